Source: an optimization exercise on an open RTL-to-GDS flow (aim: small area and a short achievable clock period). Production flows keep margins and buffers that such runs may drop.
At most, simulation tests tie the RTL to the original design; equivalence was not proved.
The runs stand in the order in which they began. Some may have run side by side, so a run need not build on the results above it, and the first need not be the original design.
Some runs may be left out. An edit can pass the tests and still lose a function that they never use.
No functional check of the RTL was part of runs 2, 3 and 10.

==> flow/design.v <==
module aipp_coherent_phase_recovery (
    input wire clk_local_ref,        
    input wire rst_n,
    input wire [127:0] optical_in,   
    input wire lock_enable,
    output reg clk_omega_out,        
    output reg phase_locked,         
    output reg [15:0] phase_error    
);
    reg [31:0] phase_accumulator;
    reg [15:0] loop_filter_acc;
    localparam KP = 16'd100;
    localparam KI = 16'd10;
    always @(posedge clk_local_ref or negedge rst_n) begin
        if (!rst_n) begin
            phase_accumulator <= 32'b0;
            loop_filter_acc <= 16'b0;
            clk_omega_out <= 1'b0;
            phase_locked <= 1'b0;
            phase_error <= 16'b0;
        end else if (lock_enable) begin
            phase_error <= optical_in[15:0] - phase_accumulator[31:16];
            loop_filter_acc <= loop_filter_acc + (phase_error * KI);
            phase_accumulator <= phase_accumulator + loop_filter_acc + (phase_error * KP);
            clk_omega_out <= phase_accumulator[31];
            if (phase_error < 16'd50) begin
                phase_locked <= 1'b1;
            end else begin
                phase_locked <= 1'b0;
            end
        end
    end
endmodule
==> flow/run.sh <==
#!/bin/bash
# synth_recipe.tcl (not shown) runs the flow's synth.tcl, then flattens the netlist and writes it again
# the make line also repeats each setting of config.mk as NAME=value (left out here)
make -C /OpenROAD-flow-scripts/flow DESIGN_CONFIG=/design/flow/config.mk WORK_HOME=/design/flow/orfs CLKGATE_MAP_FILE= SYNTH_SCRIPT=/design/flow/synth_recipe.tcl finish
==> flow/config.mk <==
export PLATFORM = sky130hd
export DESIGN_NAME = aipp_coherent_phase_recovery
export DESIGN_NICKNAME = aipp_coherent_phase_recovery
export VERILOG_FILES = /design/flow/design.v
export SDC_FILE = /design/flow/constraint.sdc
export NUM_CORES = 4
export LEC_CHECK = 0
export CAP_MARGIN = 20
export CORE_MARGIN = 2
export CORE_UTILIZATION = 40
export PLACE_DENSITY = 0.6
export SLEW_MARGIN = 20
==> flow/constraint.sdc <==
create_clock -name core_clock -period 5.5 [get_ports {clk_local_ref}]
set_input_delay 1.1000 -clock core_clock [delete_from_list [all_inputs] [get_ports {clk_local_ref}]]
set_output_delay 1.1000 -clock core_clock [all_outputs]
set_load 0.01 [all_outputs]
==> metrics.cfg, run 1 <==
[outcome]
status=timing/DRC/antenna clean

[timing]
tightestPinTransition_ns=0.7239
relSlewSlack_pct=51.74
fin_skew_ns=0.007794
max_freq_ghz=0.1922
fin_crit_ns=5.202
setup_viol=0
final-hold-violation-count=0
drv_slew=0
finalCritPeriodShare_pct=94.59
hold_slack_ns=0.4732

[job]
drv_cap=0

[clocking]
clkLatencyLatePin_ns=0.34
cts_tree=yes
clkTransAtPathRegs_ns=0.06
htreeDepth=3
cts_sinks=64
cts_buffer_depth=2
cts_buffers=9
cts-root-buf=clkbuf_16

[worst_hold_path]
hold_depth=1
min_to=phase_accumulator[29]
hp-class=register to register
hold_start=phase_accumulator[29]

[logic_synthesis]
synth-edff-count=0
ys_ff_latch=64
ys_seq_area_share_pct=20.83
yosys_warnings=1
synth_area_per_cell_um2=8.786
synth_area_leader_cell=ha_1
synth_top_area_share_pct=23.27
ys_types=65
synth.net_count=1178
synthArstFlopShare_pct=100.0
yosys-top-cells-area=ha_1 (23%), dfrtp_1 (21%), fa_1 (7.6%)
synthCells=875
yosysMostFrequentCell=inv_1
synth_common_cells=inv_1 (147), ha_1 (143), dfrtp_1 (64)
ys.flop_type=dfrtp_1
synth_area_um2=7687

[critical_path]
worstPathCellList=inv_2 -> ha_1 -> ha_1 -> fa_1 -> ha_4 -> nor2b_1 -> o21ai_2 -> a21boi_2 -> o41ai_2 -> nor2b_1 -> nor2_1 -> xor2_1 -> fa_1 -> inv_1 -> ha_2 -> a21oi_2 -> o221ai_2 -> a21oi_2 -> o221ai_2 -> a41o_1 -> a21oi_2 -> xor2_1 -> mux2i_1
arrival_ns=5.42
criticalPathCategory=register to register
worstReg2RegEnd=phase_accumulator[22]
slowest_delay_ns=0.54
critPathLaunchType=register
startpoint=phase_error[2]
path_delay_family=adder cells
critPathCaptureType=register
cp_common_cell=a21oi_2
r2r_cells=23
required_ns=5.71
crit_slowest_cell=fa_1
crit_buf_inv=2
reg2reg_from=phase_error[2]
crit_fanout=5
reg2reg_setup_slack_ns=0.30

[detailed_routing]
drtPass1Iterations=5
remaining_drc_errors=0
vias=6155
drt_iter0_drc=281
via_per_inst=5.190
wl_um=17970
ant_nets=0
wl_per_cell_um=15.15

[global_routing]
grt_antenna_before_repair=0
grt-ovfl-total=0
grt_pass1_vias=6157
grt_max_degree=57
met1_usage_pct=27.28
grt_usage_pct=18.92
grtUsageMet2_pct=30.14
met3_usage_pct=2.079
grt_busiest_layer=met2
grt_pass1_wl_um=30300

[place]
dp_hpwl_um=14310
finalWeightedCongestion=0.8204
port-buffer-count=36
dpl.cell_count=1169

[cells_and_area]
area_delta_synth_final_pct=17.61
stdcell_count=1186
layout-drive-gt1-share_pct=11.76
num_antenna_cells=0
finalNetCount=1250
final.fill_count=1823

[floorplan]
dieHeight_um=142.6
io_pins=149
rows=50
start_util_pct=40.96
core_region_area_um2=18770
dieArea_um2=20340
die_w_um=142.6

==> what timing repair did <==
action | in CTS | in global routing
hold buffers | 0 | 0
setup buffers | 1 | 0
pin swaps | 1 | 18
endpoints found under the setup margin | 2 | 13
resized for setup | 2 | 30
==> cell families (layout without fill, tap and decap cells) <==
kind of cell | count (synthesis) | in the layout | synth area share [%]
XOR/XNOR | 73 | 73 | 8.317
AO/OA/AOI/OAI | 198 | 198 | 17.12
buffers and inverters | 161 | 238 | 7.894
multiplexers | 25 | 25 | 3.450
flip-flops | 64 | 64 | 20.83
AND/OR/NAND/NOR | 182 | 182 | 11.56
adder cells (fa/ha/maj) | 172 | 172 | 30.83
==> how the worst max path moves through the flow <==
stage,to,slack (ns),cells past startpoint
final,phase_accumulator[22],0.30,23
after global routing,phase_accumulator[20],-0.03,24
after CTS,phase_accumulator[22],0.04,23
after detailed placement,phase_accumulator[22],0.07,23
after global placement,phase_accumulator[22],0.08,23
after floorplan,phase_accumulator[22],0.29,24
==> per-layer routing <==
metal  vias up  part of all wire, %  routed length [um]
li1       3146                    -                   -
met1      2892                   51                9160
met2       101                   45                8017
met3        16                  3.2                 575
met4         0                  1.2                 214
met5         -                    0                   0
==> state kept, by name (all words and copies together) (netlist names) <==
| name | flops |
|---|---|
| phase_accumulator | 31 |
| phase_error | 16 |
| loop_filter_acc | 15 |
| clk_omega_out | 1 |
| phase_locked | 1 |
==> through the flow <==
| stage | area [um2] | utilization (%) | setup slack, ns | TNS, ns |
|---|---|---|---|---|
| floorplan | 7687 | - | 0.2872 | 0 |
| global placement | 8563 | 45.63 | 0.08010 | 0 |
| detailed placement | 8563 | 45.63 | 0.06646 | 0 |
| CTS | 8894 | 47.39 | 0.03743 | 0 |
| global route | 9041 | 48.17 | -0.02733 | -0.08931 |
| finish | 9041 | 48.17 | 0.2978 | 0 |
==> cell usage in the layout, fill, tap and decap left out, drive strengths merged, types with 5 or more instances in the layout <==
cell type      Yosys  final
nand4              9      9
a21o              28     28
ha               143    143
nor3               9      9
nor2b              9      9
xor2              26     26
inv              147    147
mux2i             13     13
nand3b             7      7
mux2              12     12
xnor2             47     47
dfrtp             64     64
clkbuf            10     14
a211oi             9      9
a21boi             5      5
clkdlybuf4s50      0     34
o21ai             48     48
nand2             61     61
and3               7      7
fa                29     29
nand2b            11     11
or2                5      5
nand3             15     15
o21a               8      8
nor2              35     35
a21oi             51     51
buf                4     41
o211ai             8      8
==> area by class of cell <==
type | count | area [um2] | share of cell area [%]
well taps | 234 | 292.8 | 3.238
clock buffers | 14 | 284.0 | 3.141
flip-flops and latches | 64 | 1604 | 17.74
repair buffers | 75 | 649.4 | 7.182
inverters | 147 | 551.8 | 6.103
multi-input cells | 650 | 5624 | 62.21
clock inverters | 2 | 35.03 | 0.3875
Power of run 1 is not shown: default switching activity piles up to over one toggle a cycle in this logic, so the estimate is an artifact.
==> run 2: changes to the inputs <==
==> flow/design.v (replaced) <==
module aipp_coherent_phase_recovery (
    input wire clk_local_ref,
    input wire rst_n,
    input wire [127:0] optical_in,
    input wire lock_enable,
    output reg clk_omega_out,
    output reg phase_locked,
    output reg [15:0] phase_error
);
    reg [31:1] pa_r;
    reg [15:1] lf_r;
    reg pc16;
    wire [31:0] pa = {pa_r, 1'b0};
    wire [15:0] lf = {lf_r, 1'b0};
    wire [15:0] pe = phase_error;
    wire [15:0] opt = optical_in[15:0];
    wire [15:0] pa_hi_n = ~pa[31:16];
    wire pc16_n = ~pc16;
    wire [15:0] peg = pe & {16{lock_enable}};
    wire [15:0] lfg = lf & {16{lock_enable}};
    wire pc16g = pc16;
    wire t1 = pa[6] ^ lfg[6];
    wire t2 = pa[6] & lfg[6];
    wire t3 = pa[7] ^ lfg[7] ^ peg[5];
    wire t4 = (pa[7] & lfg[7]) | (pa[7] & peg[5]) | (lfg[7] & peg[5]);
    wire t5 = pa[8] ^ lfg[8] ^ peg[6];
    wire t6 = (pa[8] & lfg[8]) | (pa[8] & peg[6]) | (lfg[8] & peg[6]);
    wire t7 = pa[9] ^ lfg[9] ^ peg[7];
    wire t8 = (pa[9] & lfg[9]) | (pa[9] & peg[7]) | (lfg[9] & peg[7]);
    wire t9 = pa[10] ^ lfg[10] ^ peg[8];
    wire t10 = (pa[10] & lfg[10]) | (pa[10] & peg[8]) | (lfg[10] & peg[8]);
    wire t11 = pa[11] ^ lfg[11] ^ peg[9];
    wire t12 = (pa[11] & lfg[11]) | (pa[11] & peg[9]) | (lfg[11] & peg[9]);
    wire t13 = pa[12] ^ lfg[12] ^ peg[10];
    wire t14 = (pa[12] & lfg[12]) | (pa[12] & peg[10]) | (lfg[12] & peg[10]);
    wire t15 = pa[13] ^ lfg[13] ^ peg[11];
    wire t16 = (pa[13] & lfg[13]) | (pa[13] & peg[11]) | (lfg[13] & peg[11]);
    wire t17 = pa[14] ^ lfg[14] ^ peg[12];
    wire t18 = (pa[14] & lfg[14]) | (pa[14] & peg[12]) | (lfg[14] & peg[12]);
    wire t19 = pa[15] ^ lfg[15] ^ peg[13];
    wire t20 = (pa[15] & lfg[15]) | (pa[15] & peg[13]) | (lfg[15] & peg[13]);
    wire t21 = pa[16] ^ peg[14];
    wire t22 = pa[16] & peg[14];
    wire t23 = pa[17] ^ peg[15];
    wire t24 = pa[17] & peg[15];
    wire t25 = pa[5] ^ lfg[5];
    wire t26 = pa[5] & lfg[5];
    wire t27 = peg[4] ^ peg[1] ^ peg[0];
    wire t28 = (peg[4] & peg[1]) | (peg[4] & peg[0]) | (peg[1] & peg[0]);
    wire t29 = peg[2] ^ peg[1] ^ t3;
    wire t30 = (peg[2] & peg[1]) | (peg[2] & t3) | (peg[1] & t3);
    wire t31 = peg[3] ^ peg[2] ^ t5;
    wire t32 = (peg[3] & peg[2]) | (peg[3] & t5) | (peg[2] & t5);
    wire t33 = peg[4] ^ peg[3] ^ t7;
    wire t34 = (peg[4] & peg[3]) | (peg[4] & t7) | (peg[3] & t7);
    wire t35 = peg[5] ^ peg[4] ^ t9;
    wire t36 = (peg[5] & peg[4]) | (peg[5] & t9) | (peg[4] & t9);
    wire t37 = peg[6] ^ peg[5] ^ t11;
    wire t38 = (peg[6] & peg[5]) | (peg[6] & t11) | (peg[5] & t11);
    wire t39 = peg[7] ^ peg[6] ^ t13;
    wire t40 = (peg[7] & peg[6]) | (peg[7] & t13) | (peg[6] & t13);
    wire t41 = peg[8] ^ peg[7] ^ t15;
    wire t42 = (peg[8] & peg[7]) | (peg[8] & t15) | (peg[7] & t15);
    wire t43 = peg[9] ^ peg[8] ^ t17;
    wire t44 = (peg[9] & peg[8]) | (peg[9] & t17) | (peg[8] & t17);
    wire t45 = peg[10] ^ peg[9] ^ t19;
    wire t46 = (peg[10] & peg[9]) | (peg[10] & t19) | (peg[9] & t19);
    wire t47 = peg[11] ^ peg[10] ^ t21;
    wire t48 = (peg[11] & peg[10]) | (peg[11] & t21) | (peg[10] & t21);
    wire t49 = peg[12] ^ peg[11] ^ t23;
    wire t50 = (peg[12] & peg[11]) | (peg[12] & t23) | (peg[11] & t23);
    wire t51 = pa[18] ^ peg[13] ^ peg[12];
    wire t52 = (pa[18] & peg[13]) | (pa[18] & peg[12]) | (peg[13] & peg[12]);
    wire t53 = pa[19] ^ peg[14];
    wire t54 = pa[19] & peg[14];
    wire t55 = pa[20] ^ peg[15];
    wire t56 = pa[20] & peg[15];
    wire t57 = pa[2] ^ lfg[2];
    wire t58 = pa[2] & lfg[2];
    wire t59 = pa[3] ^ lfg[3] ^ peg[1];
    wire t60 = (pa[3] & lfg[3]) | (pa[3] & peg[1]) | (lfg[3] & peg[1]);
    wire t61 = pa[4] ^ lfg[4] ^ peg[2];
    wire t62 = (pa[4] & lfg[4]) | (pa[4] & peg[2]) | (lfg[4] & peg[2]);
    wire t63 = peg[3] ^ peg[0] ^ t25;
    wire t64 = (peg[3] & peg[0]) | (peg[3] & t25) | (peg[0] & t25);
    wire t65 = t1 ^ t27 ^ t26;
    wire t66 = (t1 & t27) | (t1 & t26) | (t27 & t26);
    wire t67 = t2 ^ t29 ^ t28;
    wire t68 = (t2 & t29) | (t2 & t28) | (t29 & t28);
    wire t69 = t4 ^ t31 ^ t30;
    wire t70 = (t4 & t31) | (t4 & t30) | (t31 & t30);
    wire t71 = t6 ^ t33 ^ t32;
    wire t72 = (t6 & t33) | (t6 & t32) | (t33 & t32);
    wire t73 = t8 ^ t35 ^ t34;
    wire t74 = (t8 & t35) | (t8 & t34) | (t35 & t34);
    wire t75 = t10 ^ t37 ^ t36;
    wire t76 = (t10 & t37) | (t10 & t36) | (t37 & t36);
    wire t77 = t12 ^ t39 ^ t38;
    wire t78 = (t12 & t39) | (t12 & t38) | (t39 & t38);
    wire t79 = t14 ^ t41 ^ t40;
    wire t80 = (t14 & t41) | (t14 & t40) | (t41 & t40);
    wire t81 = t16 ^ t43 ^ t42;
    wire t82 = (t16 & t43) | (t16 & t42) | (t43 & t42);
    wire t83 = t18 ^ t45 ^ t44;
    wire t84 = (t18 & t45) | (t18 & t44) | (t45 & t44);
    wire t85 = t20 ^ t47 ^ t46;
    wire t86 = (t20 & t47) | (t20 & t46) | (t47 & t46);
    wire t87 = t22 ^ t49 ^ t48;
    wire t88 = (t22 & t49) | (t22 & t48) | (t49 & t48);
    wire t89 = t24 ^ t51 ^ t50;
    wire t90 = (t24 & t51) | (t24 & t50) | (t51 & t50);
    wire t91 = peg[13] ^ t53 ^ t52;
    wire t92 = (peg[13] & t53) | (peg[13] & t52) | (t53 & t52);
    wire t93 = peg[14] ^ t55 ^ t54;
    wire t94 = (peg[14] & t55) | (peg[14] & t54) | (t55 & t54);
    wire t95 = pa[21] ^ peg[15] ^ t56;
    wire t96 = (pa[21] & peg[15]) | (pa[21] & t56) | (peg[15] & t56);
    wire t97 = pa[1] ^ lfg[1];
    wire t98 = pa[1] & lfg[1];
    wire t99 = peg[0] ^ t57;
    wire t100 = peg[0] & t57;
    wire t101 = t59 ^ t58;
    wire t102 = t59 & t58;
    wire t103 = t61 ^ t60;
    wire t104 = t61 & t60;
    wire t105 = t63 ^ t62;
    wire t106 = t63 & t62;
    wire t107 = t65 ^ t64;
    wire t108 = t65 & t64;
    wire t109 = t67 ^ t66;
    wire t110 = t67 & t66;
    wire t111 = t69 ^ t68;
    wire t112 = t69 & t68;
    wire t113 = t71 ^ t70;
    wire t114 = t71 & t70;
    wire t115 = t73 ^ t72;
    wire t116 = t73 & t72;
    wire t117 = t75 ^ t74;
    wire t118 = t75 & t74;
    wire t119 = t77 ^ t76;
    wire t120 = t77 & t76;
    wire t121 = t79 ^ t78;
    wire t122 = t79 & t78;
    wire t123 = t81 ^ t80;
    wire t124 = t81 & t80;
    wire t125 = t83 ^ t82;
    wire t126 = t83 & t82;
    wire t127 = t100 | (t99 & t98);
    wire t128 = t99 & t97;
    wire t129 = t104 | (t103 & t102);
    wire t130 = t103 & t101;
    wire t131 = t108 | (t107 & t106);
    wire t132 = t107 & t105;
    wire t133 = t112 | (t111 & t110);
    wire t134 = t111 & t109;
    wire t135 = t116 | (t115 & t114);
    wire t136 = t115 & t113;
    wire t137 = t120 | (t119 & t118);
    wire t138 = t119 & t117;
    wire t139 = t124 | (t123 & t122);
    wire t140 = t123 & t121;
    wire t141 = t102 | (t101 & t127);
    wire t142 = t101 & t128;
    wire t143 = t129 | (t130 & t127);
    wire t144 = t130 & t128;
    wire t145 = t110 | (t109 & t131);
    wire t146 = t109 & t132;
    wire t147 = t133 | (t134 & t131);
    wire t148 = t134 & t132;
    wire t149 = t118 | (t117 & t135);
    wire t150 = t117 & t136;
    wire t151 = t137 | (t138 & t135);
    wire t152 = t138 & t136;
    wire t153 = t126 | (t125 & t139);
    wire t154 = t125 & t140;
    wire t155 = t106 | (t105 & t143);
    wire t156 = t105 & t144;
    wire t157 = t131 | (t132 & t143);
    wire t158 = t132 & t144;
    wire t159 = t145 | (t146 & t143);
    wire t160 = t146 & t144;
    wire t161 = t147 | (t148 & t143);
    wire t162 = t148 & t144;
    wire t163 = t122 | (t121 & t151);
    wire t164 = t121 & t152;
    wire t165 = t139 | (t140 & t151);
    wire t166 = t140 & t152;
    wire t167 = t153 | (t154 & t151);
    wire t168 = t154 & t152;
    wire t169 = t114 | (t113 & t161);
    wire t170 = t113 & t162;
    wire t171 = t135 | (t136 & t161);
    wire t172 = t136 & t162;
    wire t173 = t149 | (t150 & t161);
    wire t174 = t150 & t162;
    wire t175 = t151 | (t152 & t161);
    wire t176 = t152 & t162;
    wire t177 = t163 | (t164 & t161);
    wire t178 = t164 & t162;
    wire t179 = t165 | (t166 & t161);
    wire t180 = t166 & t162;
    wire t181 = t167 | (t168 & t161);
    wire t182 = t168 & t162;
    wire t183 = t99 ^ t98;
    wire t184 = t101 ^ t127;
    wire t185 = t103 ^ t141;
    wire t186 = t105 ^ t143;
    wire t187 = t107 ^ t155;
    wire t188 = t109 ^ t157;
    wire t189 = t111 ^ t159;
    wire t190 = t113 ^ t161;
    wire t191 = t115 ^ t169;
    wire t192 = t117 ^ t171;
    wire t193 = t119 ^ t173;
    wire t194 = t121 ^ t175;
    wire t195 = t123 ^ t177;
    wire t196 = t125 ^ t179;
    wire t197 = t85 ^ t84;
    wire t198 = t85 & t84;
    wire t199 = t87 ^ t86;
    wire t200 = t87 & t86;
    wire t201 = t89 ^ t88;
    wire t202 = t89 & t88;
    wire t203 = t91 ^ t90;
    wire t204 = t91 & t90;
    wire t205 = t93 ^ t92;
    wire t206 = t93 & t92;
    wire t207 = t95 ^ t94;
    wire t208 = t95 & t94;
    wire t209 = pa[22] ^ t96;
    wire t210 = pa[22] & t96;
    wire t211 = pa[23] ^ 1'b0;
    wire t212 = pa[23] & 1'b0;
    wire t213 = pa[24] ^ 1'b0;
    wire t214 = pa[24] & 1'b0;
    wire t215 = pa[25] ^ 1'b0;
    wire t216 = pa[25] & 1'b0;
    wire t217 = pa[26] ^ 1'b0;
    wire t218 = pa[26] & 1'b0;
    wire t219 = pa[27] ^ 1'b0;
    wire t220 = pa[27] & 1'b0;
    wire t221 = pa[28] ^ 1'b0;
    wire t222 = pa[28] & 1'b0;
    wire t223 = pa[29] ^ 1'b0;
    wire t224 = pa[29] & 1'b0;
    wire t225 = pa[30] ^ 1'b0;
    wire t226 = pa[30] & 1'b0;
    wire t227 = pa[31] ^ 1'b0;
    wire t228 = pa[31] & 1'b0;
    wire t229 = t198 | (t197 & pc16);
    wire t230 = t200 | (t199 & t229);
    wire t231 = t199 & t197;
    wire t232 = t204 | (t203 & t202);
    wire t233 = t203 & t201;
    wire t234 = t208 | (t207 & t206);
    wire t235 = t207 & t205;
    wire t236 = t212 | (t211 & t210);
    wire t237 = t211 & t209;
    wire t238 = t216 | (t215 & t214);
    wire t239 = t215 & t213;
    wire t240 = t220 | (t219 & t218);
    wire t241 = t219 & t217;
    wire t242 = t224 | (t223 & t222);
    wire t243 = t223 & t221;
    wire t244 = t228 | (t227 & t226);
    wire t245 = t227 & t225;
    wire t246 = t202 | (t201 & t230);
    wire t247 = t201 & t231;
    wire t248 = t232 | (t233 & t230);
    wire t249 = t233 & t231;
    wire t250 = t210 | (t209 & t234);
    wire t251 = t209 & t235;
    wire t252 = t236 | (t237 & t234);
    wire t253 = t237 & t235;
    wire t254 = t218 | (t217 & t238);
    wire t255 = t217 & t239;
    wire t256 = t240 | (t241 & t238);
    wire t257 = t241 & t239;
    wire t258 = t226 | (t225 & t242);
    wire t259 = t225 & t243;
    wire t260 = t244 | (t245 & t242);
    wire t261 = t245 & t243;
    wire t262 = t206 | (t205 & t248);
    wire t263 = t205 & t249;
    wire t264 = t234 | (t235 & t248);
    wire t265 = t235 & t249;
    wire t266 = t250 | (t251 & t248);
    wire t267 = t251 & t249;
    wire t268 = t252 | (t253 & t248);
    wire t269 = t253 & t249;
    wire t270 = t222 | (t221 & t256);
    wire t271 = t221 & t257;
    wire t272 = t242 | (t243 & t256);
    wire t273 = t243 & t257;
    wire t274 = t258 | (t259 & t256);
    wire t275 = t259 & t257;
    wire t276 = t260 | (t261 & t256);
    wire t277 = t261 & t257;
    wire t278 = t214 | (t213 & t268);
    wire t279 = t213 & t269;
    wire t280 = t238 | (t239 & t268);
    wire t281 = t239 & t269;
    wire t282 = t254 | (t255 & t268);
    wire t283 = t255 & t269;
    wire t284 = t256 | (t257 & t268);
    wire t285 = t257 & t269;
    wire t286 = t270 | (t271 & t268);
    wire t287 = t271 & t269;
    wire t288 = t272 | (t273 & t268);
    wire t289 = t273 & t269;
    wire t290 = t274 | (t275 & t268);
    wire t291 = t275 & t269;
    wire t292 = t276 | (t277 & t268);
    wire t293 = t277 & t269;
    wire t294 = t197 ^ pc16;
    wire t295 = t199 ^ t229;
    wire t296 = t201 ^ t230;
    wire t297 = t203 ^ t246;
    wire t298 = t205 ^ t248;
    wire t299 = t207 ^ t262;
    wire t300 = t209 ^ t264;
    wire t301 = t211 ^ t266;
    wire t302 = t213 ^ t268;
    wire t303 = t215 ^ t278;
    wire t304 = t217 ^ t280;
    wire t305 = t219 ^ t282;
    wire t306 = t221 ^ t284;
    wire t307 = t223 ^ t286;
    wire t308 = t225 ^ t288;
    wire t309 = t227 ^ t290;
    wire t310 = lf[3] ^ peg[2];
    wire t311 = lf[3] & peg[2];
    wire t312 = lf[4] ^ peg[3] ^ peg[1];
    wire t313 = (lf[4] & peg[3]) | (lf[4] & peg[1]) | (peg[3] & peg[1]);
    wire t314 = lf[5] ^ peg[4] ^ peg[2];
    wire t315 = (lf[5] & peg[4]) | (lf[5] & peg[2]) | (peg[4] & peg[2]);
    wire t316 = lf[6] ^ peg[5] ^ peg[3];
    wire t317 = (lf[6] & peg[5]) | (lf[6] & peg[3]) | (peg[5] & peg[3]);
    wire t318 = lf[7] ^ peg[6] ^ peg[4];
    wire t319 = (lf[7] & peg[6]) | (lf[7] & peg[4]) | (peg[6] & peg[4]);
    wire t320 = lf[8] ^ peg[7] ^ peg[5];
    wire t321 = (lf[8] & peg[7]) | (lf[8] & peg[5]) | (peg[7] & peg[5]);
    wire t322 = lf[9] ^ peg[8] ^ peg[6];
    wire t323 = (lf[9] & peg[8]) | (lf[9] & peg[6]) | (peg[8] & peg[6]);
    wire t324 = lf[10] ^ peg[9] ^ peg[7];
    wire t325 = (lf[10] & peg[9]) | (lf[10] & peg[7]) | (peg[9] & peg[7]);
    wire t326 = lf[11] ^ peg[10] ^ peg[8];
    wire t327 = (lf[11] & peg[10]) | (lf[11] & peg[8]) | (peg[10] & peg[8]);
    wire t328 = lf[12] ^ peg[11] ^ peg[9];
    wire t329 = (lf[12] & peg[11]) | (lf[12] & peg[9]) | (peg[11] & peg[9]);
    wire t330 = lf[13] ^ peg[12] ^ peg[10];
    wire t331 = (lf[13] & peg[12]) | (lf[13] & peg[10]) | (peg[12] & peg[10]);
    wire t332 = lf[14] ^ peg[13] ^ peg[11];
    wire t333 = (lf[14] & peg[13]) | (lf[14] & peg[11]) | (peg[13] & peg[11]);
    wire t334 = lf[15] ^ peg[14] ^ peg[12];
    wire t335 = (lf[15] & peg[14]) | (lf[15] & peg[12]) | (peg[14] & peg[12]);
    wire t336 = lf[1] ^ peg[0];
    wire t337 = lf[1] & peg[0];
    wire t338 = lf[2] ^ peg[1];
    wire t339 = lf[2] & peg[1];
    wire t340 = peg[0] ^ t310;
    wire t341 = peg[0] & t310;
    wire t342 = t312 ^ t311;
    wire t343 = t312 & t311;
    wire t344 = t314 ^ t313;
    wire t345 = t314 & t313;
    wire t346 = t316 ^ t315;
    wire t347 = t316 & t315;
    wire t348 = t318 ^ t317;
    wire t349 = t318 & t317;
    wire t350 = t320 ^ t319;
    wire t351 = t320 & t319;
    wire t352 = t322 ^ t321;
    wire t353 = t322 & t321;
    wire t354 = t324 ^ t323;
    wire t355 = t324 & t323;
    wire t356 = t326 ^ t325;
    wire t357 = t326 & t325;
    wire t358 = t328 ^ t327;
    wire t359 = t328 & t327;
    wire t360 = t330 ^ t329;
    wire t361 = t330 & t329;
    wire t362 = t332 ^ t331;
    wire t363 = t332 & t331;
    wire t364 = t334 ^ t333;
    wire t365 = t334 & t333;
    wire t366 = t339 | (t338 & t337);
    wire t367 = t338 & t336;
    wire t368 = t343 | (t342 & t341);
    wire t369 = t342 & t340;
    wire t370 = t347 | (t346 & t345);
    wire t371 = t346 & t344;
    wire t372 = t351 | (t350 & t349);
    wire t373 = t350 & t348;
    wire t374 = t355 | (t354 & t353);
    wire t375 = t354 & t352;
    wire t376 = t359 | (t358 & t357);
    wire t377 = t358 & t356;
    wire t378 = t363 | (t362 & t361);
    wire t379 = t362 & t360;
    wire t380 = t341 | (t340 & t366);
    wire t381 = t340 & t367;
    wire t382 = t368 | (t369 & t366);
    wire t383 = t369 & t367;
    wire t384 = t349 | (t348 & t370);
    wire t385 = t348 & t371;
    wire t386 = t372 | (t373 & t370);
    wire t387 = t373 & t371;
    wire t388 = t357 | (t356 & t374);
    wire t389 = t356 & t375;
    wire t390 = t376 | (t377 & t374);
    wire t391 = t377 & t375;
    wire t392 = t365 | (t364 & t378);
    wire t393 = t364 & t379;
    wire t394 = t345 | (t344 & t382);
    wire t395 = t344 & t383;
    wire t396 = t370 | (t371 & t382);
    wire t397 = t371 & t383;
    wire t398 = t384 | (t385 & t382);
    wire t399 = t385 & t383;
    wire t400 = t386 | (t387 & t382);
    wire t401 = t387 & t383;
    wire t402 = t361 | (t360 & t390);
    wire t403 = t360 & t391;
    wire t404 = t378 | (t379 & t390);
    wire t405 = t379 & t391;
    wire t406 = t392 | (t393 & t390);
    wire t407 = t393 & t391;
    wire t408 = t353 | (t352 & t400);
    wire t409 = t352 & t401;
    wire t410 = t374 | (t375 & t400);
    wire t411 = t375 & t401;
    wire t412 = t388 | (t389 & t400);
    wire t413 = t389 & t401;
    wire t414 = t390 | (t391 & t400);
    wire t415 = t391 & t401;
    wire t416 = t402 | (t403 & t400);
    wire t417 = t403 & t401;
    wire t418 = t404 | (t405 & t400);
    wire t419 = t405 & t401;
    wire t420 = t406 | (t407 & t400);
    wire t421 = t407 & t401;
    wire t422 = t338 ^ t337;
    wire t423 = t340 ^ t366;
    wire t424 = t342 ^ t380;
    wire t425 = t344 ^ t382;
    wire t426 = t346 ^ t394;
    wire t427 = t348 ^ t396;
    wire t428 = t350 ^ t398;
    wire t429 = t352 ^ t400;
    wire t430 = t354 ^ t408;
    wire t431 = t356 ^ t410;
    wire t432 = t358 ^ t412;
    wire t433 = t360 ^ t414;
    wire t434 = t362 ^ t416;
    wire t435 = t364 ^ t418;
    wire t436 = opt[0] ^ pa_hi_n[0];
    wire t437 = opt[0] & pa_hi_n[0];
    wire t438 = opt[1] ^ pa_hi_n[1];
    wire t439 = opt[1] & pa_hi_n[1];
    wire t440 = opt[2] ^ pa_hi_n[2];
    wire t441 = opt[2] & pa_hi_n[2];
    wire t442 = opt[3] ^ pa_hi_n[3];
    wire t443 = opt[3] & pa_hi_n[3];
    wire t444 = opt[4] ^ pa_hi_n[4];
    wire t445 = opt[4] & pa_hi_n[4];
    wire t446 = opt[5] ^ pa_hi_n[5];
    wire t447 = opt[5] & pa_hi_n[5];
    wire t448 = opt[6] ^ pa_hi_n[6];
    wire t449 = opt[6] & pa_hi_n[6];
    wire t450 = opt[7] ^ pa_hi_n[7];
    wire t451 = opt[7] & pa_hi_n[7];
    wire t452 = opt[8] ^ pa_hi_n[8];
    wire t453 = opt[8] & pa_hi_n[8];
    wire t454 = opt[9] ^ pa_hi_n[9];
    wire t455 = opt[9] & pa_hi_n[9];
    wire t456 = opt[10] ^ pa_hi_n[10];
    wire t457 = opt[10] & pa_hi_n[10];
    wire t458 = opt[11] ^ pa_hi_n[11];
    wire t459 = opt[11] & pa_hi_n[11];
    wire t460 = opt[12] ^ pa_hi_n[12];
    wire t461 = opt[12] & pa_hi_n[12];
    wire t462 = opt[13] ^ pa_hi_n[13];
    wire t463 = opt[13] & pa_hi_n[13];
    wire t464 = opt[14] ^ pa_hi_n[14];
    wire t465 = opt[14] & pa_hi_n[14];
    wire t466 = opt[15] ^ pa_hi_n[15];
    wire t467 = opt[15] & pa_hi_n[15];
    wire t468 = t437 | (t436 & pc16_n);
    wire t469 = t439 | (t438 & t468);
    wire t470 = t438 & t436;
    wire t471 = t443 | (t442 & t441);
    wire t472 = t442 & t440;
    wire t473 = t447 | (t446 & t445);
    wire t474 = t446 & t444;
    wire t475 = t451 | (t450 & t449);
    wire t476 = t450 & t448;
    wire t477 = t455 | (t454 & t453);
    wire t478 = t454 & t452;
    wire t479 = t459 | (t458 & t457);
    wire t480 = t458 & t456;
    wire t481 = t463 | (t462 & t461);
    wire t482 = t462 & t460;
    wire t483 = t467 | (t466 & t465);
    wire t484 = t466 & t464;
    wire t485 = t441 | (t440 & t469);
    wire t486 = t440 & t470;
    wire t487 = t471 | (t472 & t469);
    wire t488 = t472 & t470;
    wire t489 = t449 | (t448 & t473);
    wire t490 = t448 & t474;
    wire t491 = t475 | (t476 & t473);
    wire t492 = t476 & t474;
    wire t493 = t457 | (t456 & t477);
    wire t494 = t456 & t478;
    wire t495 = t479 | (t480 & t477);
    wire t496 = t480 & t478;
    wire t497 = t465 | (t464 & t481);
    wire t498 = t464 & t482;
    wire t499 = t483 | (t484 & t481);
    wire t500 = t484 & t482;
    wire t501 = t445 | (t444 & t487);
    wire t502 = t444 & t488;
    wire t503 = t473 | (t474 & t487);
    wire t504 = t474 & t488;
    wire t505 = t489 | (t490 & t487);
    wire t506 = t490 & t488;
    wire t507 = t491 | (t492 & t487);
    wire t508 = t492 & t488;
    wire t509 = t461 | (t460 & t495);
    wire t510 = t460 & t496;
    wire t511 = t481 | (t482 & t495);
    wire t512 = t482 & t496;
    wire t513 = t497 | (t498 & t495);
    wire t514 = t498 & t496;
    wire t515 = t499 | (t500 & t495);
    wire t516 = t500 & t496;
    wire t517 = t453 | (t452 & t507);
    wire t518 = t452 & t508;
    wire t519 = t477 | (t478 & t507);
    wire t520 = t478 & t508;
    wire t521 = t493 | (t494 & t507);
    wire t522 = t494 & t508;
    wire t523 = t495 | (t496 & t507);
    wire t524 = t496 & t508;
    wire t525 = t509 | (t510 & t507);
    wire t526 = t510 & t508;
    wire t527 = t511 | (t512 & t507);
    wire t528 = t512 & t508;
    wire t529 = t513 | (t514 & t507);
    wire t530 = t514 & t508;
    wire t531 = t515 | (t516 & t507);
    wire t532 = t516 & t508;
    wire t533 = t436 ^ pc16_n;
    wire t534 = t438 ^ t468;
    wire t535 = t440 ^ t469;
    wire t536 = t442 ^ t485;
    wire t537 = t444 ^ t487;
    wire t538 = t446 ^ t501;
    wire t539 = t448 ^ t503;
    wire t540 = t450 ^ t505;
    wire t541 = t452 ^ t507;
    wire t542 = t454 ^ t517;
    wire t543 = t456 ^ t519;
    wire t544 = t458 ^ t521;
    wire t545 = t460 ^ t523;
    wire t546 = t462 ^ t525;
    wire t547 = t464 ^ t527;
    wire t548 = t466 ^ t529;
    wire [31:1] pa_d = {t309, t308, t307, t306, t305, t304, t303, t302, t301, t300, t299, t298, t297, t296, t295, t294, t196, t195, t194, t193, t192, t191, t190, t189, t188, t187, t186, t185, t184, t183, t97};
    wire [15:1] lf_d = {t435, t434, t433, t432, t431, t430, t429, t428, t427, t426, t425, t424, t423, t422, t336};
    wire pc16_d = t181;
    wire [15:0] pe_d = {t548, t547, t546, t545, t544, t543, t542, t541, t540, t539, t538, t537, t536, t535, t534, t533};
    wire pa31 = pa[31] ^ (pc16 & (&pa[30:16]));
    always @(posedge clk_local_ref or negedge rst_n) begin
        if (!rst_n) begin
            pa_r <= 31'b0; lf_r <= 15'b0; pc16 <= 1'b0;
        end else begin
            pa_r <= pa_d; lf_r <= lf_d; pc16 <= pc16_d;
        end
    end
    always @(posedge clk_local_ref or negedge rst_n) begin
        if (!rst_n) begin
            clk_omega_out <= 1'b0; phase_locked <= 1'b0; phase_error <= 16'b0;
        end else if (lock_enable) begin
            phase_error <= pe_d;
            clk_omega_out <= pa31;
            phase_locked <= (pe < 16'd50);
        end
    end
endmodule
==> run 2 against run 1 <==
Against the previous run: still clean; wire length shrank 30%; via count fell by 35%; non-clock buffer count down 33; clock-buffer cell count shrank 3; flip-flop and latch count rose by 1; fmax is 8.8% higher; register-to-register slack better by 0.93 ns; global-route usage down 1.3 points; critical endpoint is now pa_r[31]; highest routed layer unchanged.
==> metrics.cfg, run 2 <==
[cells_and_area]
regArea_um2=1627  ; was 1604 um2
reg_top3=pa_r: 31 flops, phase_error: 16 flops, lf_r: 15 flops  ; was phase_accumulator: 31 flops, phase_error: 16 flops, loop_filter_acc: 15 flops
final_cell_mix=inv_1 (106), fa_1 (67), dfrtp_1 (65), ha_1 (57), clkdlybuf4s50_1 (34)  ; was inv_1 (146), ha_1 (136), dfrtp_1 (62), nand2_1 (60), xnor2_1 (45)
multi_input_area_um2=3751  ; was 5624 um2
num_antenna_cells=0  ; unchanged
finalNetCount=863  ; was 1250
layout-drive-gt1-share_pct=5.220  ; was 11.76%
largest_reg_flops=31  ; unchanged
layout_commonest_cell=inv_1  ; unchanged
largest-register=pa_r  ; was phase_accumulator
area_delta_synth_final_pct=16.13  ; was 17.61%
final.fill_count=1371  ; was 1823

[detailed_routing]
drt_iter0_drc=168  ; was 281
via_per_inst=5.051  ; was 5.190
wl_per_cell_um=15.85  ; was 15.15 um
remaining_drc_errors=0  ; unchanged
drtPass1Iterations=4  ; was 5
wl_um=12640  ; was 17970 um
ant_nets=0  ; unchanged
vias=4026  ; was 6155

[floorplan]
rows=44  ; was 50
die_w_um=124.4  ; was 142.6 um
dieArea_um2=15480  ; was 20340 um2
core_region_area_um2=14370  ; was 18770 um2
io_pins=149  ; unchanged
start_util_pct=40.38  ; was 40.96%
dieHeight_um=124.4  ; was 142.6 um

[logic_synthesis]
ys_seq_area_share_pct=28.04  ; was 20.83%
synth_fa_ha_area_share_pct=35.41  ; was 30.83%
synth.net_count=817  ; was 1178
synthArstFlopShare_pct=100.0  ; unchanged
synth_area_per_cell_um2=10.32  ; was 8.786 um2
synthXorXnorAreaFrac_pct=5.887  ; was 8.317%
synth_top_family_by_area=adder cells  ; unchanged
synth-edff-count=0  ; unchanged
synth_area_um2=5802  ; was 7687 um2
ys_ff_latch=65  ; was 64
yosys_warnings=1  ; unchanged
ys.flop_type=dfrtp_1  ; unchanged
ys_types=48  ; was 65
synth_top_area_share_pct=28.04  ; was 23.27%
synth_compound_area_share_pct=11.73  ; was 17.12%
synth_area_leader_cell=dfrtp_1  ; was ha_1
yosys-top-cells-area=dfrtp_1 (28%), fa_1 (23%), ha_1 (12%)  ; was ha_1 (23%), dfrtp_1 (21%), fa_1 (7.6%)
yosysMostFrequentCell=inv_1  ; unchanged
synthMuxAreaShare_pct=0.9489  ; was 3.451%
synthSimpleGateAreaFrac_pct=10.68  ; was 11.56%
synth_common_cells=inv_1 (106), fa_1 (67), dfrtp_1 (65)  ; was inv_1 (147), ha_1 (143), dfrtp_1 (64)
synthCells=562  ; was 875

[timing]
fin_crit_ns=4.780  ; was 5.202 ns
finalCritPeriodShare_pct=86.90  ; was 94.59%
setup_tns_ns=0  ; unchanged
drv_slew=0  ; unchanged
hold_slack_ns=0.4839  ; was 0.4732 ns
max_freq_ghz=0.2092  ; was 0.1922 GHz
fin_skew_ns=0.007092  ; was 0.007794 ns
finalWorstSetupSlack_ns=0.7203  ; was 0.2978 ns
tightestPinTransition_ns=0.6525  ; was 0.7239 ns
setup_viol=0  ; unchanged
final-hold-violation-count=0  ; unchanged
relSlewSlack_pct=56.50  ; was 51.74%
rsz0062_at_grt=no

[place]
dp_hpwl_um=10300  ; was 14310 um
finalWeightedCongestion=0.8263  ; was 0.8204
port-buffer-count=36  ; unchanged
dp_slack_ns=0.3191  ; was 0.06646 ns

[critical_path]
required_ns=5.72  ; was 5.71 ns
crit_buf_inv=3  ; was 2
arrival_ns=5.00  ; was 5.42 ns
slowest_delay_ns=0.49  ; was 0.54 ns
startpoint=lock_enable  ; was phase_error[2]
crit_slowest_cell=fa_1  ; unchanged
path_delay_family=adder cells  ; unchanged
critPathLaunchType=primary input  ; was register
worstPathCellList=buf_2 -> inv_1 -> nor2_1 -> ha_1 -> inv_1 -> fa_1 -> fa_1 -> fa_1 -> fa_1 -> nor2b_1 -> o31a_1 -> o21ai_0 -> or3_2 -> xnor2_1  ; was inv_2 -> ha_1 -> ha_1 -> fa_1 -> ha_4 -> nor2b_1 -> o21ai_2 -> a21boi_2 -> o41ai_2 -> nor2b_1 -> nor2_1 -> xor2_1 -> fa_1 -> inv_1 -> ha_2 -> a21oi_2 -> o221ai_2 -> a21oi_2 -> o221ai_2 -> a41o_1 -> a21oi_2 -> xor2_1 -> mux2i_1
critPathCaptureType=register  ; unchanged
criticalPathCategory=primary input to register  ; was register to register
cp_common_cell=fa_1  ; was a21oi_2
crit_fanout=7  ; was 5
reg2reg_from=phase_error[14]  ; was phase_error[2]

[clocking]
clkTransAtPathRegs_ns=0.06  ; about the same
cts_tree=yes  ; unchanged
htreeDepth=3  ; unchanged
cts_setup_buffers=0  ; was 1
cts_buffers=9  ; unchanged
cts-root-buf=clkbuf_16  ; unchanged
clkLatencyLatePin_ns=0.34  ; about the same
cts_sinks=65  ; was 64
cts-resized-gates=0  ; was 2
cts_buffer_depth=2  ; unchanged
cts_hold_buf=0  ; unchanged

[global_routing]
grt_antenna_before_repair=0  ; unchanged
grt_usage_pct=17.64  ; was 18.92%
grt-ovfl-total=0  ; unchanged
grt_pass1_wl_um=21480  ; was 30300 um
grt_pass1_vias=4285  ; was 6157
grt_max_degree=42  ; was 57

[outcome]
status=timing/DRC/antenna clean  ; unchanged

[worst_hold_path]
hp-class=register to register  ; unchanged
hold_start=phase_locked  ; was phase_accumulator[29]

[job]
drv_cap=0  ; unchanged

run 2: area by class of cell:
type	instances	area share [%]
multi-input cells	384	55.67
clock inverters	5	1.541
flip-flops and latches	65	24.14
repair buffers	42	5.868
inverters	106	5.905
well taps	184	3.417
clock buffers	11	3.454
run 2: path summary, 6_finish.rpt:
path	endpoint	cells after the start	slack, ns
setup / recovery	pa_r[31]	14	0.72
hold / removal	phase_locked	1	0.48
setup reg to reg	pa_r[31]	13	1.23
hold reg to reg	phase_locked	1	0.48
max in group asynchronous	pa_r[21]	2	3.73
min in group asynchronous	pa_r[5]	1	0.78
run 2: routing by layer:
layer	global-route usage, %	wire, um
met1	22.76	5770
met3	4.467	384
met4	5.155	230
met2	29.41	6251
met5	0	0
run 2: stage by stage:
| step | std cells | cell area [um2] | utilization, % |
|---|---|---|---|
| finish | 797 | 6738 | 46.89 |
| CTS | 797 | 6738 | 46.89 |
| floorplan | 562 | 5802 | - |
| global placement | 781 | 6401 | 44.55 |
| detailed placement | 781 | 6401 | 44.55 |
| global route | 797 | 6738 | 46.89 |
run 2: kinds of logic (layout without fill, tap and decap cells):
kind of cell               Yosys count  count (layout)
DFF                                 65              65
and+or+nand+nor                    118             118
muxes                                5               5
xor gates and xnor gates            39              39
buffers and inverters              113             164
AOI/OAI and AO/OA                   98              98
adders and majority gates          124             124
Power of run 2 is not shown: the default activity estimate is doubtful for this run.
==> run 3: changes to the inputs <==
==> flow/design.v (replaced) <==
module aipp_coherent_phase_recovery (
    input wire clk_local_ref,
    input wire rst_n,
    input wire [127:0] optical_in,
    input wire lock_enable,
    output reg clk_omega_out,
    output reg phase_locked,
    output reg [15:0] phase_error
);
    reg [31:1] pa_r;
    reg [15:1] lf_r;
    reg pc16;
    wire [31:0] pa = {pa_r, 1'b0};
    wire [15:0] lf = {lf_r, 1'b0};
    wire [15:0] pe = phase_error;
    wire [15:0] opt = optical_in[15:0];
    wire [15:0] pa_hi_n = ~pa[31:16];
    wire pc16_n = ~pc16;
    wire [15:0] peg = pe & {16{lock_enable}};
    wire [15:0] lfg = lf & {16{lock_enable}};
    wire pc16g = pc16;
    wire t1 = pa[6] ^ lfg[6];
    wire t2 = pa[6] & lfg[6];
    wire t3 = pa[7] ^ lfg[7] ^ peg[5];
    wire t4 = (pa[7] & lfg[7]) | (pa[7] & peg[5]) | (lfg[7] & peg[5]);
    wire t5 = pa[8] ^ lfg[8] ^ peg[6];
    wire t6 = (pa[8] & lfg[8]) | (pa[8] & peg[6]) | (lfg[8] & peg[6]);
    wire t7 = pa[9] ^ lfg[9] ^ peg[7];
    wire t8 = (pa[9] & lfg[9]) | (pa[9] & peg[7]) | (lfg[9] & peg[7]);
    wire t9 = pa[10] ^ lfg[10] ^ peg[8];
    wire t10 = (pa[10] & lfg[10]) | (pa[10] & peg[8]) | (lfg[10] & peg[8]);
    wire t11 = pa[11] ^ lfg[11] ^ peg[9];
    wire t12 = (pa[11] & lfg[11]) | (pa[11] & peg[9]) | (lfg[11] & peg[9]);
    wire t13 = pa[12] ^ lfg[12] ^ peg[10];
    wire t14 = (pa[12] & lfg[12]) | (pa[12] & peg[10]) | (lfg[12] & peg[10]);
    wire t15 = pa[13] ^ lfg[13] ^ peg[11];
    wire t16 = (pa[13] & lfg[13]) | (pa[13] & peg[11]) | (lfg[13] & peg[11]);
    wire t17 = pa[14] ^ lfg[14] ^ peg[12];
    wire t18 = (pa[14] & lfg[14]) | (pa[14] & peg[12]) | (lfg[14] & peg[12]);
    wire t19 = pa[15] ^ lfg[15] ^ peg[13];
    wire t20 = (pa[15] & lfg[15]) | (pa[15] & peg[13]) | (lfg[15] & peg[13]);
    wire t21 = pa[16] ^ peg[14];
    wire t22 = pa[16] & peg[14];
    wire t23 = pa[17] ^ peg[15];
    wire t24 = pa[17] & peg[15];
    wire t25 = pa[5] ^ lfg[5];
    wire t26 = pa[5] & lfg[5];
    wire t27 = peg[4] ^ peg[1] ^ peg[0];
    wire t28 = (peg[4] & peg[1]) | (peg[4] & peg[0]) | (peg[1] & peg[0]);
    wire t29 = peg[2] ^ peg[1] ^ t3;
    wire t30 = (peg[2] & peg[1]) | (peg[2] & t3) | (peg[1] & t3);
    wire t31 = peg[3] ^ peg[2] ^ t5;
    wire t32 = (peg[3] & peg[2]) | (peg[3] & t5) | (peg[2] & t5);
    wire t33 = peg[4] ^ peg[3] ^ t7;
    wire t34 = (peg[4] & peg[3]) | (peg[4] & t7) | (peg[3] & t7);
    wire t35 = peg[5] ^ peg[4] ^ t9;
    wire t36 = (peg[5] & peg[4]) | (peg[5] & t9) | (peg[4] & t9);
    wire t37 = peg[6] ^ peg[5] ^ t11;
    wire t38 = (peg[6] & peg[5]) | (peg[6] & t11) | (peg[5] & t11);
    wire t39 = peg[7] ^ peg[6] ^ t13;
    wire t40 = (peg[7] & peg[6]) | (peg[7] & t13) | (peg[6] & t13);
    wire t41 = peg[8] ^ peg[7] ^ t15;
    wire t42 = (peg[8] & peg[7]) | (peg[8] & t15) | (peg[7] & t15);
    wire t43 = peg[9] ^ peg[8] ^ t17;
    wire t44 = (peg[9] & peg[8]) | (peg[9] & t17) | (peg[8] & t17);
    wire t45 = peg[10] ^ peg[9] ^ t19;
    wire t46 = (peg[10] & peg[9]) | (peg[10] & t19) | (peg[9] & t19);
    wire t47 = peg[11] ^ peg[10] ^ t21;
    wire t48 = (peg[11] & peg[10]) | (peg[11] & t21) | (peg[10] & t21);
    wire t49 = peg[12] ^ peg[11] ^ t23;
    wire t50 = (peg[12] & peg[11]) | (peg[12] & t23) | (peg[11] & t23);
    wire t51 = pa[18] ^ peg[13] ^ peg[12];
    wire t52 = (pa[18] & peg[13]) | (pa[18] & peg[12]) | (peg[13] & peg[12]);
    wire t53 = pa[19] ^ peg[14];
    wire t54 = pa[19] & peg[14];
    wire t55 = pa[20] ^ peg[15];
    wire t56 = pa[20] & peg[15];
    wire t57 = pa[2] ^ lfg[2];
    wire t58 = pa[2] & lfg[2];
    wire t59 = pa[3] ^ lfg[3] ^ peg[1];
    wire t60 = (pa[3] & lfg[3]) | (pa[3] & peg[1]) | (lfg[3] & peg[1]);
    wire t61 = pa[4] ^ lfg[4] ^ peg[2];
    wire t62 = (pa[4] & lfg[4]) | (pa[4] & peg[2]) | (lfg[4] & peg[2]);
    wire t63 = peg[3] ^ peg[0] ^ t25;
    wire t64 = (peg[3] & peg[0]) | (peg[3] & t25) | (peg[0] & t25);
    wire t65 = t1 ^ t27 ^ t26;
    wire t66 = (t1 & t27) | (t1 & t26) | (t27 & t26);
    wire t67 = t2 ^ t29 ^ t28;
    wire t68 = (t2 & t29) | (t2 & t28) | (t29 & t28);
    wire t69 = t4 ^ t31 ^ t30;
    wire t70 = (t4 & t31) | (t4 & t30) | (t31 & t30);
    wire t71 = t6 ^ t33 ^ t32;
    wire t72 = (t6 & t33) | (t6 & t32) | (t33 & t32);
    wire t73 = t8 ^ t35 ^ t34;
    wire t74 = (t8 & t35) | (t8 & t34) | (t35 & t34);
    wire t75 = t10 ^ t37 ^ t36;
    wire t76 = (t10 & t37) | (t10 & t36) | (t37 & t36);
    wire t77 = t12 ^ t39 ^ t38;
    wire t78 = (t12 & t39) | (t12 & t38) | (t39 & t38);
    wire t79 = t14 ^ t41 ^ t40;
    wire t80 = (t14 & t41) | (t14 & t40) | (t41 & t40);
    wire t81 = t16 ^ t43 ^ t42;
    wire t82 = (t16 & t43) | (t16 & t42) | (t43 & t42);
    wire t83 = t18 ^ t45 ^ t44;
    wire t84 = (t18 & t45) | (t18 & t44) | (t45 & t44);
    wire t85 = t20 ^ t47 ^ t46;
    wire t86 = (t20 & t47) | (t20 & t46) | (t47 & t46);
    wire t87 = t22 ^ t49 ^ t48;
    wire t88 = (t22 & t49) | (t22 & t48) | (t49 & t48);
    wire t89 = t24 ^ t51 ^ t50;
    wire t90 = (t24 & t51) | (t24 & t50) | (t51 & t50);
    wire t91 = peg[13] ^ t53 ^ t52;
    wire t92 = (peg[13] & t53) | (peg[13] & t52) | (t53 & t52);
    wire t93 = peg[14] ^ t55 ^ t54;
    wire t94 = (peg[14] & t55) | (peg[14] & t54) | (t55 & t54);
    wire t95 = pa[21] ^ peg[15] ^ t56;
    wire t96 = (pa[21] & peg[15]) | (pa[21] & t56) | (peg[15] & t56);
    wire t97 = pa[1] ^ lfg[1];
    wire t98 = pa[1] & lfg[1];
    wire t99 = peg[0] ^ t57;
    wire t100 = peg[0] & t57;
    wire t101 = t59 ^ t58;
    wire t102 = t59 & t58;
    wire t103 = t61 ^ t60;
    wire t104 = t61 & t60;
    wire t105 = t63 ^ t62;
    wire t106 = t63 & t62;
    wire t107 = t65 ^ t64;
    wire t108 = t65 & t64;
    wire t109 = t67 ^ t66;
    wire t110 = t67 & t66;
    wire t111 = t69 ^ t68;
    wire t112 = t69 & t68;
    wire t113 = t71 ^ t70;
    wire t114 = t71 & t70;
    wire t115 = t73 ^ t72;
    wire t116 = t73 & t72;
    wire t117 = t75 ^ t74;
    wire t118 = t75 & t74;
    wire t119 = t77 ^ t76;
    wire t120 = t77 & t76;
    wire t121 = t79 ^ t78;
    wire t122 = t79 & t78;
    wire t123 = t81 ^ t80;
    wire t124 = t81 & t80;
    wire t125 = t83 ^ t82;
    wire t126 = t83 & t82;
    wire t127 = t100 | (t99 & t98);
    wire t128 = t99 & t97;
    wire t129 = t104 | (t103 & t102);
    wire t130 = t103 & t101;
    wire t131 = t108 | (t107 & t106);
    wire t132 = t107 & t105;
    wire t133 = t112 | (t111 & t110);
    wire t134 = t111 & t109;
    wire t135 = t116 | (t115 & t114);
    wire t136 = t115 & t113;
    wire t137 = t120 | (t119 & t118);
    wire t138 = t119 & t117;
    wire t139 = t124 | (t123 & t122);
    wire t140 = t123 & t121;
    wire t141 = t129 | (t130 & t127);
    wire t142 = t130 & t128;
    wire t143 = t133 | (t134 & t131);
    wire t144 = t134 & t132;
    wire t145 = t137 | (t138 & t135);
    wire t146 = t138 & t136;
    wire t147 = t143 | (t144 & t141);
    wire t148 = t144 & t142;
    wire t149 = t145 | (t146 & t147);
    wire t150 = t146 & t148;
    wire t151 = t131 | (t132 & t141);
    wire t152 = t132 & t142;
    wire t153 = t135 | (t136 & t147);
    wire t154 = t136 & t148;
    wire t155 = t139 | (t140 & t149);
    wire t156 = t140 & t150;
    wire t157 = t102 | (t101 & t127);
    wire t158 = t101 & t128;
    wire t159 = t106 | (t105 & t141);
    wire t160 = t105 & t142;
    wire t161 = t110 | (t109 & t151);
    wire t162 = t109 & t152;
    wire t163 = t114 | (t113 & t147);
    wire t164 = t113 & t148;
    wire t165 = t118 | (t117 & t153);
    wire t166 = t117 & t154;
    wire t167 = t122 | (t121 & t149);
    wire t168 = t121 & t150;
    wire t169 = t126 | (t125 & t155);
    wire t170 = t125 & t156;
    wire t171 = t99 ^ t98;
    wire t172 = t101 ^ t127;
    wire t173 = t103 ^ t157;
    wire t174 = t105 ^ t141;
    wire t175 = t107 ^ t159;
    wire t176 = t109 ^ t151;
    wire t177 = t111 ^ t161;
    wire t178 = t113 ^ t147;
    wire t179 = t115 ^ t163;
    wire t180 = t117 ^ t153;
    wire t181 = t119 ^ t165;
    wire t182 = t121 ^ t149;
    wire t183 = t123 ^ t167;
    wire t184 = t125 ^ t155;
    wire t185 = t85 ^ t84;
    wire t186 = t85 & t84;
    wire t187 = t87 ^ t86;
    wire t188 = t87 & t86;
    wire t189 = t89 ^ t88;
    wire t190 = t89 & t88;
    wire t191 = t91 ^ t90;
    wire t192 = t91 & t90;
    wire t193 = t93 ^ t92;
    wire t194 = t93 & t92;
    wire t195 = t95 ^ t94;
    wire t196 = t95 & t94;
    wire t197 = pa[22] ^ t96;
    wire t198 = pa[22] & t96;
    wire t199 = pa[23] ^ 1'b0;
    wire t200 = pa[23] & 1'b0;
    wire t201 = pa[24] ^ 1'b0;
    wire t202 = pa[24] & 1'b0;
    wire t203 = pa[25] ^ 1'b0;
    wire t204 = pa[25] & 1'b0;
    wire t205 = pa[26] ^ 1'b0;
    wire t206 = pa[26] & 1'b0;
    wire t207 = pa[27] ^ 1'b0;
    wire t208 = pa[27] & 1'b0;
    wire t209 = pa[28] ^ 1'b0;
    wire t210 = pa[28] & 1'b0;
    wire t211 = pa[29] ^ 1'b0;
    wire t212 = pa[29] & 1'b0;
    wire t213 = pa[30] ^ 1'b0;
    wire t214 = pa[30] & 1'b0;
    wire t215 = pa[31] ^ 1'b0;
    wire t216 = pa[31] & 1'b0;
    wire t217 = t186 | (t185 & pc16);
    wire t218 = t188 | (t187 & t217);
    wire t219 = t187 & t185;
    wire t220 = t192 | (t191 & t190);
    wire t221 = t191 & t189;
    wire t222 = t196 | (t195 & t194);
    wire t223 = t195 & t193;
    wire t224 = t200 | (t199 & t198);
    wire t225 = t199 & t197;
    wire t226 = t204 | (t203 & t202);
    wire t227 = t203 & t201;
    wire t228 = t208 | (t207 & t206);
    wire t229 = t207 & t205;
    wire t230 = t212 | (t211 & t210);
    wire t231 = t211 & t209;
    wire t232 = t216 | (t215 & t214);
    wire t233 = t215 & t213;
    wire t234 = t220 | (t221 & t218);
    wire t235 = t221 & t219;
    wire t236 = t224 | (t225 & t222);
    wire t237 = t225 & t223;
    wire t238 = t228 | (t229 & t226);
    wire t239 = t229 & t227;
    wire t240 = t232 | (t233 & t230);
    wire t241 = t233 & t231;
    wire t242 = t236 | (t237 & t234);
    wire t243 = t237 & t235;
    wire t244 = t240 | (t241 & t238);
    wire t245 = t241 & t239;
    wire t246 = t244 | (t245 & t242);
    wire t247 = t245 & t243;
    wire t248 = t238 | (t239 & t242);
    wire t249 = t239 & t243;
    wire t250 = t222 | (t223 & t234);
    wire t251 = t223 & t235;
    wire t252 = t226 | (t227 & t242);
    wire t253 = t227 & t243;
    wire t254 = t230 | (t231 & t248);
    wire t255 = t231 & t249;
    wire t256 = t190 | (t189 & t218);
    wire t257 = t189 & t219;
    wire t258 = t194 | (t193 & t234);
    wire t259 = t193 & t235;
    wire t260 = t198 | (t197 & t250);
    wire t261 = t197 & t251;
    wire t262 = t202 | (t201 & t242);
    wire t263 = t201 & t243;
    wire t264 = t206 | (t205 & t252);
    wire t265 = t205 & t253;
    wire t266 = t210 | (t209 & t248);
    wire t267 = t209 & t249;
    wire t268 = t214 | (t213 & t254);
    wire t269 = t213 & t255;
    wire t270 = t185 ^ pc16;
    wire t271 = t187 ^ t217;
    wire t272 = t189 ^ t218;
    wire t273 = t191 ^ t256;
    wire t274 = t193 ^ t234;
    wire t275 = t195 ^ t258;
    wire t276 = t197 ^ t250;
    wire t277 = t199 ^ t260;
    wire t278 = t201 ^ t242;
    wire t279 = t203 ^ t262;
    wire t280 = t205 ^ t252;
    wire t281 = t207 ^ t264;
    wire t282 = t209 ^ t248;
    wire t283 = t211 ^ t266;
    wire t284 = t213 ^ t254;
    wire t285 = t215 ^ t268;
    wire t286 = lf[3] ^ peg[2];
    wire t287 = lf[3] & peg[2];
    wire t288 = lf[4] ^ peg[3] ^ peg[1];
    wire t289 = (lf[4] & peg[3]) | (lf[4] & peg[1]) | (peg[3] & peg[1]);
    wire t290 = lf[5] ^ peg[4] ^ peg[2];
    wire t291 = (lf[5] & peg[4]) | (lf[5] & peg[2]) | (peg[4] & peg[2]);
    wire t292 = lf[6] ^ peg[5] ^ peg[3];
    wire t293 = (lf[6] & peg[5]) | (lf[6] & peg[3]) | (peg[5] & peg[3]);
    wire t294 = lf[7] ^ peg[6] ^ peg[4];
    wire t295 = (lf[7] & peg[6]) | (lf[7] & peg[4]) | (peg[6] & peg[4]);
    wire t296 = lf[8] ^ peg[7] ^ peg[5];
    wire t297 = (lf[8] & peg[7]) | (lf[8] & peg[5]) | (peg[7] & peg[5]);
    wire t298 = lf[9] ^ peg[8] ^ peg[6];
    wire t299 = (lf[9] & peg[8]) | (lf[9] & peg[6]) | (peg[8] & peg[6]);
    wire t300 = lf[10] ^ peg[9] ^ peg[7];
    wire t301 = (lf[10] & peg[9]) | (lf[10] & peg[7]) | (peg[9] & peg[7]);
    wire t302 = lf[11] ^ peg[10] ^ peg[8];
    wire t303 = (lf[11] & peg[10]) | (lf[11] & peg[8]) | (peg[10] & peg[8]);
    wire t304 = lf[12] ^ peg[11] ^ peg[9];
    wire t305 = (lf[12] & peg[11]) | (lf[12] & peg[9]) | (peg[11] & peg[9]);
    wire t306 = lf[13] ^ peg[12] ^ peg[10];
    wire t307 = (lf[13] & peg[12]) | (lf[13] & peg[10]) | (peg[12] & peg[10]);
    wire t308 = lf[14] ^ peg[13] ^ peg[11];
    wire t309 = (lf[14] & peg[13]) | (lf[14] & peg[11]) | (peg[13] & peg[11]);
    wire t310 = lf[15] ^ peg[14] ^ peg[12];
    wire t311 = (lf[15] & peg[14]) | (lf[15] & peg[12]) | (peg[14] & peg[12]);
    wire t312 = lf[1] ^ peg[0];
    wire t313 = lf[1] & peg[0];
    wire t314 = lf[2] ^ peg[1];
    wire t315 = lf[2] & peg[1];
    wire t316 = peg[0] ^ t286;
    wire t317 = peg[0] & t286;
    wire t318 = t288 ^ t287;
    wire t319 = t288 & t287;
    wire t320 = t290 ^ t289;
    wire t321 = t290 & t289;
    wire t322 = t292 ^ t291;
    wire t323 = t292 & t291;
    wire t324 = t294 ^ t293;
    wire t325 = t294 & t293;
    wire t326 = t296 ^ t295;
    wire t327 = t296 & t295;
    wire t328 = t298 ^ t297;
    wire t329 = t298 & t297;
    wire t330 = t300 ^ t299;
    wire t331 = t300 & t299;
    wire t332 = t302 ^ t301;
    wire t333 = t302 & t301;
    wire t334 = t304 ^ t303;
    wire t335 = t304 & t303;
    wire t336 = t306 ^ t305;
    wire t337 = t306 & t305;
    wire t338 = t308 ^ t307;
    wire t339 = t308 & t307;
    wire t340 = t310 ^ t309;
    wire t341 = t310 & t309;
    wire t342 = t315 | (t314 & t313);
    wire t343 = t314 & t312;
    wire t344 = t319 | (t318 & t317);
    wire t345 = t318 & t316;
    wire t346 = t323 | (t322 & t321);
    wire t347 = t322 & t320;
    wire t348 = t327 | (t326 & t325);
    wire t349 = t326 & t324;
    wire t350 = t331 | (t330 & t329);
    wire t351 = t330 & t328;
    wire t352 = t335 | (t334 & t333);
    wire t353 = t334 & t332;
    wire t354 = t339 | (t338 & t337);
    wire t355 = t338 & t336;
    wire t356 = t344 | (t345 & t342);
    wire t357 = t345 & t343;
    wire t358 = t348 | (t349 & t346);
    wire t359 = t349 & t347;
    wire t360 = t352 | (t353 & t350);
    wire t361 = t353 & t351;
    wire t362 = t358 | (t359 & t356);
    wire t363 = t359 & t357;
    wire t364 = t360 | (t361 & t362);
    wire t365 = t361 & t363;
    wire t366 = t346 | (t347 & t356);
    wire t367 = t347 & t357;
    wire t368 = t350 | (t351 & t362);
    wire t369 = t351 & t363;
    wire t370 = t354 | (t355 & t364);
    wire t371 = t355 & t365;
    wire t372 = t317 | (t316 & t342);
    wire t373 = t316 & t343;
    wire t374 = t321 | (t320 & t356);
    wire t375 = t320 & t357;
    wire t376 = t325 | (t324 & t366);
    wire t377 = t324 & t367;
    wire t378 = t329 | (t328 & t362);
    wire t379 = t328 & t363;
    wire t380 = t333 | (t332 & t368);
    wire t381 = t332 & t369;
    wire t382 = t337 | (t336 & t364);
    wire t383 = t336 & t365;
    wire t384 = t341 | (t340 & t370);
    wire t385 = t340 & t371;
    wire t386 = t314 ^ t313;
    wire t387 = t316 ^ t342;
    wire t388 = t318 ^ t372;
    wire t389 = t320 ^ t356;
    wire t390 = t322 ^ t374;
    wire t391 = t324 ^ t366;
    wire t392 = t326 ^ t376;
    wire t393 = t328 ^ t362;
    wire t394 = t330 ^ t378;
    wire t395 = t332 ^ t368;
    wire t396 = t334 ^ t380;
    wire t397 = t336 ^ t364;
    wire t398 = t338 ^ t382;
    wire t399 = t340 ^ t370;
    wire t400 = opt[0] ^ pa_hi_n[0];
    wire t401 = opt[0] & pa_hi_n[0];
    wire t402 = opt[1] ^ pa_hi_n[1];
    wire t403 = opt[1] & pa_hi_n[1];
    wire t404 = opt[2] ^ pa_hi_n[2];
    wire t405 = opt[2] & pa_hi_n[2];
    wire t406 = opt[3] ^ pa_hi_n[3];
    wire t407 = opt[3] & pa_hi_n[3];
    wire t408 = opt[4] ^ pa_hi_n[4];
    wire t409 = opt[4] & pa_hi_n[4];
    wire t410 = opt[5] ^ pa_hi_n[5];
    wire t411 = opt[5] & pa_hi_n[5];
    wire t412 = opt[6] ^ pa_hi_n[6];
    wire t413 = opt[6] & pa_hi_n[6];
    wire t414 = opt[7] ^ pa_hi_n[7];
    wire t415 = opt[7] & pa_hi_n[7];
    wire t416 = opt[8] ^ pa_hi_n[8];
    wire t417 = opt[8] & pa_hi_n[8];
    wire t418 = opt[9] ^ pa_hi_n[9];
    wire t419 = opt[9] & pa_hi_n[9];
    wire t420 = opt[10] ^ pa_hi_n[10];
    wire t421 = opt[10] & pa_hi_n[10];
    wire t422 = opt[11] ^ pa_hi_n[11];
    wire t423 = opt[11] & pa_hi_n[11];
    wire t424 = opt[12] ^ pa_hi_n[12];
    wire t425 = opt[12] & pa_hi_n[12];
    wire t426 = opt[13] ^ pa_hi_n[13];
    wire t427 = opt[13] & pa_hi_n[13];
    wire t428 = opt[14] ^ pa_hi_n[14];
    wire t429 = opt[14] & pa_hi_n[14];
    wire t430 = opt[15] ^ pa_hi_n[15];
    wire t431 = opt[15] & pa_hi_n[15];
    wire t432 = t401 | (t400 & pc16_n);
    wire t433 = t403 | (t402 & t432);
    wire t434 = t402 & t400;
    wire t435 = t407 | (t406 & t405);
    wire t436 = t406 & t404;
    wire t437 = t411 | (t410 & t409);
    wire t438 = t410 & t408;
    wire t439 = t415 | (t414 & t413);
    wire t440 = t414 & t412;
    wire t441 = t419 | (t418 & t417);
    wire t442 = t418 & t416;
    wire t443 = t423 | (t422 & t421);
    wire t444 = t422 & t420;
    wire t445 = t427 | (t426 & t425);
    wire t446 = t426 & t424;
    wire t447 = t431 | (t430 & t429);
    wire t448 = t430 & t428;
    wire t449 = t435 | (t436 & t433);
    wire t450 = t436 & t434;
    wire t451 = t439 | (t440 & t437);
    wire t452 = t440 & t438;
    wire t453 = t443 | (t444 & t441);
    wire t454 = t444 & t442;
    wire t455 = t447 | (t448 & t445);
    wire t456 = t448 & t446;
    wire t457 = t451 | (t452 & t449);
    wire t458 = t452 & t450;
    wire t459 = t455 | (t456 & t453);
    wire t460 = t456 & t454;
    wire t461 = t459 | (t460 & t457);
    wire t462 = t460 & t458;
    wire t463 = t453 | (t454 & t457);
    wire t464 = t454 & t458;
    wire t465 = t437 | (t438 & t449);
    wire t466 = t438 & t450;
    wire t467 = t441 | (t442 & t457);
    wire t468 = t442 & t458;
    wire t469 = t445 | (t446 & t463);
    wire t470 = t446 & t464;
    wire t471 = t405 | (t404 & t433);
    wire t472 = t404 & t434;
    wire t473 = t409 | (t408 & t449);
    wire t474 = t408 & t450;
    wire t475 = t413 | (t412 & t465);
    wire t476 = t412 & t466;
    wire t477 = t417 | (t416 & t457);
    wire t478 = t416 & t458;
    wire t479 = t421 | (t420 & t467);
    wire t480 = t420 & t468;
    wire t481 = t425 | (t424 & t463);
    wire t482 = t424 & t464;
    wire t483 = t429 | (t428 & t469);
    wire t484 = t428 & t470;
    wire t485 = t400 ^ pc16_n;
    wire t486 = t402 ^ t432;
    wire t487 = t404 ^ t433;
    wire t488 = t406 ^ t471;
    wire t489 = t408 ^ t449;
    wire t490 = t410 ^ t473;
    wire t491 = t412 ^ t465;
    wire t492 = t414 ^ t475;
    wire t493 = t416 ^ t457;
    wire t494 = t418 ^ t477;
    wire t495 = t420 ^ t467;
    wire t496 = t422 ^ t479;
    wire t497 = t424 ^ t463;
    wire t498 = t426 ^ t481;
    wire t499 = t428 ^ t469;
    wire t500 = t430 ^ t483;
    wire [31:1] pa_d = {t285, t284, t283, t282, t281, t280, t279, t278, t277, t276, t275, t274, t273, t272, t271, t270, t184, t183, t182, t181, t180, t179, t178, t177, t176, t175, t174, t173, t172, t171, t97};
    wire [15:1] lf_d = {t399, t398, t397, t396, t395, t394, t393, t392, t391, t390, t389, t388, t387, t386, t312};
    wire pc16_d = t169;
    wire [15:0] pe_d = {t500, t499, t498, t497, t496, t495, t494, t493, t492, t491, t490, t489, t488, t487, t486, t485};
    wire pa31 = pa[31] ^ (pc16 & (&pa[30:16]));
    always @(posedge clk_local_ref or negedge rst_n) begin
        if (!rst_n) begin
            pa_r <= 31'b0; lf_r <= 15'b0; pc16 <= 1'b0;
        end else begin
            pa_r <= pa_d; lf_r <= lf_d; pc16 <= pc16_d;
        end
    end
    always @(posedge clk_local_ref or negedge rst_n) begin
        if (!rst_n) begin
            clk_omega_out <= 1'b0; phase_locked <= 1'b0; phase_error <= 16'b0;
        end else if (lock_enable) begin
            phase_error <= pe_d;
            clk_omega_out <= pa31;
            phase_locked <= (pe < 16'd50);
        end
    end
endmodule
==> run 3 against run 2 <==
Against the previous run: die area fell by 3.6%; highest routed layer unchanged; still clean; clock skew rose by 0.00093 ns; via count fell by 13%; design area fell by 3.5%; worst hold slack got worse by 0.0014 ns; synthesized area fell by 3.7%.
==> metrics.cfg, run 3 <==
[worst_hold_path]
hp-class=register to register  ; unchanged
hold_depth=1  ; unchanged

[cells_and_area]
layout_commonest_cell=inv_1  ; unchanged
largest-register=pa_r  ; unchanged
layout-drive-gt1-share_pct=6.463  ; was 5.220%
largest_reg_flops=31  ; unchanged
area_delta_synth_final_pct=16.35  ; was 16.13%
finalNetCount=820  ; was 863
reg_top3=pa_r: 31 flops, phase_error: 16 flops, lf_r: 15 flops  ; unchanged
final_cell_mix=inv_1 (107), fa_1 (79), dfrtp_1 (65), ha_1 (58), clkdlybuf4s50_1 (34)  ; was inv_1 (106), fa_1 (67), dfrtp_1 (65), ha_1 (57), clkdlybuf4s50_1 (34)
final.fill_count=1318  ; was 1371
num_antenna_cells=0  ; unchanged

[logic_synthesis]
ys_seq_area_share_pct=29.12  ; was 28.04%
synth.net_count=774  ; was 817
yosys_warnings=1  ; unchanged
synth_area_leader_cell=dfrtp_1  ; unchanged
synthCells=506  ; was 562
ys_types=47  ; was 48
yosys-top-cells-area=dfrtp_1 (29%), fa_1 (28%), ha_1 (13%)  ; was dfrtp_1 (28%), fa_1 (23%), ha_1 (12%)
yosysMostFrequentCell=inv_1  ; unchanged
ys.flop_type=dfrtp_1  ; unchanged
synth_area_um2=5587  ; was 5802 um2
synth_area_per_cell_um2=11.04  ; was 10.32 um2
synth_common_cells=inv_1 (107), fa_1 (79), dfrtp_1 (65)  ; was inv_1 (106), fa_1 (67), dfrtp_1 (65)
synth-edff-count=0  ; unchanged
ys_ff_latch=65  ; unchanged
synthArstFlopShare_pct=100.0  ; unchanged
synth_top_area_share_pct=29.12  ; was 28.04%

[clocking]
htreeDepth=3  ; unchanged
cts_buffers=9  ; unchanged
cts_tree=yes  ; unchanged
clkLatencyLatePin_ns=0.33  ; was 0.34 ns
cts_setup_buffers=0  ; unchanged
cts-root-buf=clkbuf_16  ; unchanged
clkTransAtPathRegs_ns=0.06  ; about the same
cts_sinks=65  ; unchanged
cts_buffer_depth=2  ; unchanged
cts_hold_buf=0  ; unchanged
cts-resized-gates=0  ; unchanged

[global_routing]
grt_max_degree=66  ; was 42
grt_pass1_vias=3961  ; was 4285
grt_usage_pct=17.02  ; was 17.64%
grt_pass1_wl_um=19440  ; was 21480 um
grt_antenna_before_repair=0  ; unchanged
grt-ovfl-total=0  ; unchanged

[timing]
final-hold-violation-count=0  ; unchanged
finalCritPeriodShare_pct=88.56  ; was 86.90%
fin_crit_ns=4.871  ; was 4.780 ns
rsz0062_at_grt=no  ; unchanged
relSlewSlack_pct=42.36  ; was 56.50%
setup_viol=0  ; unchanged
fin_skew_ns=0.008020  ; was 0.007092 ns
drv_slew=0  ; unchanged
setup_tns_ns=0  ; unchanged
max_freq_ghz=0.2053  ; was 0.2092 GHz
tightestPinTransition_ns=0.8646  ; was 0.6525 ns

[detailed_routing]
ant_nets=0  ; unchanged
remaining_drc_errors=0  ; unchanged
wl_per_cell_um=15.04  ; was 15.85 um
drt_iter0_drc=161  ; was 168
drtPass1Iterations=5  ; was 4
via_per_inst=4.744  ; was 5.051
wl_um=11090  ; was 12640 um
vias=3496  ; was 4026

[critical_path]
worstPathCellList=buf_2 -> and2_1 -> fa_1 -> inv_1 -> fa_1 -> fa_1 -> fa_1 -> fa_1 -> nor2b_1 -> o21ai_1 -> a21oi_1 -> o31ai_1 -> nor3_1 -> ha_1 -> xor2_1  ; was buf_2 -> inv_1 -> nor2_1 -> ha_1 -> inv_1 -> fa_1 -> fa_1 -> fa_1 -> fa_1 -> nor2b_1 -> o31a_1 -> o21ai_0 -> or3_2 -> xnor2_1
startpoint=lock_enable  ; unchanged
crit_fanout=24  ; was 7
path_delay_family=adder cells  ; unchanged
critPathCaptureType=register  ; unchanged
r2r_cells=14  ; was 13
required_ns=5.76  ; was 5.72 ns
critPathLaunchType=primary input  ; unchanged
cp.depth=15  ; was 14
crit_end=pa_r[31]  ; unchanged
crit_slowest_cell=fa_1  ; unchanged
reg2reg_from=phase_error[13]  ; was phase_error[14]
worstReg2RegEnd=pa_r[31]  ; unchanged
slowest_delay_ns=0.51  ; was 0.49 ns
crit_buf_inv=2  ; was 3
reg2reg_setup_slack_ns=1.25  ; was 1.23 ns
cp_common_cell=fa_1  ; unchanged
criticalPathCategory=primary input to register  ; unchanged
arrival_ns=5.13  ; was 5.00 ns

[floorplan]
dieArea_um2=14930  ; was 15480 um2
dieHeight_um=122.2  ; was 124.4 um
io_pins=149  ; unchanged
core_region_area_um2=13770  ; was 14370 um2
start_util_pct=40.56  ; was 40.38%
rows=43  ; was 44
die_w_um=122.2  ; was 124.4 um

[place]
port-buffer-count=36  ; unchanged
finalWeightedCongestion=0.8269  ; was 0.8263
dp_hpwl_um=9097  ; was 10300 um

[outcome]
status=timing/DRC/antenna clean  ; unchanged

[job]
drv_cap=0  ; unchanged

## run 3: cell count changes after synthesis, sizes merged, moves of 7 or more
cell    previous run  this run
o211ai             7         0
nand3             10         1
xnor2             26        17
fa                67        79
a21o              15         6
## run 3: cells by family after synthesis
kind of cell,synth area share [%]
flops,29.12
simple gates,8.287
compound gates,6.742
fa+ha+maj,41.30
xor+xnor,5.330
buf+inv,7.816
mux,1.411
## run 3: final cells by class
class | count | area [um2] | area share, %
multi-input combinational | 325 | 3523 | 54.21
inverter | 109 | 409.1 | 6.295
timing repair buffer | 42 | 395.4 | 6.083
clock inverter | 6 | 91.34 | 1.405
tap | 180 | 225.2 | 3.465
clock buffer | 10 | 229.0 | 3.523
sequential | 65 | 1627 | 25.02
## run 3: metrics by stage
stage / util, % / std cells / hold WS [ns] / setup slack (ns) / area [um2]
finish: 47.19 / 737 / 0.4824 / 0.6291 / 6500
global route: 47.19 / 737 / 0.4987 / 0.2814 / 6500
CTS: 47.19 / 737 / 0.4844 / 0.5481 / 6500
detailed placement: 44.87 / 721 / 0.4712 / 0.2106 / 6180
global placement: 44.87 / 721 / 0.4645 / 0.3171 / 6180
floorplan: - / 506 / 0.4557 / 0.6187 / 5587
## run 3: per-layer routing
layer  track usage, %  part of all wire [%]  up-vias
li1                 -                     -     1683
met1            22.73                    47     1768
met2            28.46                    49       36
met3            4.167                   3.0        9
met4            3.233                  0.86        0
met5                0                     0        -
## run 3: worst min path at each step
stage                  from  slack, ns  endpoint
finish              pa_r[1]       0.48   pa_r[1]
global route        pa_r[1]       0.50   pa_r[1]
CTS                 pa_r[1]       0.48   pa_r[1]
detailed placement  pa_r[1]       0.47   pa_r[1]
global placement    pa_r[1]       0.46   pa_r[1]
floorplan           pa_r[1]       0.46   pa_r[1]
Power of run 3 is not shown: the default activity estimate is doubtful for this run.
==> run 4: changes to the inputs <==
==> flow/design.v (replaced) <==
module aipp_coherent_phase_recovery (
    input wire clk_local_ref,
    input wire rst_n,
    input wire [127:0] optical_in,
    input wire lock_enable,
    output reg clk_omega_out,
    output reg phase_locked,
    output reg [15:0] phase_error
);
    reg [31:1] pa_r;
    reg [15:1] lf_r;
    reg pc16;
    wire [31:0] pa = {pa_r, 1'b0};
    wire [15:0] lf = {lf_r, 1'b0};
    wire [15:0] pe = phase_error;
    wire [15:0] opt = optical_in[15:0];
    wire [15:0] pa_hi_n = ~pa[31:16];
    wire pc16_n = ~pc16;
    wire [15:0] peg = pe & {16{lock_enable}};
    wire [15:0] lfg = lf & {16{lock_enable}};
    wire pc16g = pc16;
    wire t1 = lf[6] ^ pe[4];
    wire t2 = lf[6] & pe[4];
    wire t3 = lf[7] ^ pe[5] ^ pe[2];
    wire t4 = (lf[7] & pe[5]) | (lf[7] & pe[2]) | (pe[5] & pe[2]);
    wire t5 = lf[8] ^ pe[6] ^ pe[3];
    wire t6 = (lf[8] & pe[6]) | (lf[8] & pe[3]) | (pe[6] & pe[3]);
    wire t7 = lf[9] ^ pe[7] ^ pe[4];
    wire t8 = (lf[9] & pe[7]) | (lf[9] & pe[4]) | (pe[7] & pe[4]);
    wire t9 = lf[10] ^ pe[8] ^ pe[5];
    wire t10 = (lf[10] & pe[8]) | (lf[10] & pe[5]) | (pe[8] & pe[5]);
    wire t11 = lf[11] ^ pe[9] ^ pe[6];
    wire t12 = (lf[11] & pe[9]) | (lf[11] & pe[6]) | (pe[9] & pe[6]);
    wire t13 = lf[12] ^ pe[10] ^ pe[7];
    wire t14 = (lf[12] & pe[10]) | (lf[12] & pe[7]) | (pe[10] & pe[7]);
    wire t15 = lf[13] ^ pe[11] ^ pe[8];
    wire t16 = (lf[13] & pe[11]) | (lf[13] & pe[8]) | (pe[11] & pe[8]);
    wire t17 = lf[14] ^ pe[12] ^ pe[9];
    wire t18 = (lf[14] & pe[12]) | (lf[14] & pe[9]) | (pe[12] & pe[9]);
    wire t19 = lf[15] ^ pe[13] ^ pe[10];
    wire t20 = (lf[15] & pe[13]) | (lf[15] & pe[10]) | (pe[13] & pe[10]);
    wire t21 = pe[14] ^ pe[11];
    wire t22 = pe[14] & pe[11];
    wire t23 = pe[15] ^ pe[12];
    wire t24 = pe[15] & pe[12];
    wire t25 = lf[5] ^ pe[3];
    wire t26 = lf[5] & pe[3];
    wire t27 = pe[1] ^ pe[0] ^ t1;
    wire t28 = (pe[1] & pe[0]) | (pe[1] & t1) | (pe[0] & t1);
    wire t29 = pe[1] ^ t3 ^ t2;
    wire t30 = (pe[1] & t3) | (pe[1] & t2) | (t3 & t2);
    wire t31 = pe[2] ^ t5 ^ t4;
    wire t32 = (pe[2] & t5) | (pe[2] & t4) | (t5 & t4);
    wire t33 = pe[3] ^ t7 ^ t6;
    wire t34 = (pe[3] & t7) | (pe[3] & t6) | (t7 & t6);
    wire t35 = pe[4] ^ t9 ^ t8;
    wire t36 = (pe[4] & t9) | (pe[4] & t8) | (t9 & t8);
    wire t37 = pe[5] ^ t11 ^ t10;
    wire t38 = (pe[5] & t11) | (pe[5] & t10) | (t11 & t10);
    wire t39 = pe[6] ^ t13 ^ t12;
    wire t40 = (pe[6] & t13) | (pe[6] & t12) | (t13 & t12);
    wire t41 = pe[7] ^ t15 ^ t14;
    wire t42 = (pe[7] & t15) | (pe[7] & t14) | (t15 & t14);
    wire t43 = pe[8] ^ t17 ^ t16;
    wire t44 = (pe[8] & t17) | (pe[8] & t16) | (t17 & t16);
    wire t45 = pe[9] ^ t19 ^ t18;
    wire t46 = (pe[9] & t19) | (pe[9] & t18) | (t19 & t18);
    wire t47 = pe[10] ^ t21 ^ t20;
    wire t48 = (pe[10] & t21) | (pe[10] & t20) | (t21 & t20);
    wire t49 = pe[11] ^ t23 ^ t22;
    wire t50 = (pe[11] & t23) | (pe[11] & t22) | (t23 & t22);
    wire t51 = pe[13] ^ pe[12] ^ t24;
    wire t52 = (pe[13] & pe[12]) | (pe[13] & t24) | (pe[12] & t24);
    wire t53 = pe[14] ^ pe[13];
    wire t54 = pe[14] & pe[13];
    wire t55 = pe[15] ^ pe[14];
    wire t56 = pe[15] & pe[14];
    wire t57 = lf[1] & lock_enable;
    wire t58 = lf[2] & lock_enable;
    wire t59 = pe[0] & lock_enable;
    wire t60 = lf[3] & lock_enable;
    wire t61 = pe[1] & lock_enable;
    wire t62 = lf[4] & lock_enable;
    wire t63 = pe[2] & lock_enable;
    wire t64 = pe[0] & lock_enable;
    wire t65 = t25 & lock_enable;
    wire t66 = t27 & lock_enable;
    wire t67 = t26 & lock_enable;
    wire t68 = t29 & lock_enable;
    wire t69 = t28 & lock_enable;
    wire t70 = t31 & lock_enable;
    wire t71 = t30 & lock_enable;
    wire t72 = t33 & lock_enable;
    wire t73 = t32 & lock_enable;
    wire t74 = t35 & lock_enable;
    wire t75 = t34 & lock_enable;
    wire t76 = t37 & lock_enable;
    wire t77 = t36 & lock_enable;
    wire t78 = t39 & lock_enable;
    wire t79 = t38 & lock_enable;
    wire t80 = t41 & lock_enable;
    wire t81 = t40 & lock_enable;
    wire t82 = t43 & lock_enable;
    wire t83 = t42 & lock_enable;
    wire t84 = t45 & lock_enable;
    wire t85 = t44 & lock_enable;
    wire t86 = t47 & lock_enable;
    wire t87 = t46 & lock_enable;
    wire t88 = t49 & lock_enable;
    wire t89 = t48 & lock_enable;
    wire t90 = t51 & lock_enable;
    wire t91 = t50 & lock_enable;
    wire t92 = t53 & lock_enable;
    wire t93 = t52 & lock_enable;
    wire t94 = t55 & lock_enable;
    wire t95 = t54 & lock_enable;
    wire t96 = pe[15] & lock_enable;
    wire t97 = t56 & lock_enable;
    wire t98 = pa[16] ^ t86;
    wire t99 = pa[16] & t86;
    wire t100 = pa[17] ^ t88;
    wire t101 = pa[17] & t88;
    wire t102 = pa[18] ^ t90;
    wire t103 = pa[18] & t90;
    wire t104 = pa[19] ^ t92;
    wire t105 = pa[19] & t92;
    wire t106 = pa[20] ^ t94;
    wire t107 = pa[20] & t94;
    wire t108 = pa[21] ^ t96;
    wire t109 = pa[21] & t96;
    wire t110 = pa[2] ^ t58;
    wire t111 = pa[2] & t58;
    wire t112 = pa[3] ^ t60 ^ t61;
    wire t113 = (pa[3] & t60) | (pa[3] & t61) | (t60 & t61);
    wire t114 = pa[4] ^ t62 ^ t63;
    wire t115 = (pa[4] & t62) | (pa[4] & t63) | (t62 & t63);
    wire t116 = pa[5] ^ t64 ^ t65;
    wire t117 = (pa[5] & t64) | (pa[5] & t65) | (t64 & t65);
    wire t118 = pa[6] ^ t66 ^ t67;
    wire t119 = (pa[6] & t66) | (pa[6] & t67) | (t66 & t67);
    wire t120 = pa[7] ^ t68 ^ t69;
    wire t121 = (pa[7] & t68) | (pa[7] & t69) | (t68 & t69);
    wire t122 = pa[8] ^ t70 ^ t71;
    wire t123 = (pa[8] & t70) | (pa[8] & t71) | (t70 & t71);
    wire t124 = pa[9] ^ t72 ^ t73;
    wire t125 = (pa[9] & t72) | (pa[9] & t73) | (t72 & t73);
    wire t126 = pa[10] ^ t74 ^ t75;
    wire t127 = (pa[10] & t74) | (pa[10] & t75) | (t74 & t75);
    wire t128 = pa[11] ^ t76 ^ t77;
    wire t129 = (pa[11] & t76) | (pa[11] & t77) | (t76 & t77);
    wire t130 = pa[12] ^ t78 ^ t79;
    wire t131 = (pa[12] & t78) | (pa[12] & t79) | (t78 & t79);
    wire t132 = pa[13] ^ t80 ^ t81;
    wire t133 = (pa[13] & t80) | (pa[13] & t81) | (t80 & t81);
    wire t134 = pa[14] ^ t82 ^ t83;
    wire t135 = (pa[14] & t82) | (pa[14] & t83) | (t82 & t83);
    wire t136 = pa[15] ^ t84 ^ t85;
    wire t137 = (pa[15] & t84) | (pa[15] & t85) | (t84 & t85);
    wire t138 = t87 ^ pc16 ^ t98;
    wire t139 = (t87 & pc16) | (t87 & t98) | (pc16 & t98);
    wire t140 = t89 ^ t100 ^ t99;
    wire t141 = (t89 & t100) | (t89 & t99) | (t100 & t99);
    wire t142 = t91 ^ t102 ^ t101;
    wire t143 = (t91 & t102) | (t91 & t101) | (t102 & t101);
    wire t144 = t93 ^ t104 ^ t103;
    wire t145 = (t93 & t104) | (t93 & t103) | (t104 & t103);
    wire t146 = t95 ^ t106 ^ t105;
    wire t147 = (t95 & t106) | (t95 & t105) | (t106 & t105);
    wire t148 = t97 ^ t108 ^ t107;
    wire t149 = (t97 & t108) | (t97 & t107) | (t108 & t107);
    wire t150 = pa[22] ^ t109;
    wire t151 = pa[22] & t109;
    wire t152 = pa[1] ^ t57;
    wire t153 = pa[1] & t57;
    wire t154 = t59 ^ t110;
    wire t155 = t59 & t110;
    wire t156 = t112 ^ t111;
    wire t157 = t112 & t111;
    wire t158 = t114 ^ t113;
    wire t159 = t114 & t113;
    wire t160 = t116 ^ t115;
    wire t161 = t116 & t115;
    wire t162 = t118 ^ t117;
    wire t163 = t118 & t117;
    wire t164 = t120 ^ t119;
    wire t165 = t120 & t119;
    wire t166 = t122 ^ t121;
    wire t167 = t122 & t121;
    wire t168 = t124 ^ t123;
    wire t169 = t124 & t123;
    wire t170 = t126 ^ t125;
    wire t171 = t126 & t125;
    wire t172 = t128 ^ t127;
    wire t173 = t128 & t127;
    wire t174 = t130 ^ t129;
    wire t175 = t130 & t129;
    wire t176 = t132 ^ t131;
    wire t177 = t132 & t131;
    wire t178 = t134 ^ t133;
    wire t179 = t134 & t133;
    wire t180 = t136 ^ t135;
    wire t181 = t136 & t135;
    wire t182 = t155 | (t154 & t153);
    wire t183 = t154 & t152;
    wire t184 = t159 | (t158 & t157);
    wire t185 = t158 & t156;
    wire t186 = t163 | (t162 & t161);
    wire t187 = t162 & t160;
    wire t188 = t167 | (t166 & t165);
    wire t189 = t166 & t164;
    wire t190 = t171 | (t170 & t169);
    wire t191 = t170 & t168;
    wire t192 = t175 | (t174 & t173);
    wire t193 = t174 & t172;
    wire t194 = t179 | (t178 & t177);
    wire t195 = t178 & t176;
    wire t196 = t184 | (t185 & t182);
    wire t197 = t185 & t183;
    wire t198 = t188 | (t189 & t186);
    wire t199 = t189 & t187;
    wire t200 = t192 | (t193 & t190);
    wire t201 = t193 & t191;
    wire t202 = t198 | (t199 & t196);
    wire t203 = t199 & t197;
    wire t204 = t200 | (t201 & t202);
    wire t205 = t201 & t203;
    wire t206 = t186 | (t187 & t196);
    wire t207 = t187 & t197;
    wire t208 = t190 | (t191 & t202);
    wire t209 = t191 & t203;
    wire t210 = t194 | (t195 & t204);
    wire t211 = t195 & t205;
    wire t212 = t157 | (t156 & t182);
    wire t213 = t156 & t183;
    wire t214 = t161 | (t160 & t196);
    wire t215 = t160 & t197;
    wire t216 = t165 | (t164 & t206);
    wire t217 = t164 & t207;
    wire t218 = t169 | (t168 & t202);
    wire t219 = t168 & t203;
    wire t220 = t173 | (t172 & t208);
    wire t221 = t172 & t209;
    wire t222 = t177 | (t176 & t204);
    wire t223 = t176 & t205;
    wire t224 = t181 | (t180 & t210);
    wire t225 = t180 & t211;
    wire t226 = t154 ^ t153;
    wire t227 = t156 ^ t182;
    wire t228 = t158 ^ t212;
    wire t229 = t160 ^ t196;
    wire t230 = t162 ^ t214;
    wire t231 = t164 ^ t206;
    wire t232 = t166 ^ t216;
    wire t233 = t168 ^ t202;
    wire t234 = t170 ^ t218;
    wire t235 = t172 ^ t208;
    wire t236 = t174 ^ t220;
    wire t237 = t176 ^ t204;
    wire t238 = t178 ^ t222;
    wire t239 = t180 ^ t210;
    wire t240 = t138 ^ t137;
    wire t241 = t138 & t137;
    wire t242 = t140 ^ t139;
    wire t243 = t140 & t139;
    wire t244 = t142 ^ t141;
    wire t245 = t142 & t141;
    wire t246 = t144 ^ t143;
    wire t247 = t144 & t143;
    wire t248 = t146 ^ t145;
    wire t249 = t146 & t145;
    wire t250 = t148 ^ t147;
    wire t251 = t148 & t147;
    wire t252 = t150 ^ t149;
    wire t253 = t150 & t149;
    wire t254 = pa[23] ^ t151;
    wire t255 = pa[23] & t151;
    wire t256 = pa[24] ^ 1'b0;
    wire t257 = pa[24] & 1'b0;
    wire t258 = pa[25] ^ 1'b0;
    wire t259 = pa[25] & 1'b0;
    wire t260 = pa[26] ^ 1'b0;
    wire t261 = pa[26] & 1'b0;
    wire t262 = pa[27] ^ 1'b0;
    wire t263 = pa[27] & 1'b0;
    wire t264 = pa[28] ^ 1'b0;
    wire t265 = pa[28] & 1'b0;
    wire t266 = pa[29] ^ 1'b0;
    wire t267 = pa[29] & 1'b0;
    wire t268 = pa[30] ^ 1'b0;
    wire t269 = pa[30] & 1'b0;
    wire t270 = pa[31] ^ 1'b0;
    wire t271 = pa[31] & 1'b0;
    wire t272 = t243 | (t242 & t241);
    wire t273 = t242 & t240;
    wire t274 = t247 | (t246 & t245);
    wire t275 = t246 & t244;
    wire t276 = t251 | (t250 & t249);
    wire t277 = t250 & t248;
    wire t278 = t255 | (t254 & t253);
    wire t279 = t254 & t252;
    wire t280 = t259 | (t258 & t257);
    wire t281 = t258 & t256;
    wire t282 = t263 | (t262 & t261);
    wire t283 = t262 & t260;
    wire t284 = t267 | (t266 & t265);
    wire t285 = t266 & t264;
    wire t286 = t271 | (t270 & t269);
    wire t287 = t270 & t268;
    wire t288 = t274 | (t275 & t272);
    wire t289 = t275 & t273;
    wire t290 = t278 | (t279 & t276);
    wire t291 = t279 & t277;
    wire t292 = t282 | (t283 & t280);
    wire t293 = t283 & t281;
    wire t294 = t286 | (t287 & t284);
    wire t295 = t287 & t285;
    wire t296 = t290 | (t291 & t288);
    wire t297 = t291 & t289;
    wire t298 = t294 | (t295 & t292);
    wire t299 = t295 & t293;
    wire t300 = t298 | (t299 & t296);
    wire t301 = t299 & t297;
    wire t302 = t292 | (t293 & t296);
    wire t303 = t293 & t297;
    wire t304 = t276 | (t277 & t288);
    wire t305 = t277 & t289;
    wire t306 = t280 | (t281 & t296);
    wire t307 = t281 & t297;
    wire t308 = t284 | (t285 & t302);
    wire t309 = t285 & t303;
    wire t310 = t245 | (t244 & t272);
    wire t311 = t244 & t273;
    wire t312 = t249 | (t248 & t288);
    wire t313 = t248 & t289;
    wire t314 = t253 | (t252 & t304);
    wire t315 = t252 & t305;
    wire t316 = t257 | (t256 & t296);
    wire t317 = t256 & t297;
    wire t318 = t261 | (t260 & t306);
    wire t319 = t260 & t307;
    wire t320 = t265 | (t264 & t302);
    wire t321 = t264 & t303;
    wire t322 = t269 | (t268 & t308);
    wire t323 = t268 & t309;
    wire t324 = t242 ^ t241;
    wire t325 = t244 ^ t272;
    wire t326 = t246 ^ t310;
    wire t327 = t248 ^ t288;
    wire t328 = t250 ^ t312;
    wire t329 = t252 ^ t304;
    wire t330 = t254 ^ t314;
    wire t331 = t256 ^ t296;
    wire t332 = t258 ^ t316;
    wire t333 = t260 ^ t306;
    wire t334 = t262 ^ t318;
    wire t335 = t264 ^ t302;
    wire t336 = t266 ^ t320;
    wire t337 = t268 ^ t308;
    wire t338 = t270 ^ t322;
    wire t339 = lf[3] ^ peg[2];
    wire t340 = lf[3] & peg[2];
    wire t341 = lf[4] ^ peg[3] ^ peg[1];
    wire t342 = (lf[4] & peg[3]) | (lf[4] & peg[1]) | (peg[3] & peg[1]);
    wire t343 = lf[5] ^ peg[4] ^ peg[2];
    wire t344 = (lf[5] & peg[4]) | (lf[5] & peg[2]) | (peg[4] & peg[2]);
    wire t345 = lf[6] ^ peg[5] ^ peg[3];
    wire t346 = (lf[6] & peg[5]) | (lf[6] & peg[3]) | (peg[5] & peg[3]);
    wire t347 = lf[7] ^ peg[6] ^ peg[4];
    wire t348 = (lf[7] & peg[6]) | (lf[7] & peg[4]) | (peg[6] & peg[4]);
    wire t349 = lf[8] ^ peg[7] ^ peg[5];
    wire t350 = (lf[8] & peg[7]) | (lf[8] & peg[5]) | (peg[7] & peg[5]);
    wire t351 = lf[9] ^ peg[8] ^ peg[6];
    wire t352 = (lf[9] & peg[8]) | (lf[9] & peg[6]) | (peg[8] & peg[6]);
    wire t353 = lf[10] ^ peg[9] ^ peg[7];
    wire t354 = (lf[10] & peg[9]) | (lf[10] & peg[7]) | (peg[9] & peg[7]);
    wire t355 = lf[11] ^ peg[10] ^ peg[8];
    wire t356 = (lf[11] & peg[10]) | (lf[11] & peg[8]) | (peg[10] & peg[8]);
    wire t357 = lf[12] ^ peg[11] ^ peg[9];
    wire t358 = (lf[12] & peg[11]) | (lf[12] & peg[9]) | (peg[11] & peg[9]);
    wire t359 = lf[13] ^ peg[12] ^ peg[10];
    wire t360 = (lf[13] & peg[12]) | (lf[13] & peg[10]) | (peg[12] & peg[10]);
    wire t361 = lf[14] ^ peg[13] ^ peg[11];
    wire t362 = (lf[14] & peg[13]) | (lf[14] & peg[11]) | (peg[13] & peg[11]);
    wire t363 = lf[15] ^ peg[14] ^ peg[12];
    wire t364 = (lf[15] & peg[14]) | (lf[15] & peg[12]) | (peg[14] & peg[12]);
    wire t365 = lf[1] ^ peg[0];
    wire t366 = lf[1] & peg[0];
    wire t367 = lf[2] ^ peg[1];
    wire t368 = lf[2] & peg[1];
    wire t369 = peg[0] ^ t339;
    wire t370 = peg[0] & t339;
    wire t371 = t341 ^ t340;
    wire t372 = t341 & t340;
    wire t373 = t343 ^ t342;
    wire t374 = t343 & t342;
    wire t375 = t345 ^ t344;
    wire t376 = t345 & t344;
    wire t377 = t347 ^ t346;
    wire t378 = t347 & t346;
    wire t379 = t349 ^ t348;
    wire t380 = t349 & t348;
    wire t381 = t351 ^ t350;
    wire t382 = t351 & t350;
    wire t383 = t353 ^ t352;
    wire t384 = t353 & t352;
    wire t385 = t355 ^ t354;
    wire t386 = t355 & t354;
    wire t387 = t357 ^ t356;
    wire t388 = t357 & t356;
    wire t389 = t359 ^ t358;
    wire t390 = t359 & t358;
    wire t391 = t361 ^ t360;
    wire t392 = t361 & t360;
    wire t393 = t363 ^ t362;
    wire t394 = t363 & t362;
    wire t395 = t368 | (t367 & t366);
    wire t396 = t367 & t365;
    wire t397 = t372 | (t371 & t370);
    wire t398 = t371 & t369;
    wire t399 = t376 | (t375 & t374);
    wire t400 = t375 & t373;
    wire t401 = t380 | (t379 & t378);
    wire t402 = t379 & t377;
    wire t403 = t384 | (t383 & t382);
    wire t404 = t383 & t381;
    wire t405 = t388 | (t387 & t386);
    wire t406 = t387 & t385;
    wire t407 = t392 | (t391 & t390);
    wire t408 = t391 & t389;
    wire t409 = t397 | (t398 & t395);
    wire t410 = t398 & t396;
    wire t411 = t401 | (t402 & t399);
    wire t412 = t402 & t400;
    wire t413 = t405 | (t406 & t403);
    wire t414 = t406 & t404;
    wire t415 = t411 | (t412 & t409);
    wire t416 = t412 & t410;
    wire t417 = t413 | (t414 & t415);
    wire t418 = t414 & t416;
    wire t419 = t399 | (t400 & t409);
    wire t420 = t400 & t410;
    wire t421 = t403 | (t404 & t415);
    wire t422 = t404 & t416;
    wire t423 = t407 | (t408 & t417);
    wire t424 = t408 & t418;
    wire t425 = t370 | (t369 & t395);
    wire t426 = t369 & t396;
    wire t427 = t374 | (t373 & t409);
    wire t428 = t373 & t410;
    wire t429 = t378 | (t377 & t419);
    wire t430 = t377 & t420;
    wire t431 = t382 | (t381 & t415);
    wire t432 = t381 & t416;
    wire t433 = t386 | (t385 & t421);
    wire t434 = t385 & t422;
    wire t435 = t390 | (t389 & t417);
    wire t436 = t389 & t418;
    wire t437 = t394 | (t393 & t423);
    wire t438 = t393 & t424;
    wire t439 = t367 ^ t366;
    wire t440 = t369 ^ t395;
    wire t441 = t371 ^ t425;
    wire t442 = t373 ^ t409;
    wire t443 = t375 ^ t427;
    wire t444 = t377 ^ t419;
    wire t445 = t379 ^ t429;
    wire t446 = t381 ^ t415;
    wire t447 = t383 ^ t431;
    wire t448 = t385 ^ t421;
    wire t449 = t387 ^ t433;
    wire t450 = t389 ^ t417;
    wire t451 = t391 ^ t435;
    wire t452 = t393 ^ t423;
    wire t453 = opt[0] ^ pa_hi_n[0];
    wire t454 = opt[0] & pa_hi_n[0];
    wire t455 = opt[1] ^ pa_hi_n[1];
    wire t456 = opt[1] & pa_hi_n[1];
    wire t457 = opt[2] ^ pa_hi_n[2];
    wire t458 = opt[2] & pa_hi_n[2];
    wire t459 = opt[3] ^ pa_hi_n[3];
    wire t460 = opt[3] & pa_hi_n[3];
    wire t461 = opt[4] ^ pa_hi_n[4];
    wire t462 = opt[4] & pa_hi_n[4];
    wire t463 = opt[5] ^ pa_hi_n[5];
    wire t464 = opt[5] & pa_hi_n[5];
    wire t465 = opt[6] ^ pa_hi_n[6];
    wire t466 = opt[6] & pa_hi_n[6];
    wire t467 = opt[7] ^ pa_hi_n[7];
    wire t468 = opt[7] & pa_hi_n[7];
    wire t469 = opt[8] ^ pa_hi_n[8];
    wire t470 = opt[8] & pa_hi_n[8];
    wire t471 = opt[9] ^ pa_hi_n[9];
    wire t472 = opt[9] & pa_hi_n[9];
    wire t473 = opt[10] ^ pa_hi_n[10];
    wire t474 = opt[10] & pa_hi_n[10];
    wire t475 = opt[11] ^ pa_hi_n[11];
    wire t476 = opt[11] & pa_hi_n[11];
    wire t477 = opt[12] ^ pa_hi_n[12];
    wire t478 = opt[12] & pa_hi_n[12];
    wire t479 = opt[13] ^ pa_hi_n[13];
    wire t480 = opt[13] & pa_hi_n[13];
    wire t481 = opt[14] ^ pa_hi_n[14];
    wire t482 = opt[14] & pa_hi_n[14];
    wire t483 = opt[15] ^ pa_hi_n[15];
    wire t484 = opt[15] & pa_hi_n[15];
    wire t485 = t454 | (t453 & pc16_n);
    wire t486 = t456 | (t455 & t485);
    wire t487 = t455 & t453;
    wire t488 = t460 | (t459 & t458);
    wire t489 = t459 & t457;
    wire t490 = t464 | (t463 & t462);
    wire t491 = t463 & t461;
    wire t492 = t468 | (t467 & t466);
    wire t493 = t467 & t465;
    wire t494 = t472 | (t471 & t470);
    wire t495 = t471 & t469;
    wire t496 = t476 | (t475 & t474);
    wire t497 = t475 & t473;
    wire t498 = t480 | (t479 & t478);
    wire t499 = t479 & t477;
    wire t500 = t484 | (t483 & t482);
    wire t501 = t483 & t481;
    wire t502 = t488 | (t489 & t486);
    wire t503 = t489 & t487;
    wire t504 = t492 | (t493 & t490);
    wire t505 = t493 & t491;
    wire t506 = t496 | (t497 & t494);
    wire t507 = t497 & t495;
    wire t508 = t500 | (t501 & t498);
    wire t509 = t501 & t499;
    wire t510 = t504 | (t505 & t502);
    wire t511 = t505 & t503;
    wire t512 = t508 | (t509 & t506);
    wire t513 = t509 & t507;
    wire t514 = t512 | (t513 & t510);
    wire t515 = t513 & t511;
    wire t516 = t506 | (t507 & t510);
    wire t517 = t507 & t511;
    wire t518 = t490 | (t491 & t502);
    wire t519 = t491 & t503;
    wire t520 = t494 | (t495 & t510);
    wire t521 = t495 & t511;
    wire t522 = t498 | (t499 & t516);
    wire t523 = t499 & t517;
    wire t524 = t458 | (t457 & t486);
    wire t525 = t457 & t487;
    wire t526 = t462 | (t461 & t502);
    wire t527 = t461 & t503;
    wire t528 = t466 | (t465 & t518);
    wire t529 = t465 & t519;
    wire t530 = t470 | (t469 & t510);
    wire t531 = t469 & t511;
    wire t532 = t474 | (t473 & t520);
    wire t533 = t473 & t521;
    wire t534 = t478 | (t477 & t516);
    wire t535 = t477 & t517;
    wire t536 = t482 | (t481 & t522);
    wire t537 = t481 & t523;
    wire t538 = t453 ^ pc16_n;
    wire t539 = t455 ^ t485;
    wire t540 = t457 ^ t486;
    wire t541 = t459 ^ t524;
    wire t542 = t461 ^ t502;
    wire t543 = t463 ^ t526;
    wire t544 = t465 ^ t518;
    wire t545 = t467 ^ t528;
    wire t546 = t469 ^ t510;
    wire t547 = t471 ^ t530;
    wire t548 = t473 ^ t520;
    wire t549 = t475 ^ t532;
    wire t550 = t477 ^ t516;
    wire t551 = t479 ^ t534;
    wire t552 = t481 ^ t522;
    wire t553 = t483 ^ t536;
    wire [31:1] pa_d = {t338, t337, t336, t335, t334, t333, t332, t331, t330, t329, t328, t327, t326, t325, t324, t240, t239, t238, t237, t236, t235, t234, t233, t232, t231, t230, t229, t228, t227, t226, t152};
    wire [15:1] lf_d = {t452, t451, t450, t449, t448, t447, t446, t445, t444, t443, t442, t441, t440, t439, t365};
    wire pc16_d = t224;
    wire [15:0] pe_d = {t553, t552, t551, t550, t549, t548, t547, t546, t545, t544, t543, t542, t541, t540, t539, t538};
    wire pa31 = pa[31] ^ (pc16 & (&pa[30:16]));
    always @(posedge clk_local_ref or negedge rst_n) begin
        if (!rst_n) begin
            pa_r <= 31'b0; lf_r <= 15'b0; pc16 <= 1'b0;
        end else begin
            pa_r <= pa_d; lf_r <= lf_d; pc16 <= pc16_d;
        end
    end
    always @(posedge clk_local_ref or negedge rst_n) begin
        if (!rst_n) begin
            clk_omega_out <= 1'b0; phase_locked <= 1'b0; phase_error <= 16'b0;
        end else if (lock_enable) begin
            phase_error <= pe_d;
            clk_omega_out <= pa31;
            phase_locked <= (pe < 16'd50);
        end
    end
endmodule
--- a/flow/config.mk
+++ b/flow/config.mk
@@ -9,4 +9,6 @@
 export CORE_MARGIN = 2
 export CORE_UTILIZATION = 40
+export CTS_BUF_LIST = sky130_fd_sc_hd__clkbuf_4
 export PLACE_DENSITY = 0.6
+export SETUP_SLACK_MARGIN = 2.0
 export SLEW_MARGIN = 20
==> run 4 against run 3 <==
Against the previous run: still clean; worst hold slack better by 0.0081 ns; register-to-register slack better by 0.23 ns; setup slack better by 0.85 ns; largest cell class unchanged.
==> metrics.cfg, run 4 <==
[timing]
fin_crit_ns=4.023  ; was 4.871 ns
tightestPinTransition_ns=0.8673  ; was 0.8646 ns
setup_viol=0  ; unchanged
drv_slew=0  ; unchanged
relSlewSlack_pct=42.18  ; was 42.36%
setup_tns_ns=0  ; unchanged
fin_skew_ns=0.01163  ; was 0.008020 ns
max_freq_ghz=0.2486  ; was 0.2053 GHz
finalCritPeriodShare_pct=73.15  ; was 88.56%
rsz0062_at_grt=yes  ; was no
final-hold-violation-count=0  ; unchanged

[logic_synthesis]
yosys-top-cells-area=dfrtp_1 (28%), fa_1 (26%), ha_1 (15%)  ; was dfrtp_1 (29%), fa_1 (28%), ha_1 (13%)
synth_common_cells=inv_1 (105), fa_1 (77), ha_1 (71)  ; was inv_1 (107), fa_1 (79), dfrtp_1 (65)
synthCells=545  ; was 506
synthArstFlopShare_pct=100.0  ; unchanged
synth-edff-count=0  ; unchanged
yosys_warnings=1  ; unchanged
synth_area_um2=5831  ; was 5587 um2
synth_area_per_cell_um2=10.70  ; was 11.04 um2
ys_seq_area_share_pct=27.90  ; was 29.12%
ys_types=40  ; was 47
ys.flop_type=dfrtp_1  ; unchanged
yosysMostFrequentCell=inv_1  ; unchanged
synth_area_leader_cell=dfrtp_1  ; unchanged
synth.net_count=824  ; was 774
synth_top_area_share_pct=27.90  ; was 29.12%
ys_ff_latch=65  ; unchanged

[clocking]
clkTransAtPathRegs_ns=0.11  ; was 0.06 ns
clkLatencyLatePin_ns=0.46  ; was 0.33 ns
cts_tree=yes  ; unchanged
cts_buffers=9  ; unchanged
cts_buffer_depth=2  ; unchanged
htreeDepth=3  ; unchanged
cts-root-buf=clkbuf_4  ; was clkbuf_16
cts_sinks=65  ; unchanged

[detailed_routing]
drtPass1Iterations=4  ; was 5
via_per_inst=4.886  ; was 4.744
remaining_drc_errors=0  ; unchanged
vias=3948  ; was 3496
wl_per_cell_um=15.69  ; was 15.04 um
wl_um=12680  ; was 11090 um
ant_nets=0  ; unchanged
drt_iter0_drc=100  ; was 161

[floorplan]
rows=44  ; was 43
dieHeight_um=124.7  ; was 122.2 um
dieArea_um2=15560  ; was 14930 um2
die_w_um=124.7  ; was 122.2 um
core_region_area_um2=14370  ; was 13770 um2
start_util_pct=40.58  ; was 40.56%
io_pins=149  ; unchanged

[critical_path]
crit_slowest_cell=dfrtp_2  ; was fa_1
path_delay_family=adder cells  ; unchanged
critPathLaunchType=register  ; was primary input
reg2reg_setup_slack_ns=1.48  ; was 1.25 ns
critPathCaptureType=register  ; unchanged
criticalPathCategory=register to register  ; was primary input to register
slowest_delay_ns=0.45  ; was 0.51 ns
crit_fanout=4  ; was 24
arrival_ns=4.40  ; was 5.13 ns
crit_buf_inv=3  ; was 2
worstPathCellList=fa_2 -> fa_1 -> and2_4 -> ha_4 -> inv_2 -> fa_1 -> inv_1 -> ha_2 -> inv_2 -> fa_2 -> nor2b_2 -> o21ai_2 -> a21boi_2 -> o2111ai_4 -> a211oi_2 -> ha_2 -> xor2_1  ; was buf_2 -> and2_1 -> fa_1 -> inv_1 -> fa_1 -> fa_1 -> fa_1 -> fa_1 -> nor2b_1 -> o21ai_1 -> a21oi_1 -> o31ai_1 -> nor3_1 -> ha_1 -> xor2_1
required_ns=5.88  ; was 5.76 ns

[global_routing]
grt_pass1_vias=4295  ; was 3961
grt-ovfl-total=0  ; unchanged
grt_antenna_before_repair=0  ; unchanged
grt_usage_pct=17.54  ; was 17.02%
grt_max_degree=66  ; unchanged
grt_pass1_wl_um=21460  ; was 19440 um

[cells_and_area]
layout-drive-gt1-share_pct=22.76  ; was 6.463%
largest-register=pa_r  ; unchanged
area_delta_synth_final_pct=23.15  ; was 16.35%
final.fill_count=1297  ; was 1318
final_cell_mix=inv_1 (95), fa_1 (64), ha_1 (59), dfrtp_1 (52), nand2_1 (40)  ; was inv_1 (107), fa_1 (79), dfrtp_1 (65), ha_1 (58), clkdlybuf4s50_1 (34)
finalNetCount=898  ; was 820
largest_reg_flops=31  ; unchanged
reg_top3=pa_r: 31 flops, phase_error: 16 flops, lf_r: 15 flops  ; unchanged
layout_commonest_cell=inv_1  ; unchanged
num_antenna_cells=0  ; unchanged

[worst_hold_path]
hp-class=register to register  ; unchanged

[place]
port-buffer-count=36  ; unchanged
dp_hpwl_um=9469  ; was 9097 um
finalWeightedCongestion=0.8331  ; was 0.8269

[outcome]
status=timing/DRC/antenna clean  ; unchanged

[job]
drv_cap=0  ; unchanged

run 4: area by class of cell:
cell class / instances / area (um2) / share of cell area (%)
clock buffer: 9 / 67.56 / 0.9409
clock inverter: 7 / 93.84 / 1.307
inverter: 105 / 394.1 / 5.489
multi-input combinational: 366 / 4103 / 57.14
sequential: 65 / 1643 / 22.88
tap: 184 / 230.2 / 3.206
timing repair buffer: 72 / 649.4 / 9.043
run 4: per-layer routing:
metal	vias up	part of all wire (%)	wire length [um]	track usage, %
li1	1876	-	-	-
met2	53	52	6531	30.76
met3	14	3.0	382	3.737
met4	0	1.3	161	4.891
met5	-	0	0	0
met1	2005	44	5601	21.87
run 4: cells by family (layout without fill, tap and decap cells):
logic type               after synthesis  in the layout  synth area share, %
flip-flops                            65             65                27.90
AND/OR/NAND/NOR                      111            111                9.399
buffers and inverters                114            193                7.403
adder cells (fa/ha/maj)              148            148                41.67
multiplexers                           5              5               0.9442
XOR/XNOR                              34             34                5.107
AO/OA/AOI/OAI                         68             68                7.575
run 4: through the flow:
stage	utilization, %	instances	worst slack [ns]	cell area (um2)	hold WS (ns)
CTS	49.06	803	1.450	7049	0.4981
finish	49.97	808	1.477	7181	0.4905
detailed placement	45.18	760	1.010	6492	0.4712
global placement	45.18	760	1.041	6492	0.4630
floorplan	-	545	1.532	5958	0.4524
global route	49.97	808	1.327	7181	0.5064
run 4: worst paths after layout:
check,startpoint,cells after the start,endpoint
worst max register to register,phase_error[13],17,pa_r[27]
worst min-delay path,pa_r[25],1,pa_r[25]
worst max-delay path,phase_error[13],17,pa_r[27]
min in group asynchronous,rst_n,2,pa_r[5]
max in group asynchronous,rst_n,2,phase_error[13]
worst min register to register,pa_r[25],1,pa_r[25]
run 4: timing repair:
| action | CTS | global route |
|---|---|---|
| gates cloned | 0 | 0 |
| resized for setup | 42 | 28 |
| pin swaps | 32 | 25 |
| setup buffers | 27 | 5 |
| setup endpoints to repair | 28 | 26 |
| hold buffers | 0 | 0 |
Power of run 4 is left out: the tool's default activity adds up to more than one toggle a clock period on the data nets, which glitch-free logic cannot reach.
==> run 5: changes to the inputs <==
--- a/flow/config.mk
+++ b/flow/config.mk
@@ -9,6 +9,4 @@
 export CORE_MARGIN = 2
 export CORE_UTILIZATION = 40
-export CTS_BUF_LIST = sky130_fd_sc_hd__clkbuf_4
 export PLACE_DENSITY = 0.6
-export SETUP_SLACK_MARGIN = 2.0
 export SLEW_MARGIN = 20
==> run 5 against run 4 <==
Against the previous run: critical path depth stayed put; clock-buffer cell count stayed put; register-to-register slack worse by 0.58 ns; sequential share of layout area is 1.4 points higher; flip-flop and latch count stayed put; critical path type unchanged; largest cell class unchanged.
==> metrics.cfg, run 5 <==
[global_routing]
grt_usage_pct=16.98  ; was 17.54%
grt_antenna_before_repair=0  ; unchanged
grt_pass1_vias=4257  ; was 4295
grt_pass1_wl_um=20840  ; was 21460 um
grt-ovfl-total=0  ; unchanged
grt_max_degree=66  ; unchanged

[logic_synthesis]
ys_types=40  ; unchanged
ys.flop_type=dfrtp_1  ; unchanged
synthArstFlopShare_pct=100.0  ; unchanged
synth.net_count=824  ; unchanged
synthXorXnorAreaFrac_pct=5.107  ; unchanged
synth_area_leader_cell=dfrtp_1  ; unchanged
synth-edff-count=0  ; unchanged
ys_ff_latch=65  ; unchanged
yosysMostFrequentCell=inv_1  ; unchanged
synth_compound_area_share_pct=7.575  ; unchanged
synthMuxAreaShare_pct=0.9442  ; unchanged
synth_area_um2=5831  ; unchanged
synthCells=545  ; unchanged
synthSimpleGateAreaFrac_pct=9.399  ; unchanged
synth_common_cells=inv_1 (105), fa_1 (77), ha_1 (71)  ; unchanged
synth_top_family_by_area=adder cells  ; unchanged
ys_seq_area_share_pct=27.90  ; unchanged
yosys_warnings=1  ; unchanged
synth_area_per_cell_um2=10.70  ; unchanged
yosys-top-cells-area=dfrtp_1 (28%), fa_1 (26%), ha_1 (15%)  ; unchanged
synth_top_area_share_pct=27.90  ; unchanged
synth_fa_ha_area_share_pct=41.67  ; unchanged

[critical_path]
critPathLaunchType=register  ; unchanged
criticalPathCategory=register to register  ; unchanged
crit_slowest_cell=dfrtp_1  ; was dfrtp_2
path_delay_family=adder cells  ; unchanged
reg2reg_setup_slack_ns=0.89  ; was 1.48 ns
cp_common_cell=ha_1
required_ns=5.76  ; was 5.88 ns
worstPathCellList=ha_1 -> fa_1 -> and2_1 -> ha_1 -> inv_1 -> fa_1 -> inv_1 -> ha_1 -> inv_1 -> fa_1 -> nor2b_1 -> o21ai_0 -> a21boi_0 -> o2111ai_1 -> a211oi_1 -> ha_1 -> xor2_1  ; was fa_2 -> fa_1 -> and2_4 -> ha_4 -> inv_2 -> fa_1 -> inv_1 -> ha_2 -> inv_2 -> fa_2 -> nor2b_2 -> o21ai_2 -> a21boi_2 -> o2111ai_4 -> a211oi_2 -> ha_2 -> xor2_1
arrival_ns=4.86  ; was 4.40 ns
critPathCaptureType=register  ; unchanged
crit_buf_inv=3  ; unchanged
slowest_delay_ns=0.57  ; was 0.45 ns
crit_fanout=8  ; was 4

[timing]
drv_slew=0  ; unchanged
finalWorstSetupSlack_ns=0.8925  ; was 1.477 ns
max_freq_ghz=0.2170  ; was 0.2486 GHz
final-hold-violation-count=0  ; unchanged
relSlewSlack_pct=40.77  ; was 42.18%
rsz0062_at_grt=no  ; was yes
fin_skew_ns=0.004013  ; was 0.01163 ns
setup_tns_ns=0  ; unchanged
fin_crit_ns=4.608  ; was 4.023 ns
setup_viol=0  ; unchanged
finalCritPeriodShare_pct=83.77  ; was 73.15%
tightestPinTransition_ns=0.8885  ; was 0.8673 ns

[cells_and_area]
final_cell_mix=inv_1 (105), fa_1 (77), ha_1 (71), dfrtp_1 (65), nand2_1 (44)  ; was inv_1 (95), fa_1 (64), ha_1 (59), dfrtp_1 (52), nand2_1 (40)
num_antenna_cells=0  ; unchanged
reg_top3=pa_r: 31 flops, phase_error: 16 flops, lf_r: 15 flops  ; unchanged
largest-register=pa_r  ; unchanged
area_delta_synth_final_pct=14.85  ; was 23.15%
layout_commonest_cell=inv_1  ; unchanged
layout-drive-gt1-share_pct=5.405  ; was 22.76%
finalNetCount=867  ; was 898
final.fill_count=1384  ; was 1297
fin_area_um2=6696  ; was 7181 um2
largest_reg_flops=31  ; unchanged

[clocking]
cts-root-buf=clkbuf_16  ; was clkbuf_4
cts_buffer_depth=2  ; unchanged
clkLatencyLatePin_ns=0.34  ; was 0.46 ns
cts_hold_buf=0  ; unchanged
cts_setup_buffers=0  ; was 27
cts_tree=yes  ; unchanged
clkTransAtPathRegs_ns=0.06  ; was 0.11 ns
htreeDepth=3  ; unchanged
cts-resized-gates=0  ; was 42
cts_buffers=9  ; unchanged
cts_sinks=65  ; unchanged

[floorplan]
io_pins=149  ; unchanged
core_region_area_um2=14370  ; unchanged
start_util_pct=40.58  ; unchanged
dieHeight_um=124.7  ; unchanged
die_w_um=124.7  ; unchanged
dieArea_um2=15560  ; unchanged
rows=44  ; unchanged

[place]
port-buffer-count=36  ; unchanged
finalWeightedCongestion=0.8292  ; was 0.8331
dp_slack_ns=0.8368  ; was 1.010 ns
postPlaceCellArea_um2=6411  ; was 6492 um2
dp_hpwl_um=9494  ; was 9469 um

[detailed_routing]
remaining_drc_errors=0  ; unchanged
via_per_inst=4.814  ; was 4.886
routed.top_layer=met4  ; unchanged
vias=3736  ; was 3948
wl_met1_um=5347  ; was 5601 um
drt_iter0_drc=136  ; was 100
dr_wl_met2_um=6098  ; was 6531 um
wl_met3_um=469  ; was 382 um
drtPass1Iterations=4  ; unchanged
wl_um=12030  ; was 12680 um
wl_per_cell_um=15.50  ; was 15.69 um
ant_nets=0  ; unchanged

[outcome]
status=timing/DRC/antenna clean  ; unchanged

[job]
drv_cap=0  ; unchanged

[worst_hold_path]
hp-class=register to register  ; unchanged

run 5: cell counts after synthesis:
Identical to the previous run, type by type.
run 5: worst paths after layout:
kind | start | to | cells past startpoint
setup / recovery | phase_error[14] | pa_r[27] | 17
hold / removal | pa_r[1] | pa_r[1] | 1
setup reg to reg | phase_error[14] | pa_r[27] | 17
hold reg to reg | pa_r[1] | pa_r[1] | 1
max in group asynchronous | rst_n | phase_error[6] | 2
min in group asynchronous | rst_n | pa_r[8] | 2
run 5: cell families after synthesis:
logic type / Yosys count
buf+inv: 114
simple gates: 111
fa+ha+maj: 148
flops: 65
mux: 5
compound gates: 68
xor+xnor: 34
run 5: layout make-up:
class / count / area (um2) / share of cell area (%)
Multi-Input combinational cell: 366 / 3772 / 56.33
Sequential cell: 65 / 1627 / 24.29
Tap cell: 184 / 230.2 / 3.438
Inverter: 105 / 394.1 / 5.886
Clock buffer: 9 / 225.2 / 3.363
Clock inverter: 6 / 60.06 / 0.8969
Timing Repair Buffer: 41 / 387.9 / 5.792
run 5: layer usage:
| metal | vias up | track usage (%) |
|---|---|---|
| li1 | 1802 | - |
| met1 | 1870 | 21.52 |
| met2 | 57 | 29.64 |
| met3 | 7 | 4.467 |
| met4 | 0 | 2.908 |
| met5 | - | 0 |
run 5: metrics by stage:
step	hold WS, ns	cells	utilization, %
4_1_cts	0.4846	776	46.60
3_3_place_gp	0.4645	761	44.62
6_report	0.4821	776	46.60
3_5_place_dp	0.4711	761	44.62
5_1_grt	0.5091	776	46.60
2_1_floorplan	0.4554	545	-
Power of run 5 is not shown: the default activity estimate is doubtful for this run.
==> run 6: changes to the inputs <==
--- a/flow/config.mk
+++ b/flow/config.mk
@@ -10,3 +10,4 @@
 export CORE_UTILIZATION = 40
 export PLACE_DENSITY = 0.6
+export SETUP_SLACK_MARGIN = 1.0
 export SLEW_MARGIN = 20
==> run 6 against run 5 <==
Against the previous run: largest cell class unchanged; critical endpoint unchanged; utilization grew 0.20 points; design area grew 0.43%; synthesized area is the same; highest routed layer unchanged.
==> metrics.cfg, run 6 <==
[detailed_routing]
via_per_inst=4.832  ; was 4.814
drtPass1Iterations=4  ; unchanged
wl_per_cell_um=15.57  ; was 15.50 um
drt_iter0_drc=126  ; was 136
vias=3750  ; was 3736
remaining_drc_errors=0  ; unchanged
wl_um=12080  ; was 12030 um
ant_nets=0  ; unchanged

[cells_and_area]
reg_top3=pa_r: 31 flops, phase_error: 16 flops, lf_r: 15 flops  ; unchanged
layout_commonest_cell=inv_1  ; unchanged
num_antenna_cells=0  ; unchanged
stdcell_count=776  ; unchanged
largest-register=pa_r  ; unchanged
largest_reg_flops=31  ; unchanged
area_delta_synth_final_pct=15.34  ; was 14.85%
finalNetCount=867  ; unchanged
final.fill_count=1381  ; was 1384
final_cell_mix=inv_1 (105), fa_1 (77), ha_1 (71), dfrtp_1 (63), nand2_1 (44)  ; was inv_1 (105), fa_1 (77), ha_1 (71), dfrtp_1 (65), nand2_1 (44)
layout-drive-gt1-share_pct=6.250  ; was 5.405%

[timing]
setup_viol=0  ; unchanged
fin_skew_ns=0.003960  ; was 0.004013 ns
tightestPinTransition_ns=0.8952  ; was 0.8885 ns
finalCritPeriodShare_pct=76.91  ; was 83.77%
max_freq_ghz=0.2364  ; was 0.2170 GHz
drv_slew=0  ; unchanged
relSlewSlack_pct=40.32  ; was 40.77%
hold_slack_ns=0.4821  ; about the same
final-hold-violation-count=0  ; unchanged
setup_tns_ns=0  ; unchanged
fin_crit_ns=4.230  ; was 4.608 ns
rsz0062_at_grt=no  ; unchanged

[place]
finalWeightedCongestion=0.8292  ; unchanged
dpl.cell_count=761  ; unchanged
port-buffer-count=36  ; unchanged
dp_hpwl_um=9494  ; unchanged

[logic_synthesis]
synth_area_leader_cell=dfrtp_1  ; unchanged
synth_area_per_cell_um2=10.70  ; unchanged
synth-edff-count=0  ; unchanged
ys.flop_type=dfrtp_1  ; unchanged
ys_types=40  ; unchanged
synth.net_count=824  ; unchanged
synthCells=545  ; unchanged
synth_area_um2=5831  ; unchanged
ys_seq_area_share_pct=27.90  ; unchanged
yosysMostFrequentCell=inv_1  ; unchanged
ys_ff_latch=65  ; unchanged
yosys-top-cells-area=dfrtp_1 (28%), fa_1 (26%), ha_1 (15%)  ; unchanged
synth_top_area_share_pct=27.90  ; unchanged
yosys_warnings=1  ; unchanged
synthArstFlopShare_pct=100.0  ; unchanged
synth_common_cells=inv_1 (105), fa_1 (77), ha_1 (71)  ; unchanged

[clocking]
clkLatencyLatePin_ns=0.34  ; about the same
htreeDepth=3  ; unchanged
cts_sinks=65  ; unchanged
cts_buffers=9  ; unchanged
cts_tree=yes  ; unchanged
cts-root-buf=clkbuf_16  ; unchanged
cts_setup_buffers=0  ; unchanged
cts_buffer_depth=2  ; unchanged
clkTransAtPathRegs_ns=0.06  ; about the same

[global_routing]
grt_busiest_layer=met2  ; unchanged
grtUsageMet2_pct=29.64  ; unchanged
met3_usage_pct=4.467  ; unchanged
grt_pass1_wl_um=20840  ; unchanged
grt-ovfl-total=0  ; unchanged
grt_max_degree=66  ; unchanged
grt_pass1_vias=4257  ; unchanged
grt_antenna_before_repair=0  ; unchanged
grt_usage_pct=16.98  ; unchanged
met1_usage_pct=21.52  ; unchanged

[outcome]
status=timing/DRC/antenna clean  ; unchanged

[floorplan]
rows=44  ; unchanged
dieArea_um2=15560  ; unchanged
die_w_um=124.7  ; unchanged
io_pins=149  ; unchanged
start_util_pct=40.58  ; unchanged
core_region_area_um2=14370  ; unchanged
dieHeight_um=124.7  ; unchanged

[critical_path]
critPathLaunchType=register  ; unchanged
criticalPathCategory=register to register  ; unchanged
arrival_ns=4.49  ; was 4.86 ns
slowest_delay_ns=0.46  ; was 0.57 ns
worstPathCellList=fa_1 -> fa_1 -> and2_1 -> ha_1 -> inv_1 -> fa_1 -> inv_1 -> ha_1 -> inv_1 -> fa_1 -> nor2b_1 -> o21ai_0 -> a21boi_2 -> o2111ai_4 -> a211oi_2 -> ha_1 -> xor2_1  ; was ha_1 -> fa_1 -> and2_1 -> ha_1 -> inv_1 -> fa_1 -> inv_1 -> ha_1 -> inv_1 -> fa_1 -> nor2b_1 -> o21ai_0 -> a21boi_0 -> o2111ai_1 -> a211oi_1 -> ha_1 -> xor2_1
crit_fanout=4  ; was 8
required_ns=5.76  ; about the same
crit_slowest_cell=fa_1  ; was dfrtp_1
critPathCaptureType=register  ; unchanged
cp_common_cell=fa_1  ; was ha_1

[worst_hold_path]
hp-class=register to register  ; unchanged

[job]
drv_cap=0  ; unchanged

==> run 6: path summary, 6_finish.rpt <==
check                                 from         endpoint  cells after the start  slack (ns)
max                        phase_error[10]         pa_r[27]                     17        1.27
min                                pa_r[1]          pa_r[1]                      1        0.48
max reg2reg                phase_error[10]         pa_r[27]                     17        1.27
min reg2reg                        pa_r[1]          pa_r[1]                      1        0.48
max in group asynchronous            rst_n  phase_error[14]                      2        3.89
min in group asynchronous            rst_n          pa_r[8]                      2        0.97
==> run 6: stage by stage <==
step | utilization (%) | setup slack, ns | instance area [um2]
floorplan | - | 1.250 | 5831
global placement | 44.62 | 0.8290 | 6411
detailed placement | 44.62 | 0.8368 | 6411
CTS | 46.60 | 1.003 | 6696
global route | 46.80 | 1.017 | 6725
finish | 46.80 | 1.270 | 6725
==> run 6: final cells by class <==
type                       instances  area, um2  share of cell area (%)
clock buffer                       9      225.2                   3.349
tap                              184      230.2                   3.423
timing repair buffer              41      387.9                   5.767
multi-input combinational        366       3799                   56.48
sequential                        65       1629                   24.22
clock inverter                     6      60.06                  0.8930
inverter                         105      394.1                   5.860
==> run 6: worst max-delay path, delay by kind of cell, from the launching register on <==
family / cells / cell delay (ns)
adders and majority gates: 7 / 2.27
AOI/OAI and AO/OA: 4 / 0.83
DFF: 1 / 0.40
and+or+nand+nor: 2 / 0.29
buffers and inverters: 3 / 0.18
xor gates and xnor gates: 1 / 0.16
==> run 6: kinds of logic after synthesis <==
| family | count (synthesis) | share of synthesized area (%) |
|---|---|---|
| adders and majority gates | 148 | 41.67 |
| muxes | 5 | 0.9442 |
| DFF | 65 | 27.90 |
| and+or+nand+nor | 111 | 9.399 |
| xor gates and xnor gates | 34 | 5.107 |
| AOI/OAI and AO/OA | 68 | 7.575 |
| buffers and inverters | 114 | 7.403 |
==> run 6: routing by layer <==
layer / up-vias / routed length, um
li1: 1802 / -
met1: 1882 / 5340
met2: 59 / 6164
met3: 7 / 463
met4: 0 / 110
met5: - / 0
==> run 6: timing repair <==
action | in CTS | in global routing
endpoints found under the setup margin | 4 | 8
endpoints found under the hold margin | 0 | 0
hold buffers | 0 | 0
gates resized for setup | 1 | 7
cloned | 0 | 0
Power of run 6 is not shown: the default activity estimate is doubtful for this run.
==> run 7: changes to the inputs <==
==> flow/flow/run.sh (new file) <==
#!/bin/bash
# Own layout flow: the standard ORFS flow (standard.sh), with two changes:
#  - synthesis runs without Yosys's early "abc -fast" pass (SYNTH_ARGS=-noabc), so the full
#    adders that ORFS extracts from the RTL's explicit carry-save logic keep their polarity
#    (no inverter pairs around them); the final ABC mapping is unchanged;
#  - the port buffers that placement inserts are buf_1 cells rather than the default choice.
# Everything else (floorplan, power grid, taps, placement, CTS, routing) is standard.sh unchanged.
set -euo pipefail
export SYNTH_ARGS="-noabc"
export BUFFER_PORTS_ARGS="-buffer_cell sky130_fd_sc_hd__buf_1"
bash standard.sh > standard_make.log 2>&1
==> flow/standard.sh (new file) <==
#!/bin/bash
# synth_recipe.tcl (not shown) runs the flow's synth.tcl, then flattens the netlist and writes it again
# the make line also repeats each setting of config.mk as NAME=value (left out here)
make -C /OpenROAD-flow-scripts/flow DESIGN_CONFIG=/design/flow/config.mk WORK_HOME=/design/flow/orfs CLKGATE_MAP_FILE= SYNTH_SCRIPT=/design/flow/synth_recipe.tcl "${@:-finish}"
removed: flow/run.sh
==> run 7 against run 6 <==
Against the previous run: still clean on timing, DRC and antenna; fmax shrank 1.9%; clock-buffer cell count is 4 higher; sequential share of layout area is 1.7 points higher; first-iteration DRC count decreased by 24%; clock skew rose by 0.0033 ns; global-route usage down 0.23 points; critical path depth fell by 1; final cell count fell by 12%; via count shrank 9.5%.
==> metrics.cfg, run 7 <==
[critical_path]
arrival_ns=4.53  ; was 4.49 ns
critPathLaunchType=register  ; unchanged
required_ns=5.71  ; was 5.76 ns
crit_slowest_cell=fa_1  ; unchanged
worstPathCellList=fa_2 -> fa_1 -> and2_1 -> ha_1 -> fa_1 -> ha_1 -> fa_2 -> a21o_1 -> a21o_1 -> a21oi_1 -> nor2b_1 -> o41ai_4 -> buf_4 -> nor2_1 -> ha_1 -> xor2_1  ; was fa_1 -> fa_1 -> and2_1 -> ha_1 -> inv_1 -> fa_1 -> inv_1 -> ha_1 -> inv_1 -> fa_1 -> nor2b_1 -> o21ai_0 -> a21boi_2 -> o2111ai_4 -> a211oi_2 -> ha_1 -> xor2_1
critPathCaptureType=register  ; unchanged
cp_common_cell=ha_1  ; was fa_1
criticalPathCategory=register to register  ; unchanged
slowest_delay_ns=0.46  ; about the same
crit_buf_inv=1  ; was 3
crit_fanout=4  ; unchanged
path_delay_family=adder cells  ; unchanged

[clocking]
clkLatencyLatePin_ns=0.33  ; was 0.34 ns
cts_buffers=9  ; unchanged
cts-root-buf=clkbuf_16  ; unchanged
cts_buffer_depth=2  ; unchanged
cts_sinks=65  ; unchanged
clkTransAtPathRegs_ns=0.05  ; was 0.06 ns
htreeDepth=3  ; unchanged
cts_tree=yes  ; unchanged

[logic_synthesis]
synthCells=448  ; was 545
yosys_warnings=1  ; unchanged
yosysMostFrequentCell=fa_1  ; was inv_1
synth.net_count=727  ; was 824
synthSimpleGateAreaFrac_pct=10.46  ; was 9.399%
synth_fa_ha_area_share_pct=44.02  ; was 41.67%
ys_types=40  ; unchanged
synthArstFlopShare_pct=100.0  ; unchanged
synth_top_family_by_area=adder cells  ; unchanged
yosys-top-cells-area=dfrtp_1 (29%), fa_1 (29%), ha_1 (15%)  ; was dfrtp_1 (28%), fa_1 (26%), ha_1 (15%)
ys_ff_latch=65  ; unchanged
synth_area_leader_cell=dfrtp_1  ; unchanged
synth_area_um2=5572  ; was 5831 um2
ys_seq_area_share_pct=29.19  ; was 27.90%
synthMuxAreaShare_pct=1.909  ; was 0.9442%
ys.flop_type=dfrtp_1  ; unchanged
synth_area_per_cell_um2=12.44  ; was 10.70 um2
synthXorXnorAreaFrac_pct=5.030  ; was 5.107%
synth_common_cells=fa_1 (80), ha_1 (68), dfrtp_1 (65)  ; was inv_1 (105), fa_1 (77), ha_1 (71)
synth-edff-count=0  ; unchanged
synth_compound_area_share_pct=6.625  ; was 7.575%
synth_top_area_share_pct=29.19  ; was 27.90%

[cells_and_area]
num_antenna_cells=0  ; unchanged
reg_top3=pa_r: 31 flops, phase_error: 16 flops, lf_r: 15 flops  ; unchanged
largest_reg_flops=31  ; unchanged
area_delta_synth_final_pct=12.96  ; was 15.34%
finalNetCount=774  ; was 867
largest-register=pa_r  ; unchanged
layout-drive-gt1-share_pct=7.200  ; was 6.250%
final_cell_mix=fa_1 (78), ha_1 (68), dfrtp_1 (63), and2_1 (50), buf_1 (34)  ; was inv_1 (105), fa_1 (77), ha_1 (71), dfrtp_1 (63), nand2_1 (44)
layout_commonest_cell=fa_1  ; was inv_1

[timing]
max_freq_ghz=0.2319  ; was 0.2364 GHz
final-hold-violation-count=0  ; unchanged
fin_skew_ns=0.007228  ; was 0.003960 ns
relSlewSlack_pct=56.35  ; was 40.32%
tightestPinTransition_ns=0.6548  ; was 0.8952 ns
setup_tns_ns=0  ; unchanged
setup_viol=0  ; unchanged
fin_crit_ns=4.313  ; was 4.230 ns
drv_slew=0  ; unchanged
finalCritPeriodShare_pct=78.41  ; was 76.91%
rsz0062_at_grt=yes  ; was no

[detailed_routing]
drt_iter0_drc=96  ; was 126
wl_um=11010  ; was 12080 um
wl_per_cell_um=16.19  ; was 15.57 um
via_per_inst=4.988  ; was 4.832
vias=3392  ; was 3750
drtPass1Iterations=4  ; unchanged
ant_nets=0  ; unchanged
remaining_drc_errors=0  ; unchanged

[global_routing]
grt_usage_pct=16.75  ; was 16.98%
grt_max_degree=41  ; was 66
grt_antenna_before_repair=0  ; unchanged
grt_pass1_vias=3875  ; was 4257
grt_pass1_wl_um=19090  ; was 20840 um
grt-ovfl-total=0  ; unchanged

[job]
drv_cap=0  ; unchanged

[floorplan]
die_w_um=122.0  ; was 124.7 um
start_util_pct=40.61  ; was 40.58%
dieArea_um2=14890  ; was 15560 um2
dieHeight_um=122.0  ; was 124.7 um
core_region_area_um2=13720  ; was 14370 um2
io_pins=149  ; unchanged
rows=43  ; was 44

[outcome]
status=timing/DRC/antenna clean  ; unchanged

[place]
finalWeightedCongestion=0.7945  ; was 0.8292
port-buffer-count=36  ; unchanged
dp_hpwl_um=8771  ; was 9494 um

[worst_hold_path]
hp-class=register to register  ; unchanged

-- run 7: cell types whose count changed after synthesis, sizes merged, moves of 5 or more --
cell | before | now
buf | 6 | 1
xor2 | 14 | 20
a211oi | 6 | 1
a21oi | 26 | 16
nand2 | 44 | 12
inv | 105 | 33
xnor2 | 20 | 12
nor2 | 19 | 11
and2 | 26 | 51
-- run 7: repair_timing --
item,4_1_cts,5_1_grt
setup endpoints to repair,8,7
gates cloned,0,0
pin swaps,1,0
resized for setup,2,5
setup buffers,2,0
hold buffers,0,0
-- run 7: final timing paths --
path	startpoint	endpoint	slack (ns)	depth (start not counted)
min reg2reg	pa_r[1]	pa_r[1]	0.48	1
max	phase_error[10]	pa_r[27]	1.19	16
min	pa_r[1]	pa_r[1]	0.48	1
max in group asynchronous	rst_n	phase_error[13]	3.68	2
min in group asynchronous	rst_n	lf_r[8]	0.80	1
max reg2reg	phase_error[10]	pa_r[27]	1.19	16
-- run 7: area by class of cell --
class | count | area [um2]
Fill cell | 1287 | 7426
Multi-Input combinational cell | 342 | 3809
Sequential cell | 65 | 1629
Clock buffer | 13 | 240.2
Tap cell | 180 | 225.2
Timing Repair Buffer | 44 | 201.4
Inverter | 33 | 123.9
Clock inverter | 3 | 65.06
-- run 7: logic make-up after synthesis --
kind of cell             Yosys count
adder cells (fa/ha/maj)          148
AND/OR/NAND/NOR                   97
flip-flops                        65
AO/OA/AOI/OAI                     55
buffers and inverters             41
XOR/XNOR                          32
multiplexers                      10
-- run 7: worst reg2reg max path: cells and delay by family, from the launching register on --
kind,cells,cell delay [ns]
flops,1,0.40
fa+ha+maj,7,2.34
compound gates,4,0.81
simple gates,3,0.32
buf+inv,1,0.19
xor+xnor,1,0.15
-- run 7: routing by layer --
layer | GRT usage [%] | up-vias | routed length (um)
li1 | - | 1582 | -
met1 | 20.18 | 1751 | 4633
met3 | 4.588 | 11 | 387
met2 | 29.99 | 48 | 5852
met5 | 0 | - | 0
met4 | 3.520 | 0 | 139
-- run 7: per-stage QoR --
step | area, um2 | setup WS, ns | util (%) | instances | hold slack (ns)
after floorplan | 5573 | 1.039 | - | 448 | 0.4557
after global placement | 5949 | 0.7992 | 43.37 | 662 | 0.4643
after detailed placement | 5949 | 0.7316 | 43.37 | 662 | 0.4721
after CTS | 6282 | 1.045 | 45.79 | 680 | 0.4837
after global routing | 6294 | 0.9983 | 45.87 | 680 | 0.5039
final | 6294 | 1.187 | 45.87 | 680 | 0.4790
Power of run 7 is not shown: the default activity estimate is doubtful for this run.
==> run 8: changes to the inputs <==
--- a/flow/flow/run.sh
+++ b/flow/flow/run.sh
@@ -9,3 +9,4 @@
 export SYNTH_ARGS="-noabc"
 export BUFFER_PORTS_ARGS="-buffer_cell sky130_fd_sc_hd__buf_1"
+export CTS_ARGS="-sink_clustering_enable -repair_clock_nets -dont_use_dummy_load -buf_list sky130_fd_sc_hd__clkbuf_8"
 bash standard.sh > standard_make.log 2>&1
==> run 8 against run 7 <==
Against the previous run: fmax down 1.4%; clock skew grew 0.0084 ns; largest cell class unchanged; die area did not move; register-to-register slack worse by 0.06 ns.
==> metrics.cfg, run 8 <==
[outcome]
status=timing/DRC/antenna clean  ; unchanged

[logic_synthesis]
synth_common_cells=fa_1 (80), ha_1 (68), dfrtp_1 (65)  ; unchanged
synth_area_um2=5572  ; unchanged
synthCells=448  ; unchanged
yosys-top-cells-area=dfrtp_1 (29%), fa_1 (29%), ha_1 (15%)  ; unchanged
ys_seq_area_share_pct=29.19  ; unchanged
synth-edff-count=0  ; unchanged
ys.flop_type=dfrtp_1  ; unchanged
synth.net_count=727  ; unchanged
synth_top_area_share_pct=29.19  ; unchanged
synth_area_leader_cell=dfrtp_1  ; unchanged
yosys_warnings=1  ; unchanged
synthArstFlopShare_pct=100.0  ; unchanged
ys_ff_latch=65  ; unchanged
ys_types=40  ; unchanged
yosysMostFrequentCell=fa_1  ; unchanged
synth_area_per_cell_um2=12.44  ; unchanged

[floorplan]
dieArea_um2=14890  ; unchanged
dieHeight_um=122.0  ; unchanged
start_util_pct=40.61  ; unchanged
rows=43  ; unchanged
core_region_area_um2=13720  ; unchanged
die_w_um=122.0  ; unchanged
io_pins=149  ; unchanged

[worst_hold_path]
hold_start=pa_r[1]  ; unchanged
hp-class=register to register  ; unchanged

[critical_path]
required_ns=5.73  ; was 5.71 ns
crit_fanout=4  ; unchanged
startpoint=phase_error[10]  ; unchanged
critPathCaptureType=register  ; unchanged
worstReg2RegEnd=pa_r[27]  ; unchanged
crit_end=pa_r[27]  ; unchanged
criticalPathCategory=register to register  ; unchanged
reg2reg_setup_slack_ns=1.12  ; was 1.19 ns
critPathLaunchType=register  ; unchanged
reg2reg_from=phase_error[10]  ; unchanged
r2r_cells=16  ; unchanged
arrival_ns=4.61  ; was 4.53 ns

[timing]
relSlewSlack_pct=56.51  ; was 56.35%
setup_tns_ns=0  ; unchanged
fin_skew_ns=0.01562  ; was 0.007228 ns
fin_crit_ns=4.376  ; was 4.313 ns
tightestPinTransition_ns=0.6524  ; was 0.6548 ns
final-hold-violation-count=0  ; unchanged
rsz0062_at_grt=yes  ; unchanged
finalCritPeriodShare_pct=79.56  ; was 78.41%
setup_viol=0  ; unchanged
drv_slew=0  ; unchanged
max_freq_ghz=0.2285  ; was 0.2319 GHz
finalWorstSetupSlack_ns=1.124  ; was 1.187 ns

[clocking]
htreeDepth=3  ; unchanged
clkLatencyLatePin_ns=0.34  ; was 0.33 ns
cts-root-buf=clkbuf_8  ; was clkbuf_16
cts_buffer_depth=2  ; unchanged
cts_buffers=9  ; unchanged
cts_hold_buf=0  ; unchanged
clkTransAtPathRegs_ns=0.07  ; was 0.05 ns
cts_tree=yes  ; unchanged
cts_sinks=65  ; unchanged

[place]
dp_hpwl_um=8771  ; unchanged
dpl.cell_count=662  ; unchanged
finalWeightedCongestion=0.7945  ; unchanged
port-buffer-count=36  ; unchanged
dp_slack_ns=0.7316  ; unchanged
postPlaceCellArea_um2=5949  ; unchanged

[detailed_routing]
wl_per_cell_um=16.20  ; was 16.19 um
drt_iter0_drc=100  ; was 96
drtPass1Iterations=4  ; unchanged
via_per_inst=4.997  ; was 4.988
ant_nets=0  ; unchanged
wl_um=10900  ; was 11010 um
remaining_drc_errors=0  ; unchanged
vias=3363  ; was 3392

[global_routing]
grt_pass1_wl_um=18950  ; was 19090 um
grt_usage_pct=16.57  ; was 16.75%
grt_antenna_before_repair=0  ; unchanged
grt_max_degree=41  ; unchanged
grt_pass1_vias=3861  ; was 3875
grt-ovfl-total=0  ; unchanged

[job]
drv_cap=0  ; unchanged

[cells_and_area]
num_antenna_cells=0  ; unchanged
stdcell_count=673  ; was 680
reg_top3=pa_r: 31 flops, phase_error: 16 flops, lf_r: 15 flops  ; unchanged
largest_reg_flops=31  ; unchanged
layout_commonest_cell=fa_1  ; unchanged
area_delta_synth_final_pct=9.634  ; was 12.96%
fin_area_um2=6108  ; was 6294 um2
final_cell_mix=fa_1 (79), ha_1 (68), dfrtp_1 (63), and2_1 (51), buf_1 (34)  ; was fa_1 (78), ha_1 (68), dfrtp_1 (63), and2_1 (50), buf_1 (34)
layout-drive-gt1-share_pct=6.288  ; was 7.200%
largest-register=pa_r  ; unchanged
finalNetCount=774  ; unchanged

[run 8: worst max-delay path: stages, from the launching register on]
cell and delay [ns]:
dfrtp_1 0.41, fa_2 0.40, fa_1 0.47, and2_1 0.17
ha_1 0.28, fa_1 0.44, ha_1 0.21, fa_1 0.41
a21o_1 0.18, a21o_1 0.20, a21oi_1 0.16, nor2b_1 0.10
o41ai_4 0.28, buf_4 0.19, nor2_1 0.05, ha_1 0.19
xor2_1 0.15
[run 8: how the worst min path moves through the flow]
stage                     to  cells past startpoint
global route        pa_r[29]                      1
CTS                  pa_r[1]                      1
floorplan            pa_r[1]                      1
detailed placement   pa_r[1]                      1
finish               pa_r[1]                      1
global placement     pa_r[1]                      1
[run 8: cells by family (layout without fill, tap and decap cells)]
group | after synthesis | after routing | share of synthesized area (%)
flip-flops | 65 | 65 | 29.19
buffers and inverters | 41 | 86 | 2.762
AND/OR/NAND/NOR | 97 | 97 | 10.46
AO/OA/AOI/OAI | 55 | 55 | 6.625
multiplexers | 10 | 10 | 1.909
adder cells (fa/ha/maj) | 148 | 148 | 44.02
XOR/XNOR | 32 | 32 | 5.030
[run 8: timing repair]
action,CTS,global route
setup endpoints to repair,8,5
buffers inserted,2,0
pin swaps,1,0
resized for setup,2,4
[run 8: area by class of cell]
cell class                      instances  area [um2]
Multi-Input combinational cell        342        3805
Fill cell                            1313        7611
Clock buffer                            9       123.9
Inverter                               33       123.9
Sequential cell                        65        1629
Timing Repair Buffer                   44       201.4
Tap cell                              180       225.2
[run 8: through the flow]
step / hold WS [ns] / util [%]
after detailed placement: 0.4721 / 43.37
after floorplan: 0.4557 / -
after global routing: 0.5076 / 44.52
after CTS: 0.4847 / 44.47
after global placement: 0.4643 / 43.37
final: 0.4796 / 44.52
[run 8: layer usage]
metal / part of all wire [%] / routed length [um] / vias to the layer above / global-route usage [%]
met5: 0 / 0 / - / 0
met4: 1.1 / 123 / 0 / 3.879
met3: 3.5 / 379 / 11 / 3.839
met2: 54 / 5858 / 48 / 29.82
met1: 42 / 4542 / 1728 / 20.11
li1: - / - / 1576 / -
Power of run 8 is not shown: the default activity estimate is doubtful for this run.
==> run 9: changes to the inputs <==
--- a/flow/flow/run.sh
+++ b/flow/flow/run.sh
@@ -9,4 +9,4 @@
 export SYNTH_ARGS="-noabc"
 export BUFFER_PORTS_ARGS="-buffer_cell sky130_fd_sc_hd__buf_1"
-export CTS_ARGS="-sink_clustering_enable -repair_clock_nets -dont_use_dummy_load -buf_list sky130_fd_sc_hd__clkbuf_8"
+export CTS_ARGS="-sink_clustering_enable -repair_clock_nets -dont_use_dummy_load -buf_list sky130_fd_sc_hd__clkbuf_4"
 bash standard.sh > standard_make.log 2>&1
==> run 9 against run 8 <==
Against the previous run: still clean; synthesized cell count unchanged; fmax is 0.13% higher; die area did not move; final cell count unchanged; global-route usage barely moved; clock-buffer cell count stayed put; design area is 0.98% lower; synthesized area stayed put; sequential share of layout area increased by 0.26 points; critical path type unchanged; highest routed layer unchanged.
==> metrics.cfg, run 9 <==
[outcome]
status=timing/DRC/antenna clean  ; unchanged

[floorplan]
dieHeight_um=122.0  ; unchanged
io_pins=149  ; unchanged
dieArea_um2=14890  ; unchanged
core_region_area_um2=13720  ; unchanged
die_w_um=122.0  ; unchanged
start_util_pct=40.61  ; unchanged
rows=43  ; unchanged

[global_routing]
grt_pass1_wl_um=18890  ; was 18950 um
grt-ovfl-total=0  ; unchanged
grt_usage_pct=16.55  ; was 16.57%
grt_antenna_before_repair=0  ; unchanged
grt_pass1_vias=3830  ; was 3861
grt_max_degree=41  ; unchanged

[logic_synthesis]
synth_area_per_cell_um2=12.44  ; unchanged
yosys-top-cells-area=dfrtp_1 (29%), fa_1 (29%), ha_1 (15%)  ; unchanged
ys.flop_type=dfrtp_1  ; unchanged
yosys_warnings=1  ; unchanged
synthArstFlopShare_pct=100.0  ; unchanged
yosysMostFrequentCell=fa_1  ; unchanged
synth_common_cells=fa_1 (80), ha_1 (68), dfrtp_1 (65)  ; unchanged
ys_ff_latch=65  ; unchanged
ys_types=40  ; unchanged
ys_seq_area_share_pct=29.19  ; unchanged
synth_top_area_share_pct=29.19  ; unchanged
synth_area_um2=5572  ; unchanged
synthCells=448  ; unchanged
synth.net_count=727  ; unchanged
synth-edff-count=0  ; unchanged
synth_area_leader_cell=dfrtp_1  ; unchanged

[timing]
drv_slew=0  ; unchanged
final-hold-violation-count=0  ; unchanged
max_freq_ghz=0.2288  ; was 0.2285 GHz
tightestPinTransition_ns=0.6460  ; was 0.6524 ns
fin_crit_ns=4.370  ; was 4.376 ns
fin_skew_ns=0.02903  ; was 0.01562 ns
setup_viol=0  ; unchanged
finalCritPeriodShare_pct=79.46  ; was 79.56%
setup_tns_ns=0  ; unchanged
rsz0062_at_grt=no  ; was yes
relSlewSlack_pct=56.93  ; was 56.51%

[cells_and_area]
layout_commonest_cell=fa_1  ; unchanged
num_antenna_cells=0  ; unchanged
final_cell_mix=fa_1 (79), ha_1 (68), dfrtp_1 (63), and2_1 (51), buf_1 (34)  ; unchanged
multi_input_area_um2=3805  ; unchanged
largest-register=pa_r  ; unchanged
regArea_um2=1629  ; unchanged
largest_reg_flops=31  ; unchanged
finalNetCount=774  ; unchanged
reg_top3=pa_r: 31 flops, phase_error: 16 flops, lf_r: 15 flops  ; unchanged
final.fill_count=1311  ; was 1313
layout-drive-gt1-share_pct=6.288  ; unchanged
area_delta_synth_final_pct=8.556  ; was 9.634%

[critical_path]
arrival_ns=4.68  ; was 4.61 ns
criticalPathCategory=register to register  ; unchanged
reg2reg_setup_slack_ns=1.13  ; was 1.12 ns
required_ns=5.81  ; was 5.73 ns
r2r_cells=16  ; unchanged
worstReg2RegEnd=pa_r[27]  ; unchanged
critPathLaunchType=register  ; unchanged
critPathCaptureType=register  ; unchanged
crit_fanout=4  ; unchanged
reg2reg_from=phase_error[10]  ; unchanged

[worst_hold_path]
hp-class=register to register  ; unchanged
hold_start=pa_r[1]  ; unchanged
min_to=pa_r[1]  ; unchanged
hold_depth=1  ; unchanged

[detailed_routing]
wl_um=10900  ; about the same
vias=3377  ; was 3363
remaining_drc_errors=0  ; unchanged
drt_iter0_drc=105  ; was 100
ant_nets=0  ; unchanged
wl_per_cell_um=16.20  ; about the same
drtPass1Iterations=4  ; unchanged
via_per_inst=5.018  ; was 4.997

[clocking]
cts_tree=yes  ; unchanged
cts_buffers=9  ; unchanged
cts_buffer_depth=2  ; unchanged
clkLatencyLatePin_ns=0.42  ; was 0.34 ns
cts_sinks=65  ; unchanged
cts_hold_buf=0  ; unchanged
cts-root-buf=clkbuf_4  ; was clkbuf_8
clkTransAtPathRegs_ns=0.11  ; was 0.07 ns
htreeDepth=3  ; unchanged

[place]
dp_hpwl_um=8771  ; unchanged
port-buffer-count=36  ; unchanged
finalWeightedCongestion=0.7945  ; unchanged

[job]
drv_cap=0  ; unchanged

run 9: cell counts after synthesis:
No cell type changed its count.
run 9: logic make-up (layout without fill, tap and decap cells):
logic type                 Yosys count  after routing  synth area share (%)
AOI/OAI and AO/OA                   55             55                 6.625
xor gates and xnor gates            32             32                 5.030
adders and majority gates          148            148                 44.02
buffers and inverters               41             86                 2.762
DFF                                 65             65                 29.19
muxes                               10             10                 1.909
and+or+nand+nor                     97             97                 10.46
run 9: cell type report:
class,count,area share [%]
Multi-Input combinational cell,342,62.91
Sequential cell,65,26.93
Tap cell,180,3.724
Timing Repair Buffer,44,3.269
Inverter,33,2.048
Clock buffer,9,1.117
run 9: layer usage:
metal / track usage [%] / part of all wire [%]
met5: 0 / 0
met3: 3.933 / 3.1
met1: 20.20 / 42
met2: 29.68 / 54
met4: 3.664 / 0.62
run 9: worst max-delay path by stage:
stage	endpoint	cells past startpoint	startpoint	slack (ns)
4_1_cts	pa_r[29]	16	phase_error[10]	1.06
2_1_floorplan	pa_r[15]	12	lock_enable	1.04
3_5_place_dp	pa_r[29]	14	lock_enable	0.73
6_report	pa_r[27]	16	phase_error[10]	1.13
5_1_grt	pa_r[31]	16	phase_error[10]	1.00
3_3_place_gp	pa_r[29]	14	lock_enable	0.80
run 9: stage by stage:
| stage | std cells | area (um2) | hold slack (ns) | setup slack, ns | utilization (%) |
|---|---|---|---|---|---|
| finish | 673 | 6048 | 0.4860 | 1.130 | 44.09 |
| detailed placement | 662 | 5949 | 0.4721 | 0.7316 | 43.37 |
| global route | 673 | 6048 | 0.5137 | 1.000 | 44.09 |
| global placement | 662 | 5949 | 0.4643 | 0.7992 | 43.37 |
| floorplan | 448 | 5573 | 0.4557 | 1.039 | - |
| CTS | 673 | 6045 | 0.4909 | 1.057 | 44.06 |
run 9: worst max-delay path: stages, from the launching register on:
cell and delay (ns):
dfrtp_1 0.42, fa_2 0.40, fa_1 0.46, and2_1 0.17
ha_1 0.28, fa_1 0.44, ha_1 0.21, fa_1 0.41
a21o_1 0.18, a21o_1 0.19, a21oi_1 0.16, nor2b_1 0.10
o41ai_4 0.28, buf_4 0.19, nor2_1 0.05, ha_1 0.19
xor2_1 0.15
run 9: timing repair:
action,in CTS,in global routing
endpoints found under the setup margin,8,4
gates resized for setup,2,2
setup buffers,2,0
pin swaps,1,0
Power of run 9 is not shown: the default activity estimate is doubtful for this run.
==> run 10: changes to the inputs <==
==> flow/design.v (replaced) <==
module aipp_coherent_phase_recovery (
    input wire clk_local_ref,
    input wire rst_n,
    input wire [127:0] optical_in,
    input wire lock_enable,
    output reg clk_omega_out,
    output reg phase_locked,
    output reg [15:0] phase_error
);
    reg [31:1] pa_r;
    reg [15:1] lf_r;
    reg pc16;
    wire [31:0] pa = {pa_r, 1'b0};
    wire [15:0] lf = {lf_r, 1'b0};
    wire [15:0] pe = phase_error;
    wire [15:0] opt = optical_in[15:0];
    wire [15:0] pa_hi_n = ~pa[31:16];
    wire pc16_n = ~pc16;
    wire [15:0] peg = pe & {16{lock_enable}};
    wire [15:0] lfg = lf & {16{lock_enable}};
    wire pc16g = pc16;
    wire t1 = lf[6] ^ pe[4];
    wire t2 = lf[6] & pe[4];
    wire t3 = lf[7] ^ pe[5] ^ pe[2];
    wire t4 = (lf[7] & pe[5]) | (lf[7] & pe[2]) | (pe[5] & pe[2]);
    wire t5 = lf[8] ^ pe[6] ^ pe[3];
    wire t6 = (lf[8] & pe[6]) | (lf[8] & pe[3]) | (pe[6] & pe[3]);
    wire t7 = lf[9] ^ pe[7] ^ pe[4];
    wire t8 = (lf[9] & pe[7]) | (lf[9] & pe[4]) | (pe[7] & pe[4]);
    wire t9 = lf[10] ^ pe[8] ^ pe[5];
    wire t10 = (lf[10] & pe[8]) | (lf[10] & pe[5]) | (pe[8] & pe[5]);
    wire t11 = lf[11] ^ pe[9] ^ pe[6];
    wire t12 = (lf[11] & pe[9]) | (lf[11] & pe[6]) | (pe[9] & pe[6]);
    wire t13 = lf[12] ^ pe[10] ^ pe[7];
    wire t14 = (lf[12] & pe[10]) | (lf[12] & pe[7]) | (pe[10] & pe[7]);
    wire t15 = lf[13] ^ pe[11] ^ pe[8];
    wire t16 = (lf[13] & pe[11]) | (lf[13] & pe[8]) | (pe[11] & pe[8]);
    wire t17 = lf[14] ^ pe[12] ^ pe[9];
    wire t18 = (lf[14] & pe[12]) | (lf[14] & pe[9]) | (pe[12] & pe[9]);
    wire t19 = lf[15] ^ pe[13] ^ pe[10];
    wire t20 = (lf[15] & pe[13]) | (lf[15] & pe[10]) | (pe[13] & pe[10]);
    wire t21 = pe[14] ^ pe[11];
    wire t22 = pe[14] & pe[11];
    wire t23 = pe[15] ^ pe[12];
    wire t24 = pe[15] & pe[12];
    wire t25 = lf[5] ^ pe[3];
    wire t26 = lf[5] & pe[3];
    wire t27 = pe[1] ^ pe[0] ^ t1;
    wire t28 = (pe[1] & pe[0]) | (pe[1] & t1) | (pe[0] & t1);
    wire t29 = pe[1] ^ t3 ^ t2;
    wire t30 = (pe[1] & t3) | (pe[1] & t2) | (t3 & t2);
    wire t31 = pe[2] ^ t5 ^ t4;
    wire t32 = (pe[2] & t5) | (pe[2] & t4) | (t5 & t4);
    wire t33 = pe[3] ^ t7 ^ t6;
    wire t34 = (pe[3] & t7) | (pe[3] & t6) | (t7 & t6);
    wire t35 = pe[4] ^ t9 ^ t8;
    wire t36 = (pe[4] & t9) | (pe[4] & t8) | (t9 & t8);
    wire t37 = pe[5] ^ t11 ^ t10;
    wire t38 = (pe[5] & t11) | (pe[5] & t10) | (t11 & t10);
    wire t39 = pe[6] ^ t13 ^ t12;
    wire t40 = (pe[6] & t13) | (pe[6] & t12) | (t13 & t12);
    wire t41 = pe[7] ^ t15 ^ t14;
    wire t42 = (pe[7] & t15) | (pe[7] & t14) | (t15 & t14);
    wire t43 = pe[8] ^ t17 ^ t16;
    wire t44 = (pe[8] & t17) | (pe[8] & t16) | (t17 & t16);
    wire t45 = pe[9] ^ t19 ^ t18;
    wire t46 = (pe[9] & t19) | (pe[9] & t18) | (t19 & t18);
    wire t47 = pe[10] ^ t21 ^ t20;
    wire t48 = (pe[10] & t21) | (pe[10] & t20) | (t21 & t20);
    wire t49 = pe[11] ^ t23 ^ t22;
    wire t50 = (pe[11] & t23) | (pe[11] & t22) | (t23 & t22);
    wire t51 = pe[13] ^ pe[12] ^ t24;
    wire t52 = (pe[13] & pe[12]) | (pe[13] & t24) | (pe[12] & t24);
    wire t53 = pe[14] ^ pe[13];
    wire t54 = pe[14] & pe[13];
    wire t55 = pe[15] ^ pe[14];
    wire t56 = pe[15] & pe[14];
    wire t57 = lf[1] & lock_enable;
    wire t58 = lf[2] & lock_enable;
    wire t59 = pe[0] & lock_enable;
    wire t60 = lf[3] & lock_enable;
    wire t61 = pe[1] & lock_enable;
    wire t62 = lf[4] & lock_enable;
    wire t63 = pe[2] & lock_enable;
    wire t64 = pe[0] & lock_enable;
    wire t65 = t25 & lock_enable;
    wire t66 = t27 & lock_enable;
    wire t67 = t26 & lock_enable;
    wire t68 = t29 & lock_enable;
    wire t69 = t28 & lock_enable;
    wire t70 = t31 & lock_enable;
    wire t71 = t30 & lock_enable;
    wire t72 = t33 & lock_enable;
    wire t73 = t32 & lock_enable;
    wire t74 = t35 & lock_enable;
    wire t75 = t34 & lock_enable;
    wire t76 = t37 & lock_enable;
    wire t77 = t36 & lock_enable;
    wire t78 = t39 & lock_enable;
    wire t79 = t38 & lock_enable;
    wire t80 = t41 & lock_enable;
    wire t81 = t40 & lock_enable;
    wire t82 = t43 & lock_enable;
    wire t83 = t42 & lock_enable;
    wire t84 = t45 & lock_enable;
    wire t85 = t44 & lock_enable;
    wire t86 = t47 & lock_enable;
    wire t87 = t46 & lock_enable;
    wire t88 = t49 & lock_enable;
    wire t89 = t48 & lock_enable;
    wire t90 = t51 & lock_enable;
    wire t91 = t50 & lock_enable;
    wire t92 = t53 & lock_enable;
    wire t93 = t52 & lock_enable;
    wire t94 = t55 & lock_enable;
    wire t95 = t54 & lock_enable;
    wire t96 = pe[15] & lock_enable;
    wire t97 = t56 & lock_enable;
    wire t98 = pa[2] ^ t58;
    wire t99 = pa[2] & t58;
    wire t100 = pa[3] ^ t60 ^ t61;
    wire t101 = (pa[3] & t60) | (pa[3] & t61) | (t60 & t61);
    wire t102 = pa[4] ^ t62 ^ t63;
    wire t103 = (pa[4] & t62) | (pa[4] & t63) | (t62 & t63);
    wire t104 = pa[5] ^ t64 ^ t65;
    wire t105 = (pa[5] & t64) | (pa[5] & t65) | (t64 & t65);
    wire t106 = pa[6] ^ t66 ^ t67;
    wire t107 = (pa[6] & t66) | (pa[6] & t67) | (t66 & t67);
    wire t108 = pa[7] ^ t68 ^ t69;
    wire t109 = (pa[7] & t68) | (pa[7] & t69) | (t68 & t69);
    wire t110 = pa[8] ^ t70 ^ t71;
    wire t111 = (pa[8] & t70) | (pa[8] & t71) | (t70 & t71);
    wire t112 = pa[9] ^ t72 ^ t73;
    wire t113 = (pa[9] & t72) | (pa[9] & t73) | (t72 & t73);
    wire t114 = pa[10] ^ t74 ^ t75;
    wire t115 = (pa[10] & t74) | (pa[10] & t75) | (t74 & t75);
    wire t116 = pa[11] ^ t76 ^ t77;
    wire t117 = (pa[11] & t76) | (pa[11] & t77) | (t76 & t77);
    wire t118 = pa[12] ^ t78 ^ t79;
    wire t119 = (pa[12] & t78) | (pa[12] & t79) | (t78 & t79);
    wire t120 = pa[13] ^ t80 ^ t81;
    wire t121 = (pa[13] & t80) | (pa[13] & t81) | (t80 & t81);
    wire t122 = pa[14] ^ t82 ^ t83;
    wire t123 = (pa[14] & t82) | (pa[14] & t83) | (t82 & t83);
    wire t124 = pa[15] ^ t84 ^ t85;
    wire t125 = (pa[15] & t84) | (pa[15] & t85) | (t84 & t85);
    wire t126 = pa[16] ^ t86 ^ t87;
    wire t127 = (pa[16] & t86) | (pa[16] & t87) | (t86 & t87);
    wire t128 = pa[17] ^ t88 ^ t89;
    wire t129 = (pa[17] & t88) | (pa[17] & t89) | (t88 & t89);
    wire t130 = pa[18] ^ t90 ^ t91;
    wire t131 = (pa[18] & t90) | (pa[18] & t91) | (t90 & t91);
    wire t132 = pa[19] ^ t92 ^ t93;
    wire t133 = (pa[19] & t92) | (pa[19] & t93) | (t92 & t93);
    wire t134 = pa[20] ^ t94 ^ t95;
    wire t135 = (pa[20] & t94) | (pa[20] & t95) | (t94 & t95);
    wire t136 = pa[21] ^ t96 ^ t97;
    wire t137 = (pa[21] & t96) | (pa[21] & t97) | (t96 & t97);
    wire t138 = pa[1] ^ t57;
    wire t139 = pa[1] & t57;
    wire t140 = t59 ^ t98;
    wire t141 = t59 & t98;
    wire t142 = t100 ^ t99;
    wire t143 = t100 & t99;
    wire t144 = t102 ^ t101;
    wire t145 = t102 & t101;
    wire t146 = t104 ^ t103;
    wire t147 = t104 & t103;
    wire t148 = t106 ^ t105;
    wire t149 = t106 & t105;
    wire t150 = t108 ^ t107;
    wire t151 = t108 & t107;
    wire t152 = t110 ^ t109;
    wire t153 = t110 & t109;
    wire t154 = t112 ^ t111;
    wire t155 = t112 & t111;
    wire t156 = t114 ^ t113;
    wire t157 = t114 & t113;
    wire t158 = t116 ^ t115;
    wire t159 = t116 & t115;
    wire t160 = t118 ^ t117;
    wire t161 = t118 & t117;
    wire t162 = t120 ^ t119;
    wire t163 = t120 & t119;
    wire t164 = t122 ^ t121;
    wire t165 = t122 & t121;
    wire t166 = t124 ^ t123;
    wire t167 = t124 & t123;
    wire t168 = t141 | (t140 & t139);
    wire t169 = t140 & t138;
    wire t170 = t145 | (t144 & t143);
    wire t171 = t144 & t142;
    wire t172 = t149 | (t148 & t147);
    wire t173 = t148 & t146;
    wire t174 = t153 | (t152 & t151);
    wire t175 = t152 & t150;
    wire t176 = t157 | (t156 & t155);
    wire t177 = t156 & t154;
    wire t178 = t161 | (t160 & t159);
    wire t179 = t160 & t158;
    wire t180 = t165 | (t164 & t163);
    wire t181 = t164 & t162;
    wire t182 = t143 | (t142 & t168);
    wire t183 = t142 & t169;
    wire t184 = t170 | (t171 & t168);
    wire t185 = t171 & t169;
    wire t186 = t151 | (t150 & t172);
    wire t187 = t150 & t173;
    wire t188 = t174 | (t175 & t172);
    wire t189 = t175 & t173;
    wire t190 = t159 | (t158 & t176);
    wire t191 = t158 & t177;
    wire t192 = t178 | (t179 & t176);
    wire t193 = t179 & t177;
    wire t194 = t167 | (t166 & t180);
    wire t195 = t166 & t181;
    wire t196 = t147 | (t146 & t184);
    wire t197 = t146 & t185;
    wire t198 = t172 | (t173 & t184);
    wire t199 = t173 & t185;
    wire t200 = t186 | (t187 & t184);
    wire t201 = t187 & t185;
    wire t202 = t188 | (t189 & t184);
    wire t203 = t189 & t185;
    wire t204 = t163 | (t162 & t192);
    wire t205 = t162 & t193;
    wire t206 = t180 | (t181 & t192);
    wire t207 = t181 & t193;
    wire t208 = t194 | (t195 & t192);
    wire t209 = t195 & t193;
    wire t210 = t155 | (t154 & t202);
    wire t211 = t154 & t203;
    wire t212 = t176 | (t177 & t202);
    wire t213 = t177 & t203;
    wire t214 = t190 | (t191 & t202);
    wire t215 = t191 & t203;
    wire t216 = t192 | (t193 & t202);
    wire t217 = t193 & t203;
    wire t218 = t204 | (t205 & t202);
    wire t219 = t205 & t203;
    wire t220 = t206 | (t207 & t202);
    wire t221 = t207 & t203;
    wire t222 = t208 | (t209 & t202);
    wire t223 = t209 & t203;
    wire t224 = t140 ^ t139;
    wire t225 = t142 ^ t168;
    wire t226 = t144 ^ t182;
    wire t227 = t146 ^ t184;
    wire t228 = t148 ^ t196;
    wire t229 = t150 ^ t198;
    wire t230 = t152 ^ t200;
    wire t231 = t154 ^ t202;
    wire t232 = t156 ^ t210;
    wire t233 = t158 ^ t212;
    wire t234 = t160 ^ t214;
    wire t235 = t162 ^ t216;
    wire t236 = t164 ^ t218;
    wire t237 = t166 ^ t220;
    wire t238 = t126 ^ t125;
    wire t239 = t126 & t125;
    wire t240 = t128 ^ t127;
    wire t241 = t128 & t127;
    wire t242 = t130 ^ t129;
    wire t243 = t130 & t129;
    wire t244 = t132 ^ t131;
    wire t245 = t132 & t131;
    wire t246 = t134 ^ t133;
    wire t247 = t134 & t133;
    wire t248 = t136 ^ t135;
    wire t249 = t136 & t135;
    wire t250 = pa[22] ^ t137;
    wire t251 = pa[22] & t137;
    wire t252 = pa[23] ^ 1'b0;
    wire t253 = pa[23] & 1'b0;
    wire t254 = pa[24] ^ 1'b0;
    wire t255 = pa[24] & 1'b0;
    wire t256 = pa[25] ^ 1'b0;
    wire t257 = pa[25] & 1'b0;
    wire t258 = pa[26] ^ 1'b0;
    wire t259 = pa[26] & 1'b0;
    wire t260 = pa[27] ^ 1'b0;
    wire t261 = pa[27] & 1'b0;
    wire t262 = pa[28] ^ 1'b0;
    wire t263 = pa[28] & 1'b0;
    wire t264 = pa[29] ^ 1'b0;
    wire t265 = pa[29] & 1'b0;
    wire t266 = pa[30] ^ 1'b0;
    wire t267 = pa[30] & 1'b0;
    wire t268 = pa[31] ^ 1'b0;
    wire t269 = pa[31] & 1'b0;
    wire t270 = t239 | (t238 & pc16);
    wire t271 = t241 | (t240 & t270);
    wire t272 = t240 & t238;
    wire t273 = t245 | (t244 & t243);
    wire t274 = t244 & t242;
    wire t275 = t249 | (t248 & t247);
    wire t276 = t248 & t246;
    wire t277 = t253 | (t252 & t251);
    wire t278 = t252 & t250;
    wire t279 = t257 | (t256 & t255);
    wire t280 = t256 & t254;
    wire t281 = t261 | (t260 & t259);
    wire t282 = t260 & t258;
    wire t283 = t265 | (t264 & t263);
    wire t284 = t264 & t262;
    wire t285 = t269 | (t268 & t267);
    wire t286 = t268 & t266;
    wire t287 = t243 | (t242 & t271);
    wire t288 = t242 & t272;
    wire t289 = t273 | (t274 & t271);
    wire t290 = t274 & t272;
    wire t291 = t251 | (t250 & t275);
    wire t292 = t250 & t276;
    wire t293 = t277 | (t278 & t275);
    wire t294 = t278 & t276;
    wire t295 = t259 | (t258 & t279);
    wire t296 = t258 & t280;
    wire t297 = t281 | (t282 & t279);
    wire t298 = t282 & t280;
    wire t299 = t267 | (t266 & t283);
    wire t300 = t266 & t284;
    wire t301 = t285 | (t286 & t283);
    wire t302 = t286 & t284;
    wire t303 = t247 | (t246 & t289);
    wire t304 = t246 & t290;
    wire t305 = t275 | (t276 & t289);
    wire t306 = t276 & t290;
    wire t307 = t291 | (t292 & t289);
    wire t308 = t292 & t290;
    wire t309 = t293 | (t294 & t289);
    wire t310 = t294 & t290;
    wire t311 = t263 | (t262 & t297);
    wire t312 = t262 & t298;
    wire t313 = t283 | (t284 & t297);
    wire t314 = t284 & t298;
    wire t315 = t299 | (t300 & t297);
    wire t316 = t300 & t298;
    wire t317 = t301 | (t302 & t297);
    wire t318 = t302 & t298;
    wire t319 = t255 | (t254 & t309);
    wire t320 = t254 & t310;
    wire t321 = t279 | (t280 & t309);
    wire t322 = t280 & t310;
    wire t323 = t295 | (t296 & t309);
    wire t324 = t296 & t310;
    wire t325 = t297 | (t298 & t309);
    wire t326 = t298 & t310;
    wire t327 = t311 | (t312 & t309);
    wire t328 = t312 & t310;
    wire t329 = t313 | (t314 & t309);
    wire t330 = t314 & t310;
    wire t331 = t315 | (t316 & t309);
    wire t332 = t316 & t310;
    wire t333 = t317 | (t318 & t309);
    wire t334 = t318 & t310;
    wire t335 = t238 ^ pc16;
    wire t336 = t240 ^ t270;
    wire t337 = t242 ^ t271;
    wire t338 = t244 ^ t287;
    wire t339 = t246 ^ t289;
    wire t340 = t248 ^ t303;
    wire t341 = t250 ^ t305;
    wire t342 = t252 ^ t307;
    wire t343 = t254 ^ t309;
    wire t344 = t256 ^ t319;
    wire t345 = t258 ^ t321;
    wire t346 = t260 ^ t323;
    wire t347 = t262 ^ t325;
    wire t348 = t264 ^ t327;
    wire t349 = t266 ^ t329;
    wire t350 = t268 ^ t331;
    wire t351 = lf[3] ^ peg[2];
    wire t352 = lf[3] & peg[2];
    wire t353 = lf[4] ^ peg[3] ^ peg[1];
    wire t354 = (lf[4] & peg[3]) | (lf[4] & peg[1]) | (peg[3] & peg[1]);
    wire t355 = lf[5] ^ peg[4] ^ peg[2];
    wire t356 = (lf[5] & peg[4]) | (lf[5] & peg[2]) | (peg[4] & peg[2]);
    wire t357 = lf[6] ^ peg[5] ^ peg[3];
    wire t358 = (lf[6] & peg[5]) | (lf[6] & peg[3]) | (peg[5] & peg[3]);
    wire t359 = lf[7] ^ peg[6] ^ peg[4];
    wire t360 = (lf[7] & peg[6]) | (lf[7] & peg[4]) | (peg[6] & peg[4]);
    wire t361 = lf[8] ^ peg[7] ^ peg[5];
    wire t362 = (lf[8] & peg[7]) | (lf[8] & peg[5]) | (peg[7] & peg[5]);
    wire t363 = lf[9] ^ peg[8] ^ peg[6];
    wire t364 = (lf[9] & peg[8]) | (lf[9] & peg[6]) | (peg[8] & peg[6]);
    wire t365 = lf[10] ^ peg[9] ^ peg[7];
    wire t366 = (lf[10] & peg[9]) | (lf[10] & peg[7]) | (peg[9] & peg[7]);
    wire t367 = lf[11] ^ peg[10] ^ peg[8];
    wire t368 = (lf[11] & peg[10]) | (lf[11] & peg[8]) | (peg[10] & peg[8]);
    wire t369 = lf[12] ^ peg[11] ^ peg[9];
    wire t370 = (lf[12] & peg[11]) | (lf[12] & peg[9]) | (peg[11] & peg[9]);
    wire t371 = lf[13] ^ peg[12] ^ peg[10];
    wire t372 = (lf[13] & peg[12]) | (lf[13] & peg[10]) | (peg[12] & peg[10]);
    wire t373 = lf[14] ^ peg[13] ^ peg[11];
    wire t374 = (lf[14] & peg[13]) | (lf[14] & peg[11]) | (peg[13] & peg[11]);
    wire t375 = lf[15] ^ peg[14] ^ peg[12];
    wire t376 = (lf[15] & peg[14]) | (lf[15] & peg[12]) | (peg[14] & peg[12]);
    wire t377 = lf[1] ^ peg[0];
    wire t378 = lf[1] & peg[0];
    wire t379 = lf[2] ^ peg[1];
    wire t380 = lf[2] & peg[1];
    wire t381 = peg[0] ^ t351;
    wire t382 = peg[0] & t351;
    wire t383 = t353 ^ t352;
    wire t384 = t353 & t352;
    wire t385 = t355 ^ t354;
    wire t386 = t355 & t354;
    wire t387 = t357 ^ t356;
    wire t388 = t357 & t356;
    wire t389 = t359 ^ t358;
    wire t390 = t359 & t358;
    wire t391 = t361 ^ t360;
    wire t392 = t361 & t360;
    wire t393 = t363 ^ t362;
    wire t394 = t363 & t362;
    wire t395 = t365 ^ t364;
    wire t396 = t365 & t364;
    wire t397 = t367 ^ t366;
    wire t398 = t367 & t366;
    wire t399 = t369 ^ t368;
    wire t400 = t369 & t368;
    wire t401 = t371 ^ t370;
    wire t402 = t371 & t370;
    wire t403 = t373 ^ t372;
    wire t404 = t373 & t372;
    wire t405 = t375 ^ t374;
    wire t406 = t375 & t374;
    wire t407 = t380 | (t379 & t378);
    wire t408 = t379 & t377;
    wire t409 = t384 | (t383 & t382);
    wire t410 = t383 & t381;
    wire t411 = t388 | (t387 & t386);
    wire t412 = t387 & t385;
    wire t413 = t392 | (t391 & t390);
    wire t414 = t391 & t389;
    wire t415 = t396 | (t395 & t394);
    wire t416 = t395 & t393;
    wire t417 = t400 | (t399 & t398);
    wire t418 = t399 & t397;
    wire t419 = t404 | (t403 & t402);
    wire t420 = t403 & t401;
    wire t421 = t382 | (t381 & t407);
    wire t422 = t381 & t408;
    wire t423 = t409 | (t410 & t407);
    wire t424 = t410 & t408;
    wire t425 = t390 | (t389 & t411);
    wire t426 = t389 & t412;
    wire t427 = t413 | (t414 & t411);
    wire t428 = t414 & t412;
    wire t429 = t398 | (t397 & t415);
    wire t430 = t397 & t416;
    wire t431 = t417 | (t418 & t415);
    wire t432 = t418 & t416;
    wire t433 = t406 | (t405 & t419);
    wire t434 = t405 & t420;
    wire t435 = t386 | (t385 & t423);
    wire t436 = t385 & t424;
    wire t437 = t411 | (t412 & t423);
    wire t438 = t412 & t424;
    wire t439 = t425 | (t426 & t423);
    wire t440 = t426 & t424;
    wire t441 = t427 | (t428 & t423);
    wire t442 = t428 & t424;
    wire t443 = t402 | (t401 & t431);
    wire t444 = t401 & t432;
    wire t445 = t419 | (t420 & t431);
    wire t446 = t420 & t432;
    wire t447 = t433 | (t434 & t431);
    wire t448 = t434 & t432;
    wire t449 = t394 | (t393 & t441);
    wire t450 = t393 & t442;
    wire t451 = t415 | (t416 & t441);
    wire t452 = t416 & t442;
    wire t453 = t429 | (t430 & t441);
    wire t454 = t430 & t442;
    wire t455 = t431 | (t432 & t441);
    wire t456 = t432 & t442;
    wire t457 = t443 | (t444 & t441);
    wire t458 = t444 & t442;
    wire t459 = t445 | (t446 & t441);
    wire t460 = t446 & t442;
    wire t461 = t447 | (t448 & t441);
    wire t462 = t448 & t442;
    wire t463 = t379 ^ t378;
    wire t464 = t381 ^ t407;
    wire t465 = t383 ^ t421;
    wire t466 = t385 ^ t423;
    wire t467 = t387 ^ t435;
    wire t468 = t389 ^ t437;
    wire t469 = t391 ^ t439;
    wire t470 = t393 ^ t441;
    wire t471 = t395 ^ t449;
    wire t472 = t397 ^ t451;
    wire t473 = t399 ^ t453;
    wire t474 = t401 ^ t455;
    wire t475 = t403 ^ t457;
    wire t476 = t405 ^ t459;
    wire t477 = opt[0] ^ pa_hi_n[0];
    wire t478 = opt[0] & pa_hi_n[0];
    wire t479 = opt[1] ^ pa_hi_n[1];
    wire t480 = opt[1] & pa_hi_n[1];
    wire t481 = opt[2] ^ pa_hi_n[2];
    wire t482 = opt[2] & pa_hi_n[2];
    wire t483 = opt[3] ^ pa_hi_n[3];
    wire t484 = opt[3] & pa_hi_n[3];
    wire t485 = opt[4] ^ pa_hi_n[4];
    wire t486 = opt[4] & pa_hi_n[4];
    wire t487 = opt[5] ^ pa_hi_n[5];
    wire t488 = opt[5] & pa_hi_n[5];
    wire t489 = opt[6] ^ pa_hi_n[6];
    wire t490 = opt[6] & pa_hi_n[6];
    wire t491 = opt[7] ^ pa_hi_n[7];
    wire t492 = opt[7] & pa_hi_n[7];
    wire t493 = opt[8] ^ pa_hi_n[8];
    wire t494 = opt[8] & pa_hi_n[8];
    wire t495 = opt[9] ^ pa_hi_n[9];
    wire t496 = opt[9] & pa_hi_n[9];
    wire t497 = opt[10] ^ pa_hi_n[10];
    wire t498 = opt[10] & pa_hi_n[10];
    wire t499 = opt[11] ^ pa_hi_n[11];
    wire t500 = opt[11] & pa_hi_n[11];
    wire t501 = opt[12] ^ pa_hi_n[12];
    wire t502 = opt[12] & pa_hi_n[12];
    wire t503 = opt[13] ^ pa_hi_n[13];
    wire t504 = opt[13] & pa_hi_n[13];
    wire t505 = opt[14] ^ pa_hi_n[14];
    wire t506 = opt[14] & pa_hi_n[14];
    wire t507 = opt[15] ^ pa_hi_n[15];
    wire t508 = opt[15] & pa_hi_n[15];
    wire t509 = t478 | (t477 & pc16_n);
    wire t510 = t480 | (t479 & t509);
    wire t511 = t479 & t477;
    wire t512 = t484 | (t483 & t482);
    wire t513 = t483 & t481;
    wire t514 = t488 | (t487 & t486);
    wire t515 = t487 & t485;
    wire t516 = t492 | (t491 & t490);
    wire t517 = t491 & t489;
    wire t518 = t496 | (t495 & t494);
    wire t519 = t495 & t493;
    wire t520 = t500 | (t499 & t498);
    wire t521 = t499 & t497;
    wire t522 = t504 | (t503 & t502);
    wire t523 = t503 & t501;
    wire t524 = t508 | (t507 & t506);
    wire t525 = t507 & t505;
    wire t526 = t482 | (t481 & t510);
    wire t527 = t481 & t511;
    wire t528 = t512 | (t513 & t510);
    wire t529 = t513 & t511;
    wire t530 = t490 | (t489 & t514);
    wire t531 = t489 & t515;
    wire t532 = t516 | (t517 & t514);
    wire t533 = t517 & t515;
    wire t534 = t498 | (t497 & t518);
    wire t535 = t497 & t519;
    wire t536 = t520 | (t521 & t518);
    wire t537 = t521 & t519;
    wire t538 = t506 | (t505 & t522);
    wire t539 = t505 & t523;
    wire t540 = t524 | (t525 & t522);
    wire t541 = t525 & t523;
    wire t542 = t486 | (t485 & t528);
    wire t543 = t485 & t529;
    wire t544 = t514 | (t515 & t528);
    wire t545 = t515 & t529;
    wire t546 = t530 | (t531 & t528);
    wire t547 = t531 & t529;
    wire t548 = t532 | (t533 & t528);
    wire t549 = t533 & t529;
    wire t550 = t502 | (t501 & t536);
    wire t551 = t501 & t537;
    wire t552 = t522 | (t523 & t536);
    wire t553 = t523 & t537;
    wire t554 = t538 | (t539 & t536);
    wire t555 = t539 & t537;
    wire t556 = t540 | (t541 & t536);
    wire t557 = t541 & t537;
    wire t558 = t494 | (t493 & t548);
    wire t559 = t493 & t549;
    wire t560 = t518 | (t519 & t548);
    wire t561 = t519 & t549;
    wire t562 = t534 | (t535 & t548);
    wire t563 = t535 & t549;
    wire t564 = t536 | (t537 & t548);
    wire t565 = t537 & t549;
    wire t566 = t550 | (t551 & t548);
    wire t567 = t551 & t549;
    wire t568 = t552 | (t553 & t548);
    wire t569 = t553 & t549;
    wire t570 = t554 | (t555 & t548);
    wire t571 = t555 & t549;
    wire t572 = t556 | (t557 & t548);
    wire t573 = t557 & t549;
    wire t574 = t477 ^ pc16_n;
    wire t575 = t479 ^ t509;
    wire t576 = t481 ^ t510;
    wire t577 = t483 ^ t526;
    wire t578 = t485 ^ t528;
    wire t579 = t487 ^ t542;
    wire t580 = t489 ^ t544;
    wire t581 = t491 ^ t546;
    wire t582 = t493 ^ t548;
    wire t583 = t495 ^ t558;
    wire t584 = t497 ^ t560;
    wire t585 = t499 ^ t562;
    wire t586 = t501 ^ t564;
    wire t587 = t503 ^ t566;
    wire t588 = t505 ^ t568;
    wire t589 = t507 ^ t570;
    wire [31:1] pa_d = {t350, t349, t348, t347, t346, t345, t344, t343, t342, t341, t340, t339, t338, t337, t336, t335, t237, t236, t235, t234, t233, t232, t231, t230, t229, t228, t227, t226, t225, t224, t138};
    wire [15:1] lf_d = {t476, t475, t474, t473, t472, t471, t470, t469, t468, t467, t466, t465, t464, t463, t377};
    wire pc16_d = t222;
    wire [15:0] pe_d = {t589, t588, t587, t586, t585, t584, t583, t582, t581, t580, t579, t578, t577, t576, t575, t574};
    wire pa31 = pa[31] ^ (pc16 & (&pa[30:16]));
    always @(posedge clk_local_ref or negedge rst_n) begin
        if (!rst_n) begin
            pa_r <= 31'b0; lf_r <= 15'b0; pc16 <= 1'b0;
        end else begin
            pa_r <= pa_d; lf_r <= lf_d; pc16 <= pc16_d;
        end
    end
    always @(posedge clk_local_ref or negedge rst_n) begin
        if (!rst_n) begin
            clk_omega_out <= 1'b0; phase_locked <= 1'b0; phase_error <= 16'b0;
        end else if (lock_enable) begin
            phase_error <= pe_d;
            clk_omega_out <= pa31;
            phase_locked <= (pe < 16'd50);
        end
    end
endmodule
==> run 10 against run 9 <==
Against the previous run: flip-flop and latch count unchanged; final cell count increased by 4.8%; synthesized cell count increased by 7.8%; register-to-register slack about the same; wire length increased by 3.9%; highest routed layer unchanged; critical path depth decreased by 4.
==> metrics.cfg, run 10 <==
[outcome]
status=timing/DRC/antenna clean  ; unchanged

[floorplan]
rows=42  ; was 43
start_util_pct=41.30  ; was 40.61%
core_region_area_um2=13400  ; was 13720 um2
dieArea_um2=14790  ; was 14890 um2
io_pins=149  ; unchanged
die_w_um=121.6  ; was 122.0 um
dieHeight_um=121.6  ; was 122.0 um

[logic_synthesis]
synth_area_leader_cell=dfrtp_1  ; unchanged
synthCells=483  ; was 448
synth.net_count=741  ; was 727
synthArstFlopShare_pct=100.0  ; unchanged
yosys-top-cells-area=dfrtp_1 (29%), fa_1 (25%), ha_1 (13%)  ; was dfrtp_1 (29%), fa_1 (29%), ha_1 (15%)
synth_common_cells=fa_1 (69), dfrtp_1 (65), ha_1 (58)  ; was fa_1 (80), ha_1 (68), dfrtp_1 (65)
yosys_warnings=1  ; unchanged
ys_types=48  ; was 40
synth_top_area_share_pct=29.39  ; was 29.19%
synth_area_per_cell_um2=11.46  ; was 12.44 um2
ys_ff_latch=65  ; unchanged
synth_area_um2=5534  ; was 5572 um2
yosysMostFrequentCell=fa_1  ; unchanged
ys.flop_type=dfrtp_1  ; unchanged
synth-edff-count=0  ; unchanged
ys_seq_area_share_pct=29.39  ; was 29.19%

[timing]
fin_skew_ns=0.03835  ; was 0.02903 ns
setup_viol=0  ; unchanged
final-hold-violation-count=0  ; unchanged
finalCritPeriodShare_pct=79.24  ; was 79.46%
relSlewSlack_pct=41.56  ; was 56.93%
tightestPinTransition_ns=0.8767  ; was 0.6460 ns
setup_tns_ns=0  ; unchanged
max_freq_ghz=0.2295  ; was 0.2288 GHz
rsz0062_at_grt=no  ; unchanged
drv_slew=0  ; unchanged
fin_crit_ns=4.358  ; was 4.370 ns

[detailed_routing]
drt_iter0_drc=119  ; was 105
drtPass1Iterations=4  ; unchanged
wl_um=11320  ; was 10900 um
wl_met1_um=4919  ; was 4625 um
wl_per_cell_um=16.06  ; was 16.20 um
vias=3650  ; was 3377
dr_wl_met2_um=5785  ; was 5863 um
wl_met3_um=452  ; was 343 um
remaining_drc_errors=0  ; unchanged
via_per_inst=5.177  ; was 5.018
routed.top_layer=met4  ; unchanged
ant_nets=0  ; unchanged

[clocking]
cts_buffer_depth=2  ; unchanged
htreeDepth=3  ; unchanged
cts_tree=yes  ; unchanged
cts_sinks=65  ; unchanged
clkLatencyLatePin_ns=0.45  ; was 0.42 ns
cts_buffers=9  ; unchanged
cts_hold_buf=0  ; unchanged
clkTransAtPathRegs_ns=0.12  ; was 0.11 ns
cts-root-buf=clkbuf_4  ; unchanged

[global_routing]
grt_pass1_vias=3984  ; was 3830
grt-ovfl-total=0  ; unchanged
grt_max_degree=66  ; was 41
grt_antenna_before_repair=0  ; unchanged
grt_usage_pct=17.43  ; was 16.55%
grt_pass1_wl_um=19780  ; was 18890 um

[critical_path]
required_ns=5.85  ; was 5.81 ns
arrival_ns=4.71  ; was 4.68 ns
reg2reg_from=phase_error[10]  ; unchanged
startpoint=phase_error[10]  ; unchanged
critPathCaptureType=register  ; unchanged
reg2reg_setup_slack_ns=1.14  ; was 1.13 ns
criticalPathCategory=register to register  ; unchanged
critPathLaunchType=register  ; unchanged
crit_fanout=8  ; was 4

[place]
finalWeightedCongestion=0.7687  ; was 0.7945
dp_hpwl_um=8837  ; was 8771 um
port-buffer-count=36  ; unchanged

[cells_and_area]
layout_commonest_cell=fa_1  ; unchanged
area_delta_synth_final_pct=8.750  ; was 8.556%
num_antenna_cells=0  ; unchanged
layout-drive-gt1-share_pct=7.183  ; was 6.288%
largest-register=pa_r  ; unchanged
reg_top3=pa_r: 31 flops, phase_error: 16 flops, lf_r: 15 flops  ; unchanged
largest_reg_flops=31  ; unchanged
finalNetCount=789  ; was 774
final_cell_mix=fa_1 (69), dfrtp_1 (62), ha_1 (58), and2_1 (52), buf_1 (34)  ; was fa_1 (79), ha_1 (68), dfrtp_1 (63), and2_1 (51), buf_1 (34)

[worst_hold_path]
hold_start=pa_r[1]  ; unchanged
hp-class=register to register  ; unchanged

[job]
drv_cap=0  ; unchanged

-- run 10: changes by cell type after synthesis, sizes merged, moves of 6 or more --
cell   previous run  this run
inv              33        27
nor3              3         9
xnor2            12        21
fa               80        69
ha               68        58
nor2             11        26
-- run 10: final cells by class --
type / instances / area (um2)
Clock buffer: 9 / 67.56
Multi-Input combinational cell: 381 / 3766
Inverter: 27 / 101.3
Fill cell: 1286 / 7382
Sequential cell: 65 / 1630
Tap cell: 176 / 220.2
Timing Repair Buffer: 47 / 232.7
-- run 10: worst max-delay path, cell delays in order (launching register included) --
cell	delay (ns)
dfrtp_1	0.45
fa_1	0.57
fa_1	0.42
and2_1	0.19
fa_1	0.41
fa_1	0.41
fa_1	0.42
a21o_1	0.17
a21o_1	0.21
a2111o_1	0.45
and3_4	0.23
ha_1	0.19
xor2_1	0.14
-- run 10: cell families after synthesis --
group	Yosys count	synth area share, %
flip-flops	65	29.39
multiplexers	7	1.402
AND/OR/NAND/NOR	135	13.36
buffers and inverters	37	2.645
AO/OA/AOI/OAI	75	9.270
adder cells (fa/ha/maj)	127	38.07
XOR/XNOR	37	5.856
-- run 10: metal layers --
layer / vias to the layer above / GRT usage, %
li1: 1740 / -
met1: 1847 / 21.35
met2: 51 / 30.16
met3: 12 / 5.337
met4: 0 / 4.310
met5: - / 0
-- run 10: through the flow --
step	instances	cell area [um2]	setup slack [ns]	hold slack, ns	utilization [%]
2_1_floorplan	483	5534	1.073	0.4447	-
3_3_place_gp	688	5882	0.9510	0.4644	43.89
3_5_place_dp	688	5882	0.9079	0.4753	43.89
4_1_cts	697	5954	1.031	0.4957	44.44
5_1_grt	705	6018	1.042	0.5020	44.91
6_report	705	6018	1.142	0.4936	44.91
-- run 10: final timing paths --
kind / end / cells past startpoint
worst max-delay path: pa_r[25] / 12
worst max register to register: pa_r[25] / 12
min in group asynchronous: phase_error[7] / 2
worst min register to register: pa_r[1] / 1
max in group asynchronous: phase_error[13] / 2
worst min-delay path: pa_r[1] / 1
-- run 10: repair_timing --
| action | in CTS | in global routing |
|---|---|---|
| endpoints found under the hold margin | 0 | 0 |
| buffers inserted | 0 | 8 |
| resized for setup | 4 | 1 |
| cloned | 0 | 0 |
| endpoints found under the setup margin | 2 | 2 |
Power of run 10 is not shown: the default activity estimate is doubtful for this run.

==> separate check: timing with driven ports <==
Ports are ideal in the flow. The routed layouts listed here were re-timed in OpenROAD.
Step 1 sets driving cells, clkbuf_16 on the clock port and buf_2 on the other inputs (assumed; they add their load-dependent delay and slew).
Step 2 also shifts input and output timing later by t, the mid clock arrival at the registers, as if the neighbouring blocks saw the same clock.
Slacks: no drivers / after step 1 / after step 2; pairs: no drivers / after step 1.
| run | shift t [ns] | setup WS [ns] | worst data-port slew with drivers (ns) |
|---|---|---|---|
| run 1 | 0.380 | 0.298 / 0.298 / 0.298 | 0.03 |
| run 2 | 0.379 | 0.720 / 0.739 / 0.361 | 0.03 |
| run 3 | 0.367 | 0.629 / 0.648 / 0.280 | 0.03 |
| run 4 | 0.482 | 1.477 / 1.477 / 1.401 | 0.06 |
| run 5 | 0.373 | 0.892 / 0.892 / 0.827 | 0.03 |
| run 6 | 0.372 | 1.270 / 1.270 / 1.007 | 0.03 |
| run 7 | 0.366 | 1.187 / 1.187 / 0.877 | 0.04 |
| run 8 | 0.369 | 1.124 / 1.124 / 0.876 | 0.04 |
| run 9 | 0.433 | 1.130 / 1.130 / 0.795 | 0.04 |
| run 10 | 0.465 | 1.142 / 1.142 / 0.924 | 0.05 |
After both steps setup and hold are still met in every run listed. For run 2, which loses most, drivers alone change the setup slack by +0.019 ns; drivers and shift together by -0.359 ns.
